This design comes from an exercise in tuning for small area on the open sky130 flow, not from production work. Where RTL was checked, it was by simulation tests only, not by an equivalence proof against the original. The runs stand in the order in which they began. Some may have run side by side, so a run need not build on the results above it, and the first need not be the original design. Not every run is shown, and edits may drop behaviour that the tests do not exercise. The RTL of runs 2, 3, 10, 13 and 15 was laid out without a check of its function. No driver is modelled on the clock port, so clocking that relies on it looks cheaper here than on a real chip.

### run.sh
#!/bin/bash
# synth_recipe.tcl (not shown) runs the flow's synth.tcl, then flattens the netlist and writes it again
# the make line also repeats each setting of config.mk as NAME=value (left out here)
make -C /OpenROAD-flow-scripts/flow DESIGN_CONFIG=/design/flow/config.mk WORK_HOME=/design/flow/orfs CLKGATE_MAP_FILE= SYNTH_SCRIPT=/design/flow/synth_recipe.tcl finish
### config.mk
export PLATFORM = sky130hd
export DESIGN_NAME = Mesh
export DESIGN_NICKNAME = Mesh
export VERILOG_FILES = /design/flow/design.v
export SDC_FILE = /design/flow/constraint.sdc
export NUM_CORES = 4
export LEC_CHECK = 0
export CAP_MARGIN = 20
export CORE_MARGIN = 2
export CORE_UTILIZATION = 40
export SLEW_MARGIN = 20
### constraint.sdc
create_clock -name core_clock -period 5.0 [get_ports {clock}]
set_input_delay 1.0000 -clock core_clock [delete_from_list [all_inputs] [get_ports {clock}]]
set_output_delay 1.0000 -clock core_clock [all_outputs]
set_load 0.01 [all_outputs]
### design.v
`timescale 1ns / 1ps
module double_buffer(
input clock,
input io_in_control_propagate, 
input [15:0]io_in_d, 
input [15:0]io_in_c, 
output [15:0] c_fb,  
output [15:0] c_out 
    );
reg [15:0] c1_s; 
reg [15:0] c2_s;
always @(posedge clock) 
begin
 if (io_in_control_propagate)
	  begin
        c1_s <= io_in_d;
      end 
 else 
      begin
        c1_s <= io_in_c;
      end
if (!io_in_control_propagate) 
	  begin
        c2_s <= io_in_d;
      end 
 else 
	  begin
        c2_s <= io_in_c;
	  end
end
assign c_fb =io_in_control_propagate?c2_s:c1_s;
assign c_out=!io_in_control_propagate?c2_s:c1_s;
endmodule
`timescale 1ns / 1ps
module PE_16 (clock, io_in_a, io_in_b, io_in_d, io_out_a, io_out_b, io_out_c, io_in_control_propagate, 
io_out_control_propagate);
input [7:0] io_in_a, io_in_b;
input [15:0] io_in_d;
input clock, io_in_control_propagate;
output io_out_control_propagate;
output [7:0] io_out_a, io_out_b;
output [15:0] io_out_c;
wire [15:0] mul, add, c_fb, c_out;
wire io_out_control_propagate;
double_buffer d_b0(.clock(clock), .io_in_control_propagate(io_in_control_propagate), .io_in_d(io_in_d),
 .io_in_c(add), .c_fb(c_fb), .c_out(c_out));
assign io_out_control_propagate = io_in_control_propagate;
assign mul = io_in_a * io_in_b;
assign add = c_fb + mul;
assign io_out_a = io_in_a;
assign io_out_b = io_in_b;  
assign io_out_c = c_out;      
endmodule
`timescale 1ns / 1ps
module Tile( 
  input         clock, 
  input  [7:0]  io_in_a_0, 
  input  [7:0] io_in_b_0, 
  input  [15:0] io_in_d_0, 
  input         io_in_control_0_propagate, 
  output [7:0]  io_out_a_0, 
  output [15:0] io_out_c_0, 
  output [7:0] io_out_b_0, 
  output        io_out_control_0_propagate
);
  wire  tile_0_0_clock; 
  wire [7:0] tile_0_0_io_in_a; 
  wire [7:0] tile_0_0_io_in_b;
  wire [15:0] tile_0_0_io_in_d;
  wire [7:0] tile_0_0_io_out_a;
  wire [7:0] tile_0_0_io_out_b; 
  wire [15:0] tile_0_0_io_out_c; 
  wire  tile_0_0_io_in_control_propagate; 
  wire  tile_0_0_io_out_control_propagate;
  PE_16 tile_0_0 ( 
    .clock(tile_0_0_clock),
    .io_in_a(tile_0_0_io_in_a),
    .io_in_b(tile_0_0_io_in_b),
    .io_in_d(tile_0_0_io_in_d),
    .io_out_a(tile_0_0_io_out_a),
    .io_out_b(tile_0_0_io_out_b),
    .io_out_c(tile_0_0_io_out_c),
    .io_in_control_propagate(tile_0_0_io_in_control_propagate),
    .io_out_control_propagate(tile_0_0_io_out_control_propagate)
  );
  assign io_out_a_0 = tile_0_0_io_out_a; 
  assign io_out_c_0 = tile_0_0_io_out_c; 
  assign io_out_b_0 = tile_0_0_io_out_b; 
  assign io_out_control_0_propagate = tile_0_0_io_out_control_propagate;
  assign tile_0_0_clock = clock;
  assign tile_0_0_io_in_a = io_in_a_0; 
  assign tile_0_0_io_in_b = io_in_b_0; 
  assign tile_0_0_io_in_d = io_in_d_0; 
  assign tile_0_0_io_in_control_propagate = io_in_control_0_propagate; 
 endmodule
`timescale 1ns / 1ps
module row_reg(
    input clock,
    input [7:0] in0,
    input [7:0] in1,
    input [7:0] in2,
    input [7:0] in3,
    output [7:0] out0,
    output [7:0] out1,
    output [7:0] out2,
    output [7:0] out3
);
    reg [7:0] o0, o1, o2, o3;
    assign out0 = o0;
    assign out1 = o1;
    assign out2 = o2;
    assign out3 = o3;
    always @(posedge clock) begin
        o0 <= in0;
        o1 <= in1;
        o2 <= in2;
        o3 <= in3;
    end
endmodule
`timescale 1ns / 1ps
module column_reg(
    input clock,
    input [24:0] in0,
    input [24:0] in1,
    input [24:0] in2,
    input [24:0] in3,
    input [24:0] in4,
    output [24:0] out0,
    output [24:0] out1,
    output [24:0] out2,
    output [24:0] out3,
    output [24:0] out4
);
    reg [24:0] o0, o1, o2, o3, o4;
    assign out0 = o0;
    assign out1 = o1;
    assign out2 = o2;
    assign out3 = o3;
    assign out4 = o4;
    always @(posedge clock) begin
        o0 <= in0;
        o1 <= in1;
        o2 <= in2;
        o3 <= in3;
        o4 <= in4;
    end
endmodule
`timescale 1ns / 1ps
module Mesh(
    input clock,
    input [7:0] io_in_a_0_0,  
    input [7:0] io_in_a_1_0,
    input [7:0] io_in_a_2_0,
    input [7:0] io_in_a_3_0,
    input [7:0] io_in_b_0_0,  
    input [7:0] io_in_b_1_0,
    input [7:0] io_in_b_2_0,
    input [7:0] io_in_b_3_0,
    input [15:0] io_in_d_0_0,  
    input [15:0] io_in_d_1_0,
    input [15:0] io_in_d_2_0,
    input [15:0] io_in_d_3_0,
    input io_in_control_0_0_propagate,  
    input io_in_control_1_0_propagate,
    input io_in_control_2_0_propagate,
    input io_in_control_3_0_propagate,
    output [15:0] io_out_c_0_0,  
    output [15:0] io_out_c_1_0,
    output [15:0] io_out_c_2_0,
    output [15:0] io_out_c_3_0
);
    wire [7:0] out_b_0_0, out_b_1_0, out_b_2_0, out_b_3_0;
    wire [7:0] in_b_1_0, in_b_2_0, in_b_3_0, in_b_4_0;
    wire [7:0] out_b_0_1, out_b_1_1, out_b_2_1, out_b_3_1;
    wire [7:0] in_b_1_1, in_b_2_1, in_b_3_1, in_b_4_1;
    wire [7:0] out_b_0_2, out_b_1_2, out_b_2_2, out_b_3_2;
    wire [7:0] in_b_1_2, in_b_2_2, in_b_3_2, in_b_4_2;
    wire [7:0] out_b_0_3, out_b_1_3, out_b_2_3, out_b_3_3;
    wire [7:0] in_b_1_3, in_b_2_3, in_b_3_3, in_b_4_3;
row_reg row_reg_0(.clock(clock), .in0(io_in_b_0_0), .in1(in_b_1_0), .in2(in_b_2_0), .in3(in_b_3_0),
 .out0(out_b_0_0), .out1(out_b_1_0), .out2(out_b_2_0), .out3(out_b_3_0));
row_reg row_reg_1(.clock(clock), .in0(io_in_b_1_0), .in1(in_b_1_1), .in2(in_b_2_1), .in3(in_b_3_1),
 .out0(out_b_0_1), .out1(out_b_1_1), .out2(out_b_2_1), .out3(out_b_3_1));
row_reg row_reg_2(.clock(clock), .in0(io_in_b_2_0), .in1(in_b_1_2), .in2(in_b_2_2), .in3(in_b_3_2),
 .out0(out_b_0_2), .out1(out_b_1_2), .out2(out_b_2_2), .out3(out_b_3_2));
row_reg row_reg_3(.clock(clock), .in0(io_in_b_3_0), .in1(in_b_1_3), .in2(in_b_2_3), .in3(in_b_3_3),
 .out0(out_b_0_3), .out1(out_b_1_3), .out2(out_b_2_3), .out3(out_b_3_3));
    wire [7:0] out_a_0_0, out_a_1_0, out_a_2_0, out_a_3_0, out_a_4_0;
    wire [7:0] in_a_1_0, in_a_2_0, in_a_3_0, in_a_4_0;
    wire [15:0] out_d_0_0, out_d_1_0, out_d_2_0, out_d_3_0, out_d_4_0;
    wire [15:0] in_d_1_0, in_d_2_0, in_d_3_0, in_d_4_0;
    wire out_prop_0_0, out_prop_1_0, out_prop_2_0, out_prop_3_0, out_prop_4_0;
    wire in_prop_1_0, in_prop_2_0, in_prop_3_0, in_prop_4_0;
    wire [7:0] out_a_0_1, out_a_1_1, out_a_2_1, out_a_3_1, out_a_4_1;
    wire [7:0] in_a_1_1, in_a_2_1, in_a_3_1, in_a_4_1;
    wire [15:0] out_d_0_1, out_d_1_1, out_d_2_1, out_d_3_1, out_d_4_1;
    wire [15:0] in_d_1_1, in_d_2_1, in_d_3_1, in_d_4_1;
    wire out_prop_0_1, out_prop_1_1, out_prop_2_1, out_prop_3_1, out_prop_4_1;
    wire in_prop_1_1, in_prop_2_1, in_prop_3_1, in_prop_4_1;
    wire [7:0] out_a_0_2, out_a_1_2, out_a_2_2, out_a_3_2, out_a_4_2;
    wire [7:0] in_a_1_2, in_a_2_2, in_a_3_2, in_a_4_2;
    wire [15:0] out_d_0_2, out_d_1_2, out_d_2_2, out_d_3_2, out_d_4_2;
    wire [15:0] in_d_1_2, in_d_2_2, in_d_3_2, in_d_4_2;
    wire out_prop_0_2, out_prop_1_2, out_prop_2_2, out_prop_3_2, out_prop_4_2;
    wire in_prop_1_2, in_prop_2_2, in_prop_3_2, in_prop_4_2;
    wire [7:0] out_a_0_3, out_a_1_3, out_a_2_3, out_a_3_3, out_a_4_3;
    wire [7:0] in_a_1_3, in_a_2_3, in_a_3_3, in_a_4_3;
    wire [15:0] out_d_0_3, out_d_1_3, out_d_2_3, out_d_3_3, out_d_4_3;
    wire [15:0] in_d_1_3, in_d_2_3, in_d_3_3, in_d_4_3;
    wire out_prop_0_3, out_prop_1_3, out_prop_2_3, out_prop_3_3, out_prop_4_3;
    wire in_prop_1_3, in_prop_2_3, in_prop_3_3, in_prop_4_3;
column_reg column_reg_0(.clock(clock), 
.in0({io_in_a_0_0, io_in_d_0_0, io_in_control_0_0_propagate}), .in1({in_a_1_0, in_d_1_0, in_prop_1_0}), 
.in2({in_a_2_0, in_d_2_0, in_prop_2_0}), .in3({in_a_3_0, in_d_3_0, in_prop_3_0}), 
.in4({in_a_4_0, in_d_4_0, in_prop_4_0}), 
.out0({out_a_0_0, out_d_0_0, out_prop_0_0}), .out1({out_a_1_0, out_d_1_0, out_prop_1_0}), 
.out2({out_a_2_0, out_d_2_0, out_prop_2_0}), .out3({out_a_3_0, out_d_3_0, out_prop_3_0}), 
.out4({out_a_4_0, out_d_4_0, out_prop_4_0})); 
column_reg column_reg_1(.clock(clock), 
.in0({io_in_a_1_0, io_in_d_1_0, io_in_control_1_0_propagate}), .in1({in_a_1_1, in_d_1_1, in_prop_1_1}), 
.in2({in_a_2_1, in_d_2_1, in_prop_2_1}), .in3({in_a_3_1, in_d_3_1, in_prop_3_1}), 
.in4({in_a_4_1, in_d_4_1, in_prop_4_1}), 
.out0({out_a_0_1, out_d_0_1, out_prop_0_1}), .out1({out_a_1_1, out_d_1_1, out_prop_1_1}), 
.out2({out_a_2_1, out_d_2_1, out_prop_2_1}), .out3({out_a_3_1, out_d_3_1, out_prop_3_1}), 
.out4({out_a_4_1, out_d_4_1, out_prop_4_1})); 
column_reg column_reg_2(.clock(clock), 
.in0({io_in_a_2_0, io_in_d_2_0, io_in_control_2_0_propagate}), .in1({in_a_1_2, in_d_1_2, in_prop_1_2}), 
.in2({in_a_2_2, in_d_2_2, in_prop_2_2}), .in3({in_a_3_2, in_d_3_2, in_prop_3_2}), 
.in4({in_a_4_2, in_d_4_2, in_prop_4_2}), 
.out0({out_a_0_2, out_d_0_2, out_prop_0_2}), .out1({out_a_1_2, out_d_1_2, out_prop_1_2}), 
.out2({out_a_2_2, out_d_2_2, out_prop_2_2}), .out3({out_a_3_2, out_d_3_2, out_prop_3_2}), 
.out4({out_a_4_2, out_d_4_2, out_prop_4_2})); 
column_reg column_reg_3(.clock(clock), 
.in0({io_in_a_3_0, io_in_d_3_0, io_in_control_3_0_propagate}), .in1({in_a_1_3, in_d_1_3, in_prop_1_3}), 
.in2({in_a_2_3, in_d_2_3, in_prop_2_3}), .in3({in_a_3_3, in_d_3_3, in_prop_3_3}), 
.in4({in_a_4_3, in_d_4_3, in_prop_4_3}), 
.out0({out_a_0_3, out_d_0_3, out_prop_0_3}), .out1({out_a_1_3, out_d_1_3, out_prop_1_3}), 
.out2({out_a_2_3, out_d_2_3, out_prop_2_3}), .out3({out_a_3_3, out_d_3_3, out_prop_3_3}), 
.out4({out_a_4_3, out_d_4_3, out_prop_4_3})); 
Tile tile_0_0(.clock(clock), .io_in_a_0(out_a_0_0), .io_in_b_0(out_b_0_0), .io_in_d_0(out_d_0_0), 
    .io_in_control_0_propagate(out_prop_0_0), .io_out_a_0(in_a_1_0),
    .io_out_c_0(in_d_1_0), .io_out_b_0(in_b_1_0), .io_out_control_0_propagate(in_prop_1_0));
Tile tile_1_0(.clock(clock), .io_in_a_0(out_a_0_1), .io_in_b_0(out_b_1_0), .io_in_d_0(out_d_0_1), 
    .io_in_control_0_propagate(out_prop_0_1), .io_out_a_0(in_a_1_1),
    .io_out_c_0(in_d_1_1), .io_out_b_0(in_b_2_0), .io_out_control_0_propagate(in_prop_1_1));
Tile tile_2_0(.clock(clock), .io_in_a_0(out_a_0_2), .io_in_b_0(out_b_2_0), .io_in_d_0(out_d_0_2), 
    .io_in_control_0_propagate(out_prop_0_2), .io_out_a_0(in_a_1_2),
    .io_out_c_0(in_d_1_2), .io_out_b_0(in_b_3_0), .io_out_control_0_propagate(in_prop_1_2));
Tile tile_3_0(.clock(clock), .io_in_a_0(out_a_0_3), .io_in_b_0(out_b_3_0), .io_in_d_0(out_d_0_3), 
    .io_in_control_0_propagate(out_prop_0_3), .io_out_a_0(in_a_1_3),
    .io_out_c_0(in_d_1_3), .io_out_b_0(in_b_4_0), .io_out_control_0_propagate(in_prop_1_3));
Tile tile_0_1(.clock(clock), .io_in_a_0(out_a_1_0), .io_in_b_0(out_b_0_1), .io_in_d_0(out_d_1_0), 
    .io_in_control_0_propagate(out_prop_1_0), .io_out_a_0(in_a_2_0),
    .io_out_c_0(in_d_2_0), .io_out_b_0(in_b_1_1), .io_out_control_0_propagate(in_prop_2_0));
Tile tile_1_1(.clock(clock), .io_in_a_0(out_a_1_1), .io_in_b_0(out_b_1_1), .io_in_d_0(out_d_1_1), 
    .io_in_control_0_propagate(out_prop_1_1), .io_out_a_0(in_a_2_1),
    .io_out_c_0(in_d_2_1), .io_out_b_0(in_b_2_1), .io_out_control_0_propagate(in_prop_2_1));
Tile tile_2_1(.clock(clock), .io_in_a_0(out_a_1_2), .io_in_b_0(out_b_2_1), .io_in_d_0(out_d_1_2), 
    .io_in_control_0_propagate(out_prop_1_2), .io_out_a_0(in_a_2_2),
    .io_out_c_0(in_d_2_2), .io_out_b_0(in_b_3_1), .io_out_control_0_propagate(in_prop_2_2));
Tile tile_3_1(.clock(clock), .io_in_a_0(out_a_1_3), .io_in_b_0(out_b_3_1), .io_in_d_0(out_d_1_3), 
    .io_in_control_0_propagate(out_prop_1_3), .io_out_a_0(in_a_2_3),
    .io_out_c_0(in_d_2_3), .io_out_b_0(in_b_4_1), .io_out_control_0_propagate(in_prop_2_3));
Tile tile_0_2(.clock(clock), .io_in_a_0(out_a_2_0), .io_in_b_0(out_b_0_2), .io_in_d_0(out_d_2_0), 
    .io_in_control_0_propagate(out_prop_2_0), .io_out_a_0(in_a_3_0),
    .io_out_c_0(in_d_3_0), .io_out_b_0(in_b_1_2), .io_out_control_0_propagate(in_prop_3_0));
Tile tile_1_2(.clock(clock), .io_in_a_0(out_a_2_1), .io_in_b_0(out_b_1_2), .io_in_d_0(out_d_2_1), 
    .io_in_control_0_propagate(out_prop_2_1), .io_out_a_0(in_a_3_1),
    .io_out_c_0(in_d_3_1), .io_out_b_0(in_b_2_2), .io_out_control_0_propagate(in_prop_3_1));
Tile tile_2_2(.clock(clock), .io_in_a_0(out_a_2_2), .io_in_b_0(out_b_2_2), .io_in_d_0(out_d_2_2), 
    .io_in_control_0_propagate(out_prop_2_2), .io_out_a_0(in_a_3_2),
    .io_out_c_0(in_d_3_2), .io_out_b_0(in_b_3_2), .io_out_control_0_propagate(in_prop_3_2));
Tile tile_3_2(.clock(clock), .io_in_a_0(out_a_2_3), .io_in_b_0(out_b_3_2), .io_in_d_0(out_d_2_3), 
    .io_in_control_0_propagate(out_prop_2_3), .io_out_a_0(in_a_3_3),
    .io_out_c_0(in_d_3_3), .io_out_b_0(in_b_4_2), .io_out_control_0_propagate(in_prop_3_3));
Tile tile_0_3(.clock(clock), .io_in_a_0(out_a_3_0), .io_in_b_0(out_b_0_3), .io_in_d_0(out_d_3_0), 
    .io_in_control_0_propagate(out_prop_3_0), .io_out_a_0(in_a_4_0),
    .io_out_c_0(in_d_4_0), .io_out_b_0(in_b_1_3), .io_out_control_0_propagate(in_prop_4_0));
Tile tile_1_3(.clock(clock), .io_in_a_0(out_a_3_1), .io_in_b_0(out_b_1_3), .io_in_d_0(out_d_3_1), 
    .io_in_control_0_propagate(out_prop_3_1), .io_out_a_0(in_a_4_1),
    .io_out_c_0(in_d_4_1), .io_out_b_0(in_b_2_3), .io_out_control_0_propagate(in_prop_4_1));
Tile tile_2_3(.clock(clock), .io_in_a_0(out_a_3_2), .io_in_b_0(out_b_2_3), .io_in_d_0(out_d_3_2), 
    .io_in_control_0_propagate(out_prop_3_2), .io_out_a_0(in_a_4_2),
    .io_out_c_0(in_d_4_2), .io_out_b_0(in_b_3_3), .io_out_control_0_propagate(in_prop_4_2));
Tile tile_3_3(.clock(clock), .io_in_a_0(out_a_3_3), .io_in_b_0(out_b_3_3), .io_in_d_0(out_d_3_3), 
    .io_in_control_0_propagate(out_prop_3_3), .io_out_a_0(in_a_4_3),
    .io_out_c_0(in_d_4_3), .io_out_b_0(in_b_4_3), .io_out_control_0_propagate(in_prop_4_3));
assign io_out_c_0_0 = out_d_4_0;
assign io_out_c_1_0 = out_d_4_1;
assign io_out_c_2_0 = out_d_4_2;
assign io_out_c_3_0 = out_d_4_3;
endmodule
==> summary.md, run 1 <==
| Metric | Value |
|---|---|
| CP max FO | 13 |
| Sequential fraction of the synthesis area | 0.298 |
| Vias after detailed routing | 48369 |
| Setup ws final | 0.242 ns |
| Startpoint types | flop |
| Crit-path most repeated cell | inv_1 |
| Clock Path Buffers | 3 |
| Total gr overflow | 0 |
| Seq cells post-synth | 1104 |
| Skew-Pair Late Insertion Delay | just under 0.8 ns |
| Number of DRC markers in iteration 0 | 2125 |
| Initial antenna violation count | 9 |
| DPL Wire Length | 133 mm |
| Cell Count, Final, Fillers Out | just over 10000 |
| Wirelength per Cell | approximately 16 µm |
| Most instantiated cells after synthesis | inv_1 (1406), dfxtp_1 (1104), fa_1 (800) |
| Antenna viol nets, final | 0 |
| Die height | 435 µm |
| DRC violation count after routing | 0 |
| Final Critical Period | 4.76 ns |
| Ranking of synthesized cells by area | dfxtp_1 (30%), fa_1 (22%), mux2_2 (11%) |
| # setup viols final | 0 |
| Synthesized area | ~74000 µm² |
| Share of layout cells above drive strength 1 | 0.144 |
| CP Capture Type | flop |
| Largest area contributor in the netlist | dfxtp_1 |
| Input/output buffers | 196 |
| Hold Crit Class | flop to flop |
| Top cell type's share of synthesized area | 0.298 |
| Cells after DPL | about 9800 |
| Outcome | complete, no violations |
| Post-Syn Nets | 8744 |
| Cts bufs inserted | ~130 |
| Post-layout nets | 8985 |
| Die width | around 430 µm |
| Initial Utilization | 0.401 |
| Arr. time, crit path | 5.41 ns |
| # clock sinks | roughly 1100 |
| Site row count | between 150 and 200 |
| Distinct cells, synth | 86 |
| Via density | between 4 and 5 |
| Place WS | between 0.1 and 0.15 ns |
| Slew Limit Fails | 0 |
| Slowest cell on crit path | dfxtp_2 |
| Mapped Avg Cell Area | about 10 µm² |
| Synth warn | 3 |
| EDFF count, synth | 0 |
| Max-cap violations | 0 |
| Most common flop cell mapped by yosys | dfxtp_1 |
| Root Driver | clkbuf_16 |
| WL final | roughly 170 mm |
| Crit share post-route | 0.952 |
| GRT Overall Usage | 0.181 |
| GPL Wtd Cong | approximately 0.85 |
| Largest net degree at the start of global routing | 45 |
| Cells after synthesis | between 7000 and 8000 |
| First-pass GRT wire length | about 270 mm |
| Critical path class | flop to flop |
| Worst-margin pin slew | 0.761 ns |
| H-Tree Level Count | 4 |
| Top Ports | ~200 |
| Async SR Flop Fraction | 0 |
| Crit-path cells | buf_4, mux2i_1, fa_1, inv_1, ha_1, ha_1, inv_1, fa_1, inv_1, ha_1, inv_1, fa_1, nor2b_1, o31ai_1, a21boi_1, a21o_1, nor3_1, a211o_1 |
| Max-slew headroom | 0.492 |
| Max incr delay on CP | approximately 0.53 ns |
| Core area | ~180000 µm² |
| Die ar. | between 150000 and 200000 µm² |
| Design Area, Final | between 80000 and 90000 µm² |
| # Post-CTS Setup Buffers | 0 |
| Drt first pass iters | 7 |
| RSZ-0062 raised after global routing | false |
| Number of global-route vias before repair | ~50000 |
| Required time of the critical path | approximately 5.7 ns |
| Final hold vios | 0 |
| Max Clock Skew | between 0.03 and 0.04 ns |
| Fmax | about 210 MHz |
| CTS tree | done |
| Placed Area | approximately 79000 µm² |
| Fillers | around 17000 |
| Count leader, synth | inv_1 |
| Setup TNS | 0 ns |
| P&R area growth vs syn | 13.1% |
| Clk pin slew, worst setup/hold paths | about 0.06 ns |
[critical path, delay by kind of cell (launching register included)]
kind	cells	cell delay [ns]
adders and majority gates	6	2.03
AOI/OAI and AO/OA	4	1.10
DFF	1	0.53
buffers and inverters	5	0.46
muxes	1	0.27
and+or+nand+nor	2	0.24
[stage by stage]
step	util	hold slack [ns]
finish	0.454	0.442
global route	0.454	0.460
CTS	0.453	0.440
detailed placement	0.429	0.430
global placement	0.429	0.428
floorplan	-	0.326
[per-layer routing]
metal	track usage	vias to the layer above	share of wire
li1	-	23397	-
met1	0.248	23956	0.47
met2	0.295	789	0.46
met3	0.0257	227	0.038
met4	0.0589	0	0.029
met5	0	-	0
[area by class of cell]
type | instances | area (µm²) | area share
inverters | 1412 | 5300 | 0.0632
clock inverters | 63 | 860 | 0.0103
flip-flops and latches | 1104 | 22100 | 0.264
multi-input cells | 4549 | 46000 | 0.549
well taps | 2480 | 3100 | 0.0370
clock buffers | 177 | 3720 | 0.0443
repair buffers | 293 | 2700 | 0.0322
diodes | 4 | 10.0 | 0.000119
[cell usage in the layout (no fill, tap or decap), drive strengths merged, types with 24 or more instances in the layout]
cell type	n
ha	560
fa	800
inv	1425
a21o	47
dfxtp	1104
nand3	41
nand2b	24
and2	570
xnor2	130
clkdlybuf4s50	196
mux2	722
clkinv	27
nor2b	25
mux2i	172
nor2	128
o21ai	110
xor2	51
o21a	28
a21oi	144
clkbuf	177
buf	97
nand2	667
[cells by family (layout without fill, tap and decap cells)]
kind of cell	after synthesis	count (layout)	share of synthesized area
buffers and inverters	1598	1945	0.0813
AND/OR/NAND/NOR	1554	1554	0.104
adder cells (fa/ha/maj)	1360	1360	0.311
flip-flops	1104	1104	0.298
multiplexers	894	894	0.133
AO/OA/AOI/OAI	560	560	0.0514
XOR/XNOR	181	181	0.0214
other	0	4	0
[final timing paths]
| kind | start | endpoint | slack (ns) | cells after the start |
|---|---|---|---|---|
| worst max-delay path | column_reg_3.o1[0] | tile_3_1.tile_0_0.d_b0.c2_s[11] | 0.24 | 18 |
| worst min-delay path | column_reg_1.o2[10] | tile_1_2.tile_0_0.d_b0.c1_s[9] | 0.44 | 2 |
| worst max register to register | column_reg_3.o1[0] | tile_3_1.tile_0_0.d_b0.c2_s[11] | 0.24 | 18 |
| worst min register to register | column_reg_1.o2[10] | tile_1_2.tile_0_0.d_b0.c1_s[9] | 0.44 | 2 |
[timing repair]
item	CTS	global route
endpoints found under the hold margin	0	0
hold buffers	0	0
setup endpoints to repair	0	12
resized for setup	0	5
Power of run 1 is not shown: the default activity estimate is doubtful for this run.
==> run 2, diff against run 1 <==
==> design.v (replaced) <==
`timescale 1ns / 1ps
`timescale 1ns / 1ps
module PE_16 (
  input         clock,
  input  [7:0]  a,
  input  [7:0]  b,
  input  [15:0] d,
  input         flip,
  output [15:0] c_out
);
  reg [15:0] acc, sh;
  wire s1;
  wire c2;
  assign s1 = (a[0] & b[5]) ^ (a[1] & b[4]);
  assign c2 = (a[0] & b[5]) & (a[1] & b[4]);
  wire s3;
  wire c4;
  assign s3 = (a[0] & b[6]) ^ (a[1] & b[5]) ^ (a[2] & b[4]);
  assign c4 = ((a[0] & b[6]) & (a[1] & b[5])) | ((a[0] & b[6]) & (a[2] & b[4])) | ((a[1] & b[5]) & (a[2] & b[4]));
  wire s5;
  wire c6;
  assign s5 = (a[3] & b[3]) ^ (a[4] & b[2]);
  assign c6 = (a[3] & b[3]) & (a[4] & b[2]);
  wire s7;
  wire c8;
  assign s7 = (a[0] & b[7]) ^ (a[1] & b[6]) ^ (a[2] & b[5]);
  assign c8 = ((a[0] & b[7]) & (a[1] & b[6])) | ((a[0] & b[7]) & (a[2] & b[5])) | ((a[1] & b[6]) & (a[2] & b[5]));
  wire s9;
  wire c10;
  assign s9 = (a[3] & b[4]) ^ (a[4] & b[3]) ^ (a[5] & b[2]);
  assign c10 = ((a[3] & b[4]) & (a[4] & b[3])) | ((a[3] & b[4]) & (a[5] & b[2])) | ((a[4] & b[3]) & (a[5] & b[2]));
  wire s11;
  wire c12;
  assign s11 = (a[6] & b[1]) ^ (a[7] & b[0]);
  assign c12 = (a[6] & b[1]) & (a[7] & b[0]);
  wire s13;
  wire c14;
  assign s13 = (a[1] & b[7]) ^ (a[2] & b[6]) ^ (a[3] & b[5]);
  assign c14 = ((a[1] & b[7]) & (a[2] & b[6])) | ((a[1] & b[7]) & (a[3] & b[5])) | ((a[2] & b[6]) & (a[3] & b[5]));
  wire s15;
  wire c16;
  assign s15 = (a[4] & b[4]) ^ (a[5] & b[3]) ^ (a[6] & b[2]);
  assign c16 = ((a[4] & b[4]) & (a[5] & b[3])) | ((a[4] & b[4]) & (a[6] & b[2])) | ((a[5] & b[3]) & (a[6] & b[2]));
  wire s17;
  wire c18;
  assign s17 = (a[7] & b[1]) ^ acc[8];
  assign c18 = (a[7] & b[1]) & acc[8];
  wire s19;
  wire c20;
  assign s19 = (a[2] & b[7]) ^ (a[3] & b[6]) ^ (a[4] & b[5]);
  assign c20 = ((a[2] & b[7]) & (a[3] & b[6])) | ((a[2] & b[7]) & (a[4] & b[5])) | ((a[3] & b[6]) & (a[4] & b[5]));
  wire s21;
  wire c22;
  assign s21 = (a[5] & b[4]) ^ (a[6] & b[3]) ^ (a[7] & b[2]);
  assign c22 = ((a[5] & b[4]) & (a[6] & b[3])) | ((a[5] & b[4]) & (a[7] & b[2])) | ((a[6] & b[3]) & (a[7] & b[2]));
  wire s23;
  wire c24;
  assign s23 = (a[3] & b[7]) ^ (a[4] & b[6]) ^ (a[5] & b[5]);
  assign c24 = ((a[3] & b[7]) & (a[4] & b[6])) | ((a[3] & b[7]) & (a[5] & b[5])) | ((a[4] & b[6]) & (a[5] & b[5]));
  wire s25;
  wire c26;
  assign s25 = (a[0] & b[3]) ^ (a[1] & b[2]);
  assign c26 = (a[0] & b[3]) & (a[1] & b[2]);
  wire s27;
  wire c28;
  assign s27 = (a[0] & b[4]) ^ (a[1] & b[3]) ^ (a[2] & b[2]);
  assign c28 = ((a[0] & b[4]) & (a[1] & b[3])) | ((a[0] & b[4]) & (a[2] & b[2])) | ((a[1] & b[3]) & (a[2] & b[2]));
  wire s29;
  wire c30;
  assign s29 = (a[3] & b[1]) ^ (a[4] & b[0]);
  assign c30 = (a[3] & b[1]) & (a[4] & b[0]);
  wire s31;
  wire c32;
  assign s31 = (a[2] & b[3]) ^ (a[3] & b[2]) ^ (a[4] & b[1]);
  assign c32 = ((a[2] & b[3]) & (a[3] & b[2])) | ((a[2] & b[3]) & (a[4] & b[1])) | ((a[3] & b[2]) & (a[4] & b[1]));
  wire s33;
  wire c34;
  assign s33 = (a[5] & b[0]) ^ acc[5] ^ s1;
  assign c34 = ((a[5] & b[0]) & acc[5]) | ((a[5] & b[0]) & s1) | (acc[5] & s1);
  wire s35;
  wire c36;
  assign s35 = (a[5] & b[1]) ^ (a[6] & b[0]) ^ acc[6];
  assign c36 = ((a[5] & b[1]) & (a[6] & b[0])) | ((a[5] & b[1]) & acc[6]) | ((a[6] & b[0]) & acc[6]);
  wire s37;
  wire c38;
  assign s37 = c2 ^ s3 ^ s5;
  assign c38 = (c2 & s3) | (c2 & s5) | (s3 & s5);
  wire s39;
  wire c40;
  assign s39 = acc[7] ^ c4 ^ c6;
  assign c40 = (acc[7] & c4) | (acc[7] & c6) | (c4 & c6);
  wire s41;
  wire c42;
  assign s41 = s7 ^ s9 ^ s11;
  assign c42 = (s7 & s9) | (s7 & s11) | (s9 & s11);
  wire s43;
  wire c44;
  assign s43 = c8 ^ c10 ^ c12;
  assign c44 = (c8 & c10) | (c8 & c12) | (c10 & c12);
  wire s45;
  wire c46;
  assign s45 = s13 ^ s15 ^ s17;
  assign c46 = (s13 & s15) | (s13 & s17) | (s15 & s17);
  wire s47;
  wire c48;
  assign s47 = acc[9] ^ c14 ^ c16;
  assign c48 = (acc[9] & c14) | (acc[9] & c16) | (c14 & c16);
  wire s49;
  wire c50;
  assign s49 = c18 ^ s19 ^ s21;
  assign c50 = (c18 & s19) | (c18 & s21) | (s19 & s21);
  wire s51;
  wire c52;
  assign s51 = (a[6] & b[4]) ^ (a[7] & b[3]) ^ acc[10];
  assign c52 = ((a[6] & b[4]) & (a[7] & b[3])) | ((a[6] & b[4]) & acc[10]) | ((a[7] & b[3]) & acc[10]);
  wire s53;
  wire c54;
  assign s53 = c20 ^ c22 ^ s23;
  assign c54 = (c20 & c22) | (c20 & s23) | (c22 & s23);
  wire s55;
  wire c56;
  assign s55 = (a[4] & b[7]) ^ (a[5] & b[6]) ^ (a[6] & b[5]);
  assign c56 = ((a[4] & b[7]) & (a[5] & b[6])) | ((a[4] & b[7]) & (a[6] & b[5])) | ((a[5] & b[6]) & (a[6] & b[5]));
  wire s57;
  wire c58;
  assign s57 = (a[7] & b[4]) ^ acc[11] ^ c24;
  assign c58 = ((a[7] & b[4]) & acc[11]) | ((a[7] & b[4]) & c24) | (acc[11] & c24);
  wire s59;
  wire c60;
  assign s59 = (a[5] & b[7]) ^ (a[6] & b[6]) ^ (a[7] & b[5]);
  assign c60 = ((a[5] & b[7]) & (a[6] & b[6])) | ((a[5] & b[7]) & (a[7] & b[5])) | ((a[6] & b[6]) & (a[7] & b[5]));
  wire s61;
  wire c62;
  assign s61 = (a[0] & b[2]) ^ (a[1] & b[1]);
  assign c62 = (a[0] & b[2]) & (a[1] & b[1]);
  wire s63;
  wire c64;
  assign s63 = (a[2] & b[1]) ^ (a[3] & b[0]) ^ acc[3];
  assign c64 = ((a[2] & b[1]) & (a[3] & b[0])) | ((a[2] & b[1]) & acc[3]) | ((a[3] & b[0]) & acc[3]);
  wire s65;
  wire c66;
  assign s65 = acc[4] ^ c26 ^ s27;
  assign c66 = (acc[4] & c26) | (acc[4] & s27) | (c26 & s27);
  wire s67;
  wire c68;
  assign s67 = c28 ^ c30 ^ s31;
  assign c68 = (c28 & c30) | (c28 & s31) | (c30 & s31);
  wire s69;
  wire c70;
  assign s69 = c32 ^ c34 ^ s35;
  assign c70 = (c32 & c34) | (c32 & s35) | (c34 & s35);
  wire s71;
  wire c72;
  assign s71 = c36 ^ c38 ^ s39;
  assign c72 = (c36 & c38) | (c36 & s39) | (c38 & s39);
  wire s73;
  wire c74;
  assign s73 = c40 ^ c42 ^ s43;
  assign c74 = (c40 & c42) | (c40 & s43) | (c42 & s43);
  wire s75;
  wire c76;
  assign s75 = c44 ^ c46 ^ s47;
  assign c76 = (c44 & c46) | (c44 & s47) | (c46 & s47);
  wire s77;
  wire c78;
  assign s77 = c48 ^ c50 ^ s51;
  assign c78 = (c48 & c50) | (c48 & s51) | (c50 & s51);
  wire s79;
  wire c80;
  assign s79 = c52 ^ c54 ^ s55;
  assign c80 = (c52 & c54) | (c52 & s55) | (c54 & s55);
  wire s81;
  wire c82;
  assign s81 = acc[12] ^ c56 ^ c58;
  assign c82 = (acc[12] & c56) | (acc[12] & c58) | (c56 & c58);
  wire s83;
  wire c84;
  assign s83 = (a[6] & b[7]) ^ (a[7] & b[6]) ^ acc[13];
  assign c84 = ((a[6] & b[7]) & (a[7] & b[6])) | ((a[6] & b[7]) & acc[13]) | ((a[7] & b[6]) & acc[13]);
  wire s85;
  wire c86;
  assign s85 = (a[0] & b[1]) ^ (a[1] & b[0]);
  assign c86 = (a[0] & b[1]) & (a[1] & b[0]);
  wire s87;
  wire c88;
  assign s87 = (a[2] & b[0]) ^ acc[2] ^ s61;
  assign c88 = ((a[2] & b[0]) & acc[2]) | ((a[2] & b[0]) & s61) | (acc[2] & s61);
  wire s89;
  wire c90;
  assign s89 = s25 ^ c62 ^ s63;
  assign c90 = (s25 & c62) | (s25 & s63) | (c62 & s63);
  wire s91;
  wire c92;
  assign s91 = s29 ^ c64 ^ s65;
  assign c92 = (s29 & c64) | (s29 & s65) | (c64 & s65);
  wire s93;
  wire c94;
  assign s93 = s33 ^ c66 ^ s67;
  assign c94 = (s33 & c66) | (s33 & s67) | (c66 & s67);
  wire s95;
  wire c96;
  assign s95 = s37 ^ c68 ^ s69;
  assign c96 = (s37 & c68) | (s37 & s69) | (c68 & s69);
  wire s97;
  wire c98;
  assign s97 = s41 ^ c70 ^ s71;
  assign c98 = (s41 & c70) | (s41 & s71) | (c70 & s71);
  wire s99;
  wire c100;
  assign s99 = s45 ^ c72 ^ s73;
  assign c100 = (s45 & c72) | (s45 & s73) | (c72 & s73);
  wire s101;
  wire c102;
  assign s101 = s49 ^ c74 ^ s75;
  assign c102 = (s49 & c74) | (s49 & s75) | (c74 & s75);
  wire s103;
  wire c104;
  assign s103 = s53 ^ c76 ^ s77;
  assign c104 = (s53 & c76) | (s53 & s77) | (c76 & s77);
  wire s105;
  wire c106;
  assign s105 = s57 ^ c78 ^ s79;
  assign c106 = (s57 & c78) | (s57 & s79) | (c78 & s79);
  wire s107;
  wire c108;
  assign s107 = s59 ^ c80 ^ s81;
  assign c108 = (s59 & c80) | (s59 & s81) | (c80 & s81);
  wire s109;
  wire c110;
  assign s109 = c60 ^ c82 ^ s83;
  assign c110 = (c60 & c82) | (c60 & s83) | (c82 & s83);
  wire s111;
  wire c112;
  assign s111 = (a[7] & b[7]) ^ acc[14] ^ c84;
  assign c112 = ((a[7] & b[7]) & acc[14]) | ((a[7] & b[7]) & c84) | (acc[14] & c84);
  wire [15:0] r0 = {acc[15], c110, c108, c106, c104, c102, c100, c98, c96, c94, c92, c90, c88, c86, acc[1], (a[0] & b[0])};
  wire [15:0] r1 = {c112, s111, s109, s107, s105, s103, s101, s99, s97, s95, s93, s91, s89, s87, s85, acc[0]};
  wire [15:0] gg = r0 & r1;
  wire [15:0] pp_ = r0 ^ r1;
  wire k113;
  assign k113 = gg[1] | (pp_[1] & gg[0]);
  wire k114;
  assign k114 = gg[2] | (pp_[2] & k113);
  wire k115;
  assign k115 = gg[4] | (pp_[4] & gg[3]);
  wire k116;
  assign k116 = pp_[4] & pp_[3];
  wire k117;
  assign k117 = gg[6] | (pp_[6] & gg[5]);
  wire k118;
  assign k118 = pp_[6] & pp_[5];
  wire k119;
  assign k119 = gg[8] | (pp_[8] & gg[7]);
  wire k120;
  assign k120 = pp_[8] & pp_[7];
  wire k121;
  assign k121 = gg[10] | (pp_[10] & gg[9]);
  wire k122;
  assign k122 = pp_[10] & pp_[9];
  wire k123;
  assign k123 = gg[12] | (pp_[12] & gg[11]);
  wire k124;
  assign k124 = pp_[12] & pp_[11];
  wire k125;
  assign k125 = gg[14] | (pp_[14] & gg[13]);
  wire k126;
  assign k126 = pp_[14] & pp_[13];
  wire k127;
  assign k127 = gg[3] | (pp_[3] & k114);
  wire k128;
  assign k128 = k115 | (k116 & k114);
  wire k129;
  assign k129 = gg[7] | (pp_[7] & k117);
  wire k130;
  assign k130 = pp_[7] & k118;
  wire k131;
  assign k131 = k119 | (k120 & k117);
  wire k132;
  assign k132 = k120 & k118;
  wire k133;
  assign k133 = gg[11] | (pp_[11] & k121);
  wire k134;
  assign k134 = pp_[11] & k122;
  wire k135;
  assign k135 = k123 | (k124 & k121);
  wire k136;
  assign k136 = k124 & k122;
  wire k137;
  assign k137 = gg[5] | (pp_[5] & k128);
  wire k138;
  assign k138 = k117 | (k118 & k128);
  wire k139;
  assign k139 = k129 | (k130 & k128);
  wire k140;
  assign k140 = k131 | (k132 & k128);
  wire k141;
  assign k141 = gg[13] | (pp_[13] & k135);
  wire k142;
  assign k142 = pp_[13] & k136;
  wire k143;
  assign k143 = k125 | (k126 & k135);
  wire k144;
  assign k144 = k126 & k136;
  wire k145;
  assign k145 = gg[9] | (pp_[9] & k140);
  wire k146;
  assign k146 = k121 | (k122 & k140);
  wire k147;
  assign k147 = k133 | (k134 & k140);
  wire k148;
  assign k148 = k135 | (k136 & k140);
  wire k149;
  assign k149 = k141 | (k142 & k140);
  wire k150;
  assign k150 = k143 | (k144 & k140);
  wire [15:0] cy = {k150, k149, k148, k147, k146, k145, k140, k139, k138, k137, k128, k127, k114, k113, gg[0], 1'b0};
  wire [15:0] sum = pp_ ^ cy;
  always @(posedge clock) begin
    acc <= flip ? d : sum;
    sh  <= flip ? sum : d;
  end
  assign c_out = sh;
endmodule
`timescale 1ns / 1ps
`timescale 1ns / 1ps
`timescale 1ns / 1ps
`timescale 1ns / 1ps
module Mesh(
    input clock,
    input [7:0] io_in_a_0_0,
    input [7:0] io_in_a_1_0,
    input [7:0] io_in_a_2_0,
    input [7:0] io_in_a_3_0,
    input [7:0] io_in_b_0_0,
    input [7:0] io_in_b_1_0,
    input [7:0] io_in_b_2_0,
    input [7:0] io_in_b_3_0,
    input [15:0] io_in_d_0_0,
    input [15:0] io_in_d_1_0,
    input [15:0] io_in_d_2_0,
    input [15:0] io_in_d_3_0,
    input io_in_control_0_0_propagate,
    input io_in_control_1_0_propagate,
    input io_in_control_2_0_propagate,
    input io_in_control_3_0_propagate,
    output [15:0] io_out_c_0_0,
    output [15:0] io_out_c_1_0,
    output [15:0] io_out_c_2_0,
    output [15:0] io_out_c_3_0
);
  wire [7:0]  a_in [0:3];
  wire [7:0]  b_in [0:3];
  wire [15:0] d_in [0:3];
  wire        p_in [0:3];
  assign a_in[0] = io_in_a_0_0; assign a_in[1] = io_in_a_1_0;
  assign a_in[2] = io_in_a_2_0; assign a_in[3] = io_in_a_3_0;
  assign b_in[0] = io_in_b_0_0; assign b_in[1] = io_in_b_1_0;
  assign b_in[2] = io_in_b_2_0; assign b_in[3] = io_in_b_3_0;
  assign d_in[0] = io_in_d_0_0; assign d_in[1] = io_in_d_1_0;
  assign d_in[2] = io_in_d_2_0; assign d_in[3] = io_in_d_3_0;
  assign p_in[0] = io_in_control_0_0_propagate; assign p_in[1] = io_in_control_1_0_propagate;
  assign p_in[2] = io_in_control_2_0_propagate; assign p_in[3] = io_in_control_3_0_propagate;
  reg  [7:0]  a_r [0:3][0:3];
  reg  [7:0]  b_r [0:3][0:3];
  reg         p_r [0:3][0:3];
  reg  [15:0] d_r [0:3][0:4];
  wire [15:0] c_out [0:3][0:3];
  genvar i, k;
  generate
    for (i = 0; i < 4; i = i + 1) begin : chain
      for (k = 0; k < 4; k = k + 1) begin : pos
        always @(posedge clock) begin
          a_r[i][k] <= (k == 0) ? a_in[i] : a_r[i][k-1];
          b_r[k][i] <= (i == 0) ? b_in[k] : b_r[k][i-1];
          p_r[i][k] <= (k == 0) ? p_in[i] : p_r[i][k-1];
          d_r[i][k+1] <= c_out[i][k];
        end
        wire p_next = (k == 0) ? p_in[i] : p_r[i][k-1];
        PE_16 pe (
          .clock(clock),
          .a(a_r[i][k]),
          .b(b_r[k][i]),
          .d(d_r[i][k]),
          .flip(p_r[i][k] ^ p_next),
          .c_out(c_out[i][k])
        );
      end
      always @(posedge clock) d_r[i][0] <= d_in[i];
    end
  endgenerate
  assign io_out_c_0_0 = d_r[0][4];
  assign io_out_c_1_0 = d_r[1][4];
  assign io_out_c_2_0 = d_r[2][4];
  assign io_out_c_3_0 = d_r[3][4];
endmodule
==> run 2 against run 1 <==
  * Clock skew down 0.0045 ns
  * Area after synthesis decreased by 16%
  * Cell count is 14% lower
  * Non-clock buffer count fell by 26
  * Count of clock-buffer cells in the layout decreased by 27
  * Setup slack gained 0.079 ns
  * Fmax up 1.7%
  * Critical path depth shrank 5
  * Worst hold slack got worse by 0.13 ns
  * Register-to-register slack improved by 0.08 ns
  * Cell area fell by 15%
  * Synthesized cell count decreased by 14%
  * Largest cell class unchanged
==> summary.md, run 2 <==
| Metric | Value |
|---|---|
| Outcome | complete, no violations |
| Share of layout cells above drive strength 1 | 0.0516 (-0.0921) |
| Total gr overflow | 0 (unchanged) |
| Ranking of synthesized cells by area | dfxtp_1 (36%), fa_1 (27%), nand2_1 (8.1%) |
| Skew-Pair Late Insertion Delay | 0.75 ns (-0.03 ns) |
| Clk pin slew, worst setup/hold paths | 0.06 ns (about the same) |
| DPL Wire Length | 114 mm (-14%) |
| # clock sinks | 1104 (unchanged) |
| Sequential fraction of the synthesis area | 0.357 (+0.0588) |
| Final Critical Period | 4.68 ns (-0.0788 ns) |
| Max-cap violations | 0 (unchanged) |
| Initial antenna violation count | 3 (-6) |
| Worst-margin pin slew | 0.983 ns (+0.222 ns) |
| Crit share post-route | 0.936 (-0.0158) |
| Vias after detailed routing | 41527 (-14%) |
| Site row count | 144 (-8.9%) |
| # setup viols final | 0 (unchanged) |
| RSZ-0062 raised after global routing | false |
| Mapped Avg Cell Area | 9.97 µm² (-2.5%) |
| CP Capture Type | flop |
| EDFF count, synth | 0 (unchanged) |
| Top cell type's share of synthesized area | 0.357 (+0.0588) |
| Cts bufs inserted | 120 (-9.1%) |
| Clock Path Buffers | 3 (unchanged) |
| Number of global-route vias before repair | 44054 (-14%) |
| CP max FO | 9 (-4) |
| Cells after synthesis | 6210 (-14%) |
| Seq cells post-synth | 1104 (unchanged) |
| Number of DRC markers in iteration 0 | 2265 (+6.6%) |
| Required time of the critical path | 5.63 ns (-0.03 ns) |
| Commonest cells after routing, fill and taps aside | nand2_1 (1334), dfxtp_1 (1104), fa_1 (848) |
| Max reg flops | between 300 and 400 |
| Post-layout nets | 7804 (-13%) |
| Input/output buffers | 196 (unchanged) |
| Startpoint types | flop |
| Die height | 397 µm (-8.5%) |
| Root Driver | clkbuf_16 |
| Design Area, Final | 71100 µm² (-15%) |
| Most common cell after layout, fill and taps aside | nand2_1 |
| GRT Overall Usage | 0.189 (+0.00752) |
| Die ar. | 158000 µm² (-16%) |
| Top flop regs | d_r (320), chain.pos.pe.acc (256), chain.pos.pe.sh (256) |
| Die width | 397 µm (-8.5%) |
| Most common flop cell mapped by yosys | dfxtp_1 |
| Largest net degree at the start of global routing | 45 (unchanged) |
| Arr. time, crit path | 5.31 ns (-0.10 ns) |
| Critical path class | flop to flop |
| Most instantiated cells after synthesis | nand2_1 (1334), dfxtp_1 (1104), fa_1 (848) |
| Initial Utilization | 0.402 (+0.00130) |
| GPL Wtd Cong | 0.872 (+2.5%) |
| # Post-CTS Setup Buffers | 0 (unchanged) |
| DRC violation count after routing | 0 (unchanged) |
| P&R area growth vs syn | 14.8% |
| Resized cells post-CTS | 0 (unchanged) |
| Distinct cells, synth | 47 (-45%) |
| Slew Limit Fails | 0 (unchanged) |
| Largest reg by FF count | d_r |
| Post-Syn Nets | 7527 (-14%) |
| Drt first pass iters | 8 (+1) |
| Largest area contributor in the netlist | dfxtp_1 |
| Via density | 4.81 (+0.22%) |
| Max Clock Skew | 0.0295 ns (-0.00448 ns) |
| Count leader, synth | nand2_1 |
| Synth warn | 10 (+7) |
| Async SR Flop Fraction | 0 (unchanged) |
| Placed Area | 66800 µm² (-16%) |
| CTS tree | done |
| Cell Count, Final, Fillers Out | 8637 (-14%) |
| Fmax | 214 MHz (+1.7%) |
| Hold Crit Class | flop to flop |
| Top Ports | 197 (unchanged) |
| Antenna viol nets, final | 0 (unchanged) |
| Core area | 154000 µm² (-17%) |
| Fillers | 14402 (-17%) |
| WL final | 144 mm (-13%) |
| Cells after DPL | 8409 (-15%) |
| Final hold vios | 0 (unchanged) |
| Hold buffer count at cts | 0 (unchanged) |
| First-pass GRT wire length | 237 mm (-13%) |
| Synthesized area | 61900 µm² (-16%) |
| Setup TNS | 0 ns (unchanged) |
| Wirelength per Cell | 16.6 µm (+1.0%) |
| Max-slew headroom | 0.342 (-0.151) |
| H-Tree Level Count | 3 (-1) |
run 2: cell types whose count changed after synthesis, moves of 21 or more:
cell / change
ha_1: -224
a21o_1: -21
fa_1: +48
mux2i_1: -172
a21oi_1: +26
nand2b_1: +22
and2_1: -104
inv_1: -616
buf_1: -35
nand2_1: +667
xnor2_1: -48
o21ai_0: +231
buf_2: -21
mux2_2: -722
run 2: metrics by stage:
step	util	setup slack, ns	hold slack, ns
finish	0.462	0.321	0.316
global route	0.462	0.0272	0.321
CTS	0.462	0.291	0.311
detailed placement	0.434	0.306	0.312
global placement	0.434	0.365	0.310
floorplan	-	0.764	0.310
run 2: final cells by class:
class	instances	area (µm²)	area share
inverter	790	2970	0.0417
timing repair buffer	267	2490	0.0351
antenna	2	5.00	0.0000704
tap	2044	2560	0.0360
sequential	1104	22100	0.311
clock inverter	76	953	0.0134
clock buffer	150	3310	0.0465
multi-input combinational	4204	36700	0.516
run 2: logic make-up after synthesis:
group / after synthesis / share of synthesized area
DFF: 1104 / 0.357
xor gates and xnor gates: 144 / 0.0204
AOI/OAI and AO/OA: 720 / 0.0689
buffers and inverters: 902 / 0.0547
and+or+nand+nor: 2156 / 0.157
adders and majority gates: 1184 / 0.342
run 2: worst paths after layout:
check	from	endpoint	slack, ns	cells after the start
worst max register to register	b_r[5][4]	chain[1].pos[1].pe.sh[14]	0.32	13
worst max-delay path	b_r[5][4]	chain[1].pos[1].pe.sh[14]	0.32	13
worst min-delay path	chain[2].pos[0].pe.sh[3]	d_r[11][3]	0.32	0
worst min register to register	chain[2].pos[0].pe.sh[3]	d_r[11][3]	0.32	0
run 2: worst max-delay path: stages, from the launching register on:
cell and delay [ns]:
dfxtp_1 0.63, nand2_1 0.16, fa_1 0.57, inv_1 0.06
fa_1 0.41, fa_1 0.53, fa_1 0.41, ha_1 0.37
a21oi_2 0.19, nor2b_1 0.08, a221o_1 0.35, o21a_4 0.24
or4_1 0.46, o311ai_1 0.11
run 2: routing by layer:
metal  up-vias  wire, µm  GRT usage
li1      19914         -          -
met5         -        13          0
met4         2      3230     0.0545
met3       205      6380     0.0240
met2       886     69900      0.318
met1     20520     64300      0.254
Power of run 2 is not shown: the default activity estimate is doubtful for this run.
==> run 3, diff against run 2 <==
--- a/config.mk
+++ b/config.mk
@@ -9,3 +9,5 @@
 export CORE_MARGIN = 2
-export CORE_UTILIZATION = 40
+export CORE_UTILIZATION = 60
+export CTS_BUF_LIST = sky130_fd_sc_hd__clkbuf_4 sky130_fd_sc_hd__clkbuf_8
+export PLACE_DENSITY = 0.7
 export SLEW_MARGIN = 20
==> run 3 against run 2 <==
  * Non-clock buffer count is 4 lower
  * Critical path depth stayed put
  * Via count is 1.4% higher
  * Setup slack worse by 0.037 ns
  * Cell area fell by 1.4%
  * Clock skew rose by 0.0022 ns
  * Highest routed layer is now met4
  * Sequential cell count stayed put
  * Largest cell class unchanged
  * First-iteration DRC count is 18% higher
  * Critical path type unchanged
  * Count of clock-buffer cells in the layout grew 108
  * Fmax is 0.77% lower
  * Wire length is 3.6% lower
==> summary.md, run 3 <==
| Metric | Value |
|---|---|
| Crit share post-route | 0.943 (+0.00730) |
| Slew Limit Fails | 0 (unchanged) |
| Final hold vios | 0 (unchanged) |
| Stages on worst setup path | 13 (unchanged) |
| Die height | 325 µm (-18%) |
| Max-cap violations | 0 (unchanged) |
| CP top delay family | adder cells |
| RSZ-0062 raised after global routing | false |
| Clock Path Buffers | 3 (unchanged) |
| Ranking of synthesized cells by area | dfxtp_1 (36%), fa_1 (27%), nand2_1 (8.1%) |
| Most instantiated cells after synthesis | nand2_1 (1334), dfxtp_1 (1104), fa_1 (848) |
| Top cell type's share of synthesized area | 0.357 (unchanged) |
| DRC violation count after routing | 0 (unchanged) |
| Distinct cells, synth | 47 (unchanged) |
| Commonest cells after routing, fill and taps aside | nand2_1 (1334), dfxtp_1 (1104), fa_1 (848) |
| Buf/Inv on CP | 1 (unchanged) |
| Outcome | complete, no violations |
| Met2 usage | 0.442 (+0.124) |
| Count leader, synth | nand2_1 |
| Number of global-route vias before repair | 43904 (-0.34%) |
| Post-Syn Nets | 7527 (unchanged) |
| Most common flop cell mapped by yosys | dfxtp_1 |
| GR peak layer | met2 |
| Skew-Pair Late Insertion Delay | 0.88 ns (+0.13 ns) |
| CP Capture Type | flop |
| # Post-CTS Setup Buffers | 0 (unchanged) |
| GRT Overall Usage | 0.274 (+0.0850) |
| EDFF count, synth | 0 (unchanged) |
| Input/output buffers | 196 (unchanged) |
| Die ar. | 106000 µm² (-33%) |
| Cts bufs inserted | 175 (+46%) |
| Top Ports | 197 (unchanged) |
| Core area | 102000 µm² (-34%) |
| Initial antenna violation count | 2 (-1) |
| Top flop regs | d_r (320), chain.pos.pe.acc (256), chain.pos.pe.sh (256) |
| Setup crit start | b_r[5][7] |
| Antenna viol nets, final | 0 (unchanged) |
| Setup TNS | 0 ns (unchanged) |
| DPL Wire Length | 108 mm (-5.1%) |
| Slowest cell on crit path | dfxtp_1 |
| Grt met3 use | 0.0433 (+0.0193) |
| Worst r2r src | b_r[5][7] |
| FF-to-FF End | chain[1].pos[1].pe.acc[14] |
| Site row count | 117 (-19%) |
| Largest reg by FF count | d_r |
| Final Critical Period | 4.72 ns (+0.0365 ns) |
| Hold buffer count at cts | 0 (unchanged) |
| Critical path class | flop to flop |
| Arr. time, crit path | 5.50 ns (+0.19 ns) |
| # clock sinks | 1104 (unchanged) |
| Resized cells post-CTS | 0 (unchanged) |
| Worst reg-to-reg path cell count | 13 (unchanged) |
| Total gr overflow | 0 (unchanged) |
| Async SR Flop Fraction | 0 (unchanged) |
| Sequential fraction of the synthesis area | 0.357 (unchanged) |
| R2R Setup Slk | 0.28 ns (-0.04 ns) |
| Vias after detailed routing | 42109 (+1.4%) |
| Worst-margin pin slew | 1.01 ns (+0.0241 ns) |
| Crit path capture | chain[1].pos[1].pe.acc[14] |
| P&R area growth vs syn | 13.2% |
| Number of DRC markers in iteration 0 | 2670 (+18%) |
| Clk pin slew, worst setup/hold paths | 0.06 ns (about the same) |
| Synthesized area | 61900 µm² (unchanged) |
| Wirelength per Cell | 17.2 µm (+3.4%) |
| Root Driver | clkbuf_8 |
| Crit-path most repeated cell | fa_1 |
| Seq cells post-synth | 1104 (unchanged) |
| Mapped Avg Cell Area | 9.97 µm² (unchanged) |
| Crit-path cells | nand2_1, fa_1, inv_1, fa_1, fa_1, fa_1, ha_1, a21oi_2, nor2b_1, a221o_1, o21a_4, or4_1, nand3_1 |
| Max-slew headroom | 0.328 (-0.0139) |
| Initial Utilization | 0.607 (+0.204) |
| Most common cell after layout, fill and taps aside | nand2_1 |
| Startpoint types | flop |
| Max incr delay on CP | 0.62 ns (about the same) |
| H-Tree Level Count | 4 (+1) |
| Largest area contributor in the netlist | dfxtp_1 |
| Synth warn | 10 (unchanged) |
| Cells after synthesis | 6210 (unchanged) |
| Via density | 5.23 (+8.8%) |
| WL final | 139 mm (-3.6%) |
| Drt first pass iters | 5 (-3) |
| First-pass GRT wire length | 230 mm (-3.0%) |
| Fmax | 212 MHz (-0.77%) |
| Share of layout cells above drive strength 1 | 0.0664 (+0.0149) |
| Die width | 325 µm (-18%) |
| # setup viols final | 0 (unchanged) |
| Max reg flops | 320 (unchanged) |
| Met1 Resource Use GR | 0.382 (+0.127) |
| GPL Wtd Cong | 0.918 (+5.3%) |
| CP max FO | 9 (unchanged) |
| Required time of the critical path | 5.79 ns (+0.16 ns) |
| Hold Crit Class | flop to flop |
| Largest net degree at the start of global routing | 45 (unchanged) |
| CTS tree | done |
| Max Clock Skew | 0.0318 ns (+0.00222 ns) |
| Post-layout nets | 7855 (+0.65%) |
run 3: cell count changes in the layout (fill, tap and decap cells not counted), sizes merged:
cell and change:
buf -4, bufinv +2, clkinv -5, inv -10
clkbuf +108
run 3: how the worst min path moves through the flow:
stage	start	endpoint	slack, ns	depth (start not counted)
4_1_cts	chain[0].pos[2].pe.sh[2]	d_r[3][2]	0.32	0
6_report	chain[0].pos[0].pe.sh[4]	d_r[1][4]	0.31	0
5_1_grt	chain[3].pos[0].pe.sh[9]	d_r[16][9]	0.32	0
2_1_floorplan	chain[2].pos[0].pe.sh[0]	d_r[11][0]	0.31	0
3_3_place_gp	chain[0].pos[2].pe.sh[11]	d_r[3][11]	0.31	0
3_5_place_dp	chain[2].pos[0].pe.sh[12]	d_r[11][12]	0.31	0
run 3: metal layers:
layer  share of wire  vias up
met3           0.055      252
met1            0.45    20646
met5               0        -
met4           0.027        0
met2            0.47     1182
li1                -    20029
run 3: logic make-up after synthesis:
group / count (synthesis) / synth area share
AND/OR/NAND/NOR: 2156 / 0.157
adder cells (fa/ha/maj): 1184 / 0.342
flip-flops: 1104 / 0.357
buffers and inverters: 902 / 0.0547
AO/OA/AOI/OAI: 720 / 0.0689
XOR/XNOR: 144 / 0.0204
run 3: area by class of cell:
cell class	instances	area, µm²
antenna	2	5.00
clock buffer	258	3290
inverter	790	2970
fill	8002	32000
tap	1368	1710
multi-input combinational	4204	36700
clock inverter	63	845
sequential	1104	22100
timing repair buffer	263	2460
run 3: per-stage QoR:
| stage | worst slack, ns | cell area (µm²) | util | instances | hold WS, ns |
|---|---|---|---|---|---|
| floorplan | 0.764 | 61900 | - | 6210 | 0.310 |
| CTS | 0.234 | 70000 | 0.686 | 8050 | 0.318 |
| global route | 0.0637 | 70100 | 0.687 | 8051 | 0.320 |
| global placement | 0.292 | 65900 | 0.646 | 7729 | 0.310 |
| detailed placement | 0.267 | 65900 | 0.646 | 7729 | 0.312 |
| finish | 0.284 | 70100 | 0.687 | 8052 | 0.314 |
Power of run 3 is not shown: the default activity estimate is doubtful for this run.
==> run 4, diff against run 3 <==
==> design.v (replaced) <==
`timescale 1ns / 1ps
`timescale 1ns / 1ps
module PE_16 #(parameter DIN_INV = 0, parameter SH_INV = 0) (
  input         clock,
  input  [7:0]  an,
  input  [7:0]  bn,
  input  [15:0] d,
  input         flip,
  output [15:0] c_out
);
  reg [15:0] acc, sh;
  wire [63:0] pp;
  genvar gx, gy;
  generate
    for (gx = 0; gx < 8; gx = gx + 1) begin : ppx
      for (gy = 0; gy < 8; gy = gy + 1) begin : ppy
        assign pp[gx*8+gy] = ~(an[gx] | bn[gy]);
      end
    end
  endgenerate
  wire s1, c2;
  FA u_s1 (.x(acc[5]), .y(pp[5]), .z(pp[12]), .s(s1), .c(c2));
  wire s3, c4;
  FA u_s3 (.x(acc[6]), .y(pp[6]), .z(pp[13]), .s(s3), .c(c4));
  wire s5, c6;
  FA u_s5 (.x(pp[20]), .y(pp[27]), .z(pp[34]), .s(s5), .c(c6));
  wire s7, c8;
  FA u_s7 (.x(acc[7]), .y(pp[7]), .z(pp[14]), .s(s7), .c(c8));
  wire s9, c10;
  FA u_s9 (.x(pp[21]), .y(pp[28]), .z(pp[35]), .s(s9), .c(c10));
  wire s11, c12;
  FA u_s11 (.x(pp[42]), .y(pp[49]), .z(pp[56]), .s(s11), .c(c12));
  wire s13, c14;
  FA u_s13 (.x(acc[8]), .y(pp[15]), .z(pp[22]), .s(s13), .c(c14));
  wire s15, c16;
  FA u_s15 (.x(pp[29]), .y(pp[36]), .z(pp[43]), .s(s15), .c(c16));
  wire s17, c18;
  HA u_s17 (.x(pp[50]), .y(pp[57]), .s(s17), .c(c18));
  wire s19, c20;
  FA u_s19 (.x(acc[9]), .y(pp[23]), .z(pp[30]), .s(s19), .c(c20));
  wire s21, c22;
  FA u_s21 (.x(pp[37]), .y(pp[44]), .z(pp[51]), .s(s21), .c(c22));
  wire s23, c24;
  FA u_s23 (.x(acc[10]), .y(pp[31]), .z(pp[38]), .s(s23), .c(c24));
  wire s25, c26;
  FA u_s25 (.x(acc[3]), .y(pp[3]), .z(pp[10]), .s(s25), .c(c26));
  wire s27, c28;
  FA u_s27 (.x(acc[4]), .y(pp[4]), .z(pp[11]), .s(s27), .c(c28));
  wire s29, c30;
  FA u_s29 (.x(pp[18]), .y(pp[25]), .z(pp[32]), .s(s29), .c(c30));
  wire s31, c32;
  FA u_s31 (.x(pp[19]), .y(pp[26]), .z(pp[33]), .s(s31), .c(c32));
  wire s33, c34;
  HA u_s33 (.x(pp[40]), .y(s1), .s(s33), .c(c34));
  wire s35, c36;
  FA u_s35 (.x(pp[41]), .y(pp[48]), .z(c2), .s(s35), .c(c36));
  wire s37, c38;
  HA u_s37 (.x(s3), .y(s5), .s(s37), .c(c38));
  wire s39, c40;
  FA u_s39 (.x(c4), .y(c6), .z(s7), .s(s39), .c(c40));
  wire s41, c42;
  HA u_s41 (.x(s9), .y(s11), .s(s41), .c(c42));
  wire s43, c44;
  FA u_s43 (.x(c8), .y(c10), .z(c12), .s(s43), .c(c44));
  wire s45, c46;
  FA u_s45 (.x(s13), .y(s15), .z(s17), .s(s45), .c(c46));
  wire s47, c48;
  FA u_s47 (.x(pp[58]), .y(c14), .z(c16), .s(s47), .c(c48));
  wire s49, c50;
  FA u_s49 (.x(c18), .y(s19), .z(s21), .s(s49), .c(c50));
  wire s51, c52;
  FA u_s51 (.x(pp[45]), .y(pp[52]), .z(pp[59]), .s(s51), .c(c52));
  wire s53, c54;
  FA u_s53 (.x(c20), .y(c22), .z(s23), .s(s53), .c(c54));
  wire s55, c56;
  FA u_s55 (.x(acc[11]), .y(pp[39]), .z(pp[46]), .s(s55), .c(c56));
  wire s57, c58;
  FA u_s57 (.x(pp[53]), .y(pp[60]), .z(c24), .s(s57), .c(c58));
  wire s59, c60;
  FA u_s59 (.x(acc[12]), .y(pp[47]), .z(pp[54]), .s(s59), .c(c60));
  wire s61, c62;
  FA u_s61 (.x(acc[2]), .y(pp[2]), .z(pp[9]), .s(s61), .c(c62));
  wire s63, c64;
  FA u_s63 (.x(pp[17]), .y(pp[24]), .z(s25), .s(s63), .c(c64));
  wire s65, c66;
  FA u_s65 (.x(c26), .y(s27), .z(s29), .s(s65), .c(c66));
  wire s67, c68;
  FA u_s67 (.x(c28), .y(c30), .z(s31), .s(s67), .c(c68));
  wire s69, c70;
  FA u_s69 (.x(c32), .y(c34), .z(s35), .s(s69), .c(c70));
  wire s71, c72;
  FA u_s71 (.x(c36), .y(c38), .z(s39), .s(s71), .c(c72));
  wire s73, c74;
  FA u_s73 (.x(c40), .y(c42), .z(s43), .s(s73), .c(c74));
  wire s75, c76;
  FA u_s75 (.x(c44), .y(c46), .z(s47), .s(s75), .c(c76));
  wire s77, c78;
  FA u_s77 (.x(c48), .y(c50), .z(s51), .s(s77), .c(c78));
  wire s79, c80;
  FA u_s79 (.x(c52), .y(c54), .z(s55), .s(s79), .c(c80));
  wire s81, c82;
  FA u_s81 (.x(pp[61]), .y(c56), .z(c58), .s(s81), .c(c82));
  wire s83, c84;
  FA u_s83 (.x(acc[13]), .y(pp[55]), .z(pp[62]), .s(s83), .c(c84));
  wire s85, c86;
  FA u_s85 (.x(acc[1]), .y(pp[1]), .z(pp[8]), .s(s85), .c(c86));
  wire s87, c88;
  HA u_s87 (.x(pp[16]), .y(s61), .s(s87), .c(c88));
  wire s89, c90;
  HA u_s89 (.x(c62), .y(s63), .s(s89), .c(c90));
  wire s91, c92;
  HA u_s91 (.x(c64), .y(s65), .s(s91), .c(c92));
  wire s93, c94;
  FA u_s93 (.x(s33), .y(c66), .z(s67), .s(s93), .c(c94));
  wire s95, c96;
  FA u_s95 (.x(s37), .y(c68), .z(s69), .s(s95), .c(c96));
  wire s97, c98;
  FA u_s97 (.x(s41), .y(c70), .z(s71), .s(s97), .c(c98));
  wire s99, c100;
  FA u_s99 (.x(s45), .y(c72), .z(s73), .s(s99), .c(c100));
  wire s101, c102;
  FA u_s101 (.x(s49), .y(c74), .z(s75), .s(s101), .c(c102));
  wire s103, c104;
  FA u_s103 (.x(s53), .y(c76), .z(s77), .s(s103), .c(c104));
  wire s105, c106;
  FA u_s105 (.x(s57), .y(c78), .z(s79), .s(s105), .c(c106));
  wire s107, c108;
  FA u_s107 (.x(s59), .y(c80), .z(s81), .s(s107), .c(c108));
  wire s109, c110;
  FA u_s109 (.x(c60), .y(c82), .z(s83), .s(s109), .c(c110));
  wire s111, c112;
  FA u_s111 (.x(acc[14]), .y(pp[63]), .z(c84), .s(s111), .c(c112));
  wire s113, c114;
  HA u_s113 (.x(acc[0]), .y(pp[0]), .s(s113), .c(c114));
  wire s115, c116;
  HA u_s115 (.x(s85), .y(c114), .s(s115), .c(c116));
  wire s117, c118;
  FA u_s117 (.x(c86), .y(s87), .z(c116), .s(s117), .c(c118));
  wire s119, c120;
  FA u_s119 (.x(c88), .y(s89), .z(c118), .s(s119), .c(c120));
  wire s121, c122;
  FA u_s121 (.x(c90), .y(s91), .z(c120), .s(s121), .c(c122));
  wire s123, c124;
  FA u_s123 (.x(c92), .y(s93), .z(c122), .s(s123), .c(c124));
  wire s125, c126;
  HA u_s125 (.x(c94), .y(s95), .s(s125), .c(c126));
  wire s127, c128;
  HA u_s127 (.x(c96), .y(s97), .s(s127), .c(c128));
  wire s129, c130;
  HA u_s129 (.x(c98), .y(s99), .s(s129), .c(c130));
  wire s131, c132;
  HA u_s131 (.x(c100), .y(s101), .s(s131), .c(c132));
  wire s133, c134;
  HA u_s133 (.x(c102), .y(s103), .s(s133), .c(c134));
  wire s135, c136;
  HA u_s135 (.x(c104), .y(s105), .s(s135), .c(c136));
  wire s137, c138;
  HA u_s137 (.x(c106), .y(s107), .s(s137), .c(c138));
  wire s139, c140;
  HA u_s139 (.x(c108), .y(s109), .s(s139), .c(c140));
  wire s141, c142;
  HA u_s141 (.x(c110), .y(s111), .s(s141), .c(c142));
  wire s143, c144;
  HA u_s143 (.x(acc[15]), .y(c112), .s(s143), .c(c144));
  wire k145 = c126 | (s125 & c124);
  wire k146 = c130 | (s129 & c128);
  wire k147 = s129 & s127;
  wire k148 = c134 | (s133 & c132);
  wire k149 = s133 & s131;
  wire k150 = c138 | (s137 & c136);
  wire k151 = s137 & s135;
  wire k152 = c142 | (s141 & c140);
  wire k153 = s141 & s139;
  wire k154 = c128 | (s127 & k145);
  wire k155 = k146 | (k147 & k145);
  wire k156 = c136 | (s135 & k148);
  wire k157 = s135 & k149;
  wire k158 = k150 | (k151 & k148);
  wire k159 = k151 & k149;
  wire k160 = c132 | (s131 & k155);
  wire k161 = k148 | (k149 & k155);
  wire k162 = k156 | (k157 & k155);
  wire k163 = k158 | (k159 & k155);
  wire k164 = c140 | (s139 & k163);
  wire k165 = k152 | (k153 & k163);
  wire k166 = s125 ^ c124;
  wire k167 = s127 ^ k145;
  wire k168 = s129 ^ k154;
  wire k169 = s131 ^ k155;
  wire k170 = s133 ^ k160;
  wire k171 = s135 ^ k161;
  wire k172 = s137 ^ k162;
  wire k173 = s139 ^ k163;
  wire k174 = s141 ^ k164;
  wire k175 = s143 ^ k165;
  wire [15:0] sum = {k175, k174, k173, k172, k171, k170, k169, k168, k167, k166, s123, s121, s119, s117, s115, s113};
  wire [15:0] dv = DIN_INV ? ~d : d;
  wire [15:0] sh_next = flip ? sum : dv;
  always @(posedge clock) begin
    acc <= flip ? dv : sum;
    sh  <= SH_INV ? ~sh_next : sh_next;
  end
  assign c_out = sh;
endmodule
module FA (input x, input y, input z, output s, output c);
  assign s = x ^ y ^ z;
  assign c = (x & y) | (x & z) | (y & z);
endmodule
module HA (input x, input y, output s, output c);
  assign s = x ^ y;
  assign c = x & y;
endmodule
`timescale 1ns / 1ps
`timescale 1ns / 1ps
`timescale 1ns / 1ps
`timescale 1ns / 1ps
module Mesh(
    input clock,
    input [7:0] io_in_a_0_0,
    input [7:0] io_in_a_1_0,
    input [7:0] io_in_a_2_0,
    input [7:0] io_in_a_3_0,
    input [7:0] io_in_b_0_0,
    input [7:0] io_in_b_1_0,
    input [7:0] io_in_b_2_0,
    input [7:0] io_in_b_3_0,
    input [15:0] io_in_d_0_0,
    input [15:0] io_in_d_1_0,
    input [15:0] io_in_d_2_0,
    input [15:0] io_in_d_3_0,
    input io_in_control_0_0_propagate,
    input io_in_control_1_0_propagate,
    input io_in_control_2_0_propagate,
    input io_in_control_3_0_propagate,
    output [15:0] io_out_c_0_0,
    output [15:0] io_out_c_1_0,
    output [15:0] io_out_c_2_0,
    output [15:0] io_out_c_3_0
);
  wire [7:0]  a_in [0:3];
  wire [7:0]  b_in [0:3];
  wire [15:0] d_in [0:3];
  wire        p_in [0:3];
  assign a_in[0] = io_in_a_0_0; assign a_in[1] = io_in_a_1_0;
  assign a_in[2] = io_in_a_2_0; assign a_in[3] = io_in_a_3_0;
  assign b_in[0] = io_in_b_0_0; assign b_in[1] = io_in_b_1_0;
  assign b_in[2] = io_in_b_2_0; assign b_in[3] = io_in_b_3_0;
  assign d_in[0] = io_in_d_0_0; assign d_in[1] = io_in_d_1_0;
  assign d_in[2] = io_in_d_2_0; assign d_in[3] = io_in_d_3_0;
  assign p_in[0] = io_in_control_0_0_propagate; assign p_in[1] = io_in_control_1_0_propagate;
  assign p_in[2] = io_in_control_2_0_propagate; assign p_in[3] = io_in_control_3_0_propagate;
  reg  [7:0]  a_r [0:3][0:3];
  reg  [7:0]  b_r [0:3][0:3];
  reg         p_r [0:3][0:3];
  reg  [15:0] d_r [0:3][0:4];
  wire [15:0] c_out [0:3][0:3];
  genvar i, k;
  generate
    for (i = 0; i < 4; i = i + 1) begin : chain
      for (k = 0; k < 4; k = k + 1) begin : pos
        always @(posedge clock) begin
          a_r[i][k] <= (k == 0) ? ~a_in[i] : a_r[i][k-1];
          b_r[k][i] <= (i == 0) ? ~b_in[k] : b_r[k][i-1];
          p_r[i][k] <= (k == 0) ? p_in[i] : p_r[i][k-1];
          d_r[i][k+1] <= c_out[i][k];
        end
        wire p_next = (k == 0) ? p_in[i] : p_r[i][k-1];
        PE_16 #(.DIN_INV(k != 0), .SH_INV(k != 3)) pe (
          .clock(clock),
          .an(a_r[i][k]),
          .bn(b_r[k][i]),
          .d(d_r[i][k]),
          .flip(p_r[i][k] ^ p_next),
          .c_out(c_out[i][k])
        );
      end
      always @(posedge clock) d_r[i][0] <= d_in[i];
    end
  endgenerate
  assign io_out_c_0_0 = d_r[0][4];
  assign io_out_c_1_0 = d_r[1][4];
  assign io_out_c_2_0 = d_r[2][4];
  assign io_out_c_3_0 = d_r[3][4];
endmodule
--- a/config.mk
+++ b/config.mk
@@ -7,2 +7,3 @@
 export LEC_CHECK = 0
+export ABC_AREA = 1
 export CAP_MARGIN = 20
@@ -10,4 +11,7 @@
 export CORE_UTILIZATION = 60
-export CTS_BUF_LIST = sky130_fd_sc_hd__clkbuf_4 sky130_fd_sc_hd__clkbuf_8
+export CTS_BUF_LIST = sky130_fd_sc_hd__clkbuf_8
+export CTS_CLUSTER_DIAMETER = 60
+export CTS_CLUSTER_SIZE = 20
 export PLACE_DENSITY = 0.7
 export SLEW_MARGIN = 20
+export SYNTH_HIERARCHICAL = 1
==> run 4 against run 3 <==
  * Critical endpoint is now chain[1].pos[0].pe.sh[14]
  * Register-to-register slack better by 0.07 ns
  * Fmax grew 1.5%
  * Cell count down 11%
  * Count of clock-buffer cells in the layout decreased by 161
  * Die area fell by 5.7%
  * Worst hold slack got worse by 0.0020 ns
  * Cell area decreased by 9.9%
  * Critical path depth grew 6
  * Core utilization is 3.3 points lower
  * Critical path type unchanged
  * Synthesized cell count shrank 6.3%
  * Sequential cell count unchanged
  * Largest cell class unchanged
  * Clock skew rose by 0.012 ns
==> summary.md, run 4 <==
| Metric | Value |
|---|---|
| CTS tree | done |
| Ranking of synthesized cells by area | dfxtp_1 (38%), fa_1 (29%), ha_1 (7.9%) |
| Clock Path Buffers | 3 (unchanged) |
| Synth Area in Simple Gates | 0.150 (-0.00677) |
| WL final | 120 mm (-13%) |
| Arr. time, crit path | 5.32 ns (-0.18 ns) |
| Final Critical Period | 4.65 ns (-0.0695 ns) |
| Share of layout cells above drive strength 1 | 0.0597 (-0.00675) |
| Distinct cells, synth | 22 (-53%) |
| Most instantiated cells after synthesis | dfxtp_1 (1104), nor2_1 (1088), nand2_1 (896) |
| Sequential cell area | 22100 µm² (unchanged) |
| Die height | 316 µm (-2.9%) |
| Commonest cells after routing, fill and taps aside | dfxtp_1 (1104), nor2_1 (1088), nand2_1 (892) |
| Post-Synth Adder-Cell Area | 0.370 (+0.0279) |
| # setup viols final | 0 (unchanged) |
| Input/output buffers | 196 (unchanged) |
| Slew Limit Fails | 0 (unchanged) |
| Cells after synthesis | 5816 (-6.3%) |
| RSZ-0062 raised after global routing | false |
| Largest reg by FF count | d_r |
| Critical path class | flop to flop |
| Synth warn | 18 (+8) |
| Multi-input logic area | 33300 µm² (-9.2%) |
| Max reg flops | 320 (unchanged) |
| Max incr delay on CP | 0.57 ns (-0.05 ns) |
| Site row count | 114 (-2.6%) |
| Most common cell after layout, fill and taps aside | dfxtp_1 |
| Required time of the critical path | 5.67 ns (-0.12 ns) |
| # Post-CTS Setup Buffers | 0 (unchanged) |
| Core area | 96600 µm² (-5.4%) |
| Synthesized area | 58300 µm² (-5.8%) |
| Drt first pass iters | 5 (unchanged) |
| Die ar. | 99700 µm² (-5.7%) |
| Mapped Avg Cell Area | 10.0 µm² (+0.60%) |
| Post-Syn Nets | 7165 (-4.8%) |
| Crit share post-route | 0.929 (-0.0139) |
| # clock sinks | 1104 (unchanged) |
| Fmax | 215 MHz (+1.5%) |
| Buf/Inv on CP | 1 (unchanged) |
| Worst reg-to-reg path cell count | 19 (+6) |
| DPL Wire Length | 96.0 mm (-11%) |
| Root Driver | clkbuf_8 |
| Number of global-route vias before repair | 37876 (-14%) |
| First-pass GRT wire length | 197 mm (-14%) |
| Mux cell area share after synthesis | 0 (unchanged) |
| Initial Utilization | 0.604 (-0.00273) |
| Outcome | complete, no violations |
| FF-to-FF End | chain[1].pos[0].pe.sh[14] |
| Top Ports | 197 (unchanged) |
| Total gr overflow | 0 (unchanged) |
| Number of DRC markers in iteration 0 | 2448 (-8.3%) |
| Initial antenna violation count | 2 (unchanged) |
| CP max FO | 9 (unchanged) |
| Crit-path most repeated cell | fa_1 |
| Count leader, synth | dfxtp_1 |
| GPL Wtd Cong | 0.884 (-3.7%) |
| Wirelength per Cell | 16.7 µm (-2.8%) |
| Combinational family with the most area after synthesis | adder cells |
| Resized cells post-CTS | 0 (unchanged) |
| DRC violation count after routing | 0 (unchanged) |
| Die width | 316 µm (-2.9%) |
| Async SR Flop Fraction | 0 (unchanged) |
| Vias after detailed routing | 37009 (-12%) |
| Clk pin slew, worst setup/hold paths | 0.11 ns (+0.05 ns) |
| Largest net degree at the start of global routing | 64 (+42%) |
| Final hold vios | 0 (unchanged) |
| Via density | 5.16 (-1.4%) |
| Largest area contributor in the netlist | dfxtp_1 |
| Most common flop cell mapped by yosys | dfxtp_1 |
| EDFF count, synth | 0 (unchanged) |
| R2R Setup Slk | 0.35 ns (+0.07 ns) |
| Cts bufs inserted | 88 (-50%) |
| Setup TNS | 0 ns (unchanged) |
| Startpoint types | flop |
| Max-slew headroom | 0.355 (+0.0277) |
| Top cell type's share of synthesized area | 0.379 (+0.0219) |
| Top flop regs | d_r (320), chain.pos.pe.acc (256), chain.pos.pe.sh (256) |
| XOR/XNOR share of the synthesized area | 0.00781 (-0.0126) |
| Hold Path Sink | d_r[12][0] |
| Antenna viol nets, final | 0 (unchanged) |
| CP Capture Type | flop |
| Compound-Gate Fraction of Synth Area | 0.0426 (-0.0264) |
| Sequential fraction of the synthesis area | 0.379 (+0.0219) |
| Skew-Pair Late Insertion Delay | 0.76 ns (-0.12 ns) |
| Stages on worst setup path | 19 (+6) |
| Hold buffer count at cts | 0 (unchanged) |
| P&R area growth vs syn | 8.17% |
| Hold Crit Class | flop to flop |
| Worst-margin pin slew | 0.964 ns (-0.0434 ns) |
| Slowest cell on crit path | fa_1 |
| Fillers | 7590 (-5.1%) |
| H-Tree Level Count | 3 (-1) |
| Min-delay src | chain[2].pos[1].pe.sh[0] |
| Post-layout nets | 7181 (-8.6%) |
| CP top delay family | adder cells |
| Max Clock Skew | 0.0440 ns (+0.0122 ns) |
| Worst r2r src | a_r[4][0] |
| Crit-path cells | nor2_1, fa_1, fa_1, ha_1, fa_1, fa_1, fa_1, ha_1, inv_1, nand2_1, nand2_1, nand2_2, nand2_1, nand2_2, ha_1, nor2_1, xor2_1, nand2_1, o21ai_0 |
| Hold Path Cell Cnt | 0 (unchanged) |
| GRT Overall Usage | 0.251 (-0.0228) |
| Seq cells post-synth | 1104 (unchanged) |
| Max-cap violations | 0 (unchanged) |
run 4: routing by layer:
metal  share of wire  up-vias  global-route usage
li1                -    17867                   -
met1            0.46    17992               0.366
met2            0.46      992               0.391
met3           0.061      158              0.0430
met4           0.021        0              0.0675
met5               0        -                   0
run 4: worst reg2reg max path: cells and delay by family (launching register included):
| kind | cells | cell delay [ns] |
|---|---|---|
| AO/OA/AOI/OAI | 1 | 0.11 |
| buffers and inverters | 1 | 0.05 |
| AND/OR/NAND/NOR | 8 | 0.64 |
| flip-flops | 1 | 0.52 |
| adder cells (fa/ha/maj) | 8 | 3.06 |
| XOR/XNOR | 1 | 0.18 |
run 4: layout make-up:
cell class,count,area share
Timing Repair Buffer,282,0.0413
Antenna cell,2,0.0000793
Multi-Input combinational cell,3980,0.528
Sequential cell,1104,0.350
Clock buffer,97,0.0212
Clock inverter,57,0.0119
Tap cell,1276,0.0253
Inverter,376,0.0224
run 4: how the worst max path moves through the flow:
stage,slack (ns),startpoint,to
final,0.35,a_r[4][0],chain[1].pos[0].pe.sh[14]
after global routing,0.02,b_r[10][2],chain[2].pos[2].pe.sh[14]
after CTS,0.33,a_r[4][0],chain[1].pos[0].pe.sh[14]
after detailed placement,0.34,a_r[4][0],chain[1].pos[0].pe.sh[14]
after global placement,0.49,a_r[8][0],chain[2].pos[0].pe.sh[14]
after floorplan,0.64,a_r[1][0],chain[0].pos[1].pe.acc[14]
run 4: cell families (layout without fill, tap and decap cells):
logic type,count (synthesis),count (layout)
AO/OA/AOI/OAI,496,496
XOR/XNOR,52,52
adder cells (fa/ha/maj),1216,1216
buffers and inverters,732,812
flip-flops,1104,1104
other,0,2
AND/OR/NAND/NOR,2216,2216
run 4: per-stage QoR:
stage | cells | cell area (µm²) | utilization | hold slack (ns) | setup WS, ns
after floorplan | 5816 | 58300 | - | 0.310 | 0.640
after global placement | 7018 | 61000 | 0.632 | 0.310 | 0.493
after detailed placement | 7018 | 61000 | 0.632 | 0.312 | 0.342
after CTS | 7172 | 63100 | 0.653 | 0.315 | 0.326
after global routing | 7174 | 63100 | 0.653 | 0.309 | 0.0177
final | 7174 | 63100 | 0.653 | 0.312 | 0.354
run 4: Yosys stat by module (local to each module, per instance), a selection:
module	cells inside	flops+latches	area (µm²)
FA	1	0	20.0
HA	1	0	12.5
Mesh	724	592	12300
Power of run 4 is not shown: the default activity estimate is doubtful for this run.
==> run 5, diff against run 4 <==
--- a/config.mk
+++ b/config.mk
@@ -11,5 +11,5 @@
 export CORE_UTILIZATION = 60
-export CTS_BUF_LIST = sky130_fd_sc_hd__clkbuf_8
-export CTS_CLUSTER_DIAMETER = 60
-export CTS_CLUSTER_SIZE = 20
+export CTS_BUF_LIST = sky130_fd_sc_hd__clkbuf_16
+export CTS_CLUSTER_DIAMETER = 80
+export CTS_CLUSTER_SIZE = 30
 export PLACE_DENSITY = 0.7
==> run 5 against run 4 <==
  * Global-route usage is 0.15 points lower
  * Critical path type unchanged
  * Register-to-register slack worse by 0.04 ns
  * Non-clock buffer count stayed put
  * Sequential share of layout area is 0.16 points higher
  * Clock skew hardly changed
  * Worst hold slack better by 0.0026 ns
==> summary.md, run 5 <==
| Metric | Value |
|---|---|
| GRT Overall Usage | 0.249 (-0.00154) |
| Slowest cell on crit path | fa_1 |
| DPL Wire Length | 96.0 mm (unchanged) |
| Cells after DPL | 7018 (unchanged) |
| EDFF count, synth | 0 (unchanged) |
| Setup ws final | 0.319 ns (-0.0351 ns) |
| Synthesized area | 58300 µm² (unchanged) |
| Antenna viol nets, final | 0 (unchanged) |
| Fmax | 214 MHz (-0.75%) |
| Initial antenna violation count | 1 (-1) |
| Max Clock Skew | 0.0445 ns (+0.000489 ns) |
| CP max FO | 9 (unchanged) |
| FF-to-FF End | chain[1].pos[0].pe.sh[14] |
| Commonest cells after routing, fill and taps aside | dfxtp_1 (1104), nor2_1 (1088), nand2_1 (892) |
| Core area | 96600 µm² (unchanged) |
| Startpoint types | flop |
| RSZ-0062 raised after global routing | false |
| Clock Path Buffers | 3 (unchanged) |
| Largest reg by FF count | d_r |
| Drt first pass iters | 7 (+2) |
| Mapped Avg Cell Area | 10.0 µm² (unchanged) |
| Hold Path Sink | d_r[6][15] |
| GPL Wtd Cong | 0.884 (unchanged) |
| Most instantiated cells after synthesis | dfxtp_1 (1104), nor2_1 (1088), nand2_1 (896) |
| Total gr overflow | 0 (unchanged) |
| Cell Count, Final, Fillers Out | 7103 (-0.99%) |
| Max-cap violations | 0 (unchanged) |
| Diode count | 0 (-2) |
| Number of DRC markers in iteration 0 | 2507 (+2.4%) |
| Min-delay src | chain[1].pos[0].pe.sh[15] |
| Share of layout cells above drive strength 1 | 0.0482 (-0.0115) |
| Largest area contributor in the netlist | dfxtp_1 |
| Most common cell after layout, fill and taps aside | dfxtp_1 |
| Critical path class | flop to flop |
| Final Util | 0.651 (-0.00290) |
| Die height | 316 µm (unchanged) |
| Post-Syn Nets | 7165 (unchanged) |
| Max incr delay on CP | 0.57 ns (about the same) |
| Largest net degree at the start of global routing | 64 (unchanged) |
| Cells after synthesis | 5816 (unchanged) |
| Most common flop cell mapped by yosys | dfxtp_1 |
| Skew-Pair Late Insertion Delay | 0.69 ns (-0.07 ns) |
| Crit-path most repeated cell | fa_1 |
| CTS tree | done |
| Place WS | 0.342 ns (unchanged) |
| Crit share post-route | 0.936 (+0.00703) |
| Wirelength per Cell | 16.8 µm (+0.65%) |
| Root Driver | clkbuf_16 |
| Setup TNS | 0 ns (unchanged) |
| Vias after detailed routing | 36865 (-0.39%) |
| Worst-margin pin slew | 0.974 ns (+0.0107 ns) |
| Die width | 316 µm (unchanged) |
| First-pass GRT wire length | 197 mm (-0.24%) |
| # clock sinks | 1104 (unchanged) |
| Max reg flops | 320 (unchanged) |
| Clk pin slew, worst setup/hold paths | 0.11 ns (about the same) |
| CP Capture Type | flop |
| Input/output buffers | 196 (unchanged) |
| Hold buffer count at cts | 0 (unchanged) |
| Die ar. | 99700 µm² (unchanged) |
| Via density | 5.19 (+0.61%) |
| P&R area growth vs syn | 7.69% |
| Sequential fraction of the synthesis area | 0.379 (unchanged) |
| Crit-path cells | nor2_1, fa_1, fa_1, ha_1, fa_1, fa_1, fa_1, ha_1, inv_1, nand2_1, nand2_1, nand2_2, nand2_1, nand2_2, ha_1, nor2_1, xor2_1, nand2_1, o21ai_0 |
| Top cell type's share of synthesized area | 0.379 (unchanged) |
| Initial Utilization | 0.604 (unchanged) |
| H-Tree Level Count | 2 (-1) |
| Worst reg-to-reg path cell count | 19 (unchanged) |
| Slew Limit Fails | 0 (unchanged) |
| DRC violation count after routing | 0 (unchanged) |
| R2R Setup Slk | 0.32 ns (-0.04 ns) |
| Top Ports | 197 (unchanged) |
| Worst r2r src | a_r[4][0] |
| Post-layout nets | 7145 (-0.50%) |
| Resized cells post-CTS | 0 (unchanged) |
| Synth warn | 18 (unchanged) |
| # setup viols final | 0 (unchanged) |
| # Post-CTS Setup Buffers | 0 (unchanged) |
| Seq cells post-synth | 1104 (unchanged) |
| Arr. time, crit path | 5.25 ns (-0.07 ns) |
| Async SR Flop Fraction | 0 (unchanged) |
| Final hold vios | 0 (unchanged) |
| Hold Crit Class | flop to flop |
| WL final | 120 mm (-0.35%) |
| Outcome | complete, no violations |
| Max-slew headroom | 0.348 (-0.00714) |
| Required time of the critical path | 5.57 ns (-0.10 ns) |
| Ranking of synthesized cells by area | dfxtp_1 (38%), fa_1 (29%), ha_1 (7.9%) |
| Top flop regs | d_r (320), chain.pos.pe.acc (256), chain.pos.pe.sh (256) |
| Number of global-route vias before repair | 37373 (-1.3%) |
| Cts bufs inserted | 52 (-41%) |
| Distinct cells, synth | 22 (unchanged) |
| Site row count | 114 (unchanged) |
| Final Critical Period | 4.68 ns (+0.0351 ns) |
| Count leader, synth | dfxtp_1 |
| Hold Path Cell Cnt | 0 (unchanged) |
## run 5: cell counts after synthesis
Identical to the previous run, type by type.
## run 5: final cells by class
| class | instances | area, µm² |
|---|---|---|
| tap | 1276 | 1600 |
| inverter | 376 | 1410 |
| clock inverter | 32 | 487 |
| timing repair buffer | 282 | 2610 |
| fill | 7611 | 33700 |
| multi-input combinational | 3980 | 33300 |
| sequential | 1104 | 22100 |
| clock buffer | 53 | 1330 |
## run 5: metrics by stage
stage | area [µm²] | hold WS, ns
finish | 62800 | 0.315
global route | 62800 | 0.317
CTS | 62800 | 0.309
detailed placement | 61000 | 0.312
global placement | 61000 | 0.310
floorplan | 58300 | 0.310
## run 5: layer usage
metal | global-route usage | wire length, µm | vias up
met2 | 0.394 | 54900 | 945
met5 | 0 | 0 | -
met3 | 0.0346 | 6280 | 139
met4 | 0.0529 | 2140 | 0
met1 | 0.370 | 56200 | 18025
li1 | - | - | 17756
## run 5: how the worst max path moves through the flow
stage	from	to	cells past startpoint
final	a_r[4][0]	chain[1].pos[0].pe.sh[14]	19
after global routing	a_r[4][0]	chain[1].pos[0].pe.sh[14]	19
after CTS	a_r[4][0]	chain[1].pos[0].pe.sh[14]	19
after detailed placement	a_r[4][0]	chain[1].pos[0].pe.sh[14]	19
after global placement	a_r[8][0]	chain[2].pos[0].pe.sh[14]	19
after floorplan	a_r[1][0]	chain[0].pos[1].pe.acc[14]	19
## run 5: cell families (layout without fill, tap and decap cells)
family / count (synthesis) / after routing / synth area share
simple gates: 2216 / 2216 / 0.150
flops: 1104 / 1104 / 0.379
fa+ha+maj: 1216 / 1216 / 0.370
xor+xnor: 52 / 52 / 0.00781
buf+inv: 732 / 743 / 0.0506
compound gates: 496 / 496 / 0.0426
## run 5: Yosys stat by module, one instance, submodules excluded, excerpt
module | flops+latches | cells
Mesh | 592 | 724
HA | 0 | 1
FA | 0 | 1
## run 5: critical path, delay by kind of cell, from the launching register on
family,cells,cell delay (ns)
adders and majority gates,8,3.07
and+or+nand+nor,8,0.65
DFF,1,0.52
xor gates and xnor gates,1,0.18
AOI/OAI and AO/OA,1,0.11
buffers and inverters,1,0.05
Power of run 5 is not shown: the default activity estimate is doubtful for this run.
==> run 6, diff against run 5 <==
==> flow/run.sh (new file) <==
#!/bin/bash
# Own layout flow: the standard layout (standard.sh), with two changes.
# 1. Synthesis is synth_recipe.tcl, except that the final ABC technology
#    mapping runs flow/area.abc (area-oriented mapping followed by ABC's
#    timing-driven up/down sizing) in place of ORFS's speed script. The
#    registers, their names and cell types are the same as the standard
#    synthesis's.
# 2. Ports are buffered with sky130_fd_sc_hd__buf_1 instead of the buffer
#    ORFS picks by itself.
# Each tool writes its full log under orfs/logs/ (ORFS's own logs); the
# output of make itself goes to run_*.log in this folder.
set -euo pipefail
W=$(pwd)
F=$W/flow
{
  head -n 1 synth_recipe.tcl
  cat <<EOT
proc abc {args} {
  set i [lsearch -exact \$args -script]
  if { \$i >= 0 } { lset args [expr {\$i + 1}] $F/area.abc }
  yosys abc {*}\$args
}
EOT
  tail -n +2 synth_recipe.tcl
} > "$W/own_synth.tcl"
sed "s#SYNTH_SCRIPT=[^ ]*synth_recipe.tcl#SYNTH_SCRIPT=$W/own_synth.tcl#" standard.sh > "$W/own_standard.sh"
grep -q "SYNTH_SCRIPT=$W/own_synth.tcl" "$W/own_standard.sh"
export BUFFER_PORTS_ARGS="-buffer_cell sky130_fd_sc_hd__buf_1"
bash "$W/own_standard.sh" finish > "$W/run_finish.log" 2>&1
test -s "$W/out/final.def"
==> flow/area.abc (new file) <==
strash
dch
map -a
topo
stime -c
upsize -c
dnsize -c
==> standard.sh (new file) <==
#!/bin/bash
# synth_recipe.tcl (not shown) runs the flow's synth.tcl, then flattens the netlist and writes it again
# the make line also repeats each setting of config.mk as NAME=value (left out here)
make -C /OpenROAD-flow-scripts/flow DESIGN_CONFIG=/design/flow/config.mk WORK_HOME=/design/flow/orfs CLKGATE_MAP_FILE= SYNTH_SCRIPT=/design/flow/synth_recipe.tcl "${@:-finish}"
--- a/config.mk
+++ b/config.mk
@@ -7,3 +7,2 @@
 export LEC_CHECK = 0
-export ABC_AREA = 1
 export CAP_MARGIN = 20
removed: run.sh
==> run 6 against run 5 <==
  * Still clean on timing, DRC and antenna
  * Non-clock buffer count is 64 higher
  * Core utilization increased by 1.5 points
  * Setup slack lost 0.097 ns
  * Worst hold slack gained 0.0092 ns
  * Sequential cell count is the same
  * First-iteration DRC count decreased by 0.28%
  * Area after synthesis shrank 5.2%
  * Die area shrank 5.2%
==> summary.md, run 6 <==
| Metric | Value |
|---|---|
| FF-to-FF End | chain[1].pos[1].pe.acc[14] |
| Share of layout cells above drive strength 1 | 0.0572 (+0.00893) |
| Outcome | complete, no violations |
| Top cell type's share of synthesized area | 0.400 (+0.0209) |
| CP Capture Type | flop |
| Via density | 5.29 (+1.9%) |
| Die ar. | 94600 µm² (-5.2%) |
| WL final | 113 mm (-5.6%) |
| Mux cell area share after synthesis | 0 (unchanged) |
| CP max FO | 9 (unchanged) |
| Die height | 308 µm (-2.6%) |
| Final hold vios | 0 (unchanged) |
| Initial antenna violation count | 0 (-1) |
| Synth Area in Simple Gates | 0.119 (-0.0314) |
| DRC violation count after routing | 0 (unchanged) |
| Compound-Gate Fraction of Synth Area | 0.0576 (+0.0150) |
| # clock sinks | 1104 (unchanged) |
| Resized cells post-CTS | 0 (unchanged) |
| Largest reg by FF count | d_r |
| Worst reg-to-reg path cell count | 17 (-2) |
| First-pass GRT wire length | 188 mm (-4.3%) |
| Top Ports | 197 (unchanged) |
| Worst r2r src | b_r[5][2] |
| Clk pin slew, worst setup/hold paths | 0.11 ns (about the same) |
| Arr. time, crit path | 5.32 ns (+0.07 ns) |
| Post-Synth Adder-Cell Area | 0.390 (+0.0204) |
| Vias after detailed routing | 34863 (-5.4%) |
| Hold buffer count at cts | 0 (unchanged) |
| Clock Path Buffers | 3 (unchanged) |
| Async SR Flop Fraction | 0 (unchanged) |
| Root Driver | clkbuf_16 |
| Mapped Avg Cell Area | 11.1 µm² (+11%) |
| Startpoint types | flop |
| Required time of the critical path | 5.54 ns (-0.03 ns) |
| Worst-margin pin slew | 1.02 ns (+0.0420 ns) |
| Number of global-route vias before repair | 36551 (-2.2%) |
| Crit share post-route | 0.956 (+0.0194) |
| Skew-Pair Late Insertion Delay | 0.67 ns (-0.02 ns) |
| EDFF count, synth | 0 (unchanged) |
| Core area | 91500 µm² (-5.2%) |
| Most instantiated cells after synthesis | nor2_1 (1320), dfxtp_1 (1104), fa_1 (848) |
| Total gr overflow | 0 (unchanged) |
| # setup viols final | 0 (unchanged) |
| Largest net degree at the start of global routing | 65 (+1.6%) |
| Initial Utilization | 0.604 (about the same) |
| Sequential fraction of the synthesis area | 0.400 (+0.0209) |
| Final Critical Period | 4.78 ns (+0.0971 ns) |
| Commonest cells after routing, fill and taps aside | nor2_1 (1317), dfxtp_1 (1078), fa_1 (848) |
| Die width | 308 µm (-2.6%) |
| CTS tree | done |
| Seq cells post-synth | 1104 (unchanged) |
| Cts bufs inserted | 52 (unchanged) |
| Max reg flops | 320 (unchanged) |
| H-Tree Level Count | 2 (unchanged) |
| GRT Overall Usage | 0.251 (+0.00129) |
| P&R area growth vs syn | 10.1% |
| Site row count | 111 (-2.6%) |
| Hold Crit Class | flop to flop |
| Hold Path Cell Cnt | 0 (unchanged) |
| Cells after synthesis | 4976 (-14%) |
| Input/output buffers | 196 (unchanged) |
| Count leader, synth | nor2_1 |
| Max-slew headroom | 0.321 (-0.0268) |
| RSZ-0062 raised after global routing | true |
| XOR/XNOR share of the synthesized area | 0.0177 (+0.00994) |
| Post-layout nets | 6725 (-5.9%) |
| Top flop regs | d_r (320), chain.pos.pe.acc (256), chain.pos.pe.sh (256) |
| Drt first pass iters | 7 (unchanged) |
| Largest area contributor in the netlist | dfxtp_1 |
| Most common cell after layout, fill and taps aside | nor2_1 |
| # Post-CTS Setup Buffers | 0 (unchanged) |
| R2R Setup Slk | 0.22 ns (-0.10 ns) |
| Slew Limit Fails | 0 (unchanged) |
| Post-Syn Nets | 6325 (-12%) |
| Wirelength per Cell | 17.1 µm (+1.7%) |
| GPL Wtd Cong | 0.912 (+3.2%) |
| Synth warn | 18 (unchanged) |
| Number of DRC markers in iteration 0 | 2500 (-0.28%) |
| Combinational family with the most area after synthesis | adder cells |
| Max Clock Skew | 0.0192 ns (-0.0253 ns) |
| Distinct cells, synth | 19 (-14%) |
| Fmax | 209 MHz (-2.0%) |
| Antenna viol nets, final | 0 (unchanged) |
| Hold_ws | 0.324 ns (+0.00916 ns) |
| Hold Path Sink | d_r[11][0] |
| Min-delay src | chain[2].pos[0].pe.sh[0] |
| Ranking of synthesized cells by area | dfxtp_1 (40%), fa_1 (31%), nor2_1 (9.0%) |
| Most common flop cell mapped by yosys | dfxtp_1 |
| Max-cap violations | 0 (unchanged) |
| Synthesized area | 55300 µm² (-5.2%) |
| DPL Wire Length | 90.5 mm (-5.7%) |
| Critical path class | flop to flop |
-- run 6: cell types whose count changed after synthesis, moves of 76 or more --
cell      previous run  this run
nor2_1            1088      1320
a21oi_1             48       236
nand2_2             76         0
inv_1              364         0
nand2_1            896       344
clkbuf_1           300         0
clkinv_1             4       204
nand3_1            120        24
o21ai_0            436       248
-- run 6: kinds of logic after synthesis --
kind of cell,after synthesis
flops,1104
xor+xnor,112
fa+ha+maj,1216
compound gates,608
simple gates,1720
buf+inv,216
-- run 6: final cells by class --
| type | count | area (µm²) |
|---|---|---|
| fillers | 7066 | 30600 |
| multi-input cells | 3656 | 32600 |
| clock buffers | 53 | 1330 |
| clock inverters | 31 | 453 |
| well taps | 1186 | 1480 |
| flip-flops and latches | 1104 | 22100 |
| inverters | 216 | 871 |
| diodes | 1 | 2.50 |
| repair buffers | 346 | 1960 |
-- run 6: through the flow --
stage | TNS, ns | worst slack, ns | std cells | util | cell area, µm²
2_1_floorplan | 0 | 0.447 | 4976 | - | 55300
3_3_place_gp | 0 | 0.264 | 6503 | 0.643 | 58900
3_5_place_dp | 0 | 0.145 | 6503 | 0.643 | 58900
4_1_cts | 0 | 0.133 | 6587 | 0.663 | 60700
5_1_grt | -0.0193 | -0.0180 | 6592 | 0.665 | 60900
6_report | 0 | 0.221 | 6593 | 0.665 | 60900
-- run 6: worst max-delay path: stages, from the launching register on --
cell and delay [ns]:
dfxtp_2 0.45, nor2_1 0.10, fa_1 0.55, fa_1 0.43
ha_1 0.33, fa_1 0.45, fa_1 0.45, fa_1 0.42
ha_1 0.20, or2_2 0.30, nand3_1 0.09, nand2_1 0.10
nand4_1 0.08, nand2_1 0.09, ha_1 0.20, nor2_1 0.13
xor2_1 0.20, o21ai_0 0.10
-- run 6: worst max-delay path by stage --
stage          startpoint                          to
2_1_floorplan   a_r[1][0]  chain[0].pos[1].pe.acc[14]
3_3_place_gp    a_r[2][0]  chain[0].pos[2].pe.acc[14]
3_5_place_dp    a_r[2][0]  chain[0].pos[2].pe.acc[14]
4_1_cts         b_r[5][2]  chain[1].pos[1].pe.acc[14]
5_1_grt         b_r[5][2]  chain[1].pos[1].pe.acc[14]
6_report        b_r[5][2]  chain[1].pos[1].pe.acc[14]
-- run 6: layer usage --
layer  share of wire  vias to the layer above  global-route usage
li1                -                    16710                   -
met1            0.46                    17062               0.369
met2            0.46                      923               0.393
met3           0.055                      168              0.0352
met4           0.024                        0              0.0681
met5               0                        -                   0
-- run 6: modules after synthesis, one instance, submodules excluded, a selection --
| module | flip-flops and latches | cell area [µm²] |
|---|---|---|
| HA | 0 | 12.5 |
| Mesh | 592 | 12200 |
| FA | 0 | 20.0 |
Power of run 6 is not shown: the default activity estimate is doubtful for this run.
==> run 7, diff against run 6 <==
--- a/config.mk
+++ b/config.mk
@@ -7,5 +7,5 @@
 export LEC_CHECK = 0
-export CAP_MARGIN = 20
+export CAP_MARGIN = 0
 export CORE_MARGIN = 2
-export CORE_UTILIZATION = 60
+export CORE_UTILIZATION = 70
 export CTS_BUF_LIST = sky130_fd_sc_hd__clkbuf_16
@@ -13,4 +13,5 @@
 export CTS_CLUSTER_SIZE = 30
-export PLACE_DENSITY = 0.7
-export SLEW_MARGIN = 20
+export GPL_TIMING_DRIVEN = 0
+export PLACE_DENSITY = 0.8
+export SLEW_MARGIN = 0
 export SYNTH_HIERARCHICAL = 1
==> run 7 against run 6 <==
  * Critical endpoint is now chain[3].pos[1].pe.acc[14]
  * Worst hold slack got worse by 0.0054 ns
  * Sequential share of layout area rose by 0.65 points
  * Count of clock-buffer cells in the layout did not move
  * Global-route usage rose by 3.7 points
  * First-iteration DRC count fell by 1.7%
  * Still clean on timing, DRC and antenna
  * Die area fell by 14%
==> summary.md, run 7 <==
| Metric | Value |
|---|---|
| Share of layout cells above drive strength 1 | 0.0578 (+0.000646) |
| Post-Syn Nets | 6325 (unchanged) |
| Multi-input logic area | 32700 µm² (+0.26%) |
| Seq cells post-synth | 1104 (unchanged) |
| Crit share post-route | 0.963 (+0.00687) |
| Skew-Pair Late Insertion Delay | 0.66 ns (about the same) |
| Most common cell after layout, fill and taps aside | nor2_1 |
| Drt first pass iters | 7 (unchanged) |
| Antenna viol nets, final | 0 (unchanged) |
| Arr. time, crit path | 5.34 ns (+0.02 ns) |
| Most common flop cell mapped by yosys | dfxtp_1 |
| Ranking of synthesized cells by area | dfxtp_1 (40%), fa_1 (31%), nor2_1 (9.0%) |
| Commonest cells after routing, fill and taps aside | nor2_1 (1305), dfxtp_1 (1016), fa_1 (837) |
| Final hold vios | 0 (unchanged) |
| Site row count | 103 (-7.2%) |
| CP Capture Type | flop |
| Core area | 78600 µm² (-14%) |
| Startpoint types | flop |
| Largest net degree at the start of global routing | 53 (-18%) |
| CTS tree | done |
| WL final | 114 mm (+0.55%) |
| Final Util | 0.768 (+0.102) |
| Max Clock Skew | 0.0269 ns (+0.00767 ns) |
| GRT Overall Usage | 0.288 (+0.0372) |
| Die ar. | 81200 µm² (-14%) |
| Largest area contributor in the netlist | dfxtp_1 |
| Post-layout nets | 6633 (-1.4%) |
| CP max FO | 9 (unchanged) |
| Top flop regs | d_r (320), chain.pos.pe.acc (256), chain.pos.pe.sh (256) |
| Max incr delay on CP | 0.58 ns (+0.03 ns) |
| Die height | 285 µm (-7.3%) |
| Top Ports | 197 (unchanged) |
| Vias after detailed routing | 35668 (+2.3%) |
| Input/output buffers | 196 (unchanged) |
| Most instantiated cells after synthesis | nor2_1 (1320), dfxtp_1 (1104), fa_1 (848) |
| Largest reg by FF count | d_r |
| Crit-path most repeated cell | fa_1 |
| Total gr overflow | 0 (unchanged) |
| Mapped Avg Cell Area | 11.1 µm² (unchanged) |
| Fmax | 208 MHz (-0.71%) |
| Critical path class | flop to flop |
| First-pass GRT wire length | 188 mm (about the same) |
| Async SR Flop Fraction | 0 (unchanged) |
| Initial antenna violation count | 0 (unchanged) |
| EDFF count, synth | 0 (unchanged) |
| Clock Path Buffers | 3 (unchanged) |
| DPL Wire Length | 86.0 mm (-5.1%) |
| P&R area growth vs syn | 9.14% |
| Cells after synthesis | 4976 (unchanged) |
| Via density | 5.61 (+6.0%) |
| Outcome | complete, no violations |
| Diode count | 0 (-1) |
| Clk pin slew, worst setup/hold paths | 0.10 ns (about the same) |
| Final Critical Period | 4.81 ns (+0.0344 ns) |
| Initial Utilization | 0.703 (+0.0992) |
| # setup viols final | 0 (unchanged) |
| Top cell type's share of synthesized area | 0.400 (unchanged) |
| Max-slew headroom | 0.480 (+0.159) |
| Wirelength per Cell | 17.8 µm (+4.2%) |
| DRC violation count after routing | 0 (unchanged) |
| Number of DRC markers in iteration 0 | 2458 (-1.7%) |
| Cts bufs inserted | 50 (-3.8%) |
| Number of global-route vias before repair | 37524 (+2.7%) |
| H-Tree Level Count | 2 (unchanged) |
| Crit-path cells | nor2_1, fa_1, fa_1, ha_1, fa_1, fa_1, fa_1, ha_1, or2_2, nand3_1, nand2_1, nand4_1, nand2_1, ha_1, nor2_1, xor2_1, o21ai_0 |
| Required time of the critical path | 5.53 ns (about the same) |
| Max reg flops | 320 (unchanged) |
| Sequential cell area | 22300 µm² (+0.89%) |
| Slowest cell on crit path | fa_1 |
| Sequential fraction of the synthesis area | 0.400 (unchanged) |
| Root Driver | clkbuf_16 |
| Count leader, synth | nor2_1 |
| Worst-margin pin slew | 0.778 ns (-0.238 ns) |
| Hold Crit Class | flop to flop |
| Synthesized area | 55300 µm² (unchanged) |
| Slew Limit Fails | 0 (unchanged) |
| RSZ-0062 raised after global routing | true |
| Die width | 285 µm (-7.3%) |
| Distinct cells, synth | 19 (unchanged) |
| Max-cap violations | 0 (unchanged) |
| # clock sinks | 1104 (unchanged) |
| Synth warn | 18 (unchanged) |
| GPL Wtd Cong | 0.901 (-1.3%) |
| Fillers | 5084 (-28%) |
[run 7: cells by family after synthesis]
| kind of cell | count (synthesis) | synth area share |
|---|---|---|
| adder cells (fa/ha/maj) | 1216 | 0.390 |
| AO/OA/AOI/OAI | 608 | 0.0576 |
| buffers and inverters | 216 | 0.0158 |
| AND/OR/NAND/NOR | 1720 | 0.119 |
| flip-flops | 1104 | 0.400 |
| XOR/XNOR | 112 | 0.0177 |
[run 7: per-stage QoR]
step | TNS (ns) | hold slack (ns) | setup slack, ns | cell area, µm² | std cells
global route | -0.0428 | 0.317 | -0.0244 | 60300 | 6361
finish | 0 | 0.318 | 0.187 | 60300 | 6361
CTS | 0 | 0.316 | 0.000462 | 59700 | 6317
detailed placement | -0.852 | 0.312 | -0.183 | 58000 | 6238
floorplan | 0 | 0.310 | 0.447 | 55300 | 4976
global placement | -1.62 | 0.310 | -0.138 | 57300 | 6222
[run 7: routing by layer]
metal  GRT usage  routed length (µm)
met1       0.410               49000
met2       0.463               54100
met4      0.0865                3110
met3      0.0459                7290
met5     0.00116                   0
[run 7: worst max-delay path: cells and delay by family (launching register included)]
kind            cells  cell delay [ns]
xor+xnor            1             0.20
flops               1             0.46
compound gates      1             0.09
simple gates        7             0.90
fa+ha+maj           8             3.05
[run 7: worst paths after layout]
check / from / slack, ns / cells after the start / endpoint
max reg2reg: a_r[13][0] / 0.19 / 17 / chain[3].pos[1].pe.acc[14]
min reg2reg: chain[3].pos[0].pe.sh[12] / 0.32 / 0 / d_r[16][12]
max: a_r[13][0] / 0.19 / 17 / chain[3].pos[1].pe.acc[14]
min: chain[3].pos[0].pe.sh[12] / 0.32 / 0 / d_r[16][12]
[run 7: timing repair]
action,4_1_cts,5_1_grt
hold buffers,0,0
endpoints found under the setup margin,21,103
gates cloned,0,0
pin swaps,0,15
gates resized for setup,44,144
buffers inserted,0,44
[run 7: final cells by class]
class / instances / share of cell area
multi-input combinational: 3656 / 0.542
clock buffer: 53 / 0.0220
clock inverter: 26 / 0.00556
sequential: 1104 / 0.370
tap: 1050 / 0.0218
inverter: 216 / 0.0144
timing repair buffer: 256 / 0.0236
[run 7: per-module statistics from Yosys, one instance, submodules excluded, a selection]
module / flops+latches / area, µm² / times used / cells inside
Mesh: 592 / 12200 / 1 / 672
HA: 0 / 12.5 / 304 / 1
FA: 0 / 20.0 / 848 / 1
Power of run 7 is not shown: the default activity estimate is doubtful for this run.
==> run 8, diff against run 7 <==
--- a/config.mk
+++ b/config.mk
@@ -13,3 +13,2 @@
 export CTS_CLUSTER_SIZE = 30
-export GPL_TIMING_DRIVEN = 0
 export PLACE_DENSITY = 0.8
==> run 8 against run 7 <==
  * Still clean on timing, DRC and antenna
  * Global-route usage rose by 0.54 points
  * Register-to-register slack improved by 0.05 ns
  * Worst hold slack improved by 0.0050 ns
  * Largest cell class unchanged
  * Highest routed layer unchanged
==> summary.md, run 8 <==
| Metric | Value |
|---|---|
| Vias after detailed routing | 35765 (+0.27%) |
| Largest reg by FF count | d_r |
| CP max FO | 8 (-1) |
| # Post-CTS Setup Buffers | 0 (unchanged) |
| Required time of the critical path | 5.53 ns (about the same) |
| CP Capture Type | flop |
| Site row count | 103 (unchanged) |
| Root Driver | clkbuf_16 |
| Clk pin slew, worst setup/hold paths | 0.11 ns (about the same) |
| Sequential fraction of the synthesis area | 0.400 (unchanged) |
| Distinct cells, synth | 19 (unchanged) |
| Seq cells post-synth | 1104 (unchanged) |
| Skew-Pair Late Insertion Delay | 0.66 ns (about the same) |
| Ranking of synthesized cells by area | dfxtp_1 (40%), fa_1 (31%), nor2_1 (9.0%) |
| Most common cell after layout, fill and taps aside | nor2_1 |
| WL final | 114 mm (+0.41%) |
| Cts bufs inserted | 49 (-2.0%) |
| Slew Limit Fails | 0 (unchanged) |
| Final Critical Period | 4.76 ns (-0.0494 ns) |
| Final hold vios | 0 (unchanged) |
| Fillers | 5090 (+0.12%) |
| Top Ports | 197 (unchanged) |
| Cells after synthesis | 4976 (unchanged) |
| Max-slew headroom | 0.195 (-0.285) |
| Antenna viol nets, final | 0 (unchanged) |
| Most common flop cell mapped by yosys | dfxtp_1 |
| Top flop regs | d_r (320), chain.pos.pe.acc (256), chain.pos.pe.sh (256) |
| Clock Path Buffers | 3 (unchanged) |
| Diode count | 0 (unchanged) |
| Drt first pass iters | 6 (-1) |
| Critical path class | flop to flop |
| # clock sinks | 1104 (unchanged) |
| Core area | 78600 µm² (unchanged) |
| Die height | 285 µm (unchanged) |
| Number of DRC markers in iteration 0 | 2853 (+16%) |
| Initial Utilization | 0.703 (unchanged) |
| Wirelength per Cell | 17.7 µm (-0.66%) |
| Largest area contributor in the netlist | dfxtp_1 |
| Total gr overflow | 0 (unchanged) |
| Input/output buffers | 196 (unchanged) |
| Via density | 5.56 (-0.80%) |
| # setup viols final | 0 (unchanged) |
| Initial antenna violation count | 1 (+1) |
| Count leader, synth | nor2_1 |
| Hold buffer count at cts | 0 (unchanged) |
| Die width | 285 µm (unchanged) |
| Startpoint types | flop |
| Synth warn | 18 (unchanged) |
| Crit share post-route | 0.953 (-0.00988) |
| Share of layout cells above drive strength 1 | 0.0522 (-0.00557) |
| P&R area growth vs syn | 9.10% (about the same) |
| Synthesized area | 55300 µm² (unchanged) |
| Max reg flops | 320 (unchanged) |
| Hold Crit Class | flop to flop |
| Hold_ws | 0.323 ns (+0.00504 ns) |
| Fmax | 210 MHz (+1.0%) |
| Most instantiated cells after synthesis | nor2_1 (1320), dfxtp_1 (1104), fa_1 (848) |
| GPL Wtd Cong | 0.914 (+1.5%) |
| Max-cap violations | 0 (unchanged) |
| Resized cells post-CTS | 0 (-100%) |
| Arr. time, crit path | 5.29 ns (-0.05 ns) |
| Largest net degree at the start of global routing | 65 (+23%) |
| Hold Path Cell Cnt | 0 (unchanged) |
| First-pass GRT wire length | 190 mm (+1.2%) |
| GRT Overall Usage | 0.293 (+0.00543) |
| Top cell type's share of synthesized area | 0.400 (unchanged) |
| Commonest cells after routing, fill and taps aside | nor2_1 (1311), dfxtp_1 (1081), fa_1 (846) |
| Max Clock Skew | 0.0248 ns (-0.00200 ns) |
| EDFF count, synth | 0 (unchanged) |
| Mapped Avg Cell Area | 11.1 µm² (unchanged) |
| H-Tree Level Count | 2 (unchanged) |
| Async SR Flop Fraction | 0 (unchanged) |
| Number of global-route vias before repair | 37542 (+0.048%) |
| Die ar. | 81200 µm² (unchanged) |
| DPL Wire Length | 89.7 mm (+4.4%) |
| Worst reg-to-reg path cell count | 17 (unchanged) |
| Outcome | complete, no violations |
| Worst-margin pin slew | 1.21 ns (+0.427 ns) |
| Post-Syn Nets | 6325 (unchanged) |
| DRC violation count after routing | 0 (unchanged) |
| Post-layout nets | 6703 (+1.1%) |
| CTS tree | done |
-- run 8: through the flow --
stage / setup TNS, ns / instance area, µm² / setup WS (ns) / util / cells
after floorplan: 0 / 55300 / 0.447 / - / 4976
after global placement: 0 / 58600 / 0.285 / 0.746 / 6353
after detailed placement: 0 / 58600 / 0.107 / 0.746 / 6353
after CTS: 0 / 60200 / 0.0344 / 0.766 / 6430
after global routing: -0.00126 / 60300 / -0.000890 / 0.767 / 6430
final: 0 / 60300 / 0.237 / 0.767 / 6430
-- run 8: logic make-up after synthesis --
kind of cell    Yosys count  synth area share
compound gates          608            0.0576
buf+inv                 216            0.0158
flops                  1104             0.400
fa+ha+maj              1216             0.390
simple gates           1720             0.119
xor+xnor                112            0.0177
-- run 8: worst paths after layout --
kind	from	to	slack (ns)
hold / removal	chain[3].pos[2].pe.sh[0]	d_r[18][0]	0.32
hold reg to reg	chain[3].pos[2].pe.sh[0]	d_r[18][0]	0.32
setup reg to reg	b_r[15][2]	chain[3].pos[3].pe.acc[14]	0.24
setup / recovery	b_r[15][2]	chain[3].pos[3].pe.acc[14]	0.24
-- run 8: worst max-delay path, stage by stage, from the launching register on --
cell     delay (ns)
dfxtp_2        0.38
nor2_1         0.18
fa_1           0.47
fa_1           0.48
ha_1           0.33
fa_1           0.45
fa_1           0.43
fa_1           0.40
ha_1           0.20
or2_2          0.32
nand3_1        0.08
nand2_1        0.09
nand3_1        0.08
nand2_1        0.08
ha_1           0.20
nor2_1         0.16
xor2_1         0.20
o21ai_0        0.09
-- run 8: area by class of cell --
cell class                      instances  area (µm²)  area share
Clock buffer                           51        1280      0.0212
Clock inverter                         26         343     0.00568
Inverter                              216         871      0.0144
Multi-Input combinational cell       3656       32600       0.541
Sequential cell                      1104       22100       0.367
Tap cell                             1050        1310      0.0218
Timing Repair Buffer                  327        1720      0.0285
-- run 8: per-layer routing --
layer | up-vias | track usage | part of all wire
li1 | 16641 | - | -
met1 | 17635 | 0.419 | 0.43
met2 | 1263 | 0.470 | 0.47
met3 | 226 | 0.0547 | 0.069
met4 | 0 | 0.0758 | 0.026
met5 | - | 0 | 0
-- run 8: Yosys stat by module (local to each module, per instance), a selection --
module  cells inside  area (µm²)
FA                 1        20.0
HA                 1        12.5
Mesh             672       12200
Power of run 8 is not shown: the default activity estimate is doubtful for this run.
==> run 9, diff against run 8 <==
--- a/config.mk
+++ b/config.mk
@@ -9,3 +9,3 @@
 export CORE_MARGIN = 2
-export CORE_UTILIZATION = 70
+export CORE_UTILIZATION = 80
 export CTS_BUF_LIST = sky130_fd_sc_hd__clkbuf_16
@@ -13,3 +13,3 @@
 export CTS_CLUSTER_SIZE = 30
-export PLACE_DENSITY = 0.8
+export PLACE_DENSITY = 0.88
 export SLEW_MARGIN = 0
==> run 9 against run 8 <==
  * Synthesized cell count stayed put
  * Setup slack lost 0.050 ns
  * Sequential share of layout area is 0.33 points higher
  * Cell area shrank 0.69%
  * Critical path depth is 1 lower
  * Global-route usage increased by 7.1 points
  * Clock skew is 0.0012 ns lower
  * Critical endpoint is now chain[0].pos[0].pe.acc[12]
  * Still clean
  * Die area fell by 12%
  * Critical path type unchanged
==> summary.md, run 9 <==
| Metric | Value |
|---|---|
| Outcome | complete, no violations |
| DR WL met2 | 61.5 mm (+14%) |
| Hold Crit Class | flop to flop |
| Worst-margin pin slew | 1.33 ns (+0.129 ns) |
| Wirelength per Cell | 20.0 µm (+13%) |
| Number of global-route vias before repair | 39694 (+5.7%) |
| Antenna viol nets, final | 0 (unchanged) |
| Skew-Pair Late Insertion Delay | 0.65 ns (about the same) |
| Hold buffer count at cts | 0 (unchanged) |
| Max-cap violations | 0 (unchanged) |
| Synth warn | 18 (unchanged) |
| Critical path class | flop to flop |
| Site row count | 96 (-6.8%) |
| Ranking of synthesized cells by area | dfxtp_1 (40%), fa_1 (31%), nor2_1 (9.0%) |
| Max reg flops | 320 (unchanged) |
| Input/output buffers | 196 (unchanged) |
| GPL Wtd Cong | 0.924 (+1.1%) |
| Min-delay src | chain[0].pos[1].pe.sh[3] |
| Cell Count, Final, Fillers Out | 6235 (-3.0%) |
| Hold Path Cell Cnt | 0 (unchanged) |
| First-pass GRT wire length | 202 mm (+6.3%) |
| # setup viols final | 0 (unchanged) |
| Crit share post-route | 0.963 (+0.00990) |
| Cells after synthesis | 4976 (unchanged) |
| R2R Setup Slk | 0.19 ns (-0.05 ns) |
| Share of layout cells above drive strength 1 | 0.0540 (+0.00176) |
| Count leader, synth | nor2_1 |
| Mapped Avg Cell Area | 11.1 µm² (unchanged) |
| Startpoint types | flop |
| Via density | 6.02 (+8.2%) |
| DRC violation count after routing | 0 (unchanged) |
| Top flop regs | d_r (320), chain.pos.pe.acc (256), chain.pos.pe.sh (256) |
| Arr. time, crit path | 5.28 ns (about the same) |
| Sequential cell area | 22200 µm² (+0.20%) |
| DPL Wire Length | 94.8 mm (+5.7%) |
| Initial Utilization | 0.807 (+0.104) |
| Total gr overflow | 0 (unchanged) |
| H-Tree Level Count | 2 (unchanged) |
| Core area | 68500 µm² (-13%) |
| Highest metal layer with signal wires | met5 |
| Cells after DPL | 6169 (-2.9%) |
| Most common flop cell mapped by yosys | dfxtp_1 |
| Largest reg by FF count | d_r |
| CTS tree | done |
| Final hold vios | 0 (unchanged) |
| Die ar. | 71200 µm² (-12%) |
| Fmax | 208 MHz (-1.0%) |
| Final Critical Period | 4.81 ns (+0.0495 ns) |
| Clock Path Buffers | 3 (unchanged) |
| Required time of the critical path | 5.47 ns (-0.06 ns) |
| Root Driver | clkbuf_16 |
| Most common cell after layout, fill and taps aside | nor2_1 |
| CP max FO | 9 (+1) |
| Top cell type's share of synthesized area | 0.400 (unchanged) |
| Distinct cells, synth | 19 (unchanged) |
| Slew Limit Fails | 0 (unchanged) |
| Synthesized area | 55300 µm² (unchanged) |
| Fillers | 3160 (-38%) |
| Max Clock Skew | 0.0237 ns (-0.00116 ns) |
| Number of DRC markers in iteration 0 | 3418 (+20%) |
| Post-layout nets | 6685 (-0.27%) |
| Sequential fraction of the synthesis area | 0.400 (unchanged) |
| Top Ports | 197 (unchanged) |
| Diode count | 0 (unchanged) |
| Async SR Flop Fraction | 0 (unchanged) |
| Seq cells post-synth | 1104 (unchanged) |
| GRT Overall Usage | 0.364 (+0.0706) |
| Post-Syn Nets | 6325 (unchanged) |
| EDFF count, synth | 0 (unchanged) |
| Worst reg-to-reg path cell count | 16 (-1) |
| Vias after detailed routing | 37526 (+4.9%) |
| Die height | 267 µm (-6.4%) |
| Largest net degree at the start of global routing | 65 (unchanged) |
| Initial antenna violation count | 4 (+3) |
| Clk pin slew, worst setup/hold paths | 0.11 ns (about the same) |
| Multi-input logic area | 32700 µm² (+0.21%) |
| P&R area growth vs syn | 8.34% |
| Worst r2r src | a_r[0][1] |
| Met3 WL | 10.2 mm (+29%) |
| Wl on met1 | 48.5 mm (-1.4%) |
| FF-to-FF End | chain[0].pos[0].pe.acc[12] |
| Cts bufs inserted | 46 (-6.1%) |
| CP Capture Type | flop |
| Largest area contributor in the netlist | dfxtp_1 |
| Commonest cells after routing, fill and taps aside | nor2_1 (1301), dfxtp_1 (1066), fa_1 (843) |
| Die width | 267 µm (-6.4%) |
| Max-slew headroom | 0.109 (-0.0863) |
| Most instantiated cells after synthesis | nor2_1 (1320), dfxtp_1 (1104), fa_1 (848) |
| Drt first pass iters | 8 (+2) |
| # clock sinks | 1104 (unchanged) |
| WL final | 125 mm (+9.6%) |
| Hold Path Sink | d_r[2][3] |
## run 9: cell type report
| cell class | count | share of cell area |
|---|---|---|
| Clock buffer | 49 | 0.0205 |
| Multi-Input combinational cell | 3656 | 0.546 |
| Timing Repair Buffer | 312 | 0.0268 |
| Inverter | 216 | 0.0145 |
| Sequential cell | 1104 | 0.370 |
| Tap cell | 882 | 0.0184 |
| Clock inverter | 16 | 0.00309 |
## run 9: Yosys stat by module, one instance, submodules excluded, excerpt
module	cell area (µm²)	cells	copies in the design	flops+latches
Mesh	12200	672	1	592
FA	20.0	1	848	0
HA	12.5	1	304	0
## run 9: routing by layer
metal  vias up  GRT usage
met2      1965      0.604
met5         -          0
li1      16605          -
met3       439     0.0570
met4         8      0.128
met1     18509      0.496
## run 9: per-stage QoR
step            util  cell area [µm²]  hold WS, ns  setup WS [ns]  setup TNS, ns
2_1_floorplan      -            55300        0.310          0.447              0
3_3_place_gp   0.851            58300        0.310          0.269              0
3_5_place_dp   0.851            58300        0.312         0.0506              0
4_1_cts        0.872            59700        0.321         0.0470              0
5_1_grt        0.875            59900        0.321        -0.0502        -0.0960
6_report       0.875            59900        0.326          0.187              0
## run 9: worst max path at each step
stage / startpoint / endpoint / slack (ns) / depth (start not counted)
after floorplan: a_r[1][0] / chain[0].pos[1].pe.acc[14] / 0.45 / 17
after global placement: b_r[12][2] / chain[0].pos[3].pe.acc[14] / 0.27 / 17
after detailed placement: b_r[12][2] / chain[0].pos[3].pe.acc[12] / 0.05 / 16
after CTS: b_r[12][2] / chain[0].pos[3].pe.acc[12] / 0.05 / 16
after global routing: a_r[0][1] / chain[0].pos[0].pe.sh[12] / -0.05 / 17
final: a_r[0][1] / chain[0].pos[0].pe.acc[12] / 0.19 / 16
## run 9: critical path, stage by stage, from the launching register on
cell and delay [ns]:
dfxtp_4 0.40, nor2_1 0.14, fa_1 0.46, ha_1 0.35, fa_1 0.47, fa_2 0.38
fa_1 0.42, fa_1 0.40, ha_1 0.21, or2_2 0.30, nand3_1 0.09, nand2_1 0.11
a21oi_1 0.36, nor2_1 0.12, nor2_1 0.14, xor2_1 0.19, o21ai_0 0.10
## run 9: kinds of logic after synthesis
| kind of cell | after synthesis | share of synthesized area |
|---|---|---|
| adders and majority gates | 1216 | 0.390 |
| DFF | 1104 | 0.400 |
| buffers and inverters | 216 | 0.0158 |
| and+or+nand+nor | 1720 | 0.119 |
| xor gates and xnor gates | 112 | 0.0177 |
| AOI/OAI and AO/OA | 608 | 0.0576 |
## run 9: what timing repair did
action                                  4_1_cts  5_1_grt
endpoints found under the hold margin         0        0
buffers inserted                              0        1
resized for setup                             0       85
endpoints found under the setup margin        0       93
Power of run 9 is not shown: the default activity estimate is doubtful for this run.
==> run 10, diff against run 9 <==
--- a/design.v
+++ b/design.v
@@ -253,3 +253,5 @@
   reg  [7:0]  b_r [0:3][0:3];
-  reg         p_r [0:3][0:3];
+  reg         p_r [0:3];
+  reg         f_r [0:3][1:3];
+  wire        flip [0:3][0:3];
   reg  [15:0] d_r [0:3][0:4];
@@ -263,6 +265,10 @@
           b_r[k][i] <= (i == 0) ? ~b_in[k] : b_r[k][i-1];
-          p_r[i][k] <= (k == 0) ? p_in[i] : p_r[i][k-1];
           d_r[i][k+1] <= c_out[i][k];
         end
-        wire p_next = (k == 0) ? p_in[i] : p_r[i][k-1];
+        if (k == 0) begin : f0
+          assign flip[i][k] = p_r[i] ^ p_in[i];
+        end else begin : fk
+          always @(posedge clock) f_r[i][k] <= flip[i][k-1];
+          assign flip[i][k] = f_r[i][k];
+        end
         PE_16 #(.DIN_INV(k != 0), .SH_INV(k != 3)) pe (
@@ -272,3 +278,3 @@
           .d(d_r[i][k]),
-          .flip(p_r[i][k] ^ p_next),
+          .flip(flip[i][k]),
           .c_out(c_out[i][k])
@@ -276,3 +282,6 @@
       end
-      always @(posedge clock) d_r[i][0] <= d_in[i];
+      always @(posedge clock) begin
+        d_r[i][0] <= d_in[i];
+        p_r[i] <= p_in[i];
+      end
     end
==> run 10 against run 9 <==
  * Setup slack got worse by 0.046 ns
  * Register-to-register slack worse by 0.05 ns
  * Cell area shrank 0.46%
  * Global-route usage barely moved
  * Wire length down 0.30%
  * Still clean
  * Synthesized cell count shrank 0.24%
  * Die area shrank 0.19%
  * Non-clock buffer count is 5 higher
  * First-iteration DRC count rose by 2.7%
  * Sequential share of layout area up 0.18 points
  * Critical endpoint is now chain[0].pos[1].pe.sh[14]
==> summary.md, run 10 <==
| Metric | Value |
|---|---|
| Post-layout nets | 6679 (-0.090%) |
| Ranking of synthesized cells by area | dfxtp_1 (40%), fa_1 (31%), nor2_1 (9.0%) |
| WL final | 125 mm (-0.30%) |
| Skew-Pair Late Insertion Delay | 0.65 ns (about the same) |
| Most instantiated cells after synthesis | nor2_1 (1320), dfxtp_1 (1104), fa_1 (848) |
| Multi-input logic area | 32400 µm² (-1.1%) |
| Distinct cells, synth | 19 (unchanged) |
| Synth warn | 20 (+2) |
| Root Driver | clkbuf_16 |
| # setup viols final | 0 (unchanged) |
| Total gr overflow | 0 (unchanged) |
| Final hold vios | 0 (unchanged) |
| Final Critical Period | 4.86 ns (+0.0460 ns) |
| Crit share post-route | 0.972 (+0.00921) |
| Vias after detailed routing | 37646 (+0.32%) |
| CTS tree | done |
| Startpoint types | flop |
| Sequential cell area | 22200 µm² (about the same) |
| Critical path class | flop to flop |
| Hold_ws | 0.329 ns (+0.00344 ns) |
| Outcome | complete, no violations |
| Fillers | 3130 (-0.95%) |
| Sequential fraction of the synthesis area | 0.401 (+0.000761) |
| Number of global-route vias before repair | 40175 (+1.2%) |
| Initial Utilization | 0.806 (-0.00154) |
| Top Ports | 197 (unchanged) |
| Grt met3 use | 0.0665 (+0.00950) |
| Max Clock Skew | 0.0263 ns (+0.00261 ns) |
| Crit-path cells | nor2_2, fa_1, fa_1, ha_1, fa_2, fa_2, fa_1, ha_1, or2_2, nand3_1, nand2_1, nand4_1, nand2_1, ha_1, nor2_1, xor2_1, nand2_1, o21ai_1 |
| Async SR Flop Fraction | 0 (unchanged) |
| Max reg flops | 320 (unchanged) |
| DRC violation count after routing | 0 (unchanged) |
| Die ar. | 71100 µm² (-0.19%) |
| GPL Wtd Cong | 0.913 (-1.2%) |
| P&R area growth vs syn | 8.04% |
| RSZ-0062 raised after global routing | true |
| Drt first pass iters | 6 (-2) |
| Required time of the critical path | 5.58 ns (+0.11 ns) |
| Met2 usage | 0.605 (+0.000845) |
| Initial antenna violation count | 1 (-3) |
| Top flop regs | d_r (320), chain.pos.pe.acc (256), chain.pos.pe.sh (256) |
| First-pass GRT wire length | 203 mm (about the same) |
| Commonest cells after routing, fill and taps aside | nor2_1 (1302), dfxtp_1 (1062), fa_1 (841) |
| Core area | 68500 µm² (unchanged) |
| H-Tree Level Count | 2 (unchanged) |
| Synthesized area | 55200 µm² (-0.19%) |
| Max-cap violations | 0 (unchanged) |
| Site row count | 96 (unchanged) |
| Largest reg by FF count | d_r |
| Hold Crit Class | flop to flop |
| Input/output buffers | 196 (unchanged) |
| Hold buffer count at cts | 0 (unchanged) |
| Fmax | 206 MHz (-0.95%) |
| DPL Wire Length | 93.5 mm (-1.4%) |
| Slew Limit Fails | 0 (unchanged) |
| Antenna viol nets, final | 0 (unchanged) |
| Max incr delay on CP | 0.57 ns (+0.10 ns) |
| Most common cell after layout, fill and taps aside | nor2_1 |
| Slowest cell on crit path | fa_1 |
| Die height | 267 µm (about the same) |
| Worst-margin pin slew | 1.02 ns (-0.317 ns) |
| Cts bufs inserted | 47 (+2.2%) |
| Clk pin slew, worst setup/hold paths | 0.11 ns (about the same) |
| Count leader, synth | nor2_1 |
| Largest net degree at the start of global routing | 66 (+1.5%) |
| Die width | 267 µm (about the same) |
| Most common flop cell mapped by yosys | dfxtp_1 |
| Arr. time, crit path | 5.43 ns (+0.15 ns) |
| GR peak layer | met2 |
| # clock sinks | 1104 (unchanged) |
| EDFF count, synth | 0 (unchanged) |
| Met1 Resource Use GR | 0.488 (-0.00743) |
| CP max FO | 9 (unchanged) |
| GRT Overall Usage | 0.364 (about the same) |
| Clock Path Buffers | 3 (unchanged) |
| CP Capture Type | flop |
| Via density | 6.04 (+0.40%) |
| Cells after synthesis | 4964 (-0.24%) |
| Number of DRC markers in iteration 0 | 3509 (+2.7%) |
| Post-Syn Nets | 6313 (-0.19%) |
| Seq cells post-synth | 1104 (unchanged) |
| Max-slew headroom | 0.320 (+0.212) |
| Diode count | 0 (unchanged) |
| Wirelength per Cell | 20.0 µm (-0.22%) |
| Share of layout cells above drive strength 1 | 0.0535 (-0.000510) |
| Mapped Avg Cell Area | 11.1 µm² (about the same) |
| Largest area contributor in the netlist | dfxtp_1 |
| Top cell type's share of synthesized area | 0.401 (+0.000761) |
run 10: layout make-up:
type	count	share of cell area
Tap cell	882	0.0185
Multi-Input combinational cell	3644	0.543
Sequential cell	1104	0.372
Clock inverter	18	0.00357
Timing Repair Buffer	317	0.0275
Clock buffer	49	0.0206
Inverter	216	0.0146
run 10: kinds of logic after synthesis:
family          Yosys count  synth area share
flops                  1104             0.401
xor+xnor                100            0.0159
buf+inv                 216            0.0158
compound gates          608            0.0577
fa+ha+maj              1216             0.391
simple gates           1720             0.119
run 10: metrics by stage:
step | setup WS, ns | util | cell area [µm²] | instances | setup TNS, ns
3_3_place_gp | 0.280 | 0.847 | 58000 | 6161 | 0
6_report | 0.141 | 0.871 | 59600 | 6230 | 0
3_5_place_dp | 0.0116 | 0.847 | 58000 | 6161 | 0
2_1_floorplan | 0.453 | - | 55200 | 4964 | 0
4_1_cts | 0.00500 | 0.868 | 59400 | 6228 | 0
5_1_grt | -0.0137 | 0.871 | 59600 | 6230 | -0.0407
run 10: final timing paths:
kind / slack (ns) / startpoint / cells after the start / to
min: 0.33 / chain[2].pos[3].pe.sh[10] / 0 / d_r[14][10]
max reg2reg: 0.14 / a_r[1][0] / 18 / chain[0].pos[1].pe.sh[14]
max: 0.14 / a_r[1][0] / 18 / chain[0].pos[1].pe.sh[14]
min reg2reg: 0.33 / chain[2].pos[3].pe.sh[10] / 0 / d_r[14][10]
run 10: routing by layer:
| metal | wire, µm | part of all wire |
|---|---|---|
| met5 | 9 | 0.000072 |
| met4 | 4900 | 0.039 |
| met3 | 10500 | 0.084 |
| met2 | 61500 | 0.49 |
| met1 | 47800 | 0.38 |
run 10: critical path: cells and delay by family, from the launching register on:
kind | cells | cell delay, ns
and+or+nand+nor | 8 | 1.01
AOI/OAI and AO/OA | 1 | 0.12
adders and majority gates | 8 | 3.02
xor gates and xnor gates | 1 | 0.23
DFF | 1 | 0.42
run 10: Yosys stat by module, one instance, submodules excluded, excerpt:
module,flip-flops and latches,area [µm²]
FA,0,20.0
HA,0,12.5
Mesh,592,12100
run 10: repair_timing:
item | 4_1_cts | 5_1_grt
buffers inserted | 0 | 2
pin swaps | 0 | 9
cloned | 0 | 0
setup endpoints to repair | 9 | 86
resized for setup | 9 | 80
Power of run 10 is not shown: the default activity estimate is doubtful for this run.
==> run 11, diff against run 10 <==
==> design.v (replaced) <==
`timescale 1ns / 1ps
`timescale 1ns / 1ps
module PE_16 #(parameter DIN_INV = 0, parameter SH_INV = 0) (
  input         clock,
  input  [7:0]  an,
  input  [7:0]  bn,
  input  [15:0] d,
  input         flip,
  output [15:0] c_out
);
  reg [15:0] acc, sh;
  wire [63:0] pp;
  genvar gx, gy;
  generate
    for (gx = 0; gx < 8; gx = gx + 1) begin : ppx
      for (gy = 0; gy < 8; gy = gy + 1) begin : ppy
        assign pp[gx*8+gy] = ~(an[gx] | bn[gy]);
      end
    end
  endgenerate
  wire s1, c2;
  HA u_s1 (.x(acc[0]), .y(pp[0]), .s(s1), .c(c2));
  wire s3, c4;
  FA u_s3 (.x(acc[1]), .y(pp[1]), .z(pp[8]), .s(s3), .c(c4));
  wire s5, c6;
  HA u_s5 (.x(c2), .y(s3), .s(s5), .c(c6));
  wire s7, c8;
  FA u_s7 (.x(acc[2]), .y(pp[16]), .z(pp[2]), .s(s7), .c(c8));
  wire s9, c10;
  FA u_s9 (.x(pp[9]), .y(c4), .z(s7), .s(s9), .c(c10));
  wire s11, c12;
  HA u_s11 (.x(c6), .y(s9), .s(s11), .c(c12));
  wire s13, c14;
  FA u_s13 (.x(acc[3]), .y(pp[10]), .z(pp[17]), .s(s13), .c(c14));
  wire s15, c16;
  FA u_s15 (.x(pp[24]), .y(pp[3]), .z(c8), .s(s15), .c(c16));
  wire s17, c18;
  FA u_s17 (.x(s13), .y(c10), .z(s15), .s(s17), .c(c18));
  wire s19, c20;
  HA u_s19 (.x(c12), .y(s17), .s(s19), .c(c20));
  wire s21, c22;
  FA u_s21 (.x(acc[4]), .y(pp[11]), .z(pp[18]), .s(s21), .c(c22));
  wire s23, c24;
  FA u_s23 (.x(pp[25]), .y(pp[32]), .z(pp[4]), .s(s23), .c(c24));
  wire s25, c26;
  FA u_s25 (.x(c14), .y(s21), .z(s23), .s(s25), .c(c26));
  wire s27, c28;
  FA u_s27 (.x(c16), .y(s25), .z(c18), .s(s27), .c(c28));
  wire s29, c30;
  HA u_s29 (.x(c20), .y(s27), .s(s29), .c(c30));
  wire s31, c32;
  FA u_s31 (.x(acc[5]), .y(pp[12]), .z(pp[19]), .s(s31), .c(c32));
  wire s33, c34;
  FA u_s33 (.x(pp[26]), .y(pp[33]), .z(pp[40]), .s(s33), .c(c34));
  wire s35, c36;
  FA u_s35 (.x(acc[6]), .y(pp[13]), .z(pp[20]), .s(s35), .c(c36));
  wire s37, c38;
  FA u_s37 (.x(acc[7]), .y(pp[14]), .z(pp[21]), .s(s37), .c(c38));
  wire s39, c40;
  FA u_s39 (.x(pp[5]), .y(c22), .z(c24), .s(s39), .c(c40));
  wire s41, c42;
  FA u_s41 (.x(pp[27]), .y(pp[34]), .z(pp[41]), .s(s41), .c(c42));
  wire s43, c44;
  FA u_s43 (.x(pp[48]), .y(pp[6]), .z(c32), .s(s43), .c(c44));
  wire s45, c46;
  FA u_s45 (.x(pp[28]), .y(pp[35]), .z(pp[42]), .s(s45), .c(c46));
  wire s47, c48;
  FA u_s47 (.x(pp[49]), .y(pp[56]), .z(pp[7]), .s(s47), .c(c48));
  wire s49, c50;
  FA u_s49 (.x(acc[8]), .y(pp[15]), .z(pp[22]), .s(s49), .c(c50));
  wire s51, c52;
  FA u_s51 (.x(pp[29]), .y(pp[36]), .z(pp[43]), .s(s51), .c(c52));
  wire s53, c54;
  FA u_s53 (.x(pp[50]), .y(pp[57]), .z(c38), .s(s53), .c(c54));
  wire s55, c56;
  FA u_s55 (.x(acc[9]), .y(pp[23]), .z(pp[30]), .s(s55), .c(c56));
  wire s57, c58;
  FA u_s57 (.x(pp[37]), .y(pp[44]), .z(pp[51]), .s(s57), .c(c58));
  wire s59, c60;
  FA u_s59 (.x(acc[10]), .y(pp[31]), .z(pp[38]), .s(s59), .c(c60));
  wire s61, c62;
  FA u_s61 (.x(s31), .y(s33), .z(c26), .s(s61), .c(c62));
  wire s63, c64;
  FA u_s63 (.x(c34), .y(s35), .z(s41), .s(s63), .c(c64));
  wire s65, c66;
  FA u_s65 (.x(c36), .y(c42), .z(s37), .s(s65), .c(c66));
  wire s67, c68;
  FA u_s67 (.x(s45), .y(s47), .z(c44), .s(s67), .c(c68));
  wire s69, c70;
  FA u_s69 (.x(c46), .y(c48), .z(s49), .s(s69), .c(c70));
  wire s71, c72;
  HA u_s71 (.x(s51), .y(s53), .s(s71), .c(c72));
  wire s73, c74;
  FA u_s73 (.x(pp[58]), .y(c50), .z(c52), .s(s73), .c(c74));
  wire s75, c76;
  FA u_s75 (.x(s55), .y(s57), .z(c54), .s(s75), .c(c76));
  wire s77, c78;
  FA u_s77 (.x(pp[45]), .y(pp[52]), .z(pp[59]), .s(s77), .c(c78));
  wire s79, c80;
  FA u_s79 (.x(c56), .y(c58), .z(s59), .s(s79), .c(c80));
  wire s81, c82;
  FA u_s81 (.x(acc[11]), .y(pp[39]), .z(pp[46]), .s(s81), .c(c82));
  wire s83, c84;
  FA u_s83 (.x(pp[53]), .y(pp[60]), .z(c60), .s(s83), .c(c84));
  wire s85, c86;
  FA u_s85 (.x(acc[12]), .y(pp[47]), .z(pp[54]), .s(s85), .c(c86));
  wire s87, c88;
  FA u_s87 (.x(s39), .y(s61), .z(c28), .s(s87), .c(c88));
  wire s89, c90;
  FA u_s89 (.x(c40), .y(s43), .z(s63), .s(s89), .c(c90));
  wire s91, c92;
  FA u_s91 (.x(c64), .y(s65), .z(s67), .s(s91), .c(c92));
  wire s93, c94;
  FA u_s93 (.x(c66), .y(s69), .z(s71), .s(s93), .c(c94));
  wire s95, c96;
  FA u_s95 (.x(c70), .y(s73), .z(c72), .s(s95), .c(c96));
  wire s97, c98;
  FA u_s97 (.x(s77), .y(c74), .z(s79), .s(s97), .c(c98));
  wire s99, c100;
  FA u_s99 (.x(c78), .y(s81), .z(c80), .s(s99), .c(c100));
  wire s101, c102;
  FA u_s101 (.x(pp[61]), .y(c82), .z(s85), .s(s101), .c(c102));
  wire s103, c104;
  FA u_s103 (.x(acc[13]), .y(pp[55]), .z(pp[62]), .s(s103), .c(c104));
  wire s105, c106;
  FA u_s105 (.x(c62), .y(s89), .z(c88), .s(s105), .c(c106));
  wire s107, c108;
  HA u_s107 (.x(c90), .y(s91), .s(s107), .c(c108));
  wire s109, c110;
  FA u_s109 (.x(c68), .y(s93), .z(c92), .s(s109), .c(c110));
  wire s111, c112;
  FA u_s111 (.x(s75), .y(s95), .z(c94), .s(s111), .c(c112));
  wire s113, c114;
  FA u_s113 (.x(c76), .y(s97), .z(c96), .s(s113), .c(c114));
  wire s115, c116;
  FA u_s115 (.x(s83), .y(c98), .z(s99), .s(s115), .c(c116));
  wire s117, c118;
  FA u_s117 (.x(c84), .y(s101), .z(c100), .s(s117), .c(c118));
  wire s119, c120;
  FA u_s119 (.x(c86), .y(s103), .z(c102), .s(s119), .c(c120));
  wire s121, c122;
  FA u_s121 (.x(acc[14]), .y(pp[63]), .z(c104), .s(s121), .c(c122));
  wire s123, c124;
  HA u_s123 (.x(c30), .y(s87), .s(s123), .c(c124));
  wire s125, c126;
  HA u_s125 (.x(c106), .y(s107), .s(s125), .c(c126));
  wire s127, c128;
  HA u_s127 (.x(c108), .y(s109), .s(s127), .c(c128));
  wire s129, c130;
  HA u_s129 (.x(c110), .y(s111), .s(s129), .c(c130));
  wire s131, c132;
  HA u_s131 (.x(c112), .y(s113), .s(s131), .c(c132));
  wire s133, c134;
  HA u_s133 (.x(c114), .y(s115), .s(s133), .c(c134));
  wire s135, c136;
  HA u_s135 (.x(c116), .y(s117), .s(s135), .c(c136));
  wire s137, c138;
  HA u_s137 (.x(c118), .y(s119), .s(s137), .c(c138));
  wire s139, c140;
  HA u_s139 (.x(c120), .y(s121), .s(s139), .c(c140));
  wire s141, c142;
  HA u_s141 (.x(acc[15]), .y(c122), .s(s141), .c(c142));
  wire k143 = s105 & c124;
  wire k144 = s105 & s123;
  wire k145 = c128 | (s127 & c126);
  wire k146 = s127 & s125;
  wire k147 = c132 | (s131 & c130);
  wire k148 = s131 & s129;
  wire k149 = c136 | (s135 & c134);
  wire k150 = s135 & s133;
  wire k151 = c140 | (s139 & c138);
  wire k152 = s139 & s137;
  wire k153 = c126 | (s125 & k143);
  wire k154 = s125 & k144;
  wire k155 = k145 | (k146 & k143);
  wire k156 = k146 & k144;
  wire k157 = c134 | (s133 & k147);
  wire k158 = s133 & k148;
  wire k159 = k149 | (k150 & k147);
  wire k160 = k150 & k148;
  wire k161 = c130 | (s129 & k155);
  wire k162 = s129 & k156;
  wire k163 = k147 | (k148 & k155);
  wire k164 = k148 & k156;
  wire k165 = k157 | (k158 & k155);
  wire k166 = k158 & k156;
  wire k167 = k159 | (k160 & k155);
  wire k168 = k160 & k156;
  wire k169 = c138 | (s137 & k167);
  wire k170 = s137 & k168;
  wire k171 = k151 | (k152 & k167);
  wire k172 = k152 & k168;
  wire k173 = s105 ^ c124;
  wire k174 = s125 ^ k143;
  wire k175 = s127 ^ k153;
  wire k176 = s129 ^ k155;
  wire k177 = s131 ^ k161;
  wire k178 = s133 ^ k163;
  wire k179 = s135 ^ k165;
  wire k180 = s137 ^ k167;
  wire k181 = s139 ^ k169;
  wire k182 = s141 ^ k171;
  wire [15:0] sum = {k182, k181, k180, k179, k178, k177, k176, k175, k174, k173, s123, s29, s19, s11, s5, s1};
  wire [15:0] dv = DIN_INV ? ~d : d;
  wire [15:0] sh_next = flip ? sum : dv;
  always @(posedge clock) begin
    acc <= flip ? dv : sum;
    sh  <= SH_INV ? ~sh_next : sh_next;
  end
  assign c_out = sh;
endmodule
module FA (input x, input y, input z, output s, output c);
  assign s = x ^ y ^ z;
  assign c = (x & y) | (x & z) | (y & z);
endmodule
module HA (input x, input y, output s, output c);
  assign s = x ^ y;
  assign c = x & y;
endmodule
`timescale 1ns / 1ps
`timescale 1ns / 1ps
`timescale 1ns / 1ps
`timescale 1ns / 1ps
module Mesh(
    input clock,
    input [7:0] io_in_a_0_0,
    input [7:0] io_in_a_1_0,
    input [7:0] io_in_a_2_0,
    input [7:0] io_in_a_3_0,
    input [7:0] io_in_b_0_0,
    input [7:0] io_in_b_1_0,
    input [7:0] io_in_b_2_0,
    input [7:0] io_in_b_3_0,
    input [15:0] io_in_d_0_0,
    input [15:0] io_in_d_1_0,
    input [15:0] io_in_d_2_0,
    input [15:0] io_in_d_3_0,
    input io_in_control_0_0_propagate,
    input io_in_control_1_0_propagate,
    input io_in_control_2_0_propagate,
    input io_in_control_3_0_propagate,
    output [15:0] io_out_c_0_0,
    output [15:0] io_out_c_1_0,
    output [15:0] io_out_c_2_0,
    output [15:0] io_out_c_3_0
);
  wire [7:0]  a_in [0:3];
  wire [7:0]  b_in [0:3];
  wire [15:0] d_in [0:3];
  wire        p_in [0:3];
  assign a_in[0] = io_in_a_0_0; assign a_in[1] = io_in_a_1_0;
  assign a_in[2] = io_in_a_2_0; assign a_in[3] = io_in_a_3_0;
  assign b_in[0] = io_in_b_0_0; assign b_in[1] = io_in_b_1_0;
  assign b_in[2] = io_in_b_2_0; assign b_in[3] = io_in_b_3_0;
  assign d_in[0] = io_in_d_0_0; assign d_in[1] = io_in_d_1_0;
  assign d_in[2] = io_in_d_2_0; assign d_in[3] = io_in_d_3_0;
  assign p_in[0] = io_in_control_0_0_propagate; assign p_in[1] = io_in_control_1_0_propagate;
  assign p_in[2] = io_in_control_2_0_propagate; assign p_in[3] = io_in_control_3_0_propagate;
  reg  [7:0]  a_r [0:3][0:3];
  reg  [7:0]  b_r [0:3][0:3];
  reg         p_r [0:3];
  reg         f_r [0:3][1:3];
  wire        flip [0:3][0:3];
  reg  [15:0] d_r [0:3][0:4];
  wire [15:0] c_out [0:3][0:3];
  genvar i, k;
  generate
    for (i = 0; i < 4; i = i + 1) begin : chain
      for (k = 0; k < 4; k = k + 1) begin : pos
        always @(posedge clock) begin
          a_r[i][k] <= (k == 0) ? ~a_in[i] : a_r[i][k-1];
          b_r[k][i] <= (i == 0) ? ~b_in[k] : b_r[k][i-1];
          d_r[i][k+1] <= c_out[i][k];
        end
        if (k == 0) begin : f0
          assign flip[i][k] = p_r[i] ^ p_in[i];
        end else begin : fk
          always @(posedge clock) f_r[i][k] <= flip[i][k-1];
          assign flip[i][k] = f_r[i][k];
        end
        PE_16 #(.DIN_INV(k != 0), .SH_INV(k != 3)) pe (
          .clock(clock),
          .an(a_r[i][k]),
          .bn(b_r[k][i]),
          .d(d_r[i][k]),
          .flip(flip[i][k]),
          .c_out(c_out[i][k])
        );
      end
      always @(posedge clock) begin
        d_r[i][0] <= d_in[i];
        p_r[i] <= p_in[i];
      end
    end
  endgenerate
  assign io_out_c_0_0 = d_r[0][4];
  assign io_out_c_1_0 = d_r[1][4];
  assign io_out_c_2_0 = d_r[2][4];
  assign io_out_c_3_0 = d_r[3][4];
endmodule
==> run 11 against run 10 <==
  * Still clean on timing, DRC and antenna
  * Sequential share of layout area down 0.19 points
  * Cell count up 0.51%
  * Wire length up 3.3%
  * Setup slack better by 0.0041 ns
  * Cell area up 0.30%
  * Clock skew down 0.0080 ns
  * Global-route usage up 1.4 points
  * Register-to-register slack about the same
  * Fmax about the same
  * Critical path depth down 2
  * Non-clock buffer count up 62
  * Synthesized cell count down 0.64%
  * Highest routed layer unchanged
==> summary.md, run 11 <==
| Metric | Value |
|---|---|
| Skew-Pair Late Insertion Delay | 0.65 ns (about the same) |
| Max reg flops | 320 (unchanged) |
| GPL Wtd Cong | 0.977 (+7.0%) |
| Initial Utilization | 0.804 (-0.00144) |
| Site row count | 96 (unchanged) |
| Count leader, synth | nor2_1 |
| Crit-path cells | nor2_2, fa_1, fa_1, fa_1, fa_1, fa_1, fa_2, ha_1, a21oi_1, nand2_1, nand4_1, o211ai_1, ha_1, nor2_1, xor2_1, o21ai_0 |
| Cells after synthesis | 4932 (-0.64%) |
| Startpoint types | flop |
| Max incr delay on CP | 0.53 ns (-0.04 ns) |
| Post-Synth Adder-Cell Area | 0.391 (about the same) |
| Die height | 266 µm (-0.17%) |
| Die width | 266 µm (-0.17%) |
| Vias after detailed routing | 37969 (+0.86%) |
| Outcome | complete, no violations |
| Max-cap violations | 0 (unchanged) |
| Share of layout cells above drive strength 1 | 0.0558 (+0.00228) |
| Drt first pass iters | 8 (+2) |
| Ranking of synthesized cells by area | dfxtp_1 (40%), fa_1 (31%), nor2_1 (9.0%) |
| Clock Path Buffers | 3 (unchanged) |
| Synthesized area | 55000 µm² (-0.35%) |
| CTS tree | done |
| Crit-path most repeated cell | fa_1 |
| Largest net degree at the start of global routing | 66 (unchanged) |
| GRT Overall Usage | 0.378 (+0.0138) |
| Top cell type's share of synthesized area | 0.402 (+0.00142) |
| Cts bufs inserted | 47 (unchanged) |
| Max Clock Skew | 0.0183 ns (-0.00801 ns) |
| Antenna viol nets, final | 0 (unchanged) |
| Hold Crit Class | flop to flop |
| Final Critical Period | 4.85 ns (-0.00411 ns) |
| Crit share post-route | 0.971 (about the same) |
| Required time of the critical path | 5.51 ns (-0.07 ns) |
| Diode count | 0 (unchanged) |
| Most common cell after layout, fill and taps aside | nor2_1 |
| DPL Wire Length | 96.4 mm (+3.1%) |
| Number of global-route vias before repair | 40575 (+1.0%) |
| WL final | 129 mm (+3.3%) |
| Final hold vios | 0 (unchanged) |
| Max-slew headroom | 0.563 (+0.243) |
| Slew Limit Fails | 0 (unchanged) |
| Seq cells post-synth | 1104 (unchanged) |
| Initial antenna violation count | 4 (+3) |
| P&R area growth vs syn | 8.75% |
| Top Ports | 197 (unchanged) |
| Critical path class | flop to flop |
| Wirelength per Cell | 20.6 µm (+2.8%) |
| Hold buffer count at cts | 0 (unchanged) |
| Total gr overflow | 0 (unchanged) |
| Most instantiated cells after synthesis | nor2_1 (1312), dfxtp_1 (1104), fa_1 (864) |
| Distinct cells, synth | 19 (unchanged) |
| H-Tree Level Count | 2 (unchanged) |
| CP max FO | 3 (-6) |
| EDFF count, synth | 0 (unchanged) |
| Largest reg by FF count | d_r |
| Input/output buffers | 196 (unchanged) |
| Buf/Inv on CP | 0 (unchanged) |
| Clk pin slew, worst setup/hold paths | 0.11 ns (about the same) |
| Largest area contributor in the netlist | dfxtp_1 |
| # clock sinks | 1104 (unchanged) |
| Slowest cell on crit path | fa_1 |
| Most common flop cell mapped by yosys | dfxtp_1 |
| XOR/XNOR share of the synthesized area | 0.0159 (+0.0000563) |
| Synth Area in Simple Gates | 0.118 (-0.000579) |
| Number of DRC markers in iteration 0 | 3609 (+2.8%) |
| Compound-Gate Fraction of Synth Area | 0.0573 (-0.000341) |
| Hold_ws | 0.321 ns (-0.00855 ns) |
| Synth warn | 20 (unchanged) |
| Mapped Avg Cell Area | 11.1 µm² (+0.29%) |
| Root Driver | clkbuf_16 |
| # setup viols final | 0 (unchanged) |
| CP top delay family | adder cells |
| Worst-margin pin slew | 0.655 ns (-0.363 ns) |
| CP Capture Type | flop |
| Post-Syn Nets | 6265 (-0.76%) |
| Via density | 6.06 (+0.34%) |
| Post-layout nets | 6693 (+0.21%) |
| Async SR Flop Fraction | 0 (unchanged) |
| Commonest cells after routing, fill and taps aside | nor2_1 (1306), dfxtp_1 (1079), fa_1 (862) |
| Mux cell area share after synthesis | 0 (unchanged) |
| Top flop regs | d_r (320), chain.pos.pe.acc (256), chain.pos.pe.sh (256) |
| First-pass GRT wire length | 208 mm (+2.7%) |
| Arr. time, crit path | 5.37 ns (-0.06 ns) |
| Sequential fraction of the synthesis area | 0.402 (+0.00142) |
| Die ar. | 70800 µm² (-0.35%) |
| DRC violation count after routing | 0 (unchanged) |
| Core area | 68300 µm² (-0.18%) |
| Fmax | 206 MHz (about the same) |
| Combinational family with the most area after synthesis | adder cells |
-- run 11: cell types whose count changed after synthesis, moves of 16 or more --
cell | previous run | this run
a221oi_1 | 16 | 0
or2_2 | 16 | 0
fa_1 | 848 | 864
a21oi_1 | 236 | 252
ha_1 | 368 | 336
-- run 11: logic make-up (layout without fill, tap and decap cells) --
family                     after synthesis  in the layout
xor gates and xnor gates               100            100
AOI/OAI and AO/OA                      612            612
adders and majority gates             1200           1200
buffers and inverters                  208            656
DFF                                   1104           1104
and+or+nand+nor                       1708           1708
-- run 11: timing repair --
action / 4_1_cts / 5_1_grt
buffers inserted: 0 / 2
pin swaps: 0 / 4
gates resized for setup: 1 / 40
endpoints found under the setup margin: 1 / 51
cloned: 0 / 0
-- run 11: final timing paths --
| kind | start | to | cells past startpoint | slack (ns) |
|---|---|---|---|---|
| worst max-delay path | a_r[3][2] | chain[0].pos[3].pe.acc[14] | 16 | 0.15 |
| worst min-delay path | chain[0].pos[1].pe.sh[3] | d_r[2][3] | 0 | 0.32 |
| worst max register to register | a_r[3][2] | chain[0].pos[3].pe.acc[14] | 16 | 0.15 |
| worst min register to register | chain[0].pos[1].pe.sh[3] | d_r[2][3] | 0 | 0.32 |
-- run 11: cell type report --
| class | instances | area [µm²] |
|---|---|---|
| well taps | 882 | 1100 |
| multi-input cells | 3620 | 32100 |
| clock inverters | 20 | 223 |
| fillers | 3063 | 8550 |
| clock buffers | 49 | 1230 |
| inverters | 208 | 841 |
| flip-flops and latches | 1104 | 22100 |
| repair buffers | 379 | 2110 |
-- run 11: routing by layer --
metal / up-vias / wire length (µm) / global-route usage / part of all wire
met3: 567 / 12100 / 0.0754 / 0.094
met5: - / 27 / 0 / 0.00021
li1: 16578 / - / - / -
met2: 2272 / 63000 / 0.623 / 0.49
met1: 18548 / 47300 / 0.495 / 0.37
met4: 4 / 6350 / 0.160 / 0.049
-- run 11: worst reg2reg max path, cell delays in order, from the launching register on --
cell      delay [ns]
dfxtp_1         0.40
nor2_2          0.06
fa_1            0.53
fa_1            0.46
fa_1            0.45
fa_1            0.44
fa_1            0.44
fa_2            0.39
ha_1            0.23
a21oi_1         0.19
nand2_1         0.14
nand4_1         0.10
o211ai_1        0.17
ha_1            0.25
nor2_1          0.15
xor2_1          0.22
o21ai_0         0.11
-- run 11: Yosys stat by module, one instance, submodules excluded, a selection --
module  copies in the design  cells
HA                       272      1
Mesh                       1    660
FA                       864      1
-- run 11: per-stage QoR --
| step | cells | TNS [ns] | utilization | worst slack [ns] | instance area [µm²] |
|---|---|---|---|---|---|
| floorplan | 4932 | 0 | - | 0.529 | 55000 |
| global placement | 6191 | 0 | 0.852 | 0.330 | 58300 |
| detailed placement | 6191 | 0 | 0.852 | 0.0980 | 58300 |
| CTS | 6260 | 0 | 0.874 | 0.0175 | 59700 |
| global route | 6262 | -0.0762 | 0.875 | -0.0304 | 59800 |
| finish | 6262 | 0 | 0.875 | 0.145 | 59800 |
Power of run 11 is not shown: the default activity estimate is doubtful for this run.
==> run 12, diff against run 11 <==
--- a/flow/run.sh
+++ b/flow/run.sh
@@ -9,2 +9,4 @@
 #    ORFS picks by itself.
+# 3. Clock tree synthesis gets the same arguments as ORFS would give it
+#    from config.mk, plus -dont_use_dummy_load.
 # Each tool writes its full log under orfs/logs/ (ORFS's own logs); the
@@ -28,2 +30,3 @@
 export BUFFER_PORTS_ARGS="-buffer_cell sky130_fd_sc_hd__buf_1"
+export CTS_ARGS="-sink_clustering_enable -repair_clock_nets -sink_clustering_size 30 -sink_clustering_max_diameter 80 -buf_list sky130_fd_sc_hd__clkbuf_16 -dont_use_dummy_load"
 bash "$W/own_standard.sh" finish > "$W/run_finish.log" 2>&1
==> run 12 against run 11 <==
  * Critical path depth up 1
  * Fmax grew 0.75%
  * Area after synthesis is the same
  * Cell count decreased by 0.35%
  * Sequential share of layout area grew 0.18 points
  * Core utilization down 0.45 points
  * Clock skew grew 0.040 ns
==> summary.md, run 12 <==
| Metric | Value |
|---|---|
| CP max FO | 4 (+1) |
| Buf/Inv on CP | 0 (unchanged) |
| Ranking of synthesized cells by area | dfxtp_1 (40%), fa_1 (31%), nor2_1 (9.0%) |
| First-pass GRT wire length | 207 mm (-0.33%) |
| Final hold vios | 0 (unchanged) |
| H-Tree Level Count | 2 (unchanged) |
| Site row count | 96 (unchanged) |
| Setup TNS | 0 ns (unchanged) |
| Die ar. | 70800 µm² (unchanged) |
| Setup ws final | 0.181 ns (+0.0362 ns) |
| Root Driver | clkbuf_16 |
| Required time of the critical path | 5.57 ns (+0.06 ns) |
| Arr. time, crit path | 5.39 ns (+0.02 ns) |
| FF-to-FF End | chain[0].pos[2].pe.sh[14] |
| Hold Path Cell Cnt | 0 (unchanged) |
| Slowest cell on crit path | fa_1 |
| Top Ports | 197 (unchanged) |
| Max incr delay on CP | 0.50 ns (-0.03 ns) |
| DRC violation count after routing | 0 (unchanged) |
| Max reg flops | 320 (unchanged) |
| EDFF count, synth | 0 (unchanged) |
| Core area | 68300 µm² (unchanged) |
| CP Capture Type | flop |
| Number of DRC markers in iteration 0 | 3716 (+3.0%) |
| Post-layout nets | 6691 (-0.030%) |
| Mapped Avg Cell Area | 11.1 µm² (unchanged) |
| Most instantiated cells after synthesis | nor2_1 (1312), dfxtp_1 (1104), fa_1 (864) |
| Hold buffer count at cts | 0 (unchanged) |
| DPL Wire Length | 96.4 mm (unchanged) |
| Skew-Pair Late Insertion Delay | 0.65 ns (about the same) |
| Number of global-route vias before repair | 40354 (-0.54%) |
| Antenna viol nets, final | 0 (unchanged) |
| Critical path class | flop to flop |
| Hold Path Sink | d_r[2][3] |
| WL final | 127 mm (-1.2%) |
| GPL Wtd Cong | 0.977 (unchanged) |
| Count leader, synth | nor2_1 |
| # setup viols final | 0 (unchanged) |
| Cts bufs inserted | 47 (unchanged) |
| Hold Crit Class | flop to flop |
| Clock Path Buffers | 3 (unchanged) |
| Cells after synthesis | 4932 (unchanged) |
| Fillers | 3160 (+3.2%) |
| Crit share post-route | 0.964 (-0.00724) |
| Seq cells post-synth | 1104 (unchanged) |
| Synthesized area | 55000 µm² (unchanged) |
| Drt first pass iters | 6 (-2) |
| Outcome | complete, no violations |
| Max Clock Skew | 0.0584 ns (+0.0401 ns) |
| Sequential fraction of the synthesis area | 0.402 (unchanged) |
| Clk pin slew, worst setup/hold paths | 0.10 ns (about the same) |
| GRT Overall Usage | 0.376 (-0.00219) |
| Die height | 266 µm (unchanged) |
| Largest reg by FF count | d_r |
| Max-cap violations | 0 (unchanged) |
| Min-delay src | chain[0].pos[1].pe.sh[3] |
| Async SR Flop Fraction | 0 (unchanged) |
| Top cell type's share of synthesized area | 0.402 (unchanged) |
| Largest net degree at the start of global routing | 66 (unchanged) |
| Die width | 266 µm (unchanged) |
| P&R area growth vs syn | 8.20% |
| # clock sinks | 1104 (unchanged) |
| Place WS | 0.0980 ns (unchanged) |
| CP top delay family | adder cells |
| Distinct cells, synth | 19 (unchanged) |
| Share of layout cells above drive strength 1 | 0.0504 (-0.00535) |
| Wirelength per Cell | 20.4 µm (-0.82%) |
| Top flop regs | d_r (320), chain.pos.pe.acc (256), chain.pos.pe.sh (256) |
| Slew Limit Fails | 0 (unchanged) |
| Max-slew headroom | 0.556 (-0.00673) |
| Sequential cell area | 22100 µm² (about the same) |
| Final Critical Period | 4.82 ns (-0.0362 ns) |
| Via density | 6.07 (+0.12%) |
| Vias after detailed routing | 37880 (-0.23%) |
| Synth warn | 20 (unchanged) |
| Post-Syn Nets | 6265 (unchanged) |
| Most common flop cell mapped by yosys | dfxtp_1 |
| Commonest cells after routing, fill and taps aside | nor2_1 (1307), dfxtp_1 (1084), fa_1 (863) |
| Largest area contributor in the netlist | dfxtp_1 |
| Worst r2r src | b_r[8][0] |
| Input/output buffers | 196 (unchanged) |
| Initial antenna violation count | 6 (+2) |
| Crit-path cells | nor2_1, fa_1, fa_1, fa_1, fa_1, fa_1, fa_1, ha_1, nand3_1, nand2_1, nand4_1, nand3_1, ha_1, nor2_1, xor2_1, nand2_1, o21ai_0 |
| Fmax | 208 MHz (+0.75%) |
| Worst-margin pin slew | 0.665 ns (+0.0101 ns) |
| Multi-input logic area | 32100 µm² (about the same) |
| Total gr overflow | 0 (unchanged) |
| CTS tree | done |
| R2R Setup Slk | 0.18 ns (+0.04 ns) |
| Startpoint types | flop |
| Worst reg-to-reg path cell count | 17 (+1) |
| # Post-CTS Setup Buffers | 0 (unchanged) |
| Crit-path most repeated cell | fa_1 |
| Initial Utilization | 0.804 (unchanged) |
| Most common cell after layout, fill and taps aside | nor2_1 |
run 12: timing repair:
item,CTS,global route
endpoints found under the hold margin,0,0
pin swaps,0,0
endpoints found under the setup margin,1,39
gates resized for setup,1,31
run 12: worst register-to-register path, stage by stage (launching register included):
cell and delay (ns):
dfxtp_1 0.45, nor2_1 0.10, fa_1 0.50, fa_1 0.43, fa_1 0.45, fa_1 0.42
fa_1 0.42, fa_1 0.49, ha_1 0.28, nand3_1 0.12, nand2_1 0.11, nand4_1 0.11
nand3_1 0.12, ha_1 0.21, nor2_1 0.12, xor2_1 0.23, nand2_1 0.09, o21ai_0 0.09
run 12: metrics by stage:
step                      std cells  hold slack, ns  instance area (µm²)   util
final                          6240           0.306                59500  0.870
after global placement         6191           0.310                58300  0.852
after floorplan                4932           0.310                55000      -
after global routing           6239           0.308                59500  0.870
after CTS                      6238           0.299                59400  0.870
after detailed placement       6191           0.312                58300  0.852
run 12: kinds of logic (layout without fill, tap and decap cells):
family / count (synthesis) / in the layout / synth area share
xor+xnor: 100 / 100 / 0.0159
other cells: 0 / 2 / 0
fa+ha+maj: 1200 / 1200 / 0.391
compound gates: 612 / 612 / 0.0573
buf+inv: 208 / 632 / 0.0153
simple gates: 1708 / 1708 / 0.118
flops: 1104 / 1104 / 0.402
run 12: routing by layer:
| metal | GRT usage | wire length [µm] | up-vias |
|---|---|---|---|
| li1 | - | - | 16574 |
| met3 | 0.0738 | 12000 | 530 |
| met4 | 0.154 | 5810 | 6 |
| met5 | 0 | 35 | - |
| met1 | 0.497 | 47100 | 18532 |
| met2 | 0.618 | 62300 | 2238 |
run 12: cell type report:
cell class,instances,area share
Antenna cell,2,0.0000841
Timing Repair Buffer,377,0.0352
Multi-Input combinational cell,3620,0.540
Inverter,208,0.0141
Clock buffer,47,0.0198
Tap cell,882,0.0186
Sequential cell,1104,0.372
run 12: how the worst max path moves through the flow:
stage / slack [ns] / from / cells after the start / endpoint
floorplan: 0.53 / b_r[0][0] / 16 / chain[0].pos[0].pe.acc[14]
global placement: 0.33 / b_r[13][0] / 16 / chain[1].pos[3].pe.acc[14]
detailed placement: 0.1 / b_r[5][0] / 17 / chain[1].pos[1].pe.sh[14]
CTS: 0.06 / a_r[5][0] / 17 / chain[1].pos[1].pe.sh[14]
global route: -0.05 / b_r[9][0] / 16 / chain[1].pos[2].pe.acc[14]
finish: 0.18 / b_r[8][0] / 17 / chain[0].pos[2].pe.sh[14]
run 12: per-module statistics from Yosys (local to each module, per instance), a selection:
module	cells inside	flops+latches	copies in the design
FA	1	0	864
HA	1	0	272
Mesh	660	592	1
Power of run 12 is not shown: the default activity estimate is doubtful for this run.
==> run 13, diff against run 12 <==
==> design.v: back to that of run 10 <==
--- a/flow/run.sh
+++ b/flow/run.sh
@@ -11,2 +11,5 @@
 #    from config.mk, plus -dont_use_dummy_load.
+# 4. Timing-driven global placement does not keep the buffers and resizing
+#    of its internal repair (GPL_KEEP_OVERFLOW 0); the later repair steps
+#    of the standard flow still run.
 # Each tool writes its full log under orfs/logs/ (ORFS's own logs); the
@@ -31,2 +34,3 @@
 export CTS_ARGS="-sink_clustering_enable -repair_clock_nets -sink_clustering_size 30 -sink_clustering_max_diameter 80 -buf_list sky130_fd_sc_hd__clkbuf_16 -dont_use_dummy_load"
+export GPL_KEEP_OVERFLOW=0
 bash "$W/own_standard.sh" finish > "$W/run_finish.log" 2>&1
==> run 13 against run 12 <==
  * Cell count decreased by 2.2%
  * Synthesized cell count up 0.65%
  * Sequential share of layout area grew 0.79 points
  * Core utilization decreased by 1.2 points
  * First-iteration DRC count down 6.4%
  * Non-clock buffer count fell by 166
  * Cell area decreased by 1.2%
  * Count of clock-buffer cells in the layout is 1 lower
  * Area after synthesis increased by 0.35%
  * Via count down 2.7%
  * Register-to-register slack worse by 0.05 ns
  * Die area grew 0.35%
==> summary.md, run 13 <==
| Metric | Value |
|---|---|
| Async SR Flop Fraction | 0 (unchanged) |
| Crit share post-route | 0.973 (+0.00947) |
| Outcome | complete, no violations |
| Highest metal layer with signal wires | met5 |
| Clk pin slew, worst setup/hold paths | 0.11 ns (about the same) |
| Vias after detailed routing | 36856 (-2.7%) |
| Root Driver | clkbuf_16 |
| Final Critical Period | 4.87 ns (+0.0474 ns) |
| Max Clock Skew | 0.0638 ns (+0.00542 ns) |
| Hold Crit Class | flop to flop |
| Most common flop cell mapped by yosys | dfxtp_1 |
| Max-cap violations | 0 (unchanged) |
| Count leader, synth | nor2_1 |
| Hold Path Cell Cnt | 0 (unchanged) |
| Worst reg-to-reg path cell count | 17 (unchanged) |
| Initial antenna violation count | 3 (-3) |
| Total gr overflow | 0 (unchanged) |
| Synth warn | 20 (unchanged) |
| Max reg flops | 320 (unchanged) |
| Most common cell after layout, fill and taps aside | nor2_1 |
| Fmax | 206 MHz (-0.97%) |
| Required time of the critical path | 5.50 ns (-0.07 ns) |
| Critical path class | flop to flop |
| Die width | 267 µm (+0.17%) |
| Number of DRC markers in iteration 0 | 3478 (-6.4%) |
| P&R area growth vs syn | 6.55% |
| Post-layout nets | 6572 (-1.8%) |
| Number of global-route vias before repair | 38751 (-4.0%) |
| Worst-margin pin slew | 0.940 ns (+0.275 ns) |
| Clock Path Buffers | 3 (unchanged) |
| Top flop regs | d_r (320), chain.pos.pe.acc (256), chain.pos.pe.sh (256) |
| Sequential cell area | 22300 µm² (+0.91%) |
| Startpoint types | flop |
| DRC violation count after routing | 0 (unchanged) |
| Share of layout cells above drive strength 1 | 0.0423 (-0.00808) |
| Site row count | 96 (unchanged) |
| Skew-Pair Late Insertion Delay | 0.65 ns (about the same) |
| Fillers | 3322 (+5.1%) |
| Top Ports | 197 (unchanged) |
| H-Tree Level Count | 2 (unchanged) |
| DPL Wire Length | 89.6 mm (-7.1%) |
| DR WL met2 | 59.2 mm (-4.9%) |
| Sequential fraction of the synthesis area | 0.401 (-0.00142) |
| Wl on met1 | 47.6 mm (+0.91%) |
| Max-slew headroom | 0.374 (-0.183) |
| # clock sinks | 1104 (unchanged) |
| Commonest cells after routing, fill and taps aside | nor2_1 (1305), dfxtp_1 (1001), fa_1 (844) |
| Seq cells post-synth | 1104 (unchanged) |
| Cell Count, Final, Fillers Out | 6103 (-2.2%) |
| Final hold vios | 0 (unchanged) |
| CTS tree | done |
| # setup viols final | 0 (unchanged) |
| Cells after synthesis | 4964 (+0.65%) |
| Multi-input logic area | 32400 µm² (+0.79%) |
| Largest area contributor in the netlist | dfxtp_1 |
| Most instantiated cells after synthesis | nor2_1 (1320), dfxtp_1 (1104), fa_1 (848) |
| Via density | 6.04 (-0.52%) |
| Mapped Avg Cell Area | 11.1 µm² (-0.29%) |
| CP Capture Type | flop |
| Drt first pass iters | 9 (+3) |
| WL final | 122 mm (-4.2%) |
| Largest net degree at the start of global routing | 56 (-15%) |
| Wirelength per Cell | 20.0 µm (-2.0%) |
| Largest reg by FF count | d_r |
| Core area | 68500 µm² (+0.18%) |
| Antenna viol nets, final | 0 (unchanged) |
| Post-Syn Nets | 6313 (+0.77%) |
| Die ar. | 71100 µm² (+0.35%) |
| Arr. time, crit path | 5.37 ns (-0.02 ns) |
| Input/output buffers | 196 (unchanged) |
| Initial Utilization | 0.806 (+0.00144) |
| Synthesized area | 55200 µm² (+0.35%) |
| Cts bufs inserted | 46 (-2.1%) |
| Cells after DPL | 6047 (-2.3%) |
| GPL Wtd Cong | 0.924 (-5.3%) |
| GRT Overall Usage | 0.348 (-0.0273) |
| Distinct cells, synth | 19 (unchanged) |
| Diode count | 0 (-2) |
| Top cell type's share of synthesized area | 0.401 (-0.00142) |
| Met3 WL | 10.6 mm (-12%) |
| Die height | 267 µm (+0.17%) |
| First-pass GRT wire length | 195 mm (-6.0%) |
| CP max FO | 8 (+4) |
| Slew Limit Fails | 0 (unchanged) |
| EDFF count, synth | 0 (unchanged) |
| Ranking of synthesized cells by area | dfxtp_1 (40%), fa_1 (31%), nor2_1 (9.0%) |
[run 13: changes by cell type after synthesis, sizes merged, moves of 8 or more]
cell / change
clkinv: +8
a21oi: -16
a221oi: +16
nand4: -8
fa: -16
or2: +16
nand3: -8
nor2: +8
ha: +32
[run 13: cell families (layout without fill, tap and decap cells)]
family / after synthesis / in the layout / share of synthesized area
flip-flops: 1104 / 1104 / 0.401
adder cells (fa/ha/maj): 1216 / 1216 / 0.391
AO/OA/AOI/OAI: 608 / 608 / 0.0577
AND/OR/NAND/NOR: 1720 / 1720 / 0.119
XOR/XNOR: 100 / 100 / 0.0159
buffers and inverters: 216 / 473 / 0.0158
[run 13: worst max-delay path, stage by stage, from the launching register on]
cell and delay (ns):
dfxtp_4 0.42, nor2_1 0.08, fa_1 0.56, fa_1 0.44, ha_1 0.34, fa_1 0.46
fa_1 0.44, fa_1 0.41, ha_1 0.21, or2_2 0.29, nand3_1 0.07, nand2_1 0.08
a31oi_1 0.27, nor2_1 0.07, nor2_1 0.13, xor2_1 0.26, nand2_1 0.08, o21ai_0 0.11
[run 13: stage by stage]
step	area [µm²]	hold WS (ns)	TNS [ns]	util	worst slack [ns]
2_1_floorplan	55200	0.310	0	-	0.453
3_3_place_gp	57000	0.310	0	0.833	0.0478
3_5_place_dp	57200	0.312	-0.00704	0.836	-0.00704
4_1_cts	58400	0.298	0	0.853	0.00277
5_1_grt	58800	0.297	-0.103	0.859	-0.0339
6_report	58800	0.301	0	0.859	0.134
[run 13: what timing repair did]
action | CTS | global route
hold buffers | 0 | 0
setup endpoints to repair | 11 | 125
gates cloned | 0 | 0
pin swaps | 0 | 8
resized for setup | 12 | 151
setup buffers | 0 | 10
[run 13: routing by layer]
| metal | track usage | up-vias |
|---|---|---|
| met2 | 0.567 | 2019 |
| met4 | 0.115 | 4 |
| met5 | 0 | - |
| met3 | 0.0683 | 404 |
| li1 | - | 16346 |
| met1 | 0.478 | 18083 |
[run 13: cell type report]
class / count / share of cell area
multi-input combinational: 3644 / 0.551
sequential: 1104 / 0.380
clock buffer: 46 / 0.0196
tap: 882 / 0.0188
timing repair buffer: 211 / 0.0160
inverter: 216 / 0.0148
[run 13: modules after synthesis, one instance, submodules excluded, a selection]
module / cells inside / area (µm²) / copies in the design
HA: 1 / 12.5 / 304
Mesh: 660 / 12100 / 1
FA: 1 / 20.0 / 848
[run 13: worst paths after layout]
| path | startpoint | to | slack (ns) |
|---|---|---|---|
| worst max-delay path | a_r[14][0] | chain[3].pos[2].pe.sh[12] | 0.13 |
| worst min-delay path | chain[3].pos[2].pe.sh[12] | d_r[18][12] | 0.30 |
| worst max register to register | a_r[14][0] | chain[3].pos[2].pe.sh[12] | 0.13 |
| worst min register to register | chain[3].pos[2].pe.sh[12] | d_r[18][12] | 0.30 |
Power of run 13 is not shown: the default activity estimate is doubtful for this run.
==> run 14, diff against run 13 <==
==> design.v: back to that of run 11 <==
==> run 14 against run 13 <==
  * Register-to-register slack about the same
  * Count of clock-buffer cells in the layout increased by 2
  * Still clean on timing, DRC and antenna
  * Cell count shrank 0.57%
  * Critical endpoint is now chain[1].pos[2].pe.sh[14]
  * Critical path depth is 1 lower
  * Critical path type unchanged
==> summary.md, run 14 <==
| Metric | Value |
|---|---|
| CP Capture Type | flop |
| # clock sinks | 1104 (unchanged) |
| Wirelength per Cell | 20.4 µm (+2.0%) |
| Cell Count, Final, Fillers Out | 6068 (-0.57%) |
| Fillers | 3332 (+0.30%) |
| Max-slew headroom | 0.383 (+0.00988) |
| Largest reg by FF count | d_r |
| CTS tree | done |
| Slowest cell on crit path | dfxtp_1 |
| Count leader, synth | nor2_1 |
| Synth Area in Simple Gates | 0.118 (-0.000579) |
| Compound-Gate Fraction of Synth Area | 0.0573 (-0.000341) |
| Die ar. | 70800 µm² (-0.35%) |
| P&R area growth vs syn | 6.47% (about the same) |
| First-pass GRT wire length | 197 mm (+1.4%) |
| Skew-Pair Late Insertion Delay | 0.64 ns (about the same) |
| Fmax | 206 MHz (+0.10%) |
| Number of global-route vias before repair | 39272 (+1.3%) |
| Site row count | 96 (unchanged) |
| Cells after synthesis | 4932 (-0.64%) |
| Crit-path most repeated cell | fa_1 |
| Max Clock Skew | 0.0537 ns (-0.0101 ns) |
| Commonest cells after routing, fill and taps aside | nor2_1 (1303), dfxtp_1 (993), fa_1 (859) |
| Crit-path cells | nor2_1, fa_1, fa_1, fa_1, fa_1, fa_1, ha_1, a21oi_1, nand2_1, nand4_1, nand3_1, ha_1, nor2_1, xor2_1, nand2_1, o21ai_0 |
| Diode count | 0 (unchanged) |
| Initial Utilization | 0.804 (-0.00144) |
| Via density | 6.11 (+1.3%) |
| Share of layout cells above drive strength 1 | 0.0391 (-0.00319) |
| H-Tree Level Count | 2 (unchanged) |
| GPL Wtd Cong | 0.925 (about the same) |
| Most common cell after layout, fill and taps aside | nor2_1 |
| Input/output buffers | 196 (unchanged) |
| Die width | 266 µm (-0.17%) |
| # setup viols final | 0 (unchanged) |
| Top flop regs | d_r (320), chain.pos.pe.acc (256), chain.pos.pe.sh (256) |
| Largest net degree at the start of global routing | 54 (-3.6%) |
| Startpoint types | flop |
| Slew Limit Fails | 0 (unchanged) |
| Worst-margin pin slew | 0.925 ns (-0.0148 ns) |
| Clk pin slew, worst setup/hold paths | 0.10 ns (about the same) |
| Vias after detailed routing | 37104 (+0.67%) |
| Max-cap violations | 0 (unchanged) |
| Largest area contributor in the netlist | dfxtp_1 |
| Distinct cells, synth | 19 (unchanged) |
| Drt first pass iters | 8 (-1) |
| Sequential cell area | 22300 µm² (about the same) |
| Final hold vios | 0 (unchanged) |
| Mux cell area share after synthesis | 0 (unchanged) |
| CP max FO | 9 (+1) |
| Buf/Inv on CP | 0 (unchanged) |
| Setup ws final | 0.139 ns (+0.00502 ns) |
| Top cell type's share of synthesized area | 0.402 (+0.00142) |
| Synthesized area | 55000 µm² (-0.35%) |
| DRC violation count after routing | 0 (unchanged) |
| Multi-input logic area | 32200 µm² (-0.63%) |
| Most instantiated cells after synthesis | nor2_1 (1312), dfxtp_1 (1104), fa_1 (864) |
| Post-layout nets | 6521 (-0.78%) |
| Number of DRC markers in iteration 0 | 3373 (-3.0%) |
| Most common flop cell mapped by yosys | dfxtp_1 |
| Top Ports | 197 (unchanged) |
| Cells after DPL | 6014 (-0.55%) |
| Post-Synth Adder-Cell Area | 0.391 (about the same) |
| Place WS | -0.0945 ns (-0.0875 ns) |
| Seq cells post-synth | 1104 (unchanged) |
| Antenna viol nets, final | 0 (unchanged) |
| Ranking of synthesized cells by area | dfxtp_1 (40%), fa_1 (31%), nor2_1 (9.0%) |
| WL final | 124 mm (+1.4%) |
| Arr. time, crit path | 5.40 ns (+0.03 ns) |
| Cts bufs inserted | 48 (+4.3%) |
| Crit share post-route | 0.972 (-0.00100) |
| Synth warn | 20 (unchanged) |
| Die height | 266 µm (-0.17%) |
| Combinational family with the most area after synthesis | adder cells |
| Core area | 68300 µm² (-0.18%) |
| Total gr overflow | 0 (unchanged) |
| Sequential fraction of the synthesis area | 0.402 (+0.00142) |
| GRT Overall Usage | 0.355 (+0.00634) |
| EDFF count, synth | 0 (unchanged) |
| Max reg flops | 320 (unchanged) |
| Post-Syn Nets | 6265 (-0.76%) |
| Hold Crit Class | flop to flop |
| Initial antenna violation count | 1 (-2) |
| Required time of the critical path | 5.54 ns (+0.04 ns) |
| Final Critical Period | 4.86 ns (-0.00502 ns) |
| Critical path class | flop to flop |
| Max incr delay on CP | 0.59 ns (+0.03 ns) |
| Clock Path Buffers | 3 (unchanged) |
| Async SR Flop Fraction | 0 (unchanged) |
| DPL Wire Length | 90.4 mm (+0.89%) |
| Root Driver | clkbuf_16 |
| CP top delay family | adder cells |
| Mapped Avg Cell Area | 11.1 µm² (+0.29%) |
| XOR/XNOR share of the synthesized area | 0.0159 (+0.0000563) |
| Outcome | complete, no violations |
[run 14: timing repair]
| action | CTS | global route |
|---|---|---|
| hold buffers | 0 | 0 |
| setup buffers | 0 | 6 |
| pin swaps | 0 | 6 |
| setup endpoints to repair | 5 | 109 |
| gates resized for setup | 12 | 147 |
[run 14: final timing paths]
path,slack [ns],cells after the start,to,from
max,0.14,16,chain[1].pos[2].pe.sh[14],b_r[9][3]
min reg2reg,0.30,0,d_r[9][4],chain[1].pos[3].pe.sh[4]
min,0.30,0,d_r[9][4],chain[1].pos[3].pe.sh[4]
max reg2reg,0.14,16,chain[1].pos[2].pe.sh[14],b_r[9][3]
[run 14: per-module statistics from Yosys, one instance, submodules excluded, a selection]
module,cells,area [µm²]
FA,1,20.0
HA,1,12.5
Mesh,660,12100
[run 14: kinds of logic after synthesis]
logic type	Yosys count
compound gates	612
xor+xnor	100
fa+ha+maj	1200
buf+inv	208
flops	1104
simple gates	1708
[run 14: metal layers]
metal	wire [µm]	track usage	up-vias
met5	7	0	-
met3	10600	0.0691	463
li1	-	-	16241
met1	46800	0.472	18246
met4	5050	0.135	2
met2	61200	0.586	2152
[run 14: final cells by class]
cell class                 instances  share of cell area
tap                              882              0.0189
multi-input combinational       3620               0.550
inverter                         208              0.0144
sequential                      1104               0.382
timing repair buffer             206              0.0150
clock buffer                      48              0.0205
[run 14: through the flow]
step                      hold slack [ns]  instance area [µm²]   util  TNS [ns]
after floorplan                     0.310                55000      -         0
final                               0.299                58500  0.857         0
after global placement              0.310                56800  0.831         0
after CTS                           0.296                58200  0.852         0
after detailed placement            0.312                57000  0.834    -0.117
after global routing                0.300                58500  0.857    -0.251
Power of run 14 is not shown: the default activity estimate is doubtful for this run.
==> run 15, diff against run 14 <==
==> design.v (replaced) <==
`timescale 1ns / 1ps
`timescale 1ns / 1ps
module PE_16 #(parameter DIN_INV = 0, parameter SH_INV = 0) (
  input         clock,
  input  [7:0]  an,
  input  [7:0]  bn,
  input  [15:0] d,
  input         flip,
  output [15:0] c_out
);
  reg [15:0] acc, sh;
  wire [63:0] pp;
  genvar gx, gy;
  generate
    for (gx = 0; gx < 8; gx = gx + 1) begin : ppx
      for (gy = 0; gy < 8; gy = gy + 1) begin : ppy
        assign pp[gx*8+gy] = ~(an[gx] | bn[gy]);
      end
    end
  endgenerate
  wire s1, c2;
  HA u_s1 (.x(acc[0]), .y(pp[0]), .s(s1), .c(c2));
  wire s3, c4;
  FA u_s3 (.x(acc[1]), .y(pp[1]), .z(pp[8]), .s(s3), .c(c4));
  wire s5, c6;
  HA u_s5 (.x(c2), .y(s3), .s(s5), .c(c6));
  wire s7, c8;
  FA u_s7 (.x(acc[2]), .y(pp[16]), .z(pp[2]), .s(s7), .c(c8));
  wire s9, c10;
  FA u_s9 (.x(pp[9]), .y(c4), .z(s7), .s(s9), .c(c10));
  wire s11, c12;
  HA u_s11 (.x(c6), .y(s9), .s(s11), .c(c12));
  wire s13, c14;
  FA u_s13 (.x(acc[3]), .y(pp[10]), .z(pp[17]), .s(s13), .c(c14));
  wire s15, c16;
  FA u_s15 (.x(pp[24]), .y(pp[3]), .z(c8), .s(s15), .c(c16));
  wire s17, c18;
  FA u_s17 (.x(s13), .y(c10), .z(s15), .s(s17), .c(c18));
  wire s19, c20;
  HA u_s19 (.x(c12), .y(s17), .s(s19), .c(c20));
  wire s21, c22;
  FA u_s21 (.x(acc[4]), .y(pp[11]), .z(pp[18]), .s(s21), .c(c22));
  wire s23, c24;
  FA u_s23 (.x(pp[25]), .y(pp[32]), .z(pp[4]), .s(s23), .c(c24));
  wire s25, c26;
  FA u_s25 (.x(c14), .y(s21), .z(s23), .s(s25), .c(c26));
  wire s27, c28;
  FA u_s27 (.x(c16), .y(s25), .z(c18), .s(s27), .c(c28));
  wire s29, c30;
  HA u_s29 (.x(c20), .y(s27), .s(s29), .c(c30));
  wire s31, c32;
  FA u_s31 (.x(acc[5]), .y(pp[12]), .z(pp[19]), .s(s31), .c(c32));
  wire s33, c34;
  FA u_s33 (.x(pp[26]), .y(pp[33]), .z(pp[40]), .s(s33), .c(c34));
  wire s35, c36;
  FA u_s35 (.x(pp[5]), .y(c22), .z(c24), .s(s35), .c(c36));
  wire s37, c38;
  FA u_s37 (.x(s31), .y(s33), .z(c26), .s(s37), .c(c38));
  wire s39, c40;
  FA u_s39 (.x(s35), .y(s37), .z(c28), .s(s39), .c(c40));
  wire s41, c42;
  HA u_s41 (.x(c30), .y(s39), .s(s41), .c(c42));
  wire s43, c44;
  FA u_s43 (.x(acc[6]), .y(pp[13]), .z(pp[20]), .s(s43), .c(c44));
  wire s45, c46;
  FA u_s45 (.x(pp[27]), .y(pp[34]), .z(pp[41]), .s(s45), .c(c46));
  wire s47, c48;
  FA u_s47 (.x(pp[48]), .y(pp[6]), .z(c32), .s(s47), .c(c48));
  wire s49, c50;
  FA u_s49 (.x(acc[7]), .y(pp[14]), .z(pp[21]), .s(s49), .c(c50));
  wire s51, c52;
  FA u_s51 (.x(pp[28]), .y(pp[35]), .z(pp[42]), .s(s51), .c(c52));
  wire s53, c54;
  FA u_s53 (.x(acc[8]), .y(pp[15]), .z(pp[22]), .s(s53), .c(c54));
  wire s55, c56;
  FA u_s55 (.x(c34), .y(s43), .z(s45), .s(s55), .c(c56));
  wire s57, c58;
  FA u_s57 (.x(pp[49]), .y(pp[56]), .z(pp[7]), .s(s57), .c(c58));
  wire s59, c60;
  FA u_s59 (.x(c44), .y(c46), .z(s49), .s(s59), .c(c60));
  wire s61, c62;
  FA u_s61 (.x(pp[29]), .y(pp[36]), .z(pp[43]), .s(s61), .c(c62));
  wire s63, c64;
  FA u_s63 (.x(pp[50]), .y(pp[57]), .z(c50), .s(s63), .c(c64));
  wire s65, c66;
  FA u_s65 (.x(acc[9]), .y(pp[23]), .z(pp[30]), .s(s65), .c(c66));
  wire s67, c68;
  FA u_s67 (.x(pp[37]), .y(pp[44]), .z(pp[51]), .s(s67), .c(c68));
  wire s69, c70;
  FA u_s69 (.x(acc[10]), .y(pp[31]), .z(pp[38]), .s(s69), .c(c70));
  wire s71, c72;
  FA u_s71 (.x(c36), .y(s47), .z(s55), .s(s71), .c(c72));
  wire s73, c74;
  FA u_s73 (.x(s51), .y(s57), .z(c48), .s(s73), .c(c74));
  wire s75, c76;
  FA u_s75 (.x(c52), .y(c58), .z(s53), .s(s75), .c(c76));
  wire s77, c78;
  FA u_s77 (.x(s61), .y(c60), .z(s63), .s(s77), .c(c78));
  wire s79, c80;
  FA u_s79 (.x(pp[58]), .y(c54), .z(c62), .s(s79), .c(c80));
  wire s81, c82;
  FA u_s81 (.x(s65), .y(s67), .z(c64), .s(s81), .c(c82));
  wire s83, c84;
  FA u_s83 (.x(pp[45]), .y(pp[52]), .z(pp[59]), .s(s83), .c(c84));
  wire s85, c86;
  FA u_s85 (.x(c66), .y(c68), .z(s69), .s(s85), .c(c86));
  wire s87, c88;
  FA u_s87 (.x(acc[11]), .y(pp[39]), .z(pp[46]), .s(s87), .c(c88));
  wire s89, c90;
  FA u_s89 (.x(pp[53]), .y(pp[60]), .z(c70), .s(s89), .c(c90));
  wire s91, c92;
  FA u_s91 (.x(acc[12]), .y(pp[47]), .z(pp[54]), .s(s91), .c(c92));
  wire s93, c94;
  FA u_s93 (.x(c38), .y(s71), .z(c40), .s(s93), .c(c94));
  wire s95, c96;
  FA u_s95 (.x(c56), .y(s59), .z(s73), .s(s95), .c(c96));
  wire s97, c98;
  FA u_s97 (.x(s75), .y(c74), .z(s77), .s(s97), .c(c98));
  wire s99, c100;
  FA u_s99 (.x(c76), .y(s79), .z(c78), .s(s99), .c(c100));
  wire s101, c102;
  FA u_s101 (.x(s83), .y(c80), .z(s85), .s(s101), .c(c102));
  wire s103, c104;
  FA u_s103 (.x(c84), .y(s87), .z(c86), .s(s103), .c(c104));
  wire s105, c106;
  FA u_s105 (.x(pp[61]), .y(c88), .z(s91), .s(s105), .c(c106));
  wire s107, c108;
  FA u_s107 (.x(acc[13]), .y(pp[55]), .z(pp[62]), .s(s107), .c(c108));
  wire s109, c110;
  FA u_s109 (.x(c72), .y(s95), .z(c94), .s(s109), .c(c110));
  wire s111, c112;
  HA u_s111 (.x(c96), .y(s97), .s(s111), .c(c112));
  wire s113, c114;
  FA u_s113 (.x(s81), .y(c98), .z(s99), .s(s113), .c(c114));
  wire s115, c116;
  FA u_s115 (.x(c82), .y(s101), .z(c100), .s(s115), .c(c116));
  wire s117, c118;
  FA u_s117 (.x(s89), .y(c102), .z(s103), .s(s117), .c(c118));
  wire s119, c120;
  FA u_s119 (.x(c90), .y(s105), .z(c104), .s(s119), .c(c120));
  wire s121, c122;
  FA u_s121 (.x(c92), .y(s107), .z(c106), .s(s121), .c(c122));
  wire s123, c124;
  FA u_s123 (.x(acc[14]), .y(pp[63]), .z(c108), .s(s123), .c(c124));
  wire s125, c126;
  HA u_s125 (.x(c42), .y(s93), .s(s125), .c(c126));
  wire s127, c128;
  HA u_s127 (.x(c110), .y(s111), .s(s127), .c(c128));
  wire s129, c130;
  HA u_s129 (.x(c112), .y(s113), .s(s129), .c(c130));
  wire s131, c132;
  HA u_s131 (.x(c114), .y(s115), .s(s131), .c(c132));
  wire s133, c134;
  HA u_s133 (.x(c116), .y(s117), .s(s133), .c(c134));
  wire s135, c136;
  HA u_s135 (.x(c118), .y(s119), .s(s135), .c(c136));
  wire s137, c138;
  HA u_s137 (.x(c120), .y(s121), .s(s137), .c(c138));
  wire s139, c140;
  HA u_s139 (.x(c122), .y(s123), .s(s139), .c(c140));
  wire s141, c142;
  HA u_s141 (.x(acc[15]), .y(c124), .s(s141), .c(c142));
  wire k143 = s109 & c126;
  wire k144 = s109 & s125;
  wire k145 = c130 | (s129 & c128);
  wire k146 = s129 & s127;
  wire k147 = c134 | (s133 & c132);
  wire k148 = s133 & s131;
  wire k149 = c138 | (s137 & c136);
  wire k150 = s137 & s135;
  wire k151 = c128 | (s127 & k143);
  wire k152 = s127 & k144;
  wire k153 = k145 | (k146 & k143);
  wire k154 = k146 & k144;
  wire k155 = c136 | (s135 & k147);
  wire k156 = s135 & k148;
  wire k157 = k149 | (k150 & k147);
  wire k158 = k150 & k148;
  wire k159 = c132 | (s131 & k153);
  wire k160 = s131 & k154;
  wire k161 = k147 | (k148 & k153);
  wire k162 = k148 & k154;
  wire k163 = k155 | (k156 & k153);
  wire k164 = k156 & k154;
  wire k165 = k157 | (k158 & k153);
  wire k166 = k158 & k154;
  wire k167 = c140 | (s139 & k165);
  wire k168 = s139 & k166;
  wire k169 = s109 ^ c126;
  wire k170 = s127 ^ k143;
  wire k171 = s129 ^ k151;
  wire k172 = s131 ^ k153;
  wire k173 = s133 ^ k159;
  wire k174 = s135 ^ k161;
  wire k175 = s137 ^ k163;
  wire k176 = s139 ^ k165;
  wire k177 = s141 ^ k167;
  wire [15:0] sum = {k177, k176, k175, k174, k173, k172, k171, k170, k169, s125, s41, s29, s19, s11, s5, s1};
  wire [15:0] dv = DIN_INV ? ~d : d;
  wire [15:0] sh_next = flip ? sum : dv;
  always @(posedge clock) begin
    acc <= flip ? dv : sum;
    sh  <= SH_INV ? ~sh_next : sh_next;
  end
  assign c_out = sh;
endmodule
module FA (input x, input y, input z, output s, output c);
  assign s = x ^ y ^ z;
  assign c = (x & y) | (x & z) | (y & z);
endmodule
module HA (input x, input y, output s, output c);
  assign s = x ^ y;
  assign c = x & y;
endmodule
`timescale 1ns / 1ps
`timescale 1ns / 1ps
`timescale 1ns / 1ps
`timescale 1ns / 1ps
module Mesh(
    input clock,
    input [7:0] io_in_a_0_0,
    input [7:0] io_in_a_1_0,
    input [7:0] io_in_a_2_0,
    input [7:0] io_in_a_3_0,
    input [7:0] io_in_b_0_0,
    input [7:0] io_in_b_1_0,
    input [7:0] io_in_b_2_0,
    input [7:0] io_in_b_3_0,
    input [15:0] io_in_d_0_0,
    input [15:0] io_in_d_1_0,
    input [15:0] io_in_d_2_0,
    input [15:0] io_in_d_3_0,
    input io_in_control_0_0_propagate,
    input io_in_control_1_0_propagate,
    input io_in_control_2_0_propagate,
    input io_in_control_3_0_propagate,
    output [15:0] io_out_c_0_0,
    output [15:0] io_out_c_1_0,
    output [15:0] io_out_c_2_0,
    output [15:0] io_out_c_3_0
);
  wire [7:0]  a_in [0:3];
  wire [7:0]  b_in [0:3];
  wire [15:0] d_in [0:3];
  wire        p_in [0:3];
  assign a_in[0] = io_in_a_0_0; assign a_in[1] = io_in_a_1_0;
  assign a_in[2] = io_in_a_2_0; assign a_in[3] = io_in_a_3_0;
  assign b_in[0] = io_in_b_0_0; assign b_in[1] = io_in_b_1_0;
  assign b_in[2] = io_in_b_2_0; assign b_in[3] = io_in_b_3_0;
  assign d_in[0] = io_in_d_0_0; assign d_in[1] = io_in_d_1_0;
  assign d_in[2] = io_in_d_2_0; assign d_in[3] = io_in_d_3_0;
  assign p_in[0] = io_in_control_0_0_propagate; assign p_in[1] = io_in_control_1_0_propagate;
  assign p_in[2] = io_in_control_2_0_propagate; assign p_in[3] = io_in_control_3_0_propagate;
  reg  [7:0]  a_r [0:3][0:3];
  reg  [7:0]  b_r [0:3][0:3];
  reg         p_r [0:3];
  reg         f_r [0:3][1:3];
  wire        flip [0:3][0:3];
  reg  [15:0] d_r [0:3][0:4];
  wire [15:0] c_out [0:3][0:3];
  genvar i, k;
  generate
    for (i = 0; i < 4; i = i + 1) begin : chain
      for (k = 0; k < 4; k = k + 1) begin : pos
        always @(posedge clock) begin
          a_r[i][k] <= (k == 0) ? ~a_in[i] : a_r[i][k-1];
          b_r[k][i] <= (i == 0) ? ~b_in[k] : b_r[k][i-1];
          d_r[i][k+1] <= c_out[i][k];
        end
        if (k == 0) begin : f0
          assign flip[i][k] = p_r[i] ^ p_in[i];
        end else begin : fk
          always @(posedge clock) f_r[i][k] <= flip[i][k-1];
          assign flip[i][k] = f_r[i][k];
        end
        PE_16 #(.DIN_INV(k != 0), .SH_INV(k != 3)) pe (
          .clock(clock),
          .an(a_r[i][k]),
          .bn(b_r[k][i]),
          .d(d_r[i][k]),
          .flip(flip[i][k]),
          .c_out(c_out[i][k])
        );
      end
      always @(posedge clock) begin
        d_r[i][0] <= d_in[i];
        p_r[i] <= p_in[i];
      end
    end
  endgenerate
  assign io_out_c_0_0 = d_r[0][4];
  assign io_out_c_1_0 = d_r[1][4];
  assign io_out_c_2_0 = d_r[2][4];
  assign io_out_c_3_0 = d_r[3][4];
endmodule
==> run 15 against run 14 <==
  * Now fails the layout checks on setup timing
  * Non-clock buffer count grew 115
  * Fmax shrank 6.5%
  * Critical endpoint is now chain[1].pos[1].pe.acc[15]
  * Count of clock-buffer cells in the layout shrank 1
  * Core utilization grew 3.7 points
  * First-iteration DRC count grew 39%
==> summary.md, run 15 <==
| Metric | Value |
|---|---|
| Worst reg-to-reg path cell count | 18 (+2) |
| Initial Utilization | 0.810 (+0.00586) |
| Initial antenna violation count | 3 (+2) |
| Worst r2r src | a_r[5][0] |
| Die width | 265 µm (-0.42%) |
| R2R Setup Slk | -0.20 ns (-0.34 ns) |
| Commonest cells after routing, fill and taps aside | nor2_1 (1222), dfxtp_1 (909), fa_1 (760) |
| Setup ws final | -0.199 ns (-0.338 ns) |
| Post-layout nets | 6531 (+0.15%) |
| Most common cell after layout, fill and taps aside | nor2_1 |
| First-pass GRT wire length | 210 mm (+6.4%) |
| # setup viols final | 6 (+6) |
| Drt first pass iters | 6 (-2) |
| Largest area contributor in the netlist | dfxtp_1 |
| # clock sinks | 1104 (unchanged) |
| Top flop regs | d_r (320), chain.pos.pe.acc (256), chain.pos.pe.sh (256) |
| CP Capture Type | flop |
| Core area | 67300 µm² (-1.6%) |
| Cells after DPL | 5901 (-1.9%) |
| Input/output buffers | 196 (unchanged) |
| Count leader, synth | nor2_1 |
| Site row count | 95 (-1.0%) |
| Ranking of synthesized cells by area | dfxtp_1 (41%), fa_1 (32%), nor2_1 (9.1%) |
| Clock Path Buffers | 3 (unchanged) |
| Hold Path Cell Cnt | 0 (unchanged) |
| Final hold vios | 0 (unchanged) |
| Required time of the critical path | 5.50 ns (-0.04 ns) |
| Multi-input logic area | 32800 µm² (+1.8%) |
| Hold Crit Class | flop to flop |
| Total gr overflow | 0 (unchanged) |
| Die ar. | 70300 µm² (-0.83%) |
| Root Driver | clkbuf_16 |
| Sequential cell area | 22600 µm² (+1.1%) |
| Max reg flops | 320 (unchanged) |
| Worst-margin pin slew | 1.04 ns (+0.119 ns) |
| EDFF count, synth | 0 (unchanged) |
| Async SR Flop Fraction | 0 (unchanged) |
| DPL Wire Length | 87.8 mm (-2.9%) |
| Cell Count, Final, Fillers Out | 6070 (+0.033%) |
| Hold_ws | 0.308 ns (+0.00918 ns) |
| Crit path capture | chain[1].pos[1].pe.acc[15] |
| Distinct cells, synth | 16 (-3) |
| Synth warn | 20 (unchanged) |
| Arr. time, crit path | 5.70 ns (+0.30 ns) |
| Top cell type's share of synthesized area | 0.405 (+0.00343) |
| FF-to-FF End | chain[1].pos[1].pe.acc[15] |
| Cells after synthesis | 4828 (-2.1%) |
| CTS tree | done |
| WL final | 143 mm (+16%) |
| Vias after detailed routing | 38913 (+4.9%) |
| Most instantiated cells after synthesis | nor2_1 (1316), dfxtp_1 (1104), fa_1 (880) |
| Outcome | finished with violations |
| Cts bufs inserted | 47 (-2.1%) |
| Number of global-route vias before repair | 40425 (+2.9%) |
| Via density | 6.41 (+4.8%) |
| H-Tree Level Count | 2 (unchanged) |
| Max Clock Skew | 0.0535 ns (-0.000206 ns) |
| Slew Limit Fails | 0 (unchanged) |
| Final Critical Period | 5.20 ns (+0.338 ns) |
| Crit share post-route | 1.04 (+0.0677) |
| Top Ports | 197 (unchanged) |
| Fail Reasons | setup timing |
| Startpoint types | flop |
| Fillers | 2625 (-21%) |
| Share of layout cells above drive strength 1 | 0.128 (+0.0886) |
| Max-slew headroom | 0.304 (-0.0792) |
| Die height | 265 µm (-0.42%) |
| Number of DRC markers in iteration 0 | 4678 (+39%) |
| Skew-Pair Late Insertion Delay | 0.67 ns (+0.03 ns) |
| Critical path class | flop to flop |
| Final Util | 0.893 (+0.0369) |
| P&R area growth vs syn | 10.3% |
| Mapped Avg Cell Area | 11.3 µm² (+1.3%) |
| Setup crit start | a_r[5][0] |
| Clk pin slew, worst setup/hold paths | 0.11 ns (about the same) |
| Max-cap violations | 0 (unchanged) |
| Design Area, Final | 60100 µm² (+2.7%) |
| Wirelength per Cell | 23.5 µm (+15%) |
| Largest net degree at the start of global routing | 56 (+3.7%) |
| Min-delay src | chain[3].pos[2].pe.sh[1] |
| Fmax | 192 MHz (-6.5%) |
| CP max FO | 8 (-1) |
| Antenna viol nets, final | 0 (unchanged) |
| GRT Overall Usage | 0.385 (+0.0308) |
| Most common flop cell mapped by yosys | dfxtp_1 |
| Placed Area | 56500 µm² (-0.81%) |
| Largest reg by FF count | d_r |
| GPL Wtd Cong | 0.908 (-1.7%) |
| Seq cells post-synth | 1104 (unchanged) |
| Sequential fraction of the synthesis area | 0.405 (+0.00343) |
| DRC violation count after routing | 0 (unchanged) |
| Synthesized area | 54500 µm² (-0.85%) |
| Post-Syn Nets | 6161 (-1.7%) |
| RSZ-0062 raised after global routing | true |
run 15: cell types whose count changed in the layout (fill, tap and decap cells not counted), moves of 25 or more:
cell and delta:
o21ai_0 -46, clkinv_1 -32, ha_1 -54, dfxtp_1 -84, nor2_1 -81, nor2_2 +73, fa_2 +115, o21ai_1 +26
fa_1 -99, dfxtp_2 +25, buf_4 +112, dfxtp_4 +59
run 15: kinds of logic (layout without fill, tap and decap cells):
| group | after synthesis | in the layout | synth area share |
|---|---|---|---|
| xor+xnor | 84 | 84 | 0.0135 |
| other cells | 0 | 1 | 0 |
| simple gates | 1696 | 1696 | 0.118 |
| flops | 1104 | 1104 | 0.405 |
| fa+ha+maj | 1200 | 1200 | 0.397 |
| buf+inv | 176 | 544 | 0.0132 |
| compound gates | 568 | 568 | 0.0532 |
run 15: per-module statistics from Yosys (local to each module, per instance), excerpt:
module | cells inside | area, µm²
FA | 1 | 20.0
HA | 1 | 12.5
Mesh | 660 | 12100
run 15: critical path, stage by stage (launching register included):
cell	delay (ns)
dfxtp_4	0.40
nor2_2	0.18
fa_2	0.49
fa_2	0.40
fa_2	0.39
fa_2	0.44
fa_2	0.38
fa_2	0.37
fa_1	0.43
ha_2	0.22
a21oi_2	0.21
nand2_2	0.10
nand4_1	0.10
nand2_1	0.10
a21o_1	0.18
ha_1	0.19
nor2_2	0.15
xor2_2	0.21
o21ai_1	0.08
run 15: repair_timing:
item                                    CTS  global route
gates resized for setup                 302           277
hold endpoints to repair                  0             0
hold buffers                              0             0
pin swaps                                37           140
buffers inserted                         99            23
endpoints found under the setup margin  120            69
run 15: metrics by stage:
step                      TNS, ns  worst slack, ns
after detailed placement   -19.95           -0.459
final                      -0.526           -0.199
after global routing        -2.45           -0.315
after CTS                       0          0.00118
after global placement     -13.67           -0.346
after floorplan                 0          0.00616
run 15: routing by layer:
metal	wire length (µm)	part of all wire	global-route usage	vias up
li1	-	-	-	16058
met1	49000	0.34	0.498	18920
met2	68900	0.48	0.636	3007
met3	15000	0.11	0.0774	924
met4	9760	0.068	0.182	4
met5	19	0.00013	0	-
run 15: cell type report:
cell class | instances | area share
Multi-Input combinational cell | 3548 | 0.545
Sequential cell | 1104 | 0.376
Timing Repair Buffer | 321 | 0.0293
Clock buffer | 47 | 0.0196
Tap cell | 873 | 0.0182
Inverter | 176 | 0.0120
Antenna cell | 1 | 0.0000416
run 15: how the worst min path moves through the flow:
stage                  to  slack [ns]
6_report       d_r[18][1]        0.31
3_5_place_dp   d_r[12][8]        0.31
4_1_cts        d_r[18][1]        0.31
3_3_place_gp   d_r[12][6]        0.31
2_1_floorplan  d_r[11][0]        0.31
5_1_grt         d_r[8][0]        0.31
Power of run 15 is not shown: the default activity estimate is doubtful for this run.
==> run 16, diff against run 15 <==
==> design.v: back to that of run 11 <==
--- a/config.mk
+++ b/config.mk
@@ -9,3 +9,3 @@
 export CORE_MARGIN = 2
-export CORE_UTILIZATION = 80
+export CORE_UTILIZATION = 82
 export CTS_BUF_LIST = sky130_fd_sc_hd__clkbuf_16
@@ -13,3 +13,3 @@
 export CTS_CLUSTER_SIZE = 30
-export PLACE_DENSITY = 0.88
+export PLACE_DENSITY = 0.9
 export SLEW_MARGIN = 0
==> run 16 against run 15 <==
  * Worst hold slack lost 0.017 ns
  * Non-clock buffer count decreased by 106
  * Via count shrank 3.2%
  * Critical path depth shrank 3
  * Wire length down 11%
  * Die area shrank 1.6%
  * Now clean on timing, DRC and antenna
  * Sequential share of layout area is 0.56 points higher
  * Critical path type unchanged
  * Global-route usage fell by 1.3 points
  * Cell count decreased by 0.18%
  * Setup slack improved by 0.27 ns
  * Sequential cell count unchanged
  * Cell area shrank 2.3%
==> summary.md, run 16 <==
| Metric | Value |
|---|---|
| Outcome | complete, no violations |
| Diode count | 0 (-1) |
| Input/output buffers | 196 (unchanged) |
| Total gr overflow | 0 (unchanged) |
| DPL Wire Length | 92.9 mm (+5.9%) |
| Critical path class | flop to flop |
| Met2 usage | 0.612 (-0.0239) |
| Commonest cells after routing, fill and taps aside | nor2_1 (1298), dfxtp_1 (989), fa_1 (860) |
| Initial antenna violation count | 1 (-2) |
| Arr. time, crit path | 5.39 ns (-0.31 ns) |
| Combinational family with the most area after synthesis | adder cells |
| WL final | 128 mm (-11%) |
| Max Clock Skew | 0.0739 ns (+0.0204 ns) |
| Largest reg by FF count | d_r |
| DRC violation count after routing | 0 (unchanged) |
| Site row count | 94 (-1.1%) |
| Slew Limit Fails | 0 (unchanged) |
| Required time of the critical path | 5.47 ns (-0.03 ns) |
| Fmax | 203 MHz (+5.6%) |
| Core area | 66100 µm² (-1.8%) |
| Hold Crit Class | flop to flop |
| Most common cell after layout, fill and taps aside | nor2_1 |
| Seq cells post-synth | 1104 (unchanged) |
| Clock Path Buffers | 3 (unchanged) |
| Max reg flops | 320 (unchanged) |
| Largest net degree at the start of global routing | 54 (-3.6%) |
| GRT Overall Usage | 0.373 (-0.0127) |
| EDFF count, synth | 0 (unchanged) |
| Worst-margin pin slew | 0.982 ns (-0.0617 ns) |
| Skew-Pair Late Insertion Delay | 0.63 ns (-0.04 ns) |
| Initial Utilization | 0.832 (+0.0215) |
| Synth Area in Simple Gates | 0.118 (+0.000274) |
| Top Ports | 197 (unchanged) |
| Top flop regs | d_r (320), chain.pos.pe.acc (256), chain.pos.pe.sh (256) |
| CP Capture Type | flop |
| CP max FO | 8 (unchanged) |
| Ranking of synthesized cells by area | dfxtp_1 (40%), fa_1 (31%), nor2_1 (9.0%) |
| Die ar. | 69100 µm² (-1.6%) |
| Root Driver | clkbuf_16 |
| Post-Synth Adder-Cell Area | 0.391 (-0.00554) |
| Synth warn | 20 (unchanged) |
| Antenna viol nets, final | 0 (unchanged) |
| Count leader, synth | nor2_1 |
| Number of global-route vias before repair | 40248 (-0.44%) |
| GPL Wtd Cong | 0.918 (+1.1%) |
| Hold buffer count at cts | 0 (unchanged) |
| Top cell type's share of synthesized area | 0.402 (-0.00343) |
| CTS tree | done |
| GR peak layer | met2 |
| Distinct cells, synth | 19 (+3) |
| Min-delay src | chain[3].pos[0].pe.sh[15] |
| Mapped Avg Cell Area | 11.1 µm² (-1.3%) |
| Setup crit start | b_r[11][3] |
| Compound-Gate Fraction of Synth Area | 0.0573 (+0.00419) |
| Post-layout nets | 6530 (-0.015%) |
| Largest area contributor in the netlist | dfxtp_1 |
| P&R area growth vs syn | 6.76% |
| Most instantiated cells after synthesis | nor2_1 (1312), dfxtp_1 (1104), fa_1 (864) |
| Number of DRC markers in iteration 0 | 3906 (-17%) |
| Crit share post-route | 0.985 (-0.0549) |
| Drt first pass iters | 6 (unchanged) |
| # clock sinks | 1104 (unchanged) |
| Mux cell area share after synthesis | 0 (unchanged) |
| Synthesized area | 55000 µm² (+0.85%) |
| Startpoint types | flop |
| Grt met3 use | 0.0740 (-0.00337) |
| Cts bufs inserted | 48 (+2.1%) |
| Placed Area | 57000 µm² (+0.87%) |
| Clk pin slew, worst setup/hold paths | 0.11 ns (about the same) |
| Max-slew headroom | 0.345 (+0.0411) |
| Via density | 6.22 (-3.0%) |
| First-pass GRT wire length | 203 mm (-3.2%) |
| Final hold vios | 0 (unchanged) |
| Final Critical Period | 4.92 ns (-0.274 ns) |
| Async SR Flop Fraction | 0 (unchanged) |
| Die width | 263 µm (-0.79%) |
| Most common flop cell mapped by yosys | dfxtp_1 |
| Share of layout cells above drive strength 1 | 0.0431 (-0.0847) |
| # setup viols final | 0 (-6) |
| Post-Syn Nets | 6265 (+1.7%) |
| H-Tree Level Count | 2 (unchanged) |
| Die height | 263 µm (-0.79%) |
| Hold_ws | 0.291 ns (-0.0170 ns) |
| Sequential fraction of the synthesis area | 0.402 (-0.00343) |
| Met1 Resource Use GR | 0.490 (-0.00780) |
| Cells after synthesis | 4932 (+2.2%) |
| Wirelength per Cell | 21.1 µm (-10%) |
| Design Area, Final | 58700 µm² (-2.3%) |
| XOR/XNOR share of the synthesized area | 0.0159 (+0.00243) |
| Max-cap violations | 0 (unchanged) |
| Worst r2r src | b_r[11][3] |
| Vias after detailed routing | 37668 (-3.2%) |
==> run 16: cell count changes after synthesis, sizes merged, moves of 8 or more <==
cell / before / now
a31oi: 4 / 24
and2: 0 / 8
clkinv: 164 / 196
fa: 880 / 864
ha: 320 / 336
o21ai: 292 / 312
xnor2: 28 / 36
xor2: 56 / 64
==> run 16: routing by layer <==
layer,part of all wire,up-vias
met5,0.000078,-
met4,0.050,2
met3,0.094,571
met2,0.49,2433
met1,0.37,18406
li1,-,16256
==> run 16: worst paths after layout <==
| path | endpoint | slack [ns] | cells after the start |
|---|---|---|---|
| max | chain[3].pos[2].pe.acc[14] | 0.08 | 15 |
| min | d_r[16][15] | 0.29 | 0 |
| max reg2reg | chain[3].pos[2].pe.acc[14] | 0.08 | 15 |
| min reg2reg | d_r[16][15] | 0.29 | 0 |
==> run 16: cell type report <==
class	count	area (µm²)
fillers	2771	7400
clock buffers	48	1200
inverters	208	841
flip-flops and latches	1104	22400
multi-input cells	3620	32200
well taps	864	1080
repair buffers	215	983
==> run 16: worst max-delay path, stage by stage (launching register included) <==
cell	delay (ns)
dfxtp_1	0.58
nor2_1	0.14
fa_1	0.58
fa_1	0.52
fa_1	0.52
fa_1	0.46
fa_1	0.41
ha_1	0.30
nand3_1	0.09
nand2_1	0.13
nand4_1	0.11
nand3_1	0.14
ha_1	0.25
nor2_1	0.12
xor2_1	0.24
o21ai_0	0.14
==> run 16: cell families after synthesis <==
| logic type | count (synthesis) |
|---|---|
| AND/OR/NAND/NOR | 1708 |
| adder cells (fa/ha/maj) | 1200 |
| buffers and inverters | 208 |
| AO/OA/AOI/OAI | 612 |
| XOR/XNOR | 100 |
| flip-flops | 1104 |
==> run 16: per-module statistics from Yosys (local to each module, per instance), excerpt <==
| module | area (µm²) | times used | cells | flip-flops and latches |
|---|---|---|---|---|
| Mesh | 12100 | 1 | 660 | 592 |
| FA | 20.0 | 864 | 1 | 0 |
| HA | 12.5 | 272 | 1 | 0 |
==> run 16: through the flow <==
step                setup WS, ns  instances  TNS (ns)   util
CTS                      0.00654       6046         0  0.881
detailed placement        0.0136       5998         0  0.863
global route              -0.109       6059    -0.971  0.888
global placement           0.120       5992         0  0.859
finish                    0.0750       6059         0  0.888
floorplan                  0.529       4932         0      -
==> run 16: timing repair <==
action	in CTS	in global routing
endpoints found under the setup margin	9	131
setup buffers	0	13
gates resized for setup	8	184
pin swaps	0	9
Power of run 16 is not shown: the default activity estimate is doubtful for this run.
==> run 17, diff against run 16 <==
--- a/flow/run.sh
+++ b/flow/run.sh
@@ -33,3 +33,3 @@
 export BUFFER_PORTS_ARGS="-buffer_cell sky130_fd_sc_hd__buf_1"
-export CTS_ARGS="-sink_clustering_enable -repair_clock_nets -sink_clustering_size 30 -sink_clustering_max_diameter 80 -buf_list sky130_fd_sc_hd__clkbuf_16 -dont_use_dummy_load"
+export CTS_ARGS="-sink_clustering_enable -repair_clock_nets -sink_clustering_size 33 -sink_clustering_max_diameter 90 -buf_list sky130_fd_sc_hd__clkbuf_16 -dont_use_dummy_load"
 export GPL_KEEP_OVERFLOW=0
--- a/config.mk
+++ b/config.mk
@@ -9,7 +9,7 @@
 export CORE_MARGIN = 2
-export CORE_UTILIZATION = 82
+export CORE_UTILIZATION = 80
 export CTS_BUF_LIST = sky130_fd_sc_hd__clkbuf_16
-export CTS_CLUSTER_DIAMETER = 80
-export CTS_CLUSTER_SIZE = 30
-export PLACE_DENSITY = 0.9
+export CTS_CLUSTER_DIAMETER = 90
+export CTS_CLUSTER_SIZE = 33
+export PLACE_DENSITY = 0.88
 export SLEW_MARGIN = 0
==> run 17 against run 16 <==
  * Wire length shrank 6.3%
  * Die area grew 2.5%
  * Via count shrank 2.9%
  * Count of clock-buffer cells in the layout shrank 7
  * Clock skew shrank 0.020 ns
  * Sequential cell count is the same
  * Critical path depth grew 1
  * Synthesized cell count is the same
  * Sequential share of layout area grew 0.14 points
  * Register-to-register slack gained 0.06 ns
  * Worst hold slack gained 0.0074 ns
  * Critical endpoint is now chain[1].pos[2].pe.sh[14]
==> summary.md, run 17 <==
| Metric | Value |
|---|---|
| Outcome | complete, no violations |
| Top cell type's share of synthesized area | 0.402 (unchanged) |
| Final Critical Period | 4.87 ns (-0.0575 ns) |
| Setup TNS | 0 ns (unchanged) |
| Largest area contributor in the netlist | dfxtp_1 |
| Ranking of synthesized cells by area | dfxtp_1 (40%), fa_1 (31%), nor2_1 (9.0%) |
| Clock Path Buffers | 3 (unchanged) |
| Startpoint types | flop |
| CP Capture Type | flop |
| Site row count | 96 (+2.1%) |
| Die ar. | 70800 µm² (+2.5%) |
| Place WS | -0.0945 ns (-0.108 ns) |
| Most common cell after layout, fill and taps aside | nor2_1 |
| Via density | 6.03 (-3.0%) |
| DRC violation count after routing | 0 (unchanged) |
| Distinct cells, synth | 19 (unchanged) |
| Arr. time, crit path | 5.39 ns (about the same) |
| Die height | 266 µm (+1.2%) |
| Die width | 266 µm (+1.2%) |
| Top flop regs | d_r (320), chain.pos.pe.acc (256), chain.pos.pe.sh (256) |
| Hold Crit Class | flop to flop |
| Max-slew headroom | 0.373 (+0.0276) |
| H-Tree Level Count | 2 (unchanged) |
| Total gr overflow | 0 (unchanged) |
| CP top delay family | adder cells |
| CP max FO | 9 (+1) |
| Most instantiated cells after synthesis | nor2_1 (1312), dfxtp_1 (1104), fa_1 (864) |
| DPL Wire Length | 90.4 mm (-2.7%) |
| Critical path class | flop to flop |
| Commonest cells after routing, fill and taps aside | nor2_1 (1300), dfxtp_1 (991), fa_1 (858) |
| Sequential cell area | 22400 µm² (-0.12%) |
| Slowest cell on crit path | dfxtp_1 |
| WL final | 120 mm (-6.3%) |
| Initial antenna violation count | 3 (+2) |
| Cts bufs inserted | 41 (-15%) |
| Core area | 68300 µm² (+3.4%) |
| Diode count | 0 (unchanged) |
| Share of layout cells above drive strength 1 | 0.0394 (-0.00376) |
| Max Clock Skew | 0.0539 ns (-0.0200 ns) |
| Final hold vios | 0 (unchanged) |
| Top Ports | 197 (unchanged) |
| Vias after detailed routing | 36587 (-2.9%) |
| Cell Count, Final, Fillers Out | 6065 (+0.099%) |
| Number of global-route vias before repair | 38699 (-3.8%) |
| Input/output buffers | 196 (unchanged) |
| Synth warn | 20 (unchanged) |
| R2R Setup Slk | 0.13 ns (+0.06 ns) |
| RSZ-0062 raised after global routing | true |
| Worst r2r src | b_r[9][5] |
| GRT Overall Usage | 0.348 (-0.0243) |
| Initial Utilization | 0.804 (-0.0274) |
| Mapped Avg Cell Area | 11.1 µm² (unchanged) |
| Required time of the critical path | 5.52 ns (+0.05 ns) |
| Sequential fraction of the synthesis area | 0.402 (unchanged) |
| Setup crit start | b_r[9][5] |
| Fmax | 205 MHz (+1.2%) |
| Largest reg by FF count | d_r |
| EDFF count, synth | 0 (unchanged) |
| Clk pin slew, worst setup/hold paths | 0.12 ns (about the same) |
| Post-layout nets | 6518 (-0.18%) |
| Hold buffer count at cts | 0 (unchanged) |
| Antenna viol nets, final | 0 (unchanged) |
| Min-delay src | chain[0].pos[3].pe.sh[8] |
| Buf/Inv on CP | 0 (unchanged) |
| Fillers | 3373 (+22%) |
| Count leader, synth | nor2_1 |
| Max incr delay on CP | 0.60 ns (+0.02 ns) |
| Crit-path cells | nor2_1, fa_1, fa_1, ha_1, fa_1, fa_1, ha_1, a21oi_1, nand2_1, nand4_1, nand3_1, ha_1, nor2_1, xor2_1, nand2_1, o21ai_0 |
| Worst reg-to-reg path cell count | 16 (+1) |
| Setup ws final | 0.133 ns (+0.0575 ns) |
| Largest net degree at the start of global routing | 54 (unchanged) |
| Async SR Flop Fraction | 0 (unchanged) |
| Number of DRC markers in iteration 0 | 3354 (-14%) |
| CTS tree | done |
| FF-to-FF End | chain[1].pos[2].pe.sh[14] |
| GPL Wtd Cong | 0.925 (+0.70%) |
| First-pass GRT wire length | 194 mm (-4.5%) |
| P&R area growth vs syn | 6.24% |
| Crit share post-route | 0.973 (-0.0115) |
| Slew Limit Fails | 0 (unchanged) |
| Cells after synthesis | 4932 (unchanged) |
| Seq cells post-synth | 1104 (unchanged) |
| Crit-path most repeated cell | fa_1 |
| Hold Path Sink | d_r[4][8] |
| Skew-Pair Late Insertion Delay | 0.64 ns (about the same) |
| Multi-input logic area | 32200 µm² (about the same) |
| # setup viols final | 0 (unchanged) |
| Hold Path Cell Cnt | 0 (unchanged) |
| Post-Syn Nets | 6265 (unchanged) |
| # clock sinks | 1104 (unchanged) |
| Root Driver | clkbuf_16 |
| Cells after DPL | 6014 (+0.27%) |
| Wirelength per Cell | 19.7 µm (-6.4%) |
| Max reg flops | 320 (unchanged) |
| Worst-margin pin slew | 0.940 ns (-0.0414 ns) |
| Max-cap violations | 0 (unchanged) |
| Synthesized area | 55000 µm² (unchanged) |
| Drt first pass iters | 5 (-1) |
| Most common flop cell mapped by yosys | dfxtp_1 |
## run 17: logic make-up after synthesis
family / Yosys count / synth area share
buf+inv: 208 / 0.0153
compound gates: 612 / 0.0573
flops: 1104 / 0.402
xor+xnor: 100 / 0.0159
simple gates: 1708 / 0.118
fa+ha+maj: 1200 / 0.391
## run 17: worst max-delay path by stage
| stage | to | depth (start not counted) |
|---|---|---|
| 6_report | chain[1].pos[2].pe.sh[14] | 16 |
| 5_1_grt | chain[0].pos[2].pe.sh[14] | 17 |
| 4_1_cts | chain[0].pos[3].pe.acc[14] | 16 |
| 3_5_place_dp | chain[3].pos[1].pe.sh[14] | 17 |
| 3_3_place_gp | chain[2].pos[0].pe.sh[15] | 17 |
| 2_1_floorplan | chain[0].pos[0].pe.acc[14] | 16 |
## run 17: layout make-up
cell class	instances	area share
Timing Repair Buffer	210	0.0155
Sequential cell	1104	0.383
Inverter	208	0.0144
Clock buffer	41	0.0176
Tap cell	882	0.0189
Multi-Input combinational cell	3620	0.551
## run 17: per-module statistics from Yosys, one instance, submodules excluded, excerpt
module / area [µm²] / flip-flops and latches / cells inside
HA: 12.5 / 0 / 1
FA: 20.0 / 0 / 1
Mesh: 12100 / 592 / 660
## run 17: what timing repair did
| item | in CTS | in global routing |
|---|---|---|
| setup endpoints to repair | 5 | 114 |
| gates resized for setup | 10 | 160 |
| pin swaps | 0 | 7 |
| buffers inserted | 0 | 10 |
## run 17: per-stage QoR
| step | cell area, µm² | hold WS, ns | util |
|---|---|---|---|
| after floorplan | 55000 | 0.310 | - |
| after global routing | 58400 | 0.289 | 0.855 |
| after CTS | 58000 | 0.299 | 0.849 |
| after detailed placement | 57000 | 0.312 | 0.834 |
| after global placement | 56800 | 0.310 | 0.831 |
| final | 58400 | 0.298 | 0.855 |
## run 17: routing by layer
metal  up-vias  global-route usage  share of wire
met4         4               0.130          0.037
met5         -                   0        0.00019
met3       387              0.0608          0.081
met2      1850               0.571           0.49
li1      16216                   -              -
met1     18130               0.474           0.39
Power of run 17 is not shown: the default activity estimate is doubtful for this run.
==> run 18, diff against run 17 <==
--- a/flow/run.sh
+++ b/flow/run.sh
@@ -33,3 +33,3 @@
 export BUFFER_PORTS_ARGS="-buffer_cell sky130_fd_sc_hd__buf_1"
-export CTS_ARGS="-sink_clustering_enable -repair_clock_nets -sink_clustering_size 33 -sink_clustering_max_diameter 90 -buf_list sky130_fd_sc_hd__clkbuf_16 -dont_use_dummy_load"
+export CTS_ARGS="-sink_clustering_enable -repair_clock_nets -sink_clustering_size 30 -sink_clustering_max_diameter 80 -buf_list sky130_fd_sc_hd__clkbuf_16 -dont_use_dummy_load"
 export GPL_KEEP_OVERFLOW=0
--- a/config.mk
+++ b/config.mk
@@ -11,4 +11,5 @@
 export CTS_BUF_LIST = sky130_fd_sc_hd__clkbuf_16
-export CTS_CLUSTER_DIAMETER = 90
-export CTS_CLUSTER_SIZE = 33
+export CTS_CLUSTER_DIAMETER = 80
+export CTS_CLUSTER_SIZE = 30
+export GPL_TIMING_DRIVEN = 0
 export PLACE_DENSITY = 0.88
==> run 18 against run 17 <==
  * The layout now fails its checks (setup timing)
  * Non-clock buffer count rose by 17
  * Highest routed layer unchanged
  * First-iteration DRC count shrank 3.8%
  * Area after synthesis is the same
  * Die area unchanged
  * Largest cell class unchanged
  * Sequential share of layout area shrank 0.16 points
  * Worst hold slack worse by 0.019 ns
  * Synthesized cell count is the same
==> summary.md, run 18 <==
| Metric | Value |
|---|---|
| Critical path class | flop to flop |
| Async SR Flop Fraction | 0 (unchanged) |
| Top cell type's share of synthesized area | 0.402 (unchanged) |
| Ranking of synthesized cells by area | dfxtp_1 (40%), fa_1 (31%), nor2_1 (9.0%) |
| # clock sinks | 1104 (unchanged) |
| Largest area contributor in the netlist | dfxtp_1 |
| Fail Reasons | setup timing |
| Slowest cell on crit path | fa_1 |
| # setup viols final | 2 (+2) |
| Number of global-route vias before repair | 38676 (-0.059%) |
| Wirelength per Cell | 19.8 µm (+0.29%) |
| Outcome | finished with violations |
| Most common cell after layout, fill and taps aside | nor2_1 |
| Seq cells post-synth | 1104 (unchanged) |
| RSZ-0062 raised after global routing | true |
| Cts bufs inserted | 47 (+15%) |
| Root Driver | clkbuf_16 |
| Post-Syn Nets | 6265 (unchanged) |
| Crit share post-route | 1.01 (+0.0374) |
| Arr. time, crit path | 5.61 ns (+0.22 ns) |
| Initial antenna violation count | 2 (-1) |
| Die width | 266 µm (unchanged) |
| Hold buffer count at cts | 0 (unchanged) |
| Total gr overflow | 0 (unchanged) |
| H-Tree Level Count | 2 (unchanged) |
| Fillers | 3278 (-2.8%) |
| Max Clock Skew | 0.0474 ns (-0.00650 ns) |
| DPL Wire Length | 87.8 mm (-2.9%) |
| Max reg flops | 320 (unchanged) |
| GPL Wtd Cong | 0.928 (+0.35%) |
| Hold_ws | 0.279 ns (-0.0193 ns) |
| P&R area growth vs syn | 7.09% |
| Setup TNS | -0.0971 ns (-0.0971 ns) |
| Max incr delay on CP | 0.51 ns (-0.09 ns) |
| Hold Crit Class | flop to flop |
| Vias after detailed routing | 36843 (+0.70%) |
| Worst-margin pin slew | 0.971 ns (+0.0310 ns) |
| Skew-Pair Late Insertion Delay | 0.65 ns (about the same) |
| Crit-path most repeated cell | fa_1 |
| CTS tree | done |
| CP max FO | 7 (-2) |
| Clock Path Buffers | 3 (unchanged) |
| Final Critical Period | 5.05 ns (+0.187 ns) |
| Largest reg by FF count | d_r |
| Die ar. | 70800 µm² (unchanged) |
| Sequential fraction of the synthesis area | 0.402 (unchanged) |
| Die height | 266 µm (unchanged) |
| Cells after synthesis | 4932 (unchanged) |
| Fmax | 198 MHz (-3.7%) |
| Synth warn | 20 (unchanged) |
| Synthesized area | 55000 µm² (unchanged) |
| CP top delay family | adder cells |
| Max-slew headroom | 0.352 (-0.0207) |
| Crit-path cells | nor2_2, fa_1, fa_1, fa_1, fa_1, fa_1, fa_1, ha_1, nand3_1, nand2_1, nand4_1, nand3_1, ha_1, nor2_1, xor2_1, nand2_1, o21ai_0 |
| First-pass GRT wire length | 193 mm (-0.75%) |
| Largest net degree at the start of global routing | 54 (unchanged) |
| Via density | 6.05 (+0.30%) |
| Input/output buffers | 196 (unchanged) |
| Antenna viol nets, final | 0 (unchanged) |
| EDFF count, synth | 0 (unchanged) |
| Top Ports | 197 (unchanged) |
| Core area | 68300 µm² (unchanged) |
| DRC violation count after routing | 0 (unchanged) |
| Commonest cells after routing, fill and taps aside | nor2_1 (1291), dfxtp_1 (986), fa_1 (858) |
| Final hold vios | 0 (unchanged) |
| Number of DRC markers in iteration 0 | 3228 (-3.8%) |
| CP Capture Type | flop |
| Clk pin slew, worst setup/hold paths | 0.11 ns (about the same) |
| Final Util | 0.862 (+0.00687) |
| Drt first pass iters | 8 (+3) |
| Setup ws final | -0.0542 ns (-0.187 ns) |
| Mapped Avg Cell Area | 11.1 µm² (unchanged) |
| Top flop regs | d_r (320), chain.pos.pe.acc (256), chain.pos.pe.sh (256) |
| Slew Limit Fails | 0 (unchanged) |
| WL final | 120 mm (+0.68%) |
| GRT Overall Usage | 0.345 (-0.00323) |
| Post-layout nets | 6541 (+0.35%) |
| Buf/Inv on CP | 0 (unchanged) |
| Share of layout cells above drive strength 1 | 0.0480 (+0.00866) |
| Most common flop cell mapped by yosys | dfxtp_1 |
| Most instantiated cells after synthesis | nor2_1 (1312), dfxtp_1 (1104), fa_1 (864) |
| Startpoint types | flop |
| Site row count | 96 (unchanged) |
| Max-cap violations | 0 (unchanged) |
| Required time of the critical path | 5.56 ns (+0.04 ns) |
| Count leader, synth | nor2_1 |
| Distinct cells, synth | 19 (unchanged) |
| Initial Utilization | 0.804 (unchanged) |
## run 18: stage by stage
| step | worst slack (ns) | std cells | cell area, µm² |
|---|---|---|---|
| 2_1_floorplan | 0.529 | 4932 | 55000 |
| 3_3_place_gp | -0.0937 | 6010 | 56800 |
| 3_5_place_dp | -0.0673 | 6015 | 57000 |
| 4_1_cts | 0.00753 | 6062 | 58300 |
| 5_1_grt | -0.179 | 6088 | 58900 |
| 6_report | -0.0542 | 6089 | 58900 |
## run 18: timing repair
action | 4_1_cts | 5_1_grt
gates resized for setup | 41 | 195
pin swaps | 0 | 15
setup endpoints to repair | 23 | 108
buffers inserted | 0 | 26
## run 18: cell type report
| cell class | count | area, µm² | share of cell area |
|---|---|---|---|
| Sequential cell | 1104 | 22400 | 0.381 |
| Multi-Input combinational cell | 3620 | 32200 | 0.548 |
| Tap cell | 882 | 1100 | 0.0187 |
| Timing Repair Buffer | 227 | 1070 | 0.0181 |
| Antenna cell | 1 | 2.50 | 0.0000425 |
| Inverter | 208 | 841 | 0.0143 |
| Clock buffer | 47 | 1180 | 0.0200 |
## run 18: path summary, 6_finish.rpt
kind / endpoint / cells past startpoint / start / slack [ns]
max: chain[0].pos[2].pe.sh[14] / 17 / b_r[8][2] / -0.05
min: d_r[2][6] / 0 / chain[0].pos[1].pe.sh[6] / 0.28
max reg2reg: chain[0].pos[2].pe.sh[14] / 17 / b_r[8][2] / -0.05
min reg2reg: d_r[2][6] / 0 / chain[0].pos[1].pe.sh[6] / 0.28
## run 18: kinds of logic after synthesis
logic type / after synthesis / synth area share
XOR/XNOR: 100 / 0.0159
buffers and inverters: 208 / 0.0153
flip-flops: 1104 / 0.402
adder cells (fa/ha/maj): 1200 / 0.391
AND/OR/NAND/NOR: 1708 / 0.118
AO/OA/AOI/OAI: 612 / 0.0573
## run 18: worst reg2reg max path: stages, from the launching register on
cell	delay (ns)
dfxtp_4	0.40
nor2_2	0.14
fa_1	0.45
fa_1	0.43
fa_1	0.46
fa_1	0.44
fa_1	0.46
fa_1	0.51
ha_1	0.38
nand3_1	0.13
nand2_1	0.09
nand4_1	0.12
nand3_1	0.14
ha_1	0.21
nor2_1	0.13
xor2_1	0.26
nand2_1	0.09
o21ai_0	0.13
## run 18: Yosys stat by module (local to each module, per instance), excerpt
module	flops+latches	cells	copies in the design	cell area, µm²
FA	0	1	864	20.0
HA	0	1	272	12.5
Mesh	592	660	1	12100
## run 18: layer usage
metal	wire, µm	track usage	up-vias
met5	8	0	-
met4	4490	0.122	2
met3	9970	0.0659	392
met2	59500	0.566	1944
met1	46500	0.469	18234
li1	-	-	16271
Power of run 18 is not shown: the default activity estimate is doubtful for this run.
==> run 19, diff against run 18 <==
--- a/flow/run.sh
+++ b/flow/run.sh
@@ -33,3 +33,3 @@
 export BUFFER_PORTS_ARGS="-buffer_cell sky130_fd_sc_hd__buf_1"
-export CTS_ARGS="-sink_clustering_enable -repair_clock_nets -sink_clustering_size 30 -sink_clustering_max_diameter 80 -buf_list sky130_fd_sc_hd__clkbuf_16 -dont_use_dummy_load"
+export CTS_ARGS="-sink_clustering_enable -repair_clock_nets -sink_clustering_size 33 -sink_clustering_max_diameter 90 -buf_list sky130_fd_sc_hd__clkbuf_16 -dont_use_dummy_load"
 export GPL_KEEP_OVERFLOW=0
--- a/config.mk
+++ b/config.mk
@@ -11,6 +11,5 @@
 export CTS_BUF_LIST = sky130_fd_sc_hd__clkbuf_16
-export CTS_CLUSTER_DIAMETER = 80
-export CTS_CLUSTER_SIZE = 30
-export GPL_TIMING_DRIVEN = 0
-export PLACE_DENSITY = 0.88
+export CTS_CLUSTER_DIAMETER = 90
+export CTS_CLUSTER_SIZE = 33
+export PLACE_DENSITY = 0.84
 export SLEW_MARGIN = 0
==> run 19 against run 18 <==
  * The run now finishes clean
  * Fmax rose by 5.0%
  * Non-clock buffer count shrank 21
  * Area after synthesis did not move
==> summary.md, run 19 <==
| Metric | Value |
|---|---|
| Clock Path Buffers | 3 (unchanged) |
| Number of DRC markers in iteration 0 | 2954 (-8.5%) |
| Sequential fraction of the synthesis area | 0.402 (unchanged) |
| Crit share post-route | 0.963 (-0.0483) |
| Core area | 68300 µm² (unchanged) |
| Via density | 5.86 (-3.1%) |
| # setup viols final | 0 (-2) |
| Initial antenna violation count | 1 (-1) |
| Top flop regs | d_r (320), chain.pos.pe.acc (256), chain.pos.pe.sh (256) |
| P&R area growth vs syn | 6.04% |
| Startpoint types | flop |
| EDFF count, synth | 0 (unchanged) |
| Min-delay src | chain[3].pos[2].pe.sh[9] |
| Fmax | 208 MHz (+5.0%) |
| CTS tree | done |
| Largest area contributor in the netlist | dfxtp_1 |
| Async SR Flop Fraction | 0 (unchanged) |
| Synth warn | 20 (unchanged) |
| Hold buffer count at cts | 0 (unchanged) |
| Placed Area | 57000 µm² (about the same) |
| Largest reg by FF count | d_r |
| CP max FO | 9 (+2) |
| Place WS | 0.0484 ns (+0.116 ns) |
| H-Tree Level Count | 2 (unchanged) |
| Vias after detailed routing | 35532 (-3.6%) |
| Input/output buffers | 196 (unchanged) |
| Max incr delay on CP | 0.50 ns (about the same) |
| R2R Setup Slk | 0.19 ns (+0.24 ns) |
| Total gr overflow | 0 (unchanged) |
| DRC violation count after routing | 0 (unchanged) |
| Outcome | complete, no violations |
| Critical path class | flop to flop |
| Hold_ws | 0.291 ns (+0.0116 ns) |
| Diode count | 0 (-1) |
| Antenna viol nets, final | 0 (unchanged) |
| Hold Path Sink | d_r[18][9] |
| Hold Crit Class | flop to flop |
| DPL Wire Length | 87.2 mm (-0.64%) |
| Number of global-route vias before repair | 37166 (-3.9%) |
| Share of layout cells above drive strength 1 | 0.0351 (-0.0129) |
| Final Critical Period | 4.81 ns (-0.242 ns) |
| FF-to-FF End | chain[3].pos[2].pe.sh[14] |
| Die ar. | 70800 µm² (unchanged) |
| Post-Syn Nets | 6265 (unchanged) |
| Most common flop cell mapped by yosys | dfxtp_1 |
| Crit-path cells | nor2_1, fa_1, fa_1, fa_1, fa_1, fa_1, fa_1, ha_1, nand3_1, nand2_1, nand4_1, nand3_1, ha_1, nor2_1, xor2_1, nand2_1, o21ai_0 |
| Worst-margin pin slew | 0.939 ns (-0.0326 ns) |
| Root Driver | clkbuf_16 |
| Clk pin slew, worst setup/hold paths | 0.11 ns (about the same) |
| Max-slew headroom | 0.374 (+0.0217) |
| Synthesized area | 55000 µm² (unchanged) |
| Wirelength per Cell | 18.8 µm (-4.9%) |
| Slew Limit Fails | 0 (unchanged) |
| CP Capture Type | flop |
| WL final | 114 mm (-5.3%) |
| GPL Wtd Cong | 0.901 (-2.9%) |
| Skew-Pair Late Insertion Delay | 0.63 ns (-0.02 ns) |
| Final hold vios | 0 (unchanged) |
| Max reg flops | 320 (unchanged) |
| Required time of the critical path | 5.50 ns (-0.06 ns) |
| Die height | 266 µm (unchanged) |
| Fillers | 3643 (+11%) |
| Count leader, synth | nor2_1 |
| Worst reg-to-reg path cell count | 17 (unchanged) |
| Design Area, Final | 58300 µm² (-0.98%) |
| Crit-path most repeated cell | fa_1 |
| Setup ws final | 0.187 ns (+0.242 ns) |
| Slowest cell on crit path | fa_1 |
| Max Clock Skew | 0.0400 ns (-0.00743 ns) |
| Initial Utilization | 0.804 (unchanged) |
| Top cell type's share of synthesized area | 0.402 (unchanged) |
| Site row count | 96 (unchanged) |
| Hold Path Cell Cnt | 0 (unchanged) |
| Ranking of synthesized cells by area | dfxtp_1 (40%), fa_1 (31%), nor2_1 (9.0%) |
| GRT Overall Usage | 0.335 (-0.00975) |
| Post-layout nets | 6514 (-0.41%) |
| Commonest cells after routing, fill and taps aside | nor2_1 (1307), dfxtp_1 (995), fa_1 (863) |
| Worst r2r src | a_r[14][0] |
| First-pass GRT wire length | 188 mm (-2.7%) |
| Die width | 266 µm (unchanged) |
| Arr. time, crit path | 5.31 ns (-0.30 ns) |
| Distinct cells, synth | 19 (unchanged) |
| Mapped Avg Cell Area | 11.1 µm² (unchanged) |
| Cells after synthesis | 4932 (unchanged) |
| Seq cells post-synth | 1104 (unchanged) |
| Cts bufs inserted | 41 (-13%) |
| Most instantiated cells after synthesis | nor2_1 (1312), dfxtp_1 (1104), fa_1 (864) |
| Largest net degree at the start of global routing | 54 (unchanged) |
| # clock sinks | 1104 (unchanged) |
| Max-cap violations | 0 (unchanged) |
| Top Ports | 197 (unchanged) |
| Most common cell after layout, fill and taps aside | nor2_1 |
| Drt first pass iters | 6 (-2) |
-- run 19: cell counts after synthesis --
Identical to the previous run, type by type.
-- run 19: layout make-up --
type | instances | area [µm²] | area share
inverters | 208 | 841 | 0.0144
well taps | 882 | 1100 | 0.0189
repair buffers | 206 | 883 | 0.0152
flip-flops and latches | 1104 | 22300 | 0.383
multi-input cells | 3620 | 32100 | 0.551
clock buffers | 41 | 1030 | 0.0176
-- run 19: logic make-up after synthesis --
group	Yosys count	share of synthesized area
XOR/XNOR	100	0.0159
buffers and inverters	208	0.0153
AND/OR/NAND/NOR	1708	0.118
AO/OA/AOI/OAI	612	0.0573
flip-flops	1104	0.402
adder cells (fa/ha/maj)	1200	0.391
-- run 19: repair_timing --
action	4_1_cts	5_1_grt
setup endpoints to repair	1	107
gates resized for setup	1	134
buffers inserted	0	6
pin swaps	0	2
-- run 19: routing by layer --
metal	track usage	up-vias	wire length, µm
met3	0.0501	271	8270
met2	0.541	1521	55100
met1	0.478	17532	47200
li1	-	16206	-
met5	0	-	9
met4	0.107	2	3510
-- run 19: stage by stage --
step | TNS, ns | utilization | std cells
finish | 0 | 0.853 | 6061
CTS | 0 | 0.849 | 6055
detailed placement | 0 | 0.834 | 6014
floorplan | 0 | - | 4932
global route | -0.0117 | 0.853 | 6061
global placement | 0 | 0.831 | 6010
-- run 19: critical path, delay by kind of cell (launching register included) --
kind	cells	cell delay, ns
adder cells (fa/ha/maj)	8	3.18
AO/OA/AOI/OAI	1	0.12
flip-flops	1	0.46
XOR/XNOR	1	0.23
AND/OR/NAND/NOR	7	0.70
-- run 19: modules after synthesis, one instance, submodules excluded, excerpt --
module / flip-flops and latches / cells inside / cell area, µm²
Mesh: 592 / 660 / 12100
HA: 0 / 1 / 12.5
FA: 0 / 1 / 20.0
-- run 19: worst max path at each step --
stage / start / endpoint / slack [ns] / cells after the start
2_1_floorplan: b_r[0][0] / chain[0].pos[0].pe.acc[14] / 0.53 / 16
3_3_place_gp: b_r[13][0] / chain[1].pos[3].pe.acc[14] / 0.12 / 16
3_5_place_dp: b_r[2][0] / chain[2].pos[0].pe.acc[14] / 0.05 / 16
4_1_cts: b_r[13][0] / chain[1].pos[3].pe.acc[14] / 0.003 / 16
5_1_grt: b_r[8][4] / chain[0].pos[2].pe.sh[14] / -0.007 / 16
6_report: a_r[14][0] / chain[3].pos[2].pe.sh[14] / 0.19 / 17
Power of run 19 is not shown: the default activity estimate is doubtful for this run.
==> run 20, diff against run 19 <==
--- a/config.mk
+++ b/config.mk
@@ -13,3 +13,3 @@
 export CTS_CLUSTER_SIZE = 33
-export PLACE_DENSITY = 0.84
+export PLACE_DENSITY = 0.8
 export SLEW_MARGIN = 0
==> run 20 against run 19 <==
  * Still clean on timing, DRC and antenna
  * Setup slack worse by 0.010 ns
  * Die area unchanged
  * Fmax fell by 0.21%
  * Worst hold slack got worse by 0.00066 ns
==> summary.md, run 20 <==
| Metric | Value |
|---|---|
| Hold buffer count at cts | 0 (unchanged) |
| Fillers | 3688 (+1.2%) |
| R2R Setup Slk | 0.18 ns (about the same) |
| Worst r2r src | b_r[5][3] |
| Seq cells post-synth | 1104 (unchanged) |
| Number of global-route vias before repair | 37104 (-0.17%) |
| # clock sinks | 1104 (unchanged) |
| CP Capture Type | flop |
| Root Driver | clkbuf_16 |
| Via density | 5.88 (+0.24%) |
| Crit share post-route | 0.965 (+0.00206) |
| P&R area growth vs syn | 6.00% (about the same) |
| Synthesized area | 55000 µm² (unchanged) |
| Most instantiated cells after synthesis | nor2_1 (1312), dfxtp_1 (1104), fa_1 (864) |
| Required time of the critical path | 5.52 ns (+0.02 ns) |
| Core area | 68300 µm² (unchanged) |
| Top flop regs | d_r (320), chain.pos.pe.acc (256), chain.pos.pe.sh (256) |
| Hold Path Cell Cnt | 0 (unchanged) |
| Crit-path cells | nor2_1, fa_1, fa_1, fa_1, fa_1, fa_1, ha_1, a21oi_1, nand2_1, nand4_1, nand3_1, ha_1, nor2_1, xor2_1, nand2_1, o21ai_0 |
| Largest net degree at the start of global routing | 54 (unchanged) |
| Final Critical Period | 4.82 ns (+0.0103 ns) |
| Max Clock Skew | 0.0505 ns (+0.0105 ns) |
| Ranking of synthesized cells by area | dfxtp_1 (40%), fa_1 (31%), nor2_1 (9.0%) |
| Die height | 266 µm (unchanged) |
| Slowest cell on crit path | dfxtp_1 |
| Skew-Pair Late Insertion Delay | 0.61 ns (-0.02 ns) |
| Commonest cells after routing, fill and taps aside | nor2_1 (1306), dfxtp_1 (991), fa_1 (861) |
| Fmax | 207 MHz (-0.21%) |
| Count leader, synth | nor2_1 |
| Arr. time, crit path | 5.34 ns (+0.03 ns) |
| Max incr delay on CP | 0.61 ns (+0.11 ns) |
| Cells after synthesis | 4932 (unchanged) |
| Post-Syn Nets | 6265 (unchanged) |
| FF-to-FF End | chain[1].pos[1].pe.sh[14] |
| Synth warn | 20 (unchanged) |
| Input/output buffers | 196 (unchanged) |
| Max-slew headroom | 0.379 (+0.00500) |
| Critical path class | flop to flop |
| Design Area, Final | 58300 µm² (about the same) |
| # setup viols final | 0 (unchanged) |
| Hold Path Sink | d_r[8][1] |
| Sequential fraction of the synthesis area | 0.402 (unchanged) |
| Initial antenna violation count | 1 (unchanged) |
| Placed Area | 57000 µm² (about the same) |
| GPL Wtd Cong | 0.894 (-0.78%) |
| Async SR Flop Fraction | 0 (unchanged) |
| Largest reg by FF count | d_r |
| CTS tree | done |
| Most common flop cell mapped by yosys | dfxtp_1 |
| Hold Crit Class | flop to flop |
| Mapped Avg Cell Area | 11.1 µm² (unchanged) |
| CP max FO | 9 (unchanged) |
| WL final | 114 mm (-0.23%) |
| Most common cell after layout, fill and taps aside | nor2_1 |
| Drt first pass iters | 6 (unchanged) |
| Antenna viol nets, final | 0 (unchanged) |
| DPL Wire Length | 86.6 mm (-0.73%) |
| Top cell type's share of synthesized area | 0.402 (unchanged) |
| Wirelength per Cell | 18.8 µm (-0.13%) |
| Top Ports | 197 (unchanged) |
| Distinct cells, synth | 19 (unchanged) |
| Max reg flops | 320 (unchanged) |
| Largest area contributor in the netlist | dfxtp_1 |
| Final hold vios | 0 (unchanged) |
| H-Tree Level Count | 2 (unchanged) |
| Site row count | 96 (unchanged) |
| Max-cap violations | 0 (unchanged) |
| Outcome | complete, no violations |
| Worst reg-to-reg path cell count | 16 (-1) |
| Min-delay src | chain[1].pos[2].pe.sh[1] |
| Clock Path Buffers | 3 (unchanged) |
| Die width | 266 µm (unchanged) |
| Slew Limit Fails | 0 (unchanged) |
| Crit-path most repeated cell | fa_1 |
| Vias after detailed routing | 35582 (+0.14%) |
| Share of layout cells above drive strength 1 | 0.0356 (+0.000427) |
| Initial Utilization | 0.804 (unchanged) |
| Total gr overflow | 0 (unchanged) |
| Clk pin slew, worst setup/hold paths | 0.12 ns (about the same) |
| EDFF count, synth | 0 (unchanged) |
| Worst-margin pin slew | 0.931 ns (-0.00750 ns) |
| GRT Overall Usage | 0.334 (-0.00183) |
| Post-layout nets | 6508 (-0.092%) |
| Number of DRC markers in iteration 0 | 2827 (-4.3%) |
| First-pass GRT wire length | 186 mm (-0.58%) |
| DRC violation count after routing | 0 (unchanged) |
| Startpoint types | flop |
| Diode count | 0 (unchanged) |
| Die ar. | 70800 µm² (unchanged) |
| Cts bufs inserted | 41 (unchanged) |
## run 20: worst max path at each step
stage	cells after the start	to	startpoint	slack (ns)
floorplan	16	chain[0].pos[0].pe.acc[14]	b_r[0][0]	0.53
global placement	17	chain[2].pos[0].pe.sh[15]	b_r[2][0]	0.11
detailed placement	16	chain[1].pos[1].pe.acc[14]	b_r[5][0]	0.08
CTS	16	chain[0].pos[3].pe.acc[14]	a_r[3][2]	0.02
global route	17	chain[2].pos[1].pe.sh[14]	a_r[9][0]	-0.02
finish	16	chain[1].pos[1].pe.sh[14]	b_r[5][3]	0.18
## run 20: layout make-up
| cell class | count | area, µm² | area share |
|---|---|---|---|
| multi-input combinational | 3620 | 32100 | 0.552 |
| sequential | 1104 | 22300 | 0.383 |
| timing repair buffer | 200 | 846 | 0.0145 |
| inverter | 208 | 841 | 0.0144 |
| tap | 882 | 1100 | 0.0189 |
| clock buffer | 41 | 1030 | 0.0176 |
## run 20: through the flow
| step | worst slack (ns) | setup TNS (ns) | cells | hold WS [ns] | utilization |
|---|---|---|---|---|---|
| 6_report | 0.177 | 0 | 6055 | 0.290 | 0.853 |
| 4_1_cts | 0.0200 | 0 | 6055 | 0.282 | 0.849 |
| 2_1_floorplan | 0.529 | 0 | 4932 | 0.310 | - |
| 3_3_place_gp | 0.112 | 0 | 6010 | 0.310 | 0.831 |
| 3_5_place_dp | 0.0768 | 0 | 6014 | 0.312 | 0.834 |
| 5_1_grt | -0.0223 | -0.0648 | 6055 | 0.284 | 0.853 |
## run 20: worst max-delay path: cells and delay by family (launching register included)
family / cells / cell delay [ns]
AOI/OAI and AO/OA: 2 / 0.27
xor gates and xnor gates: 1 / 0.21
adders and majority gates: 7 / 2.91
and+or+nand+nor: 6 / 0.69
DFF: 1 / 0.61
## run 20: per-layer routing
layer / global-route usage / routed length [µm] / share of wire
met5: 0 / 12 / 0.00011
met4: 0.0935 / 3050 / 0.027
met3: 0.0476 / 7940 / 0.070
met2: 0.548 / 55800 / 0.49
met1: 0.474 / 47000 / 0.41
## run 20: kinds of logic (layout without fill, tap and decap cells)
group,Yosys count,in the layout,share of synthesized area
AOI/OAI and AO/OA,612,612,0.0573
DFF,1104,1104,0.402
buffers and inverters,208,449,0.0153
xor gates and xnor gates,100,100,0.0159
adders and majority gates,1200,1200,0.391
and+or+nand+nor,1708,1708,0.118
## run 20: modules after synthesis, one instance, submodules excluded, a selection
module / flip-flops and latches / copies in the design / cells / cell area (µm²)
FA: 0 / 864 / 1 / 20.0
Mesh: 592 / 1 / 660 / 12100
HA: 0 / 272 / 1 / 12.5
## run 20: repair_timing
action,4_1_cts,5_1_grt
setup buffers,0,0
endpoints found under the setup margin,0,95
resized for setup,0,143
Power of run 20 is not shown: the default activity estimate is doubtful for this run.

[afterwards: timing with drivers on the ports]
The flow's constraints put no driver on any port. The routed layouts listed below were extracted and timed again, unchanged, in two steps.
Step 1, drivers: a clkbuf_16 drives clock and a buf_2 each remaining input, both assumed.
Step 2 moves the port delays by t, midway between the first and last clock arrival at a register: inputs arrive t later, outputs are due t later. That takes back most of the time a late clock gives input paths.
Slacks: ideal / step 1 / step 2; pairs: ideal / step 1.
| run | t (ns) | setup slack, ns | worst setup path at the end |
|---|---|---|---|
| run 1 | 0.855 | 0.242 / 0.242 / 0.242 | register to register |
| run 2 | 0.813 | 0.321 / 0.321 / 0.321 | register to register |
| run 3 | 0.935 | 0.284 / 0.284 / 0.284 | register to register |
| run 4 | 0.807 | 0.354 / 0.354 / 0.354 | register to register |
| run 5 | 0.742 | 0.319 / 0.319 / 0.319 | register to register |
| run 6 | 0.726 | 0.221 / 0.221 / 0.221 | register to register |
| run 7 | 0.707 | 0.187 / 0.187 / 0.187 | register to register |
| run 8 | 0.708 | 0.237 / 0.237 / 0.237 | register to register |
| run 9 | 0.706 | 0.187 / 0.187 / 0.187 | register to register |
| run 10 | 0.702 | 0.141 / 0.141 / 0.141 | register to register |
| run 11 | 0.706 | 0.145 / 0.145 / 0.145 | register to register |
| run 12 | 0.692 | 0.181 / 0.181 / 0.181 | register to register |
| run 13 | 0.686 | 0.134 / 0.134 / 0.134 | register to register |
| run 14 | 0.694 | 0.139 / 0.139 / 0.139 | register to register |
| run 15 | 0.705 | -0.199 / -0.199 / -0.199 | register to register |
| run 16 | 0.672 | 0.075 / 0.075 / 0.075 | register to register |
| run 17 | 0.688 | 0.133 / 0.133 / 0.133 | register to register |
| run 18 | 0.694 | -0.054 / -0.054 / -0.054 | register to register |
| run 19 | 0.676 | 0.187 / 0.187 / 0.187 | register to register |
| run 20 | 0.668 | 0.177 / 0.177 / 0.177 | register to register |
